What follows belongs to an exercise in optimizing a design on an open flow for small area, a short achievable clock period and few clock cycles per item; a production flow would make more cautious choices.
In this exercise RTL edits were held to simulation tests only and were not proved equivalent to the original.
Runs are listed by start time; runs that overlapped did not see each other's results, and the first one shown may already differ from the original design.
Not every run is shown, and edits may drop behaviour that the tests do not exercise.
No activity file was given, so power comes from the tool's default toggle rates.

### constraint.sdc
create_clock -name core_clock -period 22.0 [get_ports {clk}]
set_input_delay 4.4000 -clock core_clock [delete_from_list [all_inputs] [get_ports {clk}]]
set_output_delay 4.4000 -clock core_clock [all_outputs]
set_load 0.01 [all_outputs]
### run.sh
#!/bin/bash
# synth_recipe.tcl (not shown) runs the flow's synth.tcl, then flattens the netlist and writes it again
# the make line also repeats each setting of config.mk as NAME=value (left out here)
make -C /OpenROAD-flow-scripts/flow DESIGN_CONFIG=/design/flow/config.mk WORK_HOME=/design/flow/orfs CLKGATE_MAP_FILE= SYNTH_SCRIPT=/design/flow/synth_recipe.tcl finish
### design.v
module fft(clk, rst, data_in, wr_en, data_out, next_data_rd, busy, start);
/*verilator lint_off WIDTH*/
/*verilator lint_off BLKSEQ*/
parameter INT_WIDTH = 8;
parameter FRAC_WIDTH = 12;
parameter FFT_WIDTH = 6;
parameter BIT_WIDTH = (INT_WIDTH+FRAC_WIDTH);
parameter FFT_SIZE = (2**FFT_WIDTH);
parameter MEM_SIZE = FFT_SIZE-1;
input wire clk;
input wire rst;  
input wire [BIT_WIDTH-1:0] data_in;
input wire wr_en;
output reg [BIT_WIDTH-1:0] data_out;
input wire next_data_rd;
input wire start;
output reg busy;
reg [FFT_WIDTH-1:0] cur_wr_addr;
reg [FFT_WIDTH-1:0] cur_wr_addr_calc;
reg [FFT_WIDTH:0] cur_rd_addr;  
reg [FFT_WIDTH:0] cur_rd_addr_calc;
reg running;
reg [7:0] fft_cur_stage;
reg [FFT_WIDTH-1:0] mem_addr_calc_first;
reg [FFT_WIDTH-1:0] mem_addr_calc_second;
reg [FFT_WIDTH-1:0] w_addr_calc;
reg [BIT_WIDTH*2:0] mult_calc;
reg [BIT_WIDTH*2:0] bit_ext_mem_re;
reg [BIT_WIDTH*2:0] bit_ext_mem_imag;
reg [BIT_WIDTH*2:0] bit_ext_cos;
reg [BIT_WIDTH*2:0] bit_ext_sin;
reg [BIT_WIDTH-1:0] mem_real [0:MEM_SIZE];
reg [BIT_WIDTH-1:0] mem_real_sec [0:MEM_SIZE];
reg [BIT_WIDTH-1:0] mem_imag [0:MEM_SIZE];
reg [BIT_WIDTH-1:0] mem_imag_sec [0:MEM_SIZE];
reg [FFT_WIDTH-1:0] mem_idx_counter;
wire [BIT_WIDTH-1:0] W_weights_cos [0:MEM_SIZE];
wire [BIT_WIDTH-1:0] W_weights_sin [0:MEM_SIZE];
assign W_weights_cos[0] = 20'h01000; assign W_weights_sin[0] = 20'h00000;
assign W_weights_cos[1] = 20'h00fec; assign W_weights_sin[1] = 20'h00191;
assign W_weights_cos[2] = 20'h00fb1; assign W_weights_sin[2] = 20'h0031f;
assign W_weights_cos[3] = 20'h00f50; assign W_weights_sin[3] = 20'h004a5;
assign W_weights_cos[4] = 20'h00ec8; assign W_weights_sin[4] = 20'h0061f;
assign W_weights_cos[5] = 20'h00e1c; assign W_weights_sin[5] = 20'h0078b;
assign W_weights_cos[6] = 20'h00d4e; assign W_weights_sin[6] = 20'h008e4;
assign W_weights_cos[7] = 20'h00c5e; assign W_weights_sin[7] = 20'h00a26;
assign W_weights_cos[8] = 20'h00b50; assign W_weights_sin[8] = 20'h00b50;
assign W_weights_cos[9] = 20'h00a26; assign W_weights_sin[9] = 20'h00c5e;
assign W_weights_cos[10] = 20'h008e4; assign W_weights_sin[10] = 20'h00d4e;
assign W_weights_cos[11] = 20'h0078b; assign W_weights_sin[11] = 20'h00e1c;
assign W_weights_cos[12] = 20'h0061f; assign W_weights_sin[12] = 20'h00ec8;
assign W_weights_cos[13] = 20'h004a5; assign W_weights_sin[13] = 20'h00f50;
assign W_weights_cos[14] = 20'h0031f; assign W_weights_sin[14] = 20'h00fb1;
assign W_weights_cos[15] = 20'h00191; assign W_weights_sin[15] = 20'h00fec;
assign W_weights_cos[16] = 20'h00000; assign W_weights_sin[16] = 20'h01000;
assign W_weights_cos[17] = 20'hffe6f; assign W_weights_sin[17] = 20'h00fec;
assign W_weights_cos[18] = 20'hffce1; assign W_weights_sin[18] = 20'h00fb1;
assign W_weights_cos[19] = 20'hffb5b; assign W_weights_sin[19] = 20'h00f50;
assign W_weights_cos[20] = 20'hff9e1; assign W_weights_sin[20] = 20'h00ec8;
assign W_weights_cos[21] = 20'hff875; assign W_weights_sin[21] = 20'h00e1c;
assign W_weights_cos[22] = 20'hff71c; assign W_weights_sin[22] = 20'h00d4e;
assign W_weights_cos[23] = 20'hff5da; assign W_weights_sin[23] = 20'h00c5e;
assign W_weights_cos[24] = 20'hff4b0; assign W_weights_sin[24] = 20'h00b50;
assign W_weights_cos[25] = 20'hff3a2; assign W_weights_sin[25] = 20'h00a26;
assign W_weights_cos[26] = 20'hff2b2; assign W_weights_sin[26] = 20'h008e4;
assign W_weights_cos[27] = 20'hff1e4; assign W_weights_sin[27] = 20'h0078b;
assign W_weights_cos[28] = 20'hff138; assign W_weights_sin[28] = 20'h0061f;
assign W_weights_cos[29] = 20'hff0b0; assign W_weights_sin[29] = 20'h004a5;
assign W_weights_cos[30] = 20'hff04f; assign W_weights_sin[30] = 20'h0031f;
assign W_weights_cos[31] = 20'hff014; assign W_weights_sin[31] = 20'h00191;
assign W_weights_cos[32] = 20'hff000; assign W_weights_sin[32] = 20'h00000;
assign W_weights_cos[33] = 20'hff014; assign W_weights_sin[33] = 20'hffe6f;
assign W_weights_cos[34] = 20'hff04f; assign W_weights_sin[34] = 20'hffce1;
assign W_weights_cos[35] = 20'hff0b0; assign W_weights_sin[35] = 20'hffb5b;
assign W_weights_cos[36] = 20'hff138; assign W_weights_sin[36] = 20'hff9e1;
assign W_weights_cos[37] = 20'hff1e4; assign W_weights_sin[37] = 20'hff875;
assign W_weights_cos[38] = 20'hff2b2; assign W_weights_sin[38] = 20'hff71c;
assign W_weights_cos[39] = 20'hff3a2; assign W_weights_sin[39] = 20'hff5da;
assign W_weights_cos[40] = 20'hff4b0; assign W_weights_sin[40] = 20'hff4b0;
assign W_weights_cos[41] = 20'hff5da; assign W_weights_sin[41] = 20'hff3a2;
assign W_weights_cos[42] = 20'hff71c; assign W_weights_sin[42] = 20'hff2b2;
assign W_weights_cos[43] = 20'hff875; assign W_weights_sin[43] = 20'hff1e4;
assign W_weights_cos[44] = 20'hff9e1; assign W_weights_sin[44] = 20'hff138;
assign W_weights_cos[45] = 20'hffb5b; assign W_weights_sin[45] = 20'hff0b0;
assign W_weights_cos[46] = 20'hffce1; assign W_weights_sin[46] = 20'hff04f;
assign W_weights_cos[47] = 20'hffe6f; assign W_weights_sin[47] = 20'hff014;
assign W_weights_cos[48] = 20'h00000; assign W_weights_sin[48] = 20'hff000;
assign W_weights_cos[49] = 20'h00191; assign W_weights_sin[49] = 20'hff014;
assign W_weights_cos[50] = 20'h0031f; assign W_weights_sin[50] = 20'hff04f;
assign W_weights_cos[51] = 20'h004a5; assign W_weights_sin[51] = 20'hff0b0;
assign W_weights_cos[52] = 20'h0061f; assign W_weights_sin[52] = 20'hff138;
assign W_weights_cos[53] = 20'h0078b; assign W_weights_sin[53] = 20'hff1e4;
assign W_weights_cos[54] = 20'h008e4; assign W_weights_sin[54] = 20'hff2b2;
assign W_weights_cos[55] = 20'h00a26; assign W_weights_sin[55] = 20'hff3a2;
assign W_weights_cos[56] = 20'h00b50; assign W_weights_sin[56] = 20'hff4b0;
assign W_weights_cos[57] = 20'h00c5e; assign W_weights_sin[57] = 20'hff5da;
assign W_weights_cos[58] = 20'h00d4e; assign W_weights_sin[58] = 20'hff71c;
assign W_weights_cos[59] = 20'h00e1c; assign W_weights_sin[59] = 20'hff875;
assign W_weights_cos[60] = 20'h00ec8; assign W_weights_sin[60] = 20'hff9e1;
assign W_weights_cos[61] = 20'h00f50; assign W_weights_sin[61] = 20'hffb5b;
assign W_weights_cos[62] = 20'h00fb1; assign W_weights_sin[62] = 20'hffce1;
assign W_weights_cos[63] = 20'h00fec; assign W_weights_sin[63] = 20'hffe6f;
always @(posedge clk)
begin
    busy <= 0;
    if(FFT_WIDTH[0] == 0) begin
        data_out <= cur_rd_addr[FFT_WIDTH]? mem_imag[cur_rd_addr[FFT_WIDTH-1:0]] : mem_real[cur_rd_addr[FFT_WIDTH-1:0]];
    end else begin
        data_out <= cur_rd_addr[FFT_WIDTH]? mem_imag_sec[cur_rd_addr[FFT_WIDTH-1:0]] : mem_real_sec[cur_rd_addr[FFT_WIDTH-1:0]];
    end
    if(wr_en == 1) begin
        for(int i = 0; i < FFT_WIDTH; i++) begin
            cur_wr_addr_calc[FFT_WIDTH-1-i] = cur_wr_addr[i];
        end
        mem_real[cur_wr_addr_calc] <= data_in;
        mem_imag[cur_wr_addr_calc] <= 0;
        cur_wr_addr <= cur_wr_addr+1;
    end
    if(next_data_rd == 1) begin
        cur_rd_addr_calc = cur_rd_addr+1;
        if(FFT_WIDTH[0] == 0) begin
            data_out <= cur_rd_addr_calc[FFT_WIDTH]? mem_imag[cur_rd_addr_calc[FFT_WIDTH-1:0]] : mem_real[cur_rd_addr_calc[FFT_WIDTH-1:0]];
        end else begin
            data_out <= cur_rd_addr_calc[FFT_WIDTH]? mem_imag_sec[cur_rd_addr_calc[FFT_WIDTH-1:0]] : mem_real_sec[cur_rd_addr_calc[FFT_WIDTH-1:0]];
        end
        cur_rd_addr <= cur_rd_addr+1;
    end
    if(start == 1) begin
        running <= 1;
        fft_cur_stage <= 0;
        busy <= 1;
        mem_idx_counter <= 0;
    end
    if(running == 1) begin
        busy <= 1;
        mem_addr_calc_first = mem_idx_counter;
        mem_addr_calc_first[fft_cur_stage] = 0;
        mem_addr_calc_second = mem_idx_counter;
        mem_addr_calc_second[fft_cur_stage] = 1;
        w_addr_calc = 0;
        for(int i = 0; i < FFT_WIDTH; i++) begin
            if(i <= fft_cur_stage) begin
                w_addr_calc[FFT_WIDTH-1-fft_cur_stage+i] = mem_idx_counter[i];
            end
        end
        if(fft_cur_stage[0] == 0) begin
            bit_ext_mem_re = { {BIT_WIDTH{mem_real[ mem_addr_calc_second ][BIT_WIDTH-1]}}, mem_real[ mem_addr_calc_second ]};
            bit_ext_mem_imag = { {BIT_WIDTH{mem_imag[ mem_addr_calc_second ][BIT_WIDTH-1]}}, mem_imag[ mem_addr_calc_second ]};
            bit_ext_cos = { {BIT_WIDTH{W_weights_cos[w_addr_calc][BIT_WIDTH-1]}}, W_weights_cos[w_addr_calc]};
            bit_ext_sin = { {BIT_WIDTH{W_weights_sin[w_addr_calc][BIT_WIDTH-1]}}, W_weights_sin[w_addr_calc]};
            mult_calc = (bit_ext_cos*bit_ext_mem_re)>>FRAC_WIDTH;
            mult_calc = mult_calc+((bit_ext_sin*bit_ext_mem_imag)>>FRAC_WIDTH);
            mem_real_sec[mem_idx_counter] <= mem_real[mem_addr_calc_first]+mult_calc;
            mult_calc = (bit_ext_cos*bit_ext_mem_imag)>>FRAC_WIDTH;
            mult_calc = mult_calc-((bit_ext_sin*bit_ext_mem_re)>>FRAC_WIDTH);
            mem_imag_sec[mem_idx_counter] <= mem_imag[mem_addr_calc_first]+mult_calc;
        end else begin
            bit_ext_mem_re = { {BIT_WIDTH{mem_real_sec[ mem_addr_calc_second ][BIT_WIDTH-1]}}, mem_real_sec[ mem_addr_calc_second ]};
            bit_ext_mem_imag = { {BIT_WIDTH{mem_imag_sec[ mem_addr_calc_second ][BIT_WIDTH-1]}}, mem_imag_sec[ mem_addr_calc_second ]};
            bit_ext_cos = { {BIT_WIDTH{W_weights_cos[w_addr_calc][BIT_WIDTH-1]}}, W_weights_cos[w_addr_calc]};
            bit_ext_sin = { {BIT_WIDTH{W_weights_sin[w_addr_calc][BIT_WIDTH-1]}}, W_weights_sin[w_addr_calc]};
            mult_calc = (bit_ext_cos*bit_ext_mem_re)>>FRAC_WIDTH;
            mult_calc = mult_calc+((bit_ext_sin*bit_ext_mem_imag)>>FRAC_WIDTH);
            mem_real[mem_idx_counter] <= mem_real_sec[mem_addr_calc_first]+mult_calc;
            mult_calc = (bit_ext_cos*bit_ext_mem_imag)>>FRAC_WIDTH;
            mult_calc = mult_calc-((bit_ext_sin*bit_ext_mem_re)>>FRAC_WIDTH);
            mem_imag[mem_idx_counter] <= mem_imag_sec[mem_addr_calc_first]+mult_calc;
        end
        mem_idx_counter <= mem_idx_counter+1;
        if(mem_idx_counter == MEM_SIZE) begin
            mem_idx_counter <= 0;
            fft_cur_stage <= fft_cur_stage+1;
            if(fft_cur_stage+1 == FFT_WIDTH) begin
                fft_cur_stage <= 0;
                running <= 0;
            end
        end
    end
    if(rst == 1) begin
        cur_wr_addr <= 0;
        cur_rd_addr <= 0;
        running <= 0;
        fft_cur_stage <= 0;
        busy <= 0;
    end
end
endmodule
### config.mk
export PLATFORM = sky130hd
export DESIGN_NAME = fft
export DESIGN_NICKNAME = fft
export VERILOG_FILES = /design/flow/design.v
export SDC_FILE = /design/flow/constraint.sdc
export NUM_CORES = 8
export LEC_CHECK = 0
export CAP_MARGIN = 20
export CORE_AREA = 10 10 990 990
export DIE_AREA = 0 0 1000 1000
export PLACE_DENSITY = 0.35
export SLEW_MARGIN = 20
==> impl_results.html, run 1 <==
<table>
<tr><th>Metric</th><th>Value</th></tr>
<tr><th colspan="2">Status</th></tr>
<tr><td>Outcome</td><td>timing/DRC/antenna clean</td></tr>
<tr><th colspan="2">Worst setup path</th></tr>
<tr><td>Data required time of the critical path</td><td>22.83 ns</td></tr>
<tr><td>Critical-path maximum fanout</td><td>64</td></tr>
<tr><td>Crit path DAT</td><td>21.94 ns</td></tr>
<tr><td>Delay of the slowest critical-path stage</td><td>0.89 ns</td></tr>
<tr><td>Critical path launch point type</td><td>flop</td></tr>
<tr><td>Class of the most critical setup path</td><td>flop to flop</td></tr>
<tr><td>Setup crit end kind</td><td>flop</td></tr>
<tr><td>Slowest library cell on the worst path</td><td>sky130_fd_sc_hd__o31ai_4</td></tr>
<tr><td>Most Frequent Cell on Critical Path</td><td>sky130_fd_sc_hd__nor2_1</td></tr>
<tr><th colspan="2">GRT</th></tr>
<tr><td>Total congestion overflow after global routing</td><td>0</td></tr>
<tr><td>Pin count of the biggest net entering global routing</td><td>107</td></tr>
<tr><td>Number of global-route vias before repair</td><td>306000</td></tr>
<tr><td>Antenna violations before repair</td><td>192</td></tr>
<tr><td>Total routing resource utilization after global routing</td><td>39.4%</td></tr>
<tr><td>Wire length of the first global-routing pass</td><td>2690000 µm</td></tr>
<tr><th colspan="2">Layout</th></tr>
<tr><td>Register area</td><td>0.155 mm²</td></tr>
<tr><td>Commonest cells after routing, fill and taps aside</td><td>5126 x sky130_fd_sc_hd__edfxtp_1, 4222 x sky130_fd_sc_hd__mux4_2, 3521 x sky130_fd_sc_hd__nand2_1</td></tr>
<tr><td>Final core area utilization</td><td>47.4%</td></tr>
<tr><td>Fraction of final layout cells with drive strength greater than 1</td><td>23.8%</td></tr>
<tr><td>Relative area change from synthesis to final layout</td><td>10.3%</td></tr>
<tr><td>Number of filler instances in the final layout</td><td>between 80000 and 90000</td></tr>
<tr><td>Most frequent standard cell in the layout excluding fill and tap cells</td><td>sky130_fd_sc_hd__edfxtp_1</td></tr>
<tr><td>Nets@finish</td><td>35600</td></tr>
<tr><td>Combined area of the multi-input logic cells</td><td>approximately 0.24 mm²</td></tr>
<tr><th colspan="2">Timing</th></tr>
<tr><td>Final period util</td><td>96.0%</td></tr>
<tr><td>F_max</td><td>0.0474 GHz</td></tr>
<tr><td>Setup violations, final</td><td>0</td></tr>
<tr><td>Pins over their slew limit</td><td>0</td></tr>
<tr><td>Shortest clock period the worst path allows after layout</td><td>21.11 ns</td></tr>
<tr><td>Worst max-slew margin expressed relative to the limit</td><td>11.9%</td></tr>
<tr><td>Hold Fails Final Rpt</td><td>0</td></tr>
<tr><td>Setup repair after global routing missed its margin</td><td>false</td></tr>
<tr><td>Transition time at the pin with the least slew margin</td><td>1.31 ns</td></tr>
<tr><td>Clock skew</td><td>0.124 ns</td></tr>
<tr><th colspan="2">Clocking</th></tr>
<tr><td>CTS tree</td><td>yes</td></tr>
<tr><td>Clock latency on the worst-skew pair</td><td>1.15 ns</td></tr>
<tr><td>Number of clock sinks</td><td>5175</td></tr>
<tr><td>Number of CTS-inserted buffers</td><td>632</td></tr>
<tr><td>Count of H-tree levels built during CTS</td><td>6</td></tr>
<tr><td>CTS clock-pin slew for the worst setup and hold paths</td><td>~0.060 ns</td></tr>
<tr><td>Hold-fix buffer count after cts</td><td>0</td></tr>
<tr><td>Buffer levels on the longest clock path</td><td>5</td></tr>
<tr><td>Clk Tree Root Cell</td><td>sky130_fd_sc_hd__clkbuf_16</td></tr>
<tr><th colspan="2">Floorplan</th></tr>
<tr><td>Core area</td><td>0.957 mm²</td></tr>
<tr><td>Count of pins on the block boundary</td><td>46</td></tr>
<tr><td>Initial Utilization</td><td>42.9%</td></tr>
<tr><td># rows</td><td>359</td></tr>
<tr><td>Die W</td><td>about 1000 µm</td></tr>
<tr><td>Floorplan die height</td><td>1000 µm</td></tr>
<tr><td>Die Area</td><td>1.00 mm²</td></tr>
<tr><th colspan="2">Synthesis</th></tr>
<tr><td>Synthesized netlist net count</td><td>36400</td></tr>
<tr><td>Count of synthesis-stage warnings from yosys</td><td>1</td></tr>
<tr><td>Post-synthesis compound-gate area fraction</td><td>5.63%</td></tr>
<tr><td>Multiplexer fraction of the synthesized cell area</td><td>24.0%</td></tr>
<tr><td>Share of synthesized area occupied by flip-flops and latches</td><td>a little under two fifths</td></tr>
<tr><td>Avg Synthesized Cell Area</td><td>~13 µm²</td></tr>
<tr><td>Primary FF master, synth</td><td>sky130_fd_sc_hd__edfxtp_1</td></tr>
<tr><td>Post-synthesis instance total</td><td>approximately 33000</td></tr>
<tr><td>Share of flip-flops with an asynchronous set or reset</td><td>0%</td></tr>
<tr><td>Netlist Area Pre-Place</td><td>0.411 mm²</td></tr>
<tr><td>Synth Register Bits</td><td>around 5200</td></tr>
<tr><td>Post-synthesis adder-cell area fraction</td><td>approximately 16%</td></tr>
<tr><td>Post-Synth Simple-Gate Area</td><td>9.39%</td></tr>
<tr><td>Number of enable-type register cells in the synthesized netlist</td><td>~5000</td></tr>
<tr><td>Main combinational cell family by area after synthesis</td><td>multiplexers</td></tr>
<tr><td>XOR/XNOR share of the synthesized area</td><td>1.28%</td></tr>
<tr><td>Unique cell type count in the Yosys netlist</td><td>120</td></tr>
<tr><th colspan="2">Routing</th></tr>
<tr><td>Total via count after detailed routing</td><td>311000</td></tr>
<tr><td>Number of iterations in the first detailed-routing pass</td><td>8</td></tr>
<tr><td>Post-DRT Antenna Nets</td><td>0</td></tr>
<tr><td>Iteration-0 DRC count of the detailed router</td><td>47000</td></tr>
<tr><td>Average detailed-routed wire length per instance</td><td>roughly 44 µm</td></tr>
<tr><td>Routed Wire Length</td><td>2000000 µm</td></tr>
<tr><td>Average vias per placed instance</td><td>6.89</td></tr>
<tr><td>Post-route DRC violation count</td><td>0</td></tr>
<tr><th colspan="2">Placement</th></tr>
<tr><td># port buffers</td><td>45</td></tr>
<tr><td>DP HPWL</td><td>1310000 µm</td></tr>
<tr><td>GPL Wtd Cong</td><td>around 0.93</td></tr>
<tr><th colspan="2">Job</th></tr>
<tr><td>Number of violations of the max-capacitance limit</td><td>0</td></tr>
<tr><th colspan="2">Min path</th></tr>
<tr><td>Hold crit path type</td><td>flop to flop</td></tr>
</table>
## worst paths after layout
path                                    endpoint  slack [ns]             start  cells after the start
worst max-delay path            mem_imag[40][19]        0.89  fft_cur_stage[1]                     75
worst min-delay path                        flop        0.58    cur_rd_addr[1]                      2
worst max register to register  mem_imag[40][19]        0.89  fft_cur_stage[1]                     75
worst min register to register              flop        0.58    cur_rd_addr[1]                      2
## state kept, by name, summed over array words and instances, names as in the netlist, named ones only
register and flops:
mem_imag 1280, running 1, mem_real_sec 1280, mem_idx_counter 6
data_out 20, fft_cur_stage 8, cur_wr_addr 6, mem_imag_sec 1280
cur_rd_addr 7, busy 1, mem_real 1280
## cells in the mapped netlist, drive strengths merged (47+ instances only)
| cell | count | area, µm² |
|---|---|---|
| nor4 | 53 | 387 |
| and2 | 367 | 2300 |
| or4 | 47 | 360 |
| a21oi | 474 | 2400 |
| o21ai | 1464 | 7330 |
| xnor2 | 438 | 3880 |
| or2 | 313 | 1960 |
| nor2 | 3015 | 11300 |
| nand2b | 273 | 1710 |
| fa | 2702 | 54100 |
| nor3 | 154 | 797 |
| a311oi | 361 | 3160 |
| and3 | 193 | 1210 |
| clkbuf | 2206 | 8280 |
| or3 | 58 | 363 |
| nand4 | 63 | 394 |
| inv | 3047 | 11400 |
| dfxtp | 49 | 981 |
| xor2 | 130 | 1140 |
| nor2b | 109 | 682 |
| nand2 | 3594 | 13500 |
| mux2 | 211 | 2380 |
| ha | 1084 | 13600 |
| mux2i | 114 | 1140 |
| mux4 | 4222 | 95100 |
| buf | 703 | 3040 |
| a31oi | 284 | 1800 |
| o21a | 55 | 413 |
| nand3 | 565 | 2830 |
| edfxtp | 5126 | 154000 |
| a211oi | 470 | 3540 |
| a21o | 121 | 908 |
## worst max-delay path: cells and delay by family (launching register included)
kind | cells | cell delay (ns)
AO/OA/AOI/OAI | 28 | 7.94
adder cells (fa/ha/maj) | 13 | 5.01
buffers and inverters | 9 | 1.80
AND/OR/NAND/NOR | 20 | 4.32
flip-flops | 1 | 0.44
XOR/XNOR | 5 | 1.10
## through the flow
step	TNS, ns	cells	hold WS, ns	worst slack (ns)	cell area [µm²]
6_report	0	45100	0.579	0.890	453000
2_1_floorplan	0	32600	0.491	1.60	411000
4_1_cts	0	44800	0.575	0.000139	452000
5_1_grt	0	45000	0.616	0.00803	453000
3_5_place_dp	-33.80	43800	0.567	-0.387	432000
3_3_place_gp	-27.34	43700	0.556	-0.445	432000
## layout make-up
cell class                      count  share of cell area, %
Antenna cell                      238                  0.131
Clock buffer                      778                   3.69
Clock inverter                    308                  0.629
Inverter                         3054                   2.53
Multi-Input combinational cell  21400                   52.5
Sequential cell                  5175                   34.2
Tap cell                        12600                   3.49
Timing Repair Buffer             1471                   2.84
## what timing repair did
item	in CTS	in global routing
pin swaps	0	13
setup endpoints to repair	236	1159
resized for setup	7	83
setup buffers	0	17
gates cloned	0	5
## per-layer routing
metal | GRT usage [%] | share of wire (%) | vias up
met5 | 0.265 | 0.042 | -
met4 | 21.0 | 6.5 | 71
met3 | 15.8 | 14 | 4671
met2 | 57.0 | 43 | 22700
met1 | 50.8 | 37 | 165000
li1 | - | - | 118000
## cells by family (layout without fill, tap and decap cells)
logic type               count (synthesis)  in the layout
AND/OR/NAND/NOR                       8894           8896
buffers and inverters                 5963           5611
flip-flops                            5175           5175
multiplexers                          4547           4547
adder cells (fa/ha/maj)               3787           3787
AO/OA/AOI/OAI                         3638           3640
XOR/XNOR                               578            578
other                                    0            238
Testbench counts, summed over its fixed seeds: cycles 36,992, frames 64.
Power of run 1 is not shown: default switching activity piles up to over one toggle a cycle in this logic, so the estimate is an artifact.
==> run 2, diff against run 1 <==
==> design.v (replaced) <==
module fft(clk, rst, data_in, wr_en, data_out, next_data_rd, busy, start);
input wire clk;
input wire rst;
input wire [19:0] data_in;
input wire wr_en;
output reg [19:0] data_out;
input wire next_data_rd;
input wire start;
output reg busy;
localparam ST_WR = 2'd0, ST_BUSY = 2'd1, ST_RD = 2'd2;
reg [1:0] state;
reg [5:0] wcnt;
reg wfull;
reg [6:0] bc;
reg [6:0] ir;
reg [6:0] rdc;
reg [19:0] xq;
reg weq;
function [2:0] rev3;
    input [2:0] v;
    rev3 = {v[0], v[1], v[2]};
endfunction
function [27:0] tw;
    input [5:0] w;
    case (w)
      6'd0: tw = {14'h1000, 14'h0000};
      6'd1: tw = {14'h0fec, 14'h0191};
      6'd2: tw = {14'h0fb1, 14'h031f};
      6'd3: tw = {14'h0f50, 14'h04a5};
      6'd4: tw = {14'h0ec8, 14'h061f};
      6'd5: tw = {14'h0e1c, 14'h078b};
      6'd6: tw = {14'h0d4e, 14'h08e4};
      6'd7: tw = {14'h0c5e, 14'h0a26};
      6'd8: tw = {14'h0b50, 14'h0b50};
      6'd9: tw = {14'h0a26, 14'h0c5e};
      6'd10: tw = {14'h08e4, 14'h0d4e};
      6'd11: tw = {14'h078b, 14'h0e1c};
      6'd12: tw = {14'h061f, 14'h0ec8};
      6'd13: tw = {14'h04a5, 14'h0f50};
      6'd14: tw = {14'h031f, 14'h0fb1};
      6'd15: tw = {14'h0191, 14'h0fec};
      6'd16: tw = {14'h0000, 14'h1000};
      6'd17: tw = {14'h3e6f, 14'h0fec};
      6'd18: tw = {14'h3ce1, 14'h0fb1};
      6'd19: tw = {14'h3b5b, 14'h0f50};
      6'd20: tw = {14'h39e1, 14'h0ec8};
      6'd21: tw = {14'h3875, 14'h0e1c};
      6'd22: tw = {14'h371c, 14'h0d4e};
      6'd23: tw = {14'h35da, 14'h0c5e};
      6'd24: tw = {14'h34b0, 14'h0b50};
      6'd25: tw = {14'h33a2, 14'h0a26};
      6'd26: tw = {14'h32b2, 14'h08e4};
      6'd27: tw = {14'h31e4, 14'h078b};
      6'd28: tw = {14'h3138, 14'h061f};
      6'd29: tw = {14'h30b0, 14'h04a5};
      6'd30: tw = {14'h304f, 14'h031f};
      6'd31: tw = {14'h3014, 14'h0191};
      6'd32: tw = {14'h3000, 14'h0000};
      6'd33: tw = {14'h3014, 14'h3e6f};
      6'd34: tw = {14'h304f, 14'h3ce1};
      6'd35: tw = {14'h30b0, 14'h3b5b};
      6'd36: tw = {14'h3138, 14'h39e1};
      6'd37: tw = {14'h31e4, 14'h3875};
      6'd38: tw = {14'h32b2, 14'h371c};
      6'd39: tw = {14'h33a2, 14'h35da};
      6'd40: tw = {14'h34b0, 14'h34b0};
      6'd41: tw = {14'h35da, 14'h33a2};
      6'd42: tw = {14'h371c, 14'h32b2};
      6'd43: tw = {14'h3875, 14'h31e4};
      6'd44: tw = {14'h39e1, 14'h3138};
      6'd45: tw = {14'h3b5b, 14'h30b0};
      6'd46: tw = {14'h3ce1, 14'h304f};
      6'd47: tw = {14'h3e6f, 14'h3014};
      6'd48: tw = {14'h0000, 14'h3000};
      6'd49: tw = {14'h0191, 14'h3014};
      6'd50: tw = {14'h031f, 14'h304f};
      6'd51: tw = {14'h04a5, 14'h30b0};
      6'd52: tw = {14'h061f, 14'h3138};
      6'd53: tw = {14'h078b, 14'h31e4};
      6'd54: tw = {14'h08e4, 14'h32b2};
      6'd55: tw = {14'h0a26, 14'h33a2};
      6'd56: tw = {14'h0b50, 14'h34b0};
      6'd57: tw = {14'h0c5e, 14'h35da};
      6'd58: tw = {14'h0d4e, 14'h371c};
      6'd59: tw = {14'h0e1c, 14'h3875};
      6'd60: tw = {14'h0ec8, 14'h39e1};
      6'd61: tw = {14'h0f50, 14'h3b5b};
      6'd62: tw = {14'h0fb1, 14'h3ce1};
      6'd63: tw = {14'h0fec, 14'h3e6f};
    endcase
endfunction
wire [39:0] Q [0:63];
wire [39:0] Dn [0:63];
wire [39:0] tin [0:7];
wire [7:0] en;
genvar gb, gp;
generate
    for (gb = 0; gb < 8; gb = gb + 1) begin : lane
        for (gp = 0; gp < 8; gp = gp + 1) begin : pos
            reg [39:0] r;
            assign Q[gb*8+gp] = r;
            always @(posedge clk)
                if (en[gb]) r <= Dn[gb*8+gp];
        end
    end
endgenerate
function [19:0] RE;
    input [39:0] v;
    RE = v[39:20];
endfunction
function [19:0] IM;
    input [39:0] v;
    IM = v[19:0];
endfunction
wire wr_go = (state == ST_WR) & weq & ~wfull;
wire [2:0] wb = wcnt[5:3];
wire [19:0] hH = (wb[1:0] == 2'd0) ? RE(Q[0]) : (wb[1:0] == 2'd1) ? RE(Q[8]) :
                 (wb[1:0] == 2'd2) ? RE(Q[16]) : RE(Q[24]);
wire [19:0] wp = hH + xq;
wire [19:0] wq = hH - xq;
wire [19:0] hG = wb[0] ? RE(Q[8]) : RE(Q[0]);
wire [19:0] hE = wb[0] ? RE(Q[40]) : RE(Q[32]);
wire [19:0] wGp = hG + wp;
wire [19:0] wGm = hG - wp;
wire [19:0] wnq = -wq;
wire [7:0] wsel;
wire [39:0] wval [0:7];
assign wsel[0] = (wb == 3'd0) | (wb == 3'd4) | (wb == 3'd6);
assign wsel[1] = (wb == 3'd1) | (wb == 3'd5) | (wb == 3'd7);
assign wsel[2] = (wb == 3'd2) | (wb == 3'd6);
assign wsel[3] = (wb == 3'd3) | (wb == 3'd7);
assign wsel[4] = (wb == 3'd4) | (wb == 3'd6);
assign wsel[5] = (wb == 3'd5) | (wb == 3'd7);
assign wsel[6] = (wb == 3'd6);
assign wsel[7] = (wb == 3'd7);
assign wval[0] = {(wb[2] ? (wb[1] ? wGp : wp) : xq), 20'd0};
assign wval[1] = {(wb[2] ? (wb[1] ? wGp : wp) : xq), 20'd0};
assign wval[2] = {(wb[2] ? wGm : xq), 20'd0};
assign wval[3] = {(wb[2] ? wGm : xq), 20'd0};
assign wval[4] = wb[1] ? {hE, wnq} : {wq, 20'd0};
assign wval[5] = wb[1] ? {hE, wnq} : {wq, 20'd0};
assign wval[6] = {hE, wq};
assign wval[7] = {hE, wq};
function [22:0] sched;
    input [6:0] c;
    reg inX, pX, pY;
    reg [1:0] sX, sY;
    reg [4:0] tX, tY;
    reg [6:0] cm4, cm6;
    reg [2:0] rX, rY;
    reg [5:0] wX, wY;
    begin
        inX = (c < 7'd96);
        sX = c[6:5];
        tX = c[4:0];
        pX = inX & ((sX == 2'd0) ? ~tX[3] : (sX == 2'd1) ? ~tX[2] : ~tX[1]);
        cm4 = c - 7'd4;
        cm6 = c - 7'd6;
        if (c >= 7'd4 && c < 7'd36) begin
            sY = 2'd0; tY = cm4[4:0]; pY = ~tY[3];
        end else if (c >= 7'd36 && c < 7'd64) begin
            sY = 2'd1; tY = cm4[4:0]; pY = ~tY[2];
        end else if (c >= 7'd70 && c < 7'd102) begin
            sY = 2'd2; tY = cm6[4:0]; pY = ~tY[1];
        end else begin
            sY = 2'd3; tY = 5'd0; pY = 1'b0;
        end
        rX = rev3({1'b0, tX[4:3]});
        rY = rev3({1'b1, tY[4:3]});
        wX = (sX == 2'd1) ? {1'b0, rX, 2'b00} : {2'b00, rX, 1'b0} + {1'b0, tX[2], 4'b0000};
        wY = (sY == 2'd0) ? {rY, 3'b000} : (sY == 2'd1) ? {1'b0, rY, 2'b00} :
             {2'b00, rY, 1'b0} + {1'b0, tY[2], 4'b0000};
        sched = {pX, pY, sX, sY, tX, wX, wY};
    end
endfunction
wire [22:0] sc0 = sched(bc);
wire [22:0] sc1 = sched(bc + 7'd1);
wire busy_st = (state == ST_BUSY);
wire pX0 = busy_st & sc0[22];
wire pY0 = busy_st & sc0[21];
wire [1:0] sX0 = sc0[20:19];
wire [1:0] sY0 = sc0[18:17];
wire [4:0] tX0 = sc0[16:12];
wire pX1 = sc1[22];
wire pY1 = sc1[21];
wire [1:0] sX1 = sc1[20:19];
wire [1:0] sY1 = sc1[18:17];
wire [5:0] wX1 = sc1[11:6];
wire [5:0] wY1 = sc1[5:0];
wire lkY = pY1;
wire lkX = pX1 & (sX1 != 2'd0);
wire Xflat = busy_st & (bc < 7'd96);
wire Yflat = busy_st & (bc < 7'd102);
wire Yrot = busy_st & (((bc >= 7'd4) && (bc < 7'd64)) || ((bc >= 7'd66) && (bc < 7'd102)));
wire prefill = busy_st & ((bc == 7'd101) | (bc == 7'd102));
wire iss = prefill | ((state == ST_RD) & next_data_rd);
wire [2:0] ib = rev3(ir[2:0]);
wire [39:0] iss_f = Q[{ib, 3'd0}];
wire [39:0] iss_g = Q[{ib, 3'd1}];
reg [39:0] gop;
reg [5:0] wop;
always @(*) begin
    gop = iss_g;
    wop = ir[5:0];
    if (busy_st & ~prefill) begin
        if (lkY) begin
            wop = wY1;
            case (sY1)
            2'd0: gop = (bc == 7'd3) ? Q[40] : Q[41];
            2'd1: gop = Q[37];
            default: gop = Q[35];
            endcase
        end else begin
            wop = wX1;
            gop = (sX1 == 2'd1) ? Q[5] : Q[3];
        end
    end
end
wire [27:0] twv = tw(wop);
wire signed [13:0] tC = twv[27:14];
wire signed [13:0] tS = twv[13:0];
wire signed [19:0] gre = gop[39:20];
wire signed [19:0] gim = gop[19:0];
wire signed [33:0] P1 = gre * tC;
wire signed [33:0] P2 = gim * tS;
wire signed [33:0] P3 = gim * tC;
wire signed [33:0] P4 = gre * tS;
reg [19:0] fl1, fl2, fl3, fl4;
reg z1, z2, z3, z4;
reg [19:0] FR;
reg PART;
wire mb_en = (busy_st & ~prefill) | iss;
always @(posedge clk) begin
    if (mb_en) begin
        fl1 <= P1[31:12]; z1 <= (P1[11:0] == 12'd0);
        fl2 <= P2[31:12]; z2 <= (P2[11:0] == 12'd0);
        fl3 <= P3[31:12]; z3 <= (P3[11:0] == 12'd0);
        fl4 <= P4[31:12]; z4 <= (P4[11:0] == 12'd0);
        FR <= ir[6] ? IM(iss_f) : RE(iss_f);
        PART <= ir[6];
    end
end
wire bX0 = pX0 & (sX0 != 2'd0);
wire [19:0] fre = bX0 ? RE(Q[0]) : pY0 ? RE(Q[32]) : FR;
wire [19:0] fim = bX0 ? IM(Q[0]) : pY0 ? IM(Q[32]) : FR;
wire [19:0] bf_re = fre + fl1 + fl2;
wire [19:0] bf_im = fim + fl3 + ~fl4 + 20'd1;
wire [19:0] bg_re = fre + ~fl1 + ~fl2 + {19'd0, z1} + {19'd0, z2};
wire [19:0] bg_im = fim + ~fl3 + fl4 + {19'd0, z3} + {19'd0, ~z4};
wire [39:0] bf = {bf_re, bf_im};
wire [39:0] bg = {bg_re, bg_im};
wire [19:0] tf = RE(Q[0]);
wire [19:0] tg = RE(Q[8]);
wire tw0 = ~tX0[4];
wire [19:0] tsum = tf + tg;
wire [19:0] tdif = tf - tg;
wire [19:0] tneg = -tg;
wire [39:0] trf = tw0 ? {tsum, 20'd0} : {tf, tneg};
wire [39:0] trg = tw0 ? {tdif, 20'd0} : {tf, tg};
wire xtriv = pX0 & (sX0 == 2'd0);
wire [39:0] Xout = pX0 ? (xtriv ? trf : bf) : Q[0];
wire [39:0] Yout = pY0 ? bf : Q[32];
wire [2:0] istep = (ir[4:3] == 2'd1) ? 3'd6 : (ir[4:3] == 2'd3) ? 3'd2 : 3'd4;
genvar gl;
generate
    for (gl = 0; gl < 8; gl = gl + 1) begin : lctl
        reg [2:0] rot;
        wire flat = (gl < 4) ? Xflat : Yflat;
        wire frot = (gl < 4) ? Xflat : Yrot;
        assign en[gl] = wr_go | frot | ((state != ST_WR) & (rot != 3'd0));
        wire [39:0] own = Q[gl*8];
        wire [39:0] nxt = (gl == 3) ? Xout : (gl == 7) ? Yout : Q[gl*8+8];
        assign tin[gl] = (state == ST_WR) ? (wsel[gl] ? wval[gl] : own) :
                         flat ? ((gl == 0 && xtriv) ? trg : (gl == 4 && pY0 && sY0 == 2'd0) ? bg : nxt) :
                         own;
        always @(posedge clk) begin
            if (state == ST_WR)
                rot <= 3'd0;
            else if (iss && ib == gl)
                rot <= istep;
            else if (rot != 3'd0)
                rot <= rot - 3'd1;
        end
        for (gp = 0; gp < 8; gp = gp + 1) begin : dn
            if (gp == 7) begin : t
                assign Dn[gl*8+gp] = tin[gl];
            end else if (gl == 0 && gp == 3) begin : w3x
                assign Dn[gl*8+gp] = (pX0 && sX0 == 2'd1) ? bg : Q[gl*8+gp+1];
            end else if (gl == 0 && gp == 1) begin : w1x
                assign Dn[gl*8+gp] = (pX0 && sX0 == 2'd2) ? bg : Q[gl*8+gp+1];
            end else if (gl == 4 && gp == 3) begin : w3y
                assign Dn[gl*8+gp] = (pY0 && sY0 == 2'd1) ? bg : Q[gl*8+gp+1];
            end else if (gl == 4 && gp == 1) begin : w1y
                assign Dn[gl*8+gp] = (pY0 && sY0 == 2'd2) ? bg : Q[gl*8+gp+1];
            end else begin : sh
                assign Dn[gl*8+gp] = Q[gl*8+gp+1];
            end
        end
    end
endgenerate
always @(posedge clk) begin
    xq <= data_in;
    weq <= wr_en & ~rst;
    if ((state == ST_BUSY && bc == 7'd102) || (state == ST_RD && next_data_rd))
        data_out <= PART ? bf_im : bf_re;
    if (iss)
        ir <= ir + 7'd1;
    if (rst) begin
        state <= ST_WR;
        wcnt <= 6'd0;
        wfull <= 1'b0;
        busy <= 1'b0;
        bc <= 7'd0;
    end else begin
        case (state)
        ST_WR: begin
            if (wr_go) begin
                wcnt <= wcnt + 6'd1;
                if (wcnt == 6'd63)
                    wfull <= 1'b1;
            end
            if (start) begin
                state <= ST_BUSY;
                busy <= 1'b1;
                bc <= 7'd0;
                ir <= 7'd0;
            end
        end
        ST_BUSY: begin
            bc <= bc + 7'd1;
            if (bc == 7'd102) begin
                state <= ST_RD;
                busy <= 1'b0;
                rdc <= 7'd0;
            end
        end
        default: begin
            if (next_data_rd) begin
                rdc <= rdc + 7'd1;
                if (rdc == 7'd127) begin
                    state <= ST_WR;
                    wcnt <= 6'd0;
                    wfull <= 1'b0;
                end
            end
        end
        endcase
    end
end
endmodule
==> run 2 against run 1 <==
  * Non-clock buffer count is 973 lower
  * Register-to-register slack improved by 8.1 ns
  * Maximum frequency grew 63%
  * Via count down 66%
  * Sequential share of layout area grew 11 points
  * Worst setup slack better by 8.1 ns
  * Clock-buffer cell count down 410
  * Clock skew decreased by 0.020 ns
  * Final cell count fell by 43%
  * Area after synthesis is 62% lower
  * Critical endpoint is now fl1[19]
==> impl_results.html, run 2 <==
<table>
<tr><th>Metric</th><th>Value</th></tr>
<tr><th colspan="2">Status</th></tr>
<tr><td>Outcome</td><td>timing/DRC/antenna clean</td></tr>
<tr><th colspan="2">Synthesis</th></tr>
<tr><td>Post-synthesis instance total</td><td>12600</td></tr>
<tr><td>Count of synthesis-stage warnings from yosys</td><td>1</td></tr>
<tr><td>Share of flip-flops with an asynchronous set or reset</td><td>0%</td></tr>
<tr><td>Synthesized netlist net count</td><td>~14000</td></tr>
<tr><td>Synth area leaders</td><td>sky130_fd_sc_hd__edfxtp_1 52%, sky130_fd_sc_hd__fa_1 15%, sky130_fd_sc_hd__ha_1 4.3%</td></tr>
<tr><td>Unique cell type count in the Yosys netlist</td><td>100</td></tr>
<tr><td>Share of synthesized area occupied by flip-flops and latches</td><td>53.2%</td></tr>
<tr><td>Avg Synthesized Cell Area</td><td>12.3 µm²</td></tr>
<tr><td>Leading area contributor after synthesis</td><td>sky130_fd_sc_hd__edfxtp_1</td></tr>
<tr><td>Primary FF master, synth</td><td>sky130_fd_sc_hd__edfxtp_1</td></tr>
<tr><td>Netlist Area Pre-Place</td><td>0.155 mm²</td></tr>
<tr><td>Most frequently used cell type in the post-synthesis netlist</td><td>sky130_fd_sc_hd__edfxtp_1</td></tr>
<tr><td>Share of the synthesized area in the top cell type</td><td>52.3%</td></tr>
<tr><td>Synth Register Bits</td><td>2761</td></tr>
<tr><td>Top post-synthesis cells by count</td><td>2692 x sky130_fd_sc_hd__edfxtp_1, 1481 x sky130_fd_sc_hd__inv_1, 1339 x sky130_fd_sc_hd__nand2_1</td></tr>
<tr><td>Number of enable-type register cells in the synthesized netlist</td><td>2692</td></tr>
<tr><th colspan="2">Clocking</th></tr>
<tr><td>Setup bufs post-CTS</td><td>0</td></tr>
<tr><td>Count of H-tree levels built during CTS</td><td>5</td></tr>
<tr><td>Number of clock sinks</td><td>2761</td></tr>
<tr><td>Post-cts sizing count</td><td>0</td></tr>
<tr><td>CTS tree</td><td>yes</td></tr>
<tr><td>Buffer levels on the longest clock path</td><td>4</td></tr>
<tr><td>Number of CTS-inserted buffers</td><td>311</td></tr>
<tr><td>CTS clock-pin slew for the worst setup and hold paths</td><td>roughly 0.06 ns</td></tr>
<tr><td>Hold-fix buffer count after cts</td><td>0</td></tr>
<tr><td>Clk Tree Root Cell</td><td>sky130_fd_sc_hd__clkbuf_16</td></tr>
<tr><td>Clock latency on the worst-skew pair</td><td>1.02 ns</td></tr>
<tr><th colspan="2">Timing</th></tr>
<tr><td>Final period util</td><td>about three fifths</td></tr>
<tr><td>Shortest clock period the worst path allows after layout</td><td>12.98 ns</td></tr>
<tr><td>Clock skew</td><td>0.104 ns</td></tr>
<tr><td>Worst max-slew margin expressed relative to the limit</td><td>~17%</td></tr>
<tr><td>F_max</td><td>a little under 0.08 GHz</td></tr>
<tr><td>Transition time at the pin with the least slew margin</td><td>1.24 ns</td></tr>
<tr><td>Setup repair after global routing missed its margin</td><td>false</td></tr>
<tr><td>Pins over their slew limit</td><td>0</td></tr>
<tr><td>Hold Fails Final Rpt</td><td>0</td></tr>
<tr><td>Setup violations, final</td><td>0</td></tr>
<tr><th colspan="2">Floorplan</th></tr>
<tr><td>Core area</td><td>0.957 mm²</td></tr>
<tr><td>Initial Utilization</td><td>16.2%</td></tr>
<tr><td>Die W</td><td>1000 µm</td></tr>
<tr><td># rows</td><td>359</td></tr>
<tr><td>Floorplan die height</td><td>~1000 µm</td></tr>
<tr><td>Count of pins on the block boundary</td><td>46</td></tr>
<tr><td>Die Area</td><td>1.00 mm²</td></tr>
<tr><th colspan="2">Worst setup path</th></tr>
<tr><td>Critical path launch point type</td><td>flop</td></tr>
<tr><td>Slowest library cell on the worst path</td><td>sky130_fd_sc_hd__nor4_1</td></tr>
<tr><td>Cell depth of the worst flop-to-flop path</td><td>43</td></tr>
<tr><td>Terminus of the critical flop-to-flop path</td><td>fl1[19]</td></tr>
<tr><td>R2R Path Start</td><td>bc[6]</td></tr>
<tr><td>Class of the most critical setup path</td><td>flop to flop</td></tr>
<tr><td>Minimum setup slack among reg-to-reg paths</td><td>~9.0 ns</td></tr>
<tr><td>Data required time of the critical path</td><td>22.72 ns</td></tr>
<tr><td>Critical-path maximum fanout</td><td>30</td></tr>
<tr><td>Setup crit end kind</td><td>flop</td></tr>
<tr><td>Crit path DAT</td><td>13.71 ns</td></tr>
<tr><td>Delay of the slowest critical-path stage</td><td>between 0.9 and 1 ns</td></tr>
<tr><td>Most Frequent Cell on Critical Path</td><td>sky130_fd_sc_hd__inv_1</td></tr>
<tr><th colspan="2">Routing</th></tr>
<tr><td>Routed Wire Length</td><td>678000 µm</td></tr>
<tr><td>Average detailed-routed wire length per instance</td><td>26.4 µm</td></tr>
<tr><td>Average vias per placed instance</td><td>4.07</td></tr>
<tr><td>Iteration-0 DRC count of the detailed router</td><td>11500</td></tr>
<tr><td>Post-DRT Antenna Nets</td><td>0</td></tr>
<tr><td>Post-route DRC violation count</td><td>0</td></tr>
<tr><td>Total via count after detailed routing</td><td>between 100k and 150k</td></tr>
<tr><td>Number of iterations in the first detailed-routing pass</td><td>6</td></tr>
<tr><th colspan="2">GRT</th></tr>
<tr><td>Met1 track demand over resource</td><td>between 15 and 20%</td></tr>
<tr><td>Total routing resource utilization after global routing</td><td>13.1%</td></tr>
<tr><td>Most crowded layer after global routing</td><td>met2</td></tr>
<tr><td>Antenna violations before repair</td><td>66</td></tr>
<tr><td>Number of global-route vias before repair</td><td>103000</td></tr>
<tr><td>Global-route track usage on met3</td><td>1.89%</td></tr>
<tr><td>Met2 routing resource usage after global routing</td><td>roughly a fifth</td></tr>
<tr><td>Total congestion overflow after global routing</td><td>0</td></tr>
<tr><td>Wire length of the first global-routing pass</td><td>916000 µm</td></tr>
<tr><td>Pin count of the biggest net entering global routing</td><td>141</td></tr>
<tr><th colspan="2">Placement</th></tr>
<tr><td>Cell Area, Placed</td><td>around 0.17 mm²</td></tr>
<tr><td>GPL Wtd Cong</td><td>just under 0.9</td></tr>
<tr><td># port buffers</td><td>45</td></tr>
<tr><td>DP HPWL</td><td>489000 µm</td></tr>
<tr><th colspan="2">Min path</th></tr>
<tr><td>Cells on Worst Hold Path</td><td>0</td></tr>
<tr><td>Hold wc startpoint</td><td>lane[5].pos[4].r[8]</td></tr>
<tr><td>Endpoint with the worst hold slack</td><td>lane[5].pos[3].r[8]</td></tr>
<tr><td>Hold crit path type</td><td>flop to flop</td></tr>
<tr><th colspan="2">Layout</th></tr>
<tr><td>Leading registers by flop count</td><td>lane.pos.r x2560, lctl.rot x24</td></tr>
<tr><td>Fraction of final layout cells with drive strength greater than 1</td><td>10.1%</td></tr>
<tr><td>Commonest cells after routing, fill and taps aside</td><td>2692 x sky130_fd_sc_hd__edfxtp_1, 1479 x sky130_fd_sc_hd__inv_1, 1327 x sky130_fd_sc_hd__nand2_1</td></tr>
<tr><td>Nets@finish</td><td>~14000</td></tr>
<tr><td>Most frequent standard cell in the layout excluding fill and tap cells</td><td>sky130_fd_sc_hd__edfxtp_1</td></tr>
<tr><td>Relative area change from synthesis to final layout</td><td>18.6%</td></tr>
<tr><td>Max FFs per register</td><td>2560</td></tr>
<tr><td>Final design area excluding fillers</td><td>roughly 0.18 mm²</td></tr>
<tr><td>Top reg by flops</td><td>lane.pos.r</td></tr>
<tr><th colspan="2">Job</th></tr>
<tr><td>Number of violations of the max-capacitance limit</td><td>0</td></tr>
</table>
run 2: cell types whose count changed after synthesis, moves of 276 or more:
cell | before | now
sky130_fd_sc_hd__nor2_1 | 3013 | 1088
sky130_fd_sc_hd__a211oi_1 | 468 | 66
sky130_fd_sc_hd__fa_1 | 2702 | 1125
sky130_fd_sc_hd__clkbuf_1 | 2204 | 481
sky130_fd_sc_hd__inv_1 | 3045 | 1481
sky130_fd_sc_hd__ha_1 | 1084 | 532
sky130_fd_sc_hd__or2_2 | 312 | 36
sky130_fd_sc_hd__nand2_1 | 3594 | 1339
sky130_fd_sc_hd__mux4_2 | 4222 | 36
sky130_fd_sc_hd__buf_1 | 467 | 69
sky130_fd_sc_hd__edfxtp_1 | 5126 | 2692
sky130_fd_sc_hd__a311oi_1 | 361 | 11
sky130_fd_sc_hd__nand3_1 | 565 | 112
sky130_fd_sc_hd__o21ai_0 | 1451 | 476
run 2: worst max path at each step:
stage	from	to	slack, ns
4_1_cts	bc[6]	fl1[18]	9.22
5_1_grt	bc[6]	fl1[19]	8.38
6_report	bc[6]	fl1[19]	9.02
3_5_place_dp	bc[6]	fl1[18]	9.24
2_1_floorplan	state[0]	lane[0].pos[0].r[0]	-3.32
3_3_place_gp	bc[6]	fl1[18]	9.26
run 2: layout make-up:
| class | count | area [µm²] |
|---|---|---|
| clock buffers | 368 | 8110 |
| inverters | 1486 | 5580 |
| flip-flops and latches | 2761 | 82200 |
| clock inverters | 190 | 2030 |
| multi-input cells | 7688 | 65500 |
| fillers | 104000 | 773000 |
| well taps | 12600 | 15800 |
| repair buffers | 498 | 4000 |
| diodes | 30 | 75.1 |
run 2: layer usage:
| metal | wire, µm | share of wire (%) |
|---|---|---|
| met4 | 37100 | 5.5 |
| met3 | 41100 | 6.1 |
| met1 | 292000 | 43 |
| met2 | 308000 | 45 |
| met5 | 68 | 0.010 |
run 2: cells by family after synthesis:
group | share of synthesized area (%)
and+or+nand+nor | 8.60
AOI/OAI and AO/OA | 9.30
buffers and inverters | 5.19
adders and majority gates | 18.9
muxes | 2.88
DFF | 53.2
xor gates and xnor gates | 1.99
run 2: metrics by stage:
step	setup WS [ns]	hold WS (ns)	util (%)	setup TNS [ns]	cells
3_3_place_gp	9.26	0.400	18.1	0	25100
6_report	9.02	0.329	19.2	0	25700
2_1_floorplan	-3.32	0.400	-	-7868.14	12600
4_1_cts	9.22	0.335	19.2	0	25600
3_5_place_dp	9.24	0.405	18.1	0	25100
5_1_grt	8.38	0.319	19.2	0	25600
run 2: critical path: cells and delay by family (launching register included):
kind,cells,cell delay [ns]
AO/OA/AOI/OAI,10,3.19
adder cells (fa/ha/maj),8,3.85
XOR/XNOR,1,0.08
flip-flops,1,0.30
AND/OR/NAND/NOR,10,2.27
buffers and inverters,14,2.93
Testbench counts for the RTL of run 2, summed over its fixed seeds: cycles 18,944, frames 64.
Power of run 2 is left out for the same reason.
==> run 3, diff against run 2 <==
==> design.v (replaced) <==
module fft(clk, rst, data_in, wr_en, data_out, next_data_rd, busy, start);
input wire clk;
input wire rst;
input wire [19:0] data_in;
input wire wr_en;
output reg [19:0] data_out;
input wire next_data_rd;
input wire start;
output reg busy;
localparam ST_WR = 2'd0, ST_BUSY = 2'd1, ST_RD = 2'd2;
localparam BC_DONE = 7'd105;
reg [1:0] state;
reg [5:0] wcnt;
reg wfull;
reg [6:0] bc;
reg [6:0] ir;
reg [6:0] rdc;
reg [19:0] xq;
reg weq;
function [2:0] rev3;
    input [2:0] v;
    rev3 = {v[0], v[1], v[2]};
endfunction
function [41:0] twb;
    input [5:0] w;
    case (w)
      6'd0: twb = {21'h040000, 21'h000000};
      6'd1: twb = {21'h040168, 21'h002c41};
      6'd2: twb = {21'h040b41, 21'h00d085};
      6'd3: twb = {21'h045240, 21'h009b89};
      6'd4: twb = {21'h045a70, 21'h016085};
      6'd5: twb = {21'h0460a8, 21'h010c6d};
      6'd6: twb = {21'h069246, 21'h071188};
      6'd7: twb = {21'h068286, 21'h06e396};
      6'd8: twb = {21'h06d240, 21'h06d240};
      6'd9: twb = {21'h06e396, 21'h068286};
      6'd10: twb = {21'h071188, 21'h069246};
      6'd11: twb = {21'h010c6d, 21'h0460a8};
      6'd12: twb = {21'h016085, 21'h045a70};
      6'd13: twb = {21'h009b89, 21'h045240};
      6'd14: twb = {21'h00d085, 21'h040b41};
      6'd15: twb = {21'h002c41, 21'h040168};
      6'd16: twb = {21'h000000, 21'h040000};
      6'd17: twb = {21'h006545, 21'h040168};
      6'd18: twb = {21'h029181, 21'h040b41};
      6'd19: twb = {21'h02d2ad, 21'h045240};
      6'd20: twb = {21'h032181, 21'h045a70};
      6'd21: twb = {21'h030549, 21'h0460a8};
      6'd22: twb = {21'h1550a8, 21'h069246};
      6'd23: twb = {21'h14aaae, 21'h068286};
      6'd24: twb = {21'h149b40, 21'h06d240};
      6'd25: twb = {21'h148b8e, 21'h06e396};
      6'd26: twb = {21'h14db4e, 21'h071188};
      6'd27: twb = {21'h142188, 21'h010c6d};
      6'd28: twb = {21'h141230, 21'h016085};
      6'd29: twb = {21'h141b40, 21'h009b89};
      6'd30: twb = {21'h140245, 21'h00d085};
      6'd31: twb = {21'h140048, 21'h002c41};
      6'd32: twb = {21'h140000, 21'h000000};
      6'd33: twb = {21'h140048, 21'h006545};
      6'd34: twb = {21'h140245, 21'h029181};
      6'd35: twb = {21'h141b40, 21'h02d2ad};
      6'd36: twb = {21'h141230, 21'h032181};
      6'd37: twb = {21'h142188, 21'h030549};
      6'd38: twb = {21'h14db4e, 21'h1550a8};
      6'd39: twb = {21'h148b8e, 21'h14aaae};
      6'd40: twb = {21'h149b40, 21'h149b40};
      6'd41: twb = {21'h14aaae, 21'h148b8e};
      6'd42: twb = {21'h1550a8, 21'h14db4e};
      6'd43: twb = {21'h030549, 21'h142188};
      6'd44: twb = {21'h032181, 21'h141230};
      6'd45: twb = {21'h02d2ad, 21'h141b40};
      6'd46: twb = {21'h029181, 21'h140245};
      6'd47: twb = {21'h006545, 21'h140048};
      6'd48: twb = {21'h000000, 21'h140000};
      6'd49: twb = {21'h002c41, 21'h140048};
      6'd50: twb = {21'h00d085, 21'h140245};
      6'd51: twb = {21'h009b89, 21'h141b40};
      6'd52: twb = {21'h016085, 21'h141230};
      6'd53: twb = {21'h010c6d, 21'h142188};
      6'd54: twb = {21'h071188, 21'h14db4e};
      6'd55: twb = {21'h06e396, 21'h148b8e};
      6'd56: twb = {21'h06d240, 21'h149b40};
      6'd57: twb = {21'h068286, 21'h14aaae};
      6'd58: twb = {21'h069246, 21'h1550a8};
      6'd59: twb = {21'h0460a8, 21'h030549};
      6'd60: twb = {21'h045a70, 21'h032181};
      6'd61: twb = {21'h045240, 21'h02d2ad};
      6'd62: twb = {21'h040b41, 21'h029181};
      6'd63: twb = {21'h040168, 21'h006545};
    endcase
endfunction
function [19:0] RE;
    input [39:0] v;
    RE = v[39:20];
endfunction
function [19:0] IM;
    input [39:0] v;
    IM = v[19:0];
endfunction
function [17:0] proc;
    input [6:0] e;
    reg pX, pY;
    reg [1:0] sX, sY;
    reg [4:0] tX, tY;
    reg [6:0] em4, em6;
    reg [2:0] rX, rY;
    reg [5:0] wX, wY;
    begin
        sX = e[6:5];
        tX = e[4:0];
        pX = (e < 7'd96) & ((sX == 2'd0) ? ~tX[3] : (sX == 2'd1) ? ~tX[2] : ~tX[1]);
        em4 = e - 7'd4;
        em6 = e - 7'd6;
        if (e >= 7'd4 && e < 7'd36) begin
            sY = 2'd0; tY = em4[4:0]; pY = ~tY[3];
        end else if (e >= 7'd36 && e < 7'd64) begin
            sY = 2'd1; tY = em4[4:0]; pY = ~tY[2];
        end else if (e >= 7'd70 && e < 7'd102) begin
            sY = 2'd2; tY = em6[4:0]; pY = ~tY[1];
        end else begin
            sY = 2'd3; tY = 5'd0; pY = 1'b0;
        end
        rX = rev3({1'b0, tX[4:3]});
        rY = rev3({1'b1, tY[4:3]});
        wX = (sX == 2'd1) ? {1'b0, rX, 2'b00} : {2'b00, rX, 1'b0} + {1'b0, tX[2], 4'b0000};
        wY = (sY == 2'd0) ? {rY, 3'b000} : (sY == 2'd1) ? {1'b0, rY, 2'b00} :
             {2'b00, rY, 1'b0} + {1'b0, tY[2], 4'b0000};
        proc = {pX, sX, wX, pY, sY, wY};
    end
endfunction
localparam CW_XROT = 0, CW_YROT = 1, CW_YFLAT = 2, CW_PXT = 3, CW_TW0 = 4, CW_PXB = 5,
           CW_WBX3 = 6, CW_WBX1 = 7, CW_PY = 8, CW_WBY7 = 9, CW_WBY3 = 10, CW_WBY1 = 11,
           CW_TX6 = 12, CW_TX4 = 13, CW_TY0 = 14, CW_TY1 = 15, CW_TY2 = 16, CW_TY6 = 17,
           CW_TY4 = 18, CW_W = 19, CW_PRE = 25, CW_DONE = 26, CW_PB1 = 27, CW_PB2 = 28,
           CW_FX = 29, CW_FY0 = 30, CW_FY1 = 31, CW_N = 32;
function [CW_N-1:0] dec;
    input [6:0] c;
    reg [17:0] p0, p1, p2;
    reg pX0, pY0, pX1, pY1, pX2, pY2;
    reg [1:0] sX0, sY0, sX1, sX2, sY2;
    reg [CW_N-1:0] d;
    begin
        p0 = proc(c);
        p1 = proc(c + 7'd1);
        p2 = proc(c + 7'd2);
        pX1 = p1[17]; sX1 = p1[16:15]; pY1 = p1[8];
        pX0 = p0[17]; sX0 = p0[16:15]; pY0 = p0[8]; sY0 = p0[7:6];
        pX2 = p2[17]; sX2 = p2[16:15]; pY2 = p2[8]; sY2 = p2[7:6];
        d = {CW_N{1'b0}};
        d[CW_XROT] = (c < 7'd96);
        d[CW_YROT] = ((c >= 7'd4) && (c < 7'd64)) || ((c >= 7'd66) && (c < 7'd102));
        d[CW_YFLAT] = (c < 7'd102);
        d[CW_PXT] = pX0 & (sX0 == 2'd0);
        d[CW_TW0] = ~c[4];
        d[CW_PXB] = pX0 & (sX0 != 2'd0);
        d[CW_WBX3] = pX0 & (sX0 == 2'd1);
        d[CW_WBX1] = pX0 & (sX0 == 2'd2);
        d[CW_PY] = pY0;
        d[CW_WBY7] = pY0 & (sY0 == 2'd0);
        d[CW_WBY3] = pY0 & (sY0 == 2'd1);
        d[CW_WBY1] = pY0 & (sY0 == 2'd2);
        if (pY2) begin
            d[CW_TY0] = (sY2 == 2'd0) & (c == 7'd2);
            d[CW_TY1] = (sY2 == 2'd0) & (c == 7'd3);
            d[CW_TY2] = (sY2 == 2'd0) & (c != 7'd2) & (c != 7'd3);
            d[CW_TY6] = (sY2 == 2'd1);
            d[CW_TY4] = (sY2 == 2'd2);
            d[CW_W+5:CW_W] = p2[5:0];
        end else if (pX2 & (sX2 != 2'd0)) begin
            d[CW_TX6] = (sX2 == 2'd1);
            d[CW_TX4] = (sX2 == 2'd2);
            d[CW_W+5:CW_W] = p2[14:9];
        end
        d[CW_FX] = pX1 & (sX1 != 2'd0);
        d[CW_FY0] = pY1 & (c == 7'd3);
        d[CW_FY1] = pY1 & (c != 7'd3);
        d[CW_PRE] = (c >= 7'd101) && (c <= BC_DONE);
        d[CW_DONE] = (c == BC_DONE);
        d[CW_PB1] = (c == BC_DONE - 7'd1);
        d[CW_PB2] = (c == BC_DONE - 7'd2);
        dec = d;
    end
endfunction
wire busy_st = (state == ST_BUSY);
reg [CW_N-1:0] cw;
always @(posedge clk)
    cw <= (state == ST_WR) ? dec(7'd0) : (busy_st & ~cw[CW_DONE]) ? dec(bc + 7'd1) : {CW_N{1'b0}};
wire [CW_N-1:0] cwb = cw;
wire [39:0] Q [0:63];
wire [39:0] Dn [0:63];
wire [39:0] tin [0:7];
wire [7:0] en;
genvar gb, gp;
generate
    for (gb = 0; gb < 8; gb = gb + 1) begin : lane
        for (gp = 0; gp < 8; gp = gp + 1) begin : pos
            reg [39:0] r;
            assign Q[gb*8+gp] = r;
            always @(posedge clk)
                if (en[gb]) r <= Dn[gb*8+gp];
        end
    end
endgenerate
wire wr_go = (state == ST_WR) & weq & ~wfull;
wire [2:0] wb = wcnt[5:3];
wire [19:0] hH = (wb[1:0] == 2'd0) ? RE(Q[0]) : (wb[1:0] == 2'd1) ? RE(Q[8]) :
                 (wb[1:0] == 2'd2) ? RE(Q[16]) : RE(Q[24]);
wire [19:0] wp = hH + xq;
wire [19:0] wq = hH - xq;
wire [19:0] hG = wb[0] ? RE(Q[8]) : RE(Q[0]);
wire [19:0] hE = wb[0] ? RE(Q[40]) : RE(Q[32]);
wire [19:0] wGp = hG + wp;
wire [19:0] wGm = hG - wp;
wire [19:0] wnq = -wq;
wire [7:0] wsel;
wire [39:0] wval [0:7];
assign wsel[0] = (wb == 3'd0) | (wb == 3'd4) | (wb == 3'd6);
assign wsel[1] = (wb == 3'd1) | (wb == 3'd5) | (wb == 3'd7);
assign wsel[2] = (wb == 3'd2) | (wb == 3'd6);
assign wsel[3] = (wb == 3'd3) | (wb == 3'd7);
assign wsel[4] = (wb == 3'd4) | (wb == 3'd6);
assign wsel[5] = (wb == 3'd5) | (wb == 3'd7);
assign wsel[6] = (wb == 3'd6);
assign wsel[7] = (wb == 3'd7);
assign wval[0] = {(wb[2] ? (wb[1] ? wGp : wp) : xq), 20'd0};
assign wval[1] = {(wb[2] ? (wb[1] ? wGp : wp) : xq), 20'd0};
assign wval[2] = {(wb[2] ? wGm : xq), 20'd0};
assign wval[3] = {(wb[2] ? wGm : xq), 20'd0};
assign wval[4] = wb[1] ? {hE, wnq} : {wq, 20'd0};
assign wval[5] = wb[1] ? {hE, wnq} : {wq, 20'd0};
assign wval[6] = {hE, wq};
assign wval[7] = {hE, wq};
reg rdq;
wire rd_st = (state == ST_RD);
wire rd_go = rd_st & next_data_rd;
wire iss = cwb[CW_PRE] | (rd_st & rdq);
wire imode = rd_st | cwb[CW_PRE];
wire adv = busy_st | (rd_st & rdq);
wire [2:0] ib = rev3(ir[2:0]);
wire [39:0] iss_f = Q[{ib, 3'd0}];
wire [39:0] iss_g = Q[{ib, 3'd1}];
wire [39:0] tap = ({40{cwb[CW_TX6]}} & Q[6]) | ({40{cwb[CW_TX4]}} & Q[4]) |
                  ({40{cwb[CW_TY0]}} & Q[40]) | ({40{cwb[CW_TY1]}} & Q[41]) |
                  ({40{cwb[CW_TY2]}} & Q[42]) | ({40{cwb[CW_TY6]}} & Q[38]) |
                  ({40{cwb[CW_TY4]}} & Q[36]);
wire [41:0] twv = twb(imode ? ir[5:0] : cw[CW_W+5:CW_W]);
reg [39:0] ga;
reg [20:0] tca, tsa;
reg [19:0] fa;
reg pa;
always @(posedge clk) begin
    if (adv) begin
        ga <= imode ? iss_g : tap;
        tca <= twv[41:21];
        tsa <= twv[20:0];
        fa <= ir[6] ? IM(iss_f) : RE(iss_f);
        pa <= ir[6];
    end
end
wire [19:0] S1, C1, S2, C2, S3, C3, S4, C4;
wire c1, c2, c3, c4, y1, y2, y3, y4;
bmul m1 (.x(ga[39:20]), .bd(tca), .sh(S1), .ch(C1), .c12(c1), .z(y1));
bmul m2 (.x(ga[19:0]),  .bd(tsa), .sh(S2), .ch(C2), .c12(c2), .z(y2));
bmul m3 (.x(ga[19:0]),  .bd(tca), .sh(S3), .ch(C3), .c12(c3), .z(y3));
bmul m4 (.x(ga[39:20]), .bd(tsa), .sh(S4), .ch(C4), .c12(c4), .z(y4));
function [39:0] csa20;
    input [19:0] a, b, c;
    input cin;
    reg [19:0] x, y;
    begin
        x = a ^ b ^ c;
        y = (a & b) | (a & c) | (b & c);
        csa20 = {x, y[18:0], cin};
    end
endfunction
wire [39:0] ra1 = csa20(S1, C1, S2, c1);
wire [39:0] ra2 = csa20(ra1[39:20], ra1[19:0], C2, c2);
wire [39:0] ri1 = csa20(S3, C3, ~S4, c3);
wire [39:0] ri2 = csa20(ri1[39:20], ri1[19:0], ~C4, ~c4);
reg [19:0] rA, rB, rD, rE;
reg z1, z2, z3, z4;
reg [39:0] F;
reg pb;
always @(posedge clk) begin
    if (adv) begin
        rA <= ra2[39:20]; rB <= ra2[19:0];
        rD <= ri2[39:20]; rE <= ri2[19:0];
        z1 <= y1; z2 <= y2; z3 <= y3; z4 <= y4;
        F <= cwb[CW_FX] ? Q[1] : cwb[CW_FY0] ? Q[32] : cwb[CW_FY1] ? Q[33] : {fa, fa};
        pb <= pa;
    end
end
wire [19:0] fre = F[39:20];
wire [19:0] fim = F[19:0];
wire [19:0] bf_re = fre + rA + rB;
wire [19:0] bf_im = fim + rD + rE + 20'd1;
wire [19:0] bg_re = fre + ~rA + ~rB + {19'd0, z1} + {19'd0, z2};
wire [19:0] bg_im = fim + ~rD + ~rE + {19'd0, z3} + {19'd0, ~z4};
wire [39:0] bf = {bf_re, bf_im};
wire [39:0] bg = {bg_re, bg_im};
wire [19:0] tf = RE(Q[0]);
wire [19:0] tg = RE(Q[8]);
wire [19:0] tsum = tf + tg;
wire [19:0] tdif = tf - tg;
wire [19:0] tneg = -tg;
wire [39:0] trf = cw[CW_TW0] ? {tsum, 20'd0} : {tf, tneg};
wire [39:0] trg = cw[CW_TW0] ? {tdif, 20'd0} : {tf, tg};
wire [19:0] ow = pb ? bf_im : bf_re;
reg [19:0] ob1, ob2;
wire [39:0] Xout = cwb[CW_PXT] ? trf : cwb[CW_PXB] ? bf : Q[0];
wire [39:0] Yout = cwb[CW_PY] ? bf : Q[32];
wire [2:0] istep = (ir[4:3] == 2'd1) ? 3'd6 : (ir[4:3] == 2'd3) ? 3'd2 : 3'd4;
genvar gl;
generate
    for (gl = 0; gl < 8; gl = gl + 1) begin : lctl
        reg [2:0] rot;
        wire flat = busy_st & ((gl < 4) ? cw[CW_XROT] : cw[CW_YFLAT]);
        wire frot = busy_st & ((gl < 4) ? cw[CW_XROT] : cw[CW_YROT]);
        assign en[gl] = wr_go | frot | ((state != ST_WR) & (rot != 3'd0));
        wire [39:0] own = Q[gl*8];
        wire [39:0] nxt = (gl == 3) ? Xout : (gl == 7) ? Yout :
                          (gl == 0 && 1) ? (cwb[CW_PXT] ? trg : Q[8]) :
                          (gl == 4 && 1) ? (cwb[CW_WBY7] ? bg : Q[40]) : Q[gl*8+8];
        assign tin[gl] = (state == ST_WR) ? (wsel[gl] ? wval[gl] : own) :
                         flat ? nxt : own;
        always @(posedge clk) begin
            if (state == ST_WR)
                rot <= 3'd0;
            else if (iss && ib == gl)
                rot <= istep;
            else if (rot != 3'd0)
                rot <= rot - 3'd1;
        end
        for (gp = 0; gp < 8; gp = gp + 1) begin : dn
            if (gp == 7) begin : t
                assign Dn[gl*8+gp] = tin[gl];
            end else if (gl == 0 && gp == 3) begin : w3x
                assign Dn[gl*8+gp] = cwb[CW_WBX3] ? bg : Q[gl*8+gp+1];
            end else if (gl == 0 && gp == 1) begin : w1x
                assign Dn[gl*8+gp] = cwb[CW_WBX1] ? bg : Q[gl*8+gp+1];
            end else if (gl == 4 && gp == 3) begin : w3y
                assign Dn[gl*8+gp] = cwb[CW_WBY3] ? bg : Q[gl*8+gp+1];
            end else if (gl == 4 && gp == 1) begin : w1y
                assign Dn[gl*8+gp] = cwb[CW_WBY1] ? bg : Q[gl*8+gp+1];
            end else begin : sh
                assign Dn[gl*8+gp] = Q[gl*8+gp+1];
            end
        end
    end
endgenerate
always @(posedge clk) begin
    xq <= data_in;
    weq <= wr_en & ~rst;
    rdq <= rd_go;
    if (cwb[CW_PB2] | rd_go)
        data_out <= cwb[CW_PB2] ? ow : ob1;
    if (cwb[CW_PB1] | rd_go)
        ob1 <= (cwb[CW_PB1] | rdq) ? ow : ob2;
    if (cwb[CW_DONE] | (rd_st & rdq))
        ob2 <= ow;
    if (iss)
        ir <= ir + 7'd1;
    if (rst) begin
        state <= ST_WR;
        wcnt <= 6'd0;
        wfull <= 1'b0;
        busy <= 1'b0;
        bc <= 7'd0;
    end else begin
        case (state)
        ST_WR: begin
            if (wr_go) begin
                wcnt <= wcnt + 6'd1;
                if (wcnt == 6'd63)
                    wfull <= 1'b1;
            end
            if (start) begin
                state <= ST_BUSY;
                busy <= 1'b1;
                bc <= 7'd0;
                ir <= 7'd0;
            end
        end
        ST_BUSY: begin
            bc <= bc + 7'd1;
            if (cw[CW_DONE]) begin
                state <= ST_RD;
                busy <= 1'b0;
                rdc <= 7'd0;
            end
        end
        default: begin
            if (next_data_rd) begin
                rdc <= rdc + 7'd1;
                if (rdc == 7'd127) begin
                    state <= ST_WR;
                    wcnt <= 6'd0;
                    wfull <= 1'b0;
                end
            end
        end
        endcase
    end
end
endmodule
module bmul(x, bd, sh, ch, c12, z);
input wire [19:0] x;
input wire [20:0] bd;
output wire [19:0] sh;
output wire [19:0] ch;
output wire c12;
output wire z;
wire [20:0] xe = {x[19], x};
wire [20:0] xt = {x, 1'b0};
wire [31:0] row [0:6];
wire [6:0] ng;
genvar i;
generate
    for (i = 0; i < 7; i = i + 1) begin : pp
        wire one = bd[3*i];
        wire two = bd[3*i+1];
        assign ng[i] = bd[3*i+2];
        wire [20:0] r = (({21{one}} & xe) | ({21{two}} & xt)) ^ {21{ng[i]}};
        wire [31:0] u = {11'd0, ~r[20], r[19:0]};
        assign row[i] = u << (2*i);
    end
endgenerate
wire [31:0] nv = 32'haab00000 | {19'd0, ng[6], 1'b0, ng[5], 1'b0, ng[4], 1'b0, ng[3], 1'b0,
                                  ng[2], 1'b0, ng[1], 1'b0, ng[0]};
function [63:0] csa;
    input [31:0] a, b, c;
    reg [31:0] s, k;
    begin
        s = a ^ b ^ c;
        k = (a & b) | (a & c) | (b & c);
        csa = {s, k[30:0], 1'b0};
    end
endfunction
wire [63:0] l1a = csa(row[0], row[1], row[2]);
wire [63:0] l1b = csa(row[3], row[4], row[5]);
wire [63:0] l2a = csa(l1a[63:32], l1a[31:0], l1b[63:32]);
wire [63:0] l2b = csa(l1b[31:0], row[6], nv);
wire [63:0] l3 = csa(l2a[63:32], l2a[31:0], l2b[63:32]);
wire [63:0] l4 = csa(l3[63:32], l3[31:0], l2b[31:0]);
wire [31:0] S = l4[63:32];
wire [31:0] C = l4[31:0];
wire [12:0] lo = {1'b0, S[11:0]} + {1'b0, C[11:0]};
assign sh = S[31:12];
assign ch = C[31:12];
assign c12 = lo[12];
assign z = (lo[11:0] == 12'd0);
endmodule
==> config.mk (replaced) <==
export PLATFORM = sky130hd
export DESIGN_NAME = fft
export DESIGN_NICKNAME = fft
export VERILOG_FILES = /design/flow/design.v
export SDC_FILE = /design/flow/constraint.sdc
export NUM_CORES = 8
export LEC_CHECK = 0
export CAP_MARGIN = 70
export CORE_AREA = 5 5 555 555
export DIE_AREA = 0 0 560 560
export PLACE_DENSITY = 0.65
export SETUP_SLACK_MARGIN = 5
export SLEW_MARGIN = 70
==> run 3 against run 2 <==
  * Wire length down 21%
  * Global-route usage increased by 20 points
  * Register-to-register slack improved by 6.9 ns
  * Sequential share of layout area increased by 6.8 points
  * Still clean on timing, DRC and antenna
  * Clock skew grew 0.0020 ns
  * Flip-flop and latch count grew 193
  * Clock-buffer cell count grew 1
  * Final cell count fell by 40%
  * Utilization grew 37 points
  * Maximum frequency is 100% higher
  * Via count fell by 3.3%
  * Area after synthesis fell by 5.1%
==> impl_results.html, run 3 <==
<table>
<tr><th>Metric</th><th>Value</th></tr>
<tr><th colspan="2">Routing</th></tr>
<tr><td>Average detailed-routed wire length per instance</td><td>between 30 and 40 µm</td></tr>
<tr><td>Routed Wire Length</td><td>538000 µm</td></tr>
<tr><td>Average vias per placed instance</td><td>~6.6</td></tr>
<tr><td>Post-route DRC violation count</td><td>0</td></tr>
<tr><td>Iteration-0 DRC count of the detailed router</td><td>15900</td></tr>
<tr><td>Number of iterations in the first detailed-routing pass</td><td>9</td></tr>
<tr><td>Total via count after detailed routing</td><td>101000</td></tr>
<tr><td>Post-DRT Antenna Nets</td><td>0</td></tr>
<tr><th colspan="2">Floorplan</th></tr>
<tr><td>Count of pins on the block boundary</td><td>46</td></tr>
<tr><td>Die W</td><td>approximately 560 µm</td></tr>
<tr><td>Initial Utilization</td><td>48.6%</td></tr>
<tr><td># rows</td><td>202</td></tr>
<tr><td>Die Area</td><td>0.314 mm²</td></tr>
<tr><td>Core area</td><td>0.302 mm²</td></tr>
<tr><td>Floorplan die height</td><td>560 µm</td></tr>
<tr><th colspan="2">Layout</th></tr>
<tr><td>Relative area change from synthesis to final layout</td><td>15.9%</td></tr>
<tr><td>Fraction of final layout cells with drive strength greater than 1</td><td>15.7%</td></tr>
<tr><td>Max FFs per register</td><td>around 2600</td></tr>
<tr><td>Commonest cells after routing, fill and taps aside</td><td>2853 x sky130_fd_sc_hd__edfxtp_1, 788 x sky130_fd_sc_hd__inv_1, 600 x sky130_fd_sc_hd__nand2_1</td></tr>
<tr><td>Most frequent standard cell in the layout excluding fill and tap cells</td><td>sky130_fd_sc_hd__edfxtp_1</td></tr>
<tr><td>Final core area utilization</td><td>56.3%</td></tr>
<tr><td>Leading registers by flop count</td><td>lane.pos.r x2560, F x40, ga x40</td></tr>
<tr><td>Nets@finish</td><td>12200</td></tr>
<tr><td>Number of filler instances in the final layout</td><td>approximately 24000</td></tr>
<tr><td>Top reg by flops</td><td>lane.pos.r</td></tr>
<tr><th colspan="2">Synthesis</th></tr>
<tr><td>Synth area leaders</td><td>sky130_fd_sc_hd__edfxtp_1 58%, sky130_fd_sc_hd__fa_1 7.2%, sky130_fd_sc_hd__ha_1 4.0%</td></tr>
<tr><td>Avg Synthesized Cell Area</td><td>13.4 µm²</td></tr>
<tr><td>Primary FF master, synth</td><td>sky130_fd_sc_hd__edfxtp_1</td></tr>
<tr><td>Synth Register Bits</td><td>2954</td></tr>
<tr><td>Leading area contributor after synthesis</td><td>sky130_fd_sc_hd__edfxtp_1</td></tr>
<tr><td>Top post-synthesis cells by count</td><td>2853 x sky130_fd_sc_hd__edfxtp_1, 789 x sky130_fd_sc_hd__inv_1, 619 x sky130_fd_sc_hd__nand2_1</td></tr>
<tr><td>Number of enable-type register cells in the synthesized netlist</td><td>2853</td></tr>
<tr><td>Synthesized netlist net count</td><td>between 10000 and 15000</td></tr>
<tr><td>Count of synthesis-stage warnings from yosys</td><td>2</td></tr>
<tr><td>Post-synthesis instance total</td><td>about 11000</td></tr>
<tr><td>Most frequently used cell type in the post-synthesis netlist</td><td>sky130_fd_sc_hd__edfxtp_1</td></tr>
<tr><td>Share of the synthesized area in the top cell type</td><td>approximately three fifths</td></tr>
<tr><td>Unique cell type count in the Yosys netlist</td><td>100</td></tr>
<tr><td>Share of flip-flops with an asynchronous set or reset</td><td>0%</td></tr>
<tr><td>Share of synthesized area occupied by flip-flops and latches</td><td>between 50% and 60%</td></tr>
<tr><td>Netlist Area Pre-Place</td><td>roughly 0.15 mm²</td></tr>
<tr><th colspan="2">Min path</th></tr>
<tr><td>Hold crit path type</td><td>flop to flop</td></tr>
<tr><td>Endpoint with the worst hold slack</td><td>lane[5].pos[2].r[25]</td></tr>
<tr><td>Hold wc startpoint</td><td>lane[5].pos[3].r[25]</td></tr>
<tr><td>Cells on Worst Hold Path</td><td>0</td></tr>
<tr><th colspan="2">Clocking</th></tr>
<tr><td>Buffer levels on the longest clock path</td><td>4</td></tr>
<tr><td>Clk Tree Root Cell</td><td>sky130_fd_sc_hd__clkbuf_16</td></tr>
<tr><td>CTS clock-pin slew for the worst setup and hold paths</td><td>around 0.060 ns</td></tr>
<tr><td>Count of H-tree levels built during CTS</td><td>5</td></tr>
<tr><td>Number of CTS-inserted buffers</td><td>a little over 300</td></tr>
<tr><td>Hold-fix buffer count after cts</td><td>0</td></tr>
<tr><td>Setup bufs post-CTS</td><td>0</td></tr>
<tr><td>Post-cts sizing count</td><td>0</td></tr>
<tr><td>Number of clock sinks</td><td>2954</td></tr>
<tr><td>CTS tree</td><td>yes</td></tr>
<tr><td>Clock latency on the worst-skew pair</td><td>0.98 ns</td></tr>
<tr><th colspan="2">Timing</th></tr>
<tr><td>F_max</td><td>0.155 GHz</td></tr>
<tr><td>Worst max-slew margin expressed relative to the limit</td><td>approximately two thirds</td></tr>
<tr><td>Shortest clock period the worst path allows after layout</td><td>about 6.5 ns</td></tr>
<tr><td>Hold Fails Final Rpt</td><td>0</td></tr>
<tr><td>Transition time at the pin with the least slew margin</td><td>0.525 ns</td></tr>
<tr><td>Clock skew</td><td>0.106 ns</td></tr>
<tr><td>Pins over their slew limit</td><td>0</td></tr>
<tr><td>Smallest hold slack</td><td>0.374 ns</td></tr>
<tr><td>Setup repair after global routing missed its margin</td><td>false</td></tr>
<tr><td>Final period util</td><td>29.3%</td></tr>
<tr><td>Setup violations, final</td><td>0</td></tr>
<tr><th colspan="2">Worst setup path</th></tr>
<tr><td>Slowest library cell on the worst path</td><td>sky130_fd_sc_hd__clkdlybuf4s50_1</td></tr>
<tr><td>Count of buffer and inverter cells on the critical path</td><td>1</td></tr>
<tr><td>Data required time of the critical path</td><td>about 18 ns</td></tr>
<tr><td>R2R Path Start</td><td>wcnt[3]</td></tr>
<tr><td>Delay of the slowest critical-path stage</td><td>0.59 ns</td></tr>
<tr><td>Minimum setup slack among reg-to-reg paths</td><td>15.93 ns</td></tr>
<tr><td>Critical path launch point type</td><td>flop</td></tr>
<tr><td>Critical-path maximum fanout</td><td>1</td></tr>
<tr><td>Cell depth of the worst flop-to-flop path</td><td>19</td></tr>
<tr><td>Crit path DAT</td><td>between 2 and 2.5 ns</td></tr>
<tr><td>Terminus of the critical flop-to-flop path</td><td>lane[0].pos[7].r[39]</td></tr>
<tr><td>Family of cells with the greatest summed delay on the critical path</td><td>buffers and inverters</td></tr>
<tr><td>Setup crit end kind</td><td>output pin</td></tr>
<tr><td>Chain of cells forming the critical path</td><td>clkdlybuf4s50_1</td></tr>
<tr><td>Class of the most critical setup path</td><td>flop to output pin</td></tr>
<tr><th colspan="2">GRT</th></tr>
<tr><td>Pin count of the biggest net entering global routing</td><td>52</td></tr>
<tr><td>Wire length of the first global-routing pass</td><td>about 750000 µm</td></tr>
<tr><td>Number of global-route vias before repair</td><td>97800</td></tr>
<tr><td>Total congestion overflow after global routing</td><td>0</td></tr>
<tr><td>Total routing resource utilization after global routing</td><td>33.6%</td></tr>
<tr><td>Antenna violations before repair</td><td>49</td></tr>
<tr><th colspan="2">Pwr</th></tr>
<tr><td>Maximum vdd drop</td><td>~210 µV</td></tr>
<tr><td>Power after layout</td><td>roughly 25000 µW</td></tr>
<tr><td>Static power due to leakage</td><td>0.0607 µW</td></tr>
<tr><td>Ratio of total power to cell area</td><td>146 mW/mm²</td></tr>
<tr><th colspan="2">Job</th></tr>
<tr><td>Number of violations of the max-capacitance limit</td><td>0</td></tr>
<tr><th colspan="2">Placement</th></tr>
<tr><td># port buffers</td><td>45</td></tr>
<tr><td>DP HPWL</td><td>378000 µm</td></tr>
<tr><td>GPL Wtd Cong</td><td>1.00</td></tr>
<tr><th colspan="2">Status</th></tr>
<tr><td>Outcome</td><td>timing/DRC/antenna clean</td></tr>
</table>
==> run 3: cell types whose count changed after synthesis, sizes merged, moves of 133 or more <==
cell    previous run  this run
fa              1125       527
nor2            1088       553
xnor2            264       600
clkbuf           482       615
a22oi            177       572
nand2           1339       619
xor2              82       251
inv             1484       795
edfxtp          2692      2853
==> run 3: cell type report <==
type                       instances  area [µm²]  share of cell area, %
timing repair buffer             634        7630                   4.48
sequential                      2954       87800                   51.6
tap                             3978        4980                   2.93
clock inverter                   183        2010                   1.18
antenna                           24        60.1                 0.0353
inverter                         797        3010                   1.77
multi-input combinational       6474       56600                   33.3
clock buffer                     369        8020                   4.72
==> run 3: cells by family (layout without fill, tap and decap cells) <==
| kind of cell | Yosys count | count (layout) | share of synthesized area [%] |
|---|---|---|---|
| other | 1 | 25 | 0.00255 |
| xor gates and xnor gates | 851 | 851 | 5.08 |
| buffers and inverters | 1517 | 1983 | 3.92 |
| and+or+nand+nor | 1720 | 1720 | 5.21 |
| muxes | 424 | 424 | 3.43 |
| DFF | 2954 | 2954 | 59.7 |
| adders and majority gates | 1001 | 1001 | 11.2 |
| AOI/OAI and AO/OA | 2477 | 2477 | 11.4 |
==> run 3: worst max path at each step <==
stage            startpoint                   end  slack (ns)  depth (start not counted)
3_5_place_dp   next_data_rd               wcnt[3]       15.73                          6
5_1_grt        data_out[18]          data_out[18]       15.54                          1
6_report       data_out[18]          data_out[18]       15.54                          1
4_1_cts        data_out[18]          data_out[18]       15.54                          1
2_1_floorplan      state[1]   lane[0].pos[0].r[0]       -2.84                          5
3_3_place_gp        wcnt[3]  lane[0].pos[7].r[39]       15.10                         19
==> run 3: metrics by stage <==
step           cells  cell area [µm²]  worst slack, ns  TNS [ns]
2_1_floorplan  10900           147000            -2.84  -7026.25
3_3_place_gp   14600           153000            15.10         0
3_5_place_dp   14800           159000            15.73         0
4_1_cts        15400           169000            15.54         0
5_1_grt        15400           170000            15.54         0
6_report       15400           170000            15.54         0
==> run 3: per-layer routing <==
layer / track usage (%) / wire length [µm] / part of all wire (%) / up-vias
met4: 20.0 / 42500 / 7.9 / 40
met5: 0 / 281 / 0.052 / -
met1: 43.3 / 192000 / 36 / 50500
met3: 12.0 / 75100 / 14 / 1899
met2: 48.9 / 228000 / 42 / 7787
li1: - / - / - / 40700
==> run 3: power by group <==
part,switching [µW],internal (µW)
Sequential,449,7490
Clock,2330,2940
Combinational,7620,4100
Testbench counts for the RTL of run 3, summed over its fixed seeds: cycles 19,136, frames 64.
==> run 4, diff against run 3 <==
--- a/design.v
+++ b/design.v
@@ -9,5 +9,5 @@
 output reg busy;
 localparam ST_WR = 2'd0, ST_BUSY = 2'd1, ST_RD = 2'd2;
-localparam BC_DONE = 7'd105;
+localparam BC_DONE = 7'd103;
 reg [1:0] state;
 reg [5:0] wcnt;
@@ -104,21 +104,24 @@
     reg [1:0] sX, sY;
     reg [4:0] tX, tY;
-    reg [6:0] em4, em6;
+    reg [6:0] em2, em4;
     reg [2:0] rX, rY;
     reg [5:0] wX, wY;
     begin
-        sX = e[6:5];
-        tX = e[4:0];
-        pX = (e < 7'd96) & ((sX == 2'd0) ? ~tX[3] : (sX == 2'd1) ? ~tX[2] : ~tX[1]);
+        em2 = e - 7'd2;
         em4 = e - 7'd4;
-        em6 = e - 7'd6;
-        if (e >= 7'd4 && e < 7'd36) begin
-            sY = 2'd0; tY = em4[4:0]; pY = ~tY[3];
-        end else if (e >= 7'd36 && e < 7'd64) begin
-            sY = 2'd1; tY = em4[4:0]; pY = ~tY[2];
-        end else if (e >= 7'd70 && e < 7'd102) begin
-            sY = 2'd2; tY = em6[4:0]; pY = ~tY[1];
+        if (e < 7'd32) begin
+            sX = 2'd0; tX = e[4:0]; pX = ~tX[3];
+        end else if (e < 7'd60) begin
+            sX = 2'd1; tX = e[4:0]; pX = ~tX[2];
+        end else if (e >= 7'd66 && e < 7'd98) begin
+            sX = 2'd2; tX = em2[4:0]; pX = ~tX[1];
         end else begin
-            sY = 2'd3; tY = 5'd0; pY = 1'b0;
+            sX = 2'd3; tX = 5'd0; pX = 1'b0;
+        end
+        tY = em4[4:0];
+        if (e >= 7'd4 && e < 7'd100) begin
+            sY = em4[6:5]; pY = (sY == 2'd0) ? ~tY[3] : (sY == 2'd1) ? ~tY[2] : ~tY[1];
+        end else begin
+            sY = 2'd3; pY = 1'b0;
         end
         rX = rev3({1'b0, tX[4:3]});
@@ -134,5 +137,5 @@
            CW_TX6 = 12, CW_TX4 = 13, CW_TY0 = 14, CW_TY1 = 15, CW_TY2 = 16, CW_TY6 = 17,
            CW_TY4 = 18, CW_W = 19, CW_PRE = 25, CW_DONE = 26, CW_PB1 = 27, CW_PB2 = 28,
-           CW_FX = 29, CW_FY0 = 30, CW_FY1 = 31, CW_N = 32;
+           CW_FX = 29, CW_FY0 = 30, CW_FY1 = 31, CW_XFLAT = 32, CW_N = 33;
 function [CW_N-1:0] dec;
     input [6:0] c;
@@ -149,7 +152,8 @@
         pX2 = p2[17]; sX2 = p2[16:15]; pY2 = p2[8]; sY2 = p2[7:6];
         d = {CW_N{1'b0}};
-        d[CW_XROT] = (c < 7'd96);
-        d[CW_YROT] = ((c >= 7'd4) && (c < 7'd64)) || ((c >= 7'd66) && (c < 7'd102));
-        d[CW_YFLAT] = (c < 7'd102);
+        d[CW_XROT] = (c < 7'd60) || ((c >= 7'd62) && (c < 7'd98));
+        d[CW_XFLAT] = (c < 7'd98);
+        d[CW_YROT] = (c >= 7'd4) && (c < 7'd100);
+        d[CW_YFLAT] = (c < 7'd100);
         d[CW_PXT] = pX0 & (sX0 == 2'd0);
         d[CW_TW0] = ~c[4];
@@ -176,5 +180,5 @@
         d[CW_FY0] = pY1 & (c == 7'd3);
         d[CW_FY1] = pY1 & (c != 7'd3);
-        d[CW_PRE] = (c >= 7'd101) && (c <= BC_DONE);
+        d[CW_PRE] = (c >= BC_DONE - 7'd4) && (c <= BC_DONE);
         d[CW_DONE] = (c == BC_DONE);
         d[CW_PB1] = (c == BC_DONE - 7'd1);
@@ -309,4 +313,5 @@
 wire [19:0] ow = pb ? bf_im : bf_re;
 reg [19:0] ob1, ob2;
+reg [19:0] dq;        
 wire [39:0] Xout = cwb[CW_PXT] ? trf : cwb[CW_PXB] ? bf : Q[0];
 wire [39:0] Yout = cwb[CW_PY] ? bf : Q[32];
@@ -316,5 +321,5 @@
     for (gl = 0; gl < 8; gl = gl + 1) begin : lctl
         reg [2:0] rot;
-        wire flat = busy_st & ((gl < 4) ? cw[CW_XROT] : cw[CW_YFLAT]);
+        wire flat = busy_st & ((gl < 4) ? cw[CW_XFLAT] : cw[CW_YFLAT]);
         wire frot = busy_st & ((gl < 4) ? cw[CW_XROT] : cw[CW_YROT]);
         assign en[gl] = wr_go | frot | ((state != ST_WR) & (rot != 3'd0));
@@ -355,5 +360,7 @@
     rdq <= rd_go;
     if (cwb[CW_PB2] | rd_go)
-        data_out <= cwb[CW_PB2] ? ow : ob1;
+        dq <= cwb[CW_PB2] ? ow : ob1;
+    data_out <= cwb[CW_PB2] ? ow : rd_go ? ob1 : dq;
+    busy <= ~rst & (((state == ST_WR) & start) | (busy_st & ~cw[CW_DONE]));
     if (cwb[CW_PB1] | rd_go)
         ob1 <= (cwb[CW_PB1] | rdq) ? ow : ob2;
@@ -366,5 +373,4 @@
         wcnt <= 6'd0;
         wfull <= 1'b0;
-        busy <= 1'b0;
         bc <= 7'd0;
     end else begin
@@ -378,5 +384,4 @@
             if (start) begin
                 state <= ST_BUSY;
-                busy <= 1'b1;
                 bc <= 7'd0;
                 ir <= 7'd0;
@@ -387,5 +392,4 @@
             if (cw[CW_DONE]) begin
                 state <= ST_RD;
-                busy <= 1'b0;
                 rdc <= 7'd0;
             end
==> run 4 against run 3 <==
  * Hold slack better by 0.017 ns
  * Area after synthesis up 0.72%
  * Global-route usage down 1.3 points
  * Register-to-register slack worse by 0.14 ns
  * Utilization up 0.32 points
  * Cell area up 0.58%
  * Non-clock buffer count up 14
  * Critical path depth unchanged
  * Combinational power up 4%
  * Wire length down 3.8%
  * Highest routed layer unchanged
  * Synthesized cell count up 0.92%
==> impl_results.html, run 4 <==
<table>
<tr><th>Metric</th><th>Value</th></tr>
<tr><th colspan="2">Timing</th></tr>
<tr><td>F_max</td><td>0.158 GHz</td></tr>
<tr><td>Clock skew</td><td>0.0710 ns</td></tr>
<tr><td>Hold Fails Final Rpt</td><td>0</td></tr>
<tr><td>Setup violations, final</td><td>0</td></tr>
<tr><td>Setup repair after global routing missed its margin</td><td>false</td></tr>
<tr><td>Sum of negative setup slack</td><td>0 ns</td></tr>
<tr><td>Transition time at the pin with the least slew margin</td><td>0.524 ns</td></tr>
<tr><td>Worst max-slew margin expressed relative to the limit</td><td>65.1%</td></tr>
<tr><td>Shortest clock period the worst path allows after layout</td><td>6.33 ns</td></tr>
<tr><td>Pins over their slew limit</td><td>0</td></tr>
<tr><td>Final period util</td><td>between 20% and 30%</td></tr>
<tr><th colspan="2">Routing</th></tr>
<tr><td>Routed Wire Length</td><td>518000 µm</td></tr>
<tr><td>Number of iterations in the first detailed-routing pass</td><td>10</td></tr>
<tr><td>Total via count after detailed routing</td><td>100000</td></tr>
<tr><td>Post-DRT Antenna Nets</td><td>0</td></tr>
<tr><td>Average detailed-routed wire length per instance</td><td>33.3 µm</td></tr>
<tr><td>Average vias per placed instance</td><td>6.45</td></tr>
<tr><td>Iteration-0 DRC count of the detailed router</td><td>15100</td></tr>
<tr><td>Post-route DRC violation count</td><td>0</td></tr>
<tr><th colspan="2">Synthesis</th></tr>
<tr><td>Netlist Area Pre-Place</td><td>0.148 mm²</td></tr>
<tr><td>Share of flip-flops with an asynchronous set or reset</td><td>0%</td></tr>
<tr><td>Unique cell type count in the Yosys netlist</td><td>90</td></tr>
<tr><td>Most frequently used cell type in the post-synthesis netlist</td><td>sky130_fd_sc_hd__edfxtp_1</td></tr>
<tr><td>Primary FF master, synth</td><td>sky130_fd_sc_hd__edfxtp_1</td></tr>
<tr><td>Leading area contributor after synthesis</td><td>sky130_fd_sc_hd__edfxtp_1</td></tr>
<tr><td>Count of synthesis-stage warnings from yosys</td><td>2</td></tr>
<tr><td>Share of the synthesized area in the top cell type</td><td>slightly below 60%</td></tr>
<tr><td>Number of enable-type register cells in the synthesized netlist</td><td>2853</td></tr>
<tr><td>Avg Synthesized Cell Area</td><td>around 13 µm²</td></tr>
<tr><td>Synth area leaders</td><td>sky130_fd_sc_hd__edfxtp_1 58%, sky130_fd_sc_hd__fa_1 7.1%, sky130_fd_sc_hd__ha_1 4.0%</td></tr>
<tr><td>Post-synthesis instance total</td><td>11000</td></tr>
<tr><td>Synthesized netlist net count</td><td>12100</td></tr>
<tr><td>Synth Register Bits</td><td>slightly below 3000</td></tr>
<tr><td>Top post-synthesis cells by count</td><td>2853 x sky130_fd_sc_hd__edfxtp_1, 792 x sky130_fd_sc_hd__inv_1, 629 x sky130_fd_sc_hd__clkbuf_1</td></tr>
<tr><td>Share of synthesized area occupied by flip-flops and latches</td><td>59.6%</td></tr>
<tr><th colspan="2">Clocking</th></tr>
<tr><td>Post-cts sizing count</td><td>0</td></tr>
<tr><td>Number of CTS-inserted buffers</td><td>308</td></tr>
<tr><td>Buffer levels on the longest clock path</td><td>4</td></tr>
<tr><td>CTS clock-pin slew for the worst setup and hold paths</td><td>around 0.060 ns</td></tr>
<tr><td>Number of clock sinks</td><td>between 2000 and 3000</td></tr>
<tr><td>CTS tree</td><td>yes</td></tr>
<tr><td>Setup bufs post-CTS</td><td>0</td></tr>
<tr><td>Clk Tree Root Cell</td><td>sky130_fd_sc_hd__clkbuf_16</td></tr>
<tr><td>Count of H-tree levels built during CTS</td><td>5</td></tr>
<tr><td>Clock latency on the worst-skew pair</td><td>0.96 ns</td></tr>
<tr><td>Hold-fix buffer count after cts</td><td>0</td></tr>
<tr><th colspan="2">Worst setup path</th></tr>
<tr><td>Critical-path maximum fanout</td><td>1</td></tr>
<tr><td>Class of the most critical setup path</td><td>flop to output pin</td></tr>
<tr><td>Minimum setup slack among reg-to-reg paths</td><td>15.79 ns</td></tr>
<tr><td>Slowest library cell on the worst path</td><td>sky130_fd_sc_hd__clkdlybuf4s50_1</td></tr>
<tr><td>Setup crit end kind</td><td>output pin</td></tr>
<tr><td>Count of buffer and inverter cells on the critical path</td><td>1</td></tr>
<tr><td>Family of cells with the greatest summed delay on the critical path</td><td>buffers and inverters</td></tr>
<tr><td>Crit path DAT</td><td>1.93 ns</td></tr>
<tr><td>Chain of cells forming the critical path</td><td>clkdlybuf4s50_1</td></tr>
<tr><td>R2R Path Start</td><td>wcnt[3]</td></tr>
<tr><td>Terminus of the critical flop-to-flop path</td><td>lane[0].pos[7].r[39]</td></tr>
<tr><td>Delay of the slowest critical-path stage</td><td>approximately 0.58 ns</td></tr>
<tr><td>Critical path launch point type</td><td>flop</td></tr>
<tr><td>Cell depth of the worst flop-to-flop path</td><td>22</td></tr>
<tr><td>Data required time of the critical path</td><td>~18 ns</td></tr>
<tr><th colspan="2">Pwr</th></tr>
<tr><td>Maximum vdd drop</td><td>167 µV</td></tr>
<tr><td>P_sw</td><td>10700 µW</td></tr>
<tr><td>Ratio of total power to cell area</td><td>between 100 and 150 mW/mm²</td></tr>
<tr><td>Proportion of power drawn by combinational gates</td><td>47.9%</td></tr>
<tr><td>Portion of total power attributed to sequential cells</td><td>31.0%</td></tr>
<tr><td>Net Sw Frac</td><td>42.2%</td></tr>
<tr><td>Internal power consumption</td><td>14700 µW</td></tr>
<tr><td>Static power due to leakage</td><td>between 0.06 and 0.07 µW</td></tr>
<tr><td>Clock group share of total power</td><td>21.1%</td></tr>
<tr><th colspan="2">Min path</th></tr>
<tr><td>Endpoint with the worst hold slack</td><td>lane[4].pos[4].r[6]</td></tr>
<tr><td>Hold crit path type</td><td>flop to flop</td></tr>
<tr><td>Hold wc startpoint</td><td>lane[4].pos[5].r[6]</td></tr>
<tr><td>Cells on Worst Hold Path</td><td>0</td></tr>
<tr><th colspan="2">GRT</th></tr>
<tr><td>Total congestion overflow after global routing</td><td>0</td></tr>
<tr><td>Antenna violations before repair</td><td>40</td></tr>
<tr><td>Total routing resource utilization after global routing</td><td>32.2%</td></tr>
<tr><td>Number of global-route vias before repair</td><td>97700</td></tr>
<tr><td>Wire length of the first global-routing pass</td><td>730000 µm</td></tr>
<tr><td>Pin count of the biggest net entering global routing</td><td>around 80</td></tr>
<tr><th colspan="2">Layout</th></tr>
<tr><td>Register area</td><td>0.0882 mm²</td></tr>
<tr><td>Top reg by flops</td><td>lane.pos.r</td></tr>
<tr><td>Number of filler instances in the final layout</td><td>23800</td></tr>
<tr><td>Fraction of final layout cells with drive strength greater than 1</td><td>15.6%</td></tr>
<tr><td>Commonest cells after routing, fill and taps aside</td><td>2853 x sky130_fd_sc_hd__edfxtp_1, 788 x sky130_fd_sc_hd__inv_1, 573 x sky130_fd_sc_hd__a21oi_1</td></tr>
<tr><td>Max FFs per register</td><td>2560</td></tr>
<tr><td>Leading registers by flop count</td><td>lane.pos.r x2560, F x40, ga x40</td></tr>
<tr><td>Combined area of the multi-input logic cells</td><td>0.0569 mm²</td></tr>
<tr><td>Relative area change from synthesis to final layout</td><td>15.7%</td></tr>
<tr><td>Final core area utilization</td><td>56.6%</td></tr>
<tr><td>Nets@finish</td><td>~12000</td></tr>
<tr><td>Most frequent standard cell in the layout excluding fill and tap cells</td><td>sky130_fd_sc_hd__edfxtp_1</td></tr>
<tr><th colspan="2">Floorplan</th></tr>
<tr><td># rows</td><td>202</td></tr>
<tr><td>Floorplan die height</td><td>560 µm</td></tr>
<tr><td>Die Area</td><td>~0.31 mm²</td></tr>
<tr><td>Die W</td><td>560 µm</td></tr>
<tr><td>Count of pins on the block boundary</td><td>46</td></tr>
<tr><td>Initial Utilization</td><td>about half</td></tr>
<tr><td>Core area</td><td>0.302 mm²</td></tr>
<tr><th colspan="2">Job</th></tr>
<tr><td>Number of violations of the max-capacitance limit</td><td>0</td></tr>
<tr><th colspan="2">Status</th></tr>
<tr><td>Outcome</td><td>timing/DRC/antenna clean</td></tr>
<tr><th colspan="2">Placement</th></tr>
<tr><td>GPL Wtd Cong</td><td>between 0.9 and 1</td></tr>
<tr><td># port buffers</td><td>45</td></tr>
<tr><td>DP HPWL</td><td>365000 µm</td></tr>
</table>
## run 4: layout make-up
class                   instances  share of cell area (%)
repair buffers                648                    4.50
multi-input cells            6543                    33.3
well taps                    3978                    2.91
inverters                     798                    1.76
diodes                         21                  0.0307
flip-flops and latches       2975                    51.6
clock inverters               170                    1.22
clock buffers                 388                    4.74
## run 4: per-stage QoR
stage | instances | power [µW] | hold slack [ns] | setup slack [ns] | instance area, µm²
after detailed placement | 14900 | 19600 | 0.405 | 15.68 | 160000
after CTS | 15400 | 25100 | 0.392 | 15.61 | 170000
after global routing | 15500 | 26400 | 0.397 | 15.50 | 171000
after floorplan | 11000 | 13900 | 0.400 | -2.72 | 148000
after global placement | 14600 | 18600 | 0.400 | 14.42 | 153000
final | 15500 | 25400 | 0.391 | 15.67 | 171000
## run 4: per-layer routing
layer	GRT usage [%]	wire, µm	up-vias
met3	10.5	66800	1450
li1	-	-	41100
met2	48.1	226000	6999
met4	16.7	32800	20
met1	42.3	192000	50500
met5	0	256	-
## run 4: how the worst max path moves through the flow
stage                      start                    to  slack, ns  cells past startpoint
floorplan               state[1]   lane[4].pos[0].r[0]      -2.72                      4
global placement    next_data_rd                dq[17]      14.42                      3
detailed placement  next_data_rd               wcnt[5]      15.68                      8
CTS                 data_out[18]          data_out[18]      15.61                      1
global route             wcnt[3]  lane[1].pos[7].r[39]      15.50                     22
finish              data_out[18]          data_out[18]      15.67                      1
## run 4: cells by family (layout without fill, tap and decap cells)
family / after synthesis / after routing / share of synthesized area, %
other: 1 / 22 / 0.00254
AOI/OAI and AO/OA: 2501 / 2501 / 11.3
DFF: 2975 / 2975 / 59.6
muxes: 465 / 465 / 3.79
buffers and inverters: 1528 / 2004 / 3.88
adders and majority gates: 997 / 997 / 11.1
xor gates and xnor gates: 853 / 853 / 5.08
and+or+nand+nor: 1726 / 1726 / 5.22
## run 4: power groups by stage
stage,clock network (µW),logic [µW],registers [µW]
final,5350,12200,7880
after global routing,5640,12800,7930
after CTS,5400,11800,7880
after detailed placement,0,11600,7980
after global placement,0,10700,7990
after floorplan,0,5520,8360
Testbench counts for the RTL of run 4, summed over its fixed seeds: cycles 19,008, frames 64.
==> run 5, diff against run 4 <==
==> flow/run.sh (new file) <==
#!/bin/bash
# Layout flow: the standard ORFS flow (standard.sh, all steps, with the
# settings of config.mk), except that the timing repairs (after floorplan,
# clock tree synthesis and global routing) aim for 16 ns of setup slack at
# the 22 ns clock instead of 0, so that they also speed up paths that already
# meet it.  The clock, constraints, synthesis and everything else are the
# standard flow's.  The whole output of the flow goes to flow.log; ORFS keeps
# the log of each of its steps under orfs/logs.
set -euo pipefail
export SETUP_SLACK_MARGIN=16
bash standard.sh > flow.log 2>&1
==> standard.sh (new file) <==
#!/bin/bash
# synth_recipe.tcl (not shown) runs the flow's synth.tcl, then flattens the netlist and writes it again
# the make line also repeats each setting of config.mk as NAME=value (left out here)
make -C /OpenROAD-flow-scripts/flow DESIGN_CONFIG=/design/flow/config.mk WORK_HOME=/design/flow/orfs CLKGATE_MAP_FILE= SYNTH_SCRIPT=/design/flow/synth_recipe.tcl "${@:-finish}"
--- a/config.mk
+++ b/config.mk
@@ -10,4 +10,3 @@
 export DIE_AREA = 0 0 560 560
 export PLACE_DENSITY = 0.65
-export SETUP_SLACK_MARGIN = 5
 export SLEW_MARGIN = 70
removed: run.sh
==> run 5 against run 4 <==
  * Still clean
  * Maximum frequency increased by 6.6%
  * Global-route usage decreased by 0.28 points
  * Register-to-register slack improved by 0.43 ns
  * Wire length decreased by 0.91%
  * Utilization decreased by 0.079 points
  * First-iteration DRC count increased by 0.49%
  * Via count about the same
  * Power decreased by 1.0%
  * Flip-flop and latch count unchanged
  * Die area unchanged
  * Largest power group unchanged
==> impl_results.html, run 5 <==
<table>
<tr><th>Metric</th><th>Value</th></tr>
<tr><th colspan="2">Placement</th></tr>
<tr><td>DP HPWL</td><td>roughly 360000 µm</td></tr>
<tr><td># port buffers</td><td>45</td></tr>
<tr><td>Cell Area, Placed</td><td>0.160 mm²</td></tr>
<tr><td>GPL Wtd Cong</td><td>0.966</td></tr>
<tr><th colspan="2">Synthesis</th></tr>
<tr><td>Share of synthesized area occupied by flip-flops and latches</td><td>59.6%</td></tr>
<tr><td>Primary FF master, synth</td><td>sky130_fd_sc_hd__edfxtp_1</td></tr>
<tr><td>Post-synthesis instance total</td><td>11000</td></tr>
<tr><td>Synth Register Bits</td><td>slightly below 3000</td></tr>
<tr><td>Avg Synthesized Cell Area</td><td>13.4 µm²</td></tr>
<tr><td>Count of synthesis-stage warnings from yosys</td><td>2</td></tr>
<tr><td>Number of enable-type register cells in the synthesized netlist</td><td>2853</td></tr>
<tr><td>Share of flip-flops with an asynchronous set or reset</td><td>0%</td></tr>
<tr><td>Most frequently used cell type in the post-synthesis netlist</td><td>sky130_fd_sc_hd__edfxtp_1</td></tr>
<tr><td>Synthesized netlist net count</td><td>12100</td></tr>
<tr><td>Unique cell type count in the Yosys netlist</td><td>90</td></tr>
<tr><td>Top post-synthesis cells by count</td><td>2853 x sky130_fd_sc_hd__edfxtp_1, 792 x sky130_fd_sc_hd__inv_1, 629 x sky130_fd_sc_hd__clkbuf_1</td></tr>
<tr><td>Synth area leaders</td><td>sky130_fd_sc_hd__edfxtp_1 58%, sky130_fd_sc_hd__fa_1 7.1%, sky130_fd_sc_hd__ha_1 4.0%</td></tr>
<tr><td>Netlist Area Pre-Place</td><td>0.148 mm²</td></tr>
<tr><td>Share of the synthesized area in the top cell type</td><td>57.9%</td></tr>
<tr><td>Leading area contributor after synthesis</td><td>sky130_fd_sc_hd__edfxtp_1</td></tr>
<tr><th colspan="2">Routing</th></tr>
<tr><td>Iteration-0 DRC count of the detailed router</td><td>15100</td></tr>
<tr><td>Total via count after detailed routing</td><td>roughly 100k</td></tr>
<tr><td>Average detailed-routed wire length per instance</td><td>33.0 µm</td></tr>
<tr><td>Average vias per placed instance</td><td>6.45</td></tr>
<tr><td>Post-DRT Antenna Nets</td><td>0</td></tr>
<tr><td>Post-route DRC violation count</td><td>0</td></tr>
<tr><td>Routed Wire Length</td><td>approximately 510000 µm</td></tr>
<tr><td>Number of iterations in the first detailed-routing pass</td><td>9</td></tr>
<tr><th colspan="2">GRT</th></tr>
<tr><td>Number of global-route vias before repair</td><td>97900</td></tr>
<tr><td>Antenna violations before repair</td><td>36</td></tr>
<tr><td>Total routing resource utilization after global routing</td><td>31.9%</td></tr>
<tr><td>Wire length of the first global-routing pass</td><td>between 700000 and 800000 µm</td></tr>
<tr><td>Total congestion overflow after global routing</td><td>0</td></tr>
<tr><td>Pin count of the biggest net entering global routing</td><td>58</td></tr>
<tr><th colspan="2">Clocking</th></tr>
<tr><td>Clock latency on the worst-skew pair</td><td>0.90 ns</td></tr>
<tr><td>CTS clock-pin slew for the worst setup and hold paths</td><td>~0.060 ns</td></tr>
<tr><td>Clk Tree Root Cell</td><td>sky130_fd_sc_hd__clkbuf_16</td></tr>
<tr><td>CTS tree</td><td>yes</td></tr>
<tr><td>Buffer levels on the longest clock path</td><td>4</td></tr>
<tr><td>Number of clock sinks</td><td>2975</td></tr>
<tr><td>Count of H-tree levels built during CTS</td><td>5</td></tr>
<tr><td>Number of CTS-inserted buffers</td><td>313</td></tr>
<tr><th colspan="2">Floorplan</th></tr>
<tr><td>Die Area</td><td>between 0.3 and 0.4 mm²</td></tr>
<tr><td>Initial Utilization</td><td>49.0%</td></tr>
<tr><td>Core area</td><td>slightly above 0.3 mm²</td></tr>
<tr><td>Die W</td><td>560 µm</td></tr>
<tr><td>Count of pins on the block boundary</td><td>46</td></tr>
<tr><td># rows</td><td>202</td></tr>
<tr><td>Floorplan die height</td><td>560 µm</td></tr>
<tr><th colspan="2">Layout</th></tr>
<tr><td>Top reg by flops</td><td>lane.pos.r</td></tr>
<tr><td>Final design area excluding fillers</td><td>0.171 mm²</td></tr>
<tr><td>Register area</td><td>between 0.08 and 0.09 mm²</td></tr>
<tr><td>Nets@finish</td><td>12300</td></tr>
<tr><td>Leading registers by flop count</td><td>lane.pos.r x2560, F x40, ga x40</td></tr>
<tr><td>Combined area of the multi-input logic cells</td><td>~0.057 mm²</td></tr>
<tr><td>Most frequent standard cell in the layout excluding fill and tap cells</td><td>sky130_fd_sc_hd__edfxtp_1</td></tr>
<tr><td>Relative area change from synthesis to final layout</td><td>15.5%</td></tr>
<tr><td>Fraction of final layout cells with drive strength greater than 1</td><td>between 10% and 20%</td></tr>
<tr><td>Commonest cells after routing, fill and taps aside</td><td>2853 x sky130_fd_sc_hd__edfxtp_1, 787 x sky130_fd_sc_hd__inv_1, 565 x sky130_fd_sc_hd__a21oi_1</td></tr>
<tr><td>Max FFs per register</td><td>2560</td></tr>
<tr><td>Number of filler instances in the final layout</td><td>between 20000 and 25000</td></tr>
<tr><td>Final core area utilization</td><td>a little under three fifths</td></tr>
<tr><th colspan="2">Timing</th></tr>
<tr><td>F_max</td><td>0.168 GHz</td></tr>
<tr><td>Final period util</td><td>27.0%</td></tr>
<tr><td>Worst max-slew margin expressed relative to the limit</td><td>65.2%</td></tr>
<tr><td>Sum of negative setup slack</td><td>0 ns</td></tr>
<tr><td>Setup violations, final</td><td>0</td></tr>
<tr><td>Shortest clock period the worst path allows after layout</td><td>about 6 ns</td></tr>
<tr><td>Transition time at the pin with the least slew margin</td><td>between 0.5 and 0.6 ns</td></tr>
<tr><td>Clock skew</td><td>approximately 0.06 ns</td></tr>
<tr><td>Hold Fails Final Rpt</td><td>0</td></tr>
<tr><td>Pins over their slew limit</td><td>0</td></tr>
<tr><td>Setup repair after global routing missed its margin</td><td>false</td></tr>
<tr><th colspan="2">Worst setup path</th></tr>
<tr><td>Data required time of the critical path</td><td>17.60 ns</td></tr>
<tr><td>Slowest library cell on the worst path</td><td>sky130_fd_sc_hd__dfxtp_2</td></tr>
<tr><td>Chain of cells forming the critical path</td><td>dlygate4sd2_1</td></tr>
<tr><td>Delay of the slowest critical-path stage</td><td>0.37 ns</td></tr>
<tr><td>Setup crit end kind</td><td>output pin</td></tr>
<tr><td>Critical path launch point type</td><td>flop</td></tr>
<tr><td>Count of buffer and inverter cells on the critical path</td><td>1</td></tr>
<tr><td>Crit path DAT</td><td>approximately 1.5 ns</td></tr>
<tr><td>Critical-path maximum fanout</td><td>1</td></tr>
<tr><td>Family of cells with the greatest summed delay on the critical path</td><td>flip-flops</td></tr>
<tr><td>R2R Path Start</td><td>lane[1].pos[0].r[20]</td></tr>
<tr><td>Class of the most critical setup path</td><td>flop to output pin</td></tr>
<tr><td>Crit path launch</td><td>data_out[17]</td></tr>
<tr><th colspan="2">Status</th></tr>
<tr><td>Outcome</td><td>timing/DRC/antenna clean</td></tr>
<tr><th colspan="2">Pwr</th></tr>
<tr><td>Ratio of total power to cell area</td><td>147 mW/mm²</td></tr>
<tr><td>Static power due to leakage</td><td>0.0609 µW</td></tr>
<tr><td>Power after layout</td><td>25100 µW</td></tr>
<tr><td>Maximum vdd drop</td><td>around 210 µV</td></tr>
<tr><th colspan="2">Job</th></tr>
<tr><td>Number of violations of the max-capacitance limit</td><td>0</td></tr>
<tr><th colspan="2">Min path</th></tr>
<tr><td>Hold wc startpoint</td><td>lane[0].pos[5].r[27]</td></tr>
<tr><td>Hold crit path type</td><td>flop to flop</td></tr>
</table>
==> run 5: cell counts after synthesis <==
Identical to the previous run, type by type.
==> run 5: per-stage QoR <==
step / std cells / setup slack (ns) / hold WS (ns)
6_report: 15500 / 16.06 / 0.390
5_1_grt: 15500 / 16.01 / 0.399
4_1_cts: 15400 / 15.98 / 0.393
3_5_place_dp: 14900 / 15.74 / 0.405
3_3_place_gp: 14600 / 14.50 / 0.400
2_1_floorplan: 11000 / 15.47 / 0.400
==> run 5: kinds of logic after synthesis <==
group / count (synthesis) / share of synthesized area [%]
other cells: 1 / 0.00254
simple gates: 1726 / 5.22
fa+ha+maj: 997 / 11.1
xor+xnor: 853 / 5.08
compound gates: 2501 / 11.3
buf+inv: 1528 / 3.88
mux: 465 / 3.79
flops: 2975 / 59.6
==> run 5: worst paths after layout <==
path	slack, ns	end	depth (start not counted)
setup / recovery	16.06	data_out[17]	1
hold / removal	0.39	lane[0].pos[4].r[27]	0
setup reg to reg	16.22	lane[3].pos[7].r[39]	23
hold reg to reg	0.39	lane[0].pos[4].r[27]	0
==> run 5: report_power, final <==
group	switching, µW	leakage (µW)	internal (µW)
sequential	429	0.0279	7460
combinational	7720	0.0281	4220
clock	2290	0.00488	3010
==> run 5: layout make-up <==
type | instances | area share [%]
flip-flops and latches | 2975 | 51.6
multi-input cells | 6543 | 33.4
clock buffers | 366 | 4.78
repair buffers | 646 | 4.39
well taps | 3978 | 2.91
inverters | 798 | 1.76
clock inverters | 193 | 1.10
diodes | 28 | 0.0410
==> run 5: per-layer routing <==
metal,part of all wire (%),vias up,track usage (%)
met3,13,1421,9.44
met2,44,6944,48.3
met4,6.1,28,15.4
met1,37,50600,42.4
met5,0.047,-,0.168
li1,-,41100,-
==> run 5: timing repair <==
item                                    in CTS  in global routing
endpoints found under the setup margin      31                 18
pin swaps                                    0                  5
buffers inserted                             0                  9
gates resized for setup                     35                 15
hold buffers                                 0                  0
cloned                                       0                  1
==> run 6, diff against run 5 <==
--- a/design.v
+++ b/design.v
@@ -9,5 +9,5 @@
 output reg busy;
 localparam ST_WR = 2'd0, ST_BUSY = 2'd1, ST_RD = 2'd2;
-localparam BC_DONE = 7'd103;
+localparam BC_DONE = 7'd102;
 reg [1:0] state;
 reg [5:0] wcnt;
@@ -180,8 +180,8 @@
         d[CW_FY0] = pY1 & (c == 7'd3);
         d[CW_FY1] = pY1 & (c != 7'd3);
-        d[CW_PRE] = (c >= BC_DONE - 7'd4) && (c <= BC_DONE);
+        d[CW_PRE] = (c >= BC_DONE - 7'd3) && (c <= BC_DONE);
         d[CW_DONE] = (c == BC_DONE);
-        d[CW_PB1] = (c == BC_DONE - 7'd1);
-        d[CW_PB2] = (c == BC_DONE - 7'd2);
+        d[CW_PB1] = (c == BC_DONE);
+        d[CW_PB2] = (c == BC_DONE - 7'd1);
         dec = d;
     end
@@ -358,5 +358,5 @@
     xq <= data_in;
     weq <= wr_en & ~rst;
-    rdq <= rd_go;
+    rdq <= rd_go | cwb[CW_DONE];
     if (cwb[CW_PB2] | rd_go)
         dq <= cwb[CW_PB2] ? ow : ob1;
@@ -365,5 +365,5 @@
     if (cwb[CW_PB1] | rd_go)
         ob1 <= (cwb[CW_PB1] | rdq) ? ow : ob2;
-    if (cwb[CW_DONE] | (rd_st & rdq))
+    if (rd_st & rdq)
         ob2 <= ow;
     if (iss)
@@ -418,36 +418,254 @@
 wire [20:0] xe = {x[19], x};
 wire [20:0] xt = {x, 1'b0};
-wire [31:0] row [0:6];
-wire [6:0] ng;
-genvar i;
-generate
-    for (i = 0; i < 7; i = i + 1) begin : pp
-        wire one = bd[3*i];
-        wire two = bd[3*i+1];
-        assign ng[i] = bd[3*i+2];
-        wire [20:0] r = (({21{one}} & xe) | ({21{two}} & xt)) ^ {21{ng[i]}};
-        wire [31:0] u = {11'd0, ~r[20], r[19:0]};
-        assign row[i] = u << (2*i);
-    end
-endgenerate
-wire [31:0] nv = 32'haab00000 | {19'd0, ng[6], 1'b0, ng[5], 1'b0, ng[4], 1'b0, ng[3], 1'b0,
-                                  ng[2], 1'b0, ng[1], 1'b0, ng[0]};
-function [63:0] csa;
-    input [31:0] a, b, c;
-    reg [31:0] s, k;
-    begin
-        s = a ^ b ^ c;
-        k = (a & b) | (a & c) | (b & c);
-        csa = {s, k[30:0], 1'b0};
-    end
-endfunction
-wire [63:0] l1a = csa(row[0], row[1], row[2]);
-wire [63:0] l1b = csa(row[3], row[4], row[5]);
-wire [63:0] l2a = csa(l1a[63:32], l1a[31:0], l1b[63:32]);
-wire [63:0] l2b = csa(l1b[31:0], row[6], nv);
-wire [63:0] l3 = csa(l2a[63:32], l2a[31:0], l2b[63:32]);
-wire [63:0] l4 = csa(l3[63:32], l3[31:0], l2b[31:0]);
-wire [31:0] S = l4[63:32];
-wire [31:0] C = l4[31:0];
+wire [6:0] ng = {bd[20], bd[17], bd[14], bd[11], bd[8], bd[5], bd[2]};
+wire [20:0] pp0 = (({21{bd[0]}} & xe) | ({21{bd[1]}} & xt)) ^ {21{ng[0]}};
+wire [20:0] pp1 = (({21{bd[3]}} & xe) | ({21{bd[4]}} & xt)) ^ {21{ng[1]}};
+wire [20:0] pp2 = (({21{bd[6]}} & xe) | ({21{bd[7]}} & xt)) ^ {21{ng[2]}};
+wire [20:0] pp3 = (({21{bd[9]}} & xe) | ({21{bd[10]}} & xt)) ^ {21{ng[3]}};
+wire [20:0] pp4 = (({21{bd[12]}} & xe) | ({21{bd[13]}} & xt)) ^ {21{ng[4]}};
+wire [20:0] pp5 = (({21{bd[15]}} & xe) | ({21{bd[16]}} & xt)) ^ {21{ng[5]}};
+wire [20:0] pp6 = (({21{bd[18]}} & xe) | ({21{bd[19]}} & xt)) ^ {21{ng[6]}};
+wire s1 = pp0[10] ^ pp1[8];
+wire k2 = pp0[10] & pp1[8];
+wire s3 = pp0[11] ^ pp1[9];
+wire k4 = pp0[11] & pp1[9];
+wire s5 = pp0[12] ^ pp1[10] ^ pp2[8];
+wire k6 = (pp0[12] & pp1[10]) | (pp0[12] & pp2[8]) | (pp1[10] & pp2[8]);
+wire s7 = pp3[6] ^ pp4[4];
+wire k8 = pp3[6] & pp4[4];
+wire s9 = pp0[13] ^ pp1[11] ^ pp2[9];
+wire k10 = (pp0[13] & pp1[11]) | (pp0[13] & pp2[9]) | (pp1[11] & pp2[9]);
+wire s11 = pp3[7] ^ pp4[5];
+wire k12 = pp3[7] & pp4[5];
+wire s13 = pp0[14] ^ pp1[12] ^ pp2[10];
+wire k14 = (pp0[14] & pp1[12]) | (pp0[14] & pp2[10]) | (pp1[12] & pp2[10]);
+wire s15 = pp3[8] ^ pp4[6];
+wire k16 = pp3[8] & pp4[6];
+wire s17 = pp0[15] ^ pp1[13] ^ pp2[11];
+wire k18 = (pp0[15] & pp1[13]) | (pp0[15] & pp2[11]) | (pp1[13] & pp2[11]);
+wire s19 = pp3[9] ^ pp4[7];
+wire k20 = pp3[9] & pp4[7];
+wire s21 = pp0[16] ^ pp1[14] ^ pp2[12];
+wire k22 = (pp0[16] & pp1[14]) | (pp0[16] & pp2[12]) | (pp1[14] & pp2[12]);
+wire s23 = pp3[10] ^ pp4[8];
+wire k24 = pp3[10] & pp4[8];
+wire s25 = pp0[17] ^ pp1[15] ^ pp2[13];
+wire k26 = (pp0[17] & pp1[15]) | (pp0[17] & pp2[13]) | (pp1[15] & pp2[13]);
+wire s27 = pp3[11] ^ pp4[9];
+wire k28 = pp3[11] & pp4[9];
+wire s29 = pp0[18] ^ pp1[16] ^ pp2[14];
+wire k30 = (pp0[18] & pp1[16]) | (pp0[18] & pp2[14]) | (pp1[16] & pp2[14]);
+wire s31 = pp3[12] ^ pp4[10];
+wire k32 = pp3[12] & pp4[10];
+wire s33 = pp0[19] ^ pp1[17] ^ pp2[15];
+wire k34 = (pp0[19] & pp1[17]) | (pp0[19] & pp2[15]) | (pp1[17] & pp2[15]);
+wire s35 = pp3[13] ^ pp4[11];
+wire k36 = pp3[13] & pp4[11];
+wire s37 = ~pp0[20] ^ pp1[18] ^ pp2[16];
+wire k38 = (~pp0[20] & pp1[18]) | (~pp0[20] & pp2[16]) | (pp1[18] & pp2[16]);
+wire s39 = pp3[14] ^ pp4[12] ^ pp5[10];
+wire k40 = (pp3[14] & pp4[12]) | (pp3[14] & pp5[10]) | (pp4[12] & pp5[10]);
+wire s41 = pp1[19] ^ pp2[17] ^ pp3[15];
+wire k42 = (pp1[19] & pp2[17]) | (pp1[19] & pp3[15]) | (pp2[17] & pp3[15]);
+wire s43 = pp4[13] ^ pp5[11];
+wire k44 = pp4[13] & pp5[11];
+wire s45 = ~pp1[20] ^ pp2[18] ^ pp3[16];
+wire k46 = (~pp1[20] & pp2[18]) | (~pp1[20] & pp3[16]) | (pp2[18] & pp3[16]);
+wire s47 = pp2[19] ^ pp3[17];
+wire k48 = pp2[19] & pp3[17];
+wire s49 = pp0[6] ^ pp1[4];
+wire k50 = pp0[6] & pp1[4];
+wire s51 = pp0[7] ^ pp1[5];
+wire k52 = pp0[7] & pp1[5];
+wire s53 = pp0[8] ^ pp1[6] ^ pp2[4];
+wire k54 = (pp0[8] & pp1[6]) | (pp0[8] & pp2[4]) | (pp1[6] & pp2[4]);
+wire s55 = pp3[2] ^ pp4[0];
+wire k56 = pp3[2] & pp4[0];
+wire s57 = pp0[9] ^ pp1[7] ^ pp2[5];
+wire k58 = (pp0[9] & pp1[7]) | (pp0[9] & pp2[5]) | (pp1[7] & pp2[5]);
+wire s59 = pp3[3] ^ pp4[1];
+wire k60 = pp3[3] & pp4[1];
+wire s61 = s1 ^ pp2[6] ^ pp3[4];
+wire k62 = (s1 & pp2[6]) | (s1 & pp3[4]) | (pp2[6] & pp3[4]);
+wire s63 = pp4[2] ^ pp5[0] ^ ng[5];
+wire k64 = (pp4[2] & pp5[0]) | (pp4[2] & ng[5]) | (pp5[0] & ng[5]);
+wire s65 = k2 ^ s3 ^ pp2[7];
+wire k66 = (k2 & s3) | (k2 & pp2[7]) | (s3 & pp2[7]);
+wire s67 = pp3[5] ^ pp4[3] ^ pp5[1];
+wire k68 = (pp3[5] & pp4[3]) | (pp3[5] & pp5[1]) | (pp4[3] & pp5[1]);
+wire s69 = k4 ^ s5 ^ s7;
+wire k70 = (k4 & s5) | (k4 & s7) | (s5 & s7);
+wire s71 = pp5[2] ^ pp6[0] ^ ng[6];
+wire k72 = (pp5[2] & pp6[0]) | (pp5[2] & ng[6]) | (pp6[0] & ng[6]);
+wire s73 = k6 ^ k8 ^ s9;
+wire k74 = (k6 & k8) | (k6 & s9) | (k8 & s9);
+wire s75 = s11 ^ pp5[3] ^ pp6[1];
+wire k76 = (s11 & pp5[3]) | (s11 & pp6[1]) | (pp5[3] & pp6[1]);
+wire s77 = k10 ^ k12 ^ s13;
+wire k78 = (k10 & k12) | (k10 & s13) | (k12 & s13);
+wire s79 = s15 ^ pp5[4] ^ pp6[2];
+wire k80 = (s15 & pp5[4]) | (s15 & pp6[2]) | (pp5[4] & pp6[2]);
+wire s81 = k14 ^ k16 ^ s17;
+wire k82 = (k14 & k16) | (k14 & s17) | (k16 & s17);
+wire s83 = s19 ^ pp5[5] ^ pp6[3];
+wire k84 = (s19 & pp5[5]) | (s19 & pp6[3]) | (pp5[5] & pp6[3]);
+wire s85 = k18 ^ k20 ^ s21;
+wire k86 = (k18 & k20) | (k18 & s21) | (k20 & s21);
+wire s87 = s23 ^ pp5[6] ^ pp6[4];
+wire k88 = (s23 & pp5[6]) | (s23 & pp6[4]) | (pp5[6] & pp6[4]);
+wire s89 = k22 ^ k24 ^ s25;
+wire k90 = (k22 & k24) | (k22 & s25) | (k24 & s25);
+wire s91 = s27 ^ pp5[7] ^ pp6[5];
+wire k92 = (s27 & pp5[7]) | (s27 & pp6[5]) | (pp5[7] & pp6[5]);
+wire s93 = k26 ^ k28 ^ s29;
+wire k94 = (k26 & k28) | (k26 & s29) | (k28 & s29);
+wire s95 = s31 ^ pp5[8] ^ pp6[6];
+wire k96 = (s31 & pp5[8]) | (s31 & pp6[6]) | (pp5[8] & pp6[6]);
+wire s97 = k30 ^ k32 ^ s33;
+wire k98 = (k30 & k32) | (k30 & s33) | (k32 & s33);
+wire s99 = s35 ^ pp5[9] ^ pp6[7];
+wire k100 = (s35 & pp5[9]) | (s35 & pp6[7]) | (pp5[9] & pp6[7]);
+wire s101 = k34 ^ k36 ^ s37;
+wire k102 = (k34 & k36) | (k34 & s37) | (k36 & s37);
+wire s103 = s39 ^ pp6[8] ^ 1'b1;
+wire k104 = (s39 & pp6[8]) | (s39 & 1'b1) | (pp6[8] & 1'b1);
+wire s105 = k38 ^ k40 ^ s41;
+wire k106 = (k38 & k40) | (k38 & s41) | (k40 & s41);
+wire s107 = s43 ^ pp6[9] ^ 1'b1;
+wire k108 = (s43 & pp6[9]) | (s43 & 1'b1) | (pp6[9] & 1'b1);
+wire s109 = k42 ^ k44 ^ s45;
+wire k110 = (k42 & k44) | (k42 & s45) | (k44 & s45);
+wire s111 = pp4[14] ^ pp5[12] ^ pp6[10];
+wire k112 = (pp4[14] & pp5[12]) | (pp4[14] & pp6[10]) | (pp5[12] & pp6[10]);
+wire s113 = k46 ^ s47 ^ pp4[15];
+wire k114 = (k46 & s47) | (k46 & pp4[15]) | (s47 & pp4[15]);
+wire s115 = pp5[13] ^ pp6[11] ^ 1'b1;
+wire k116 = (pp5[13] & pp6[11]) | (pp5[13] & 1'b1) | (pp6[11] & 1'b1);
+wire s117 = k48 ^ ~pp2[20] ^ pp3[18];
+wire k118 = (k48 & ~pp2[20]) | (k48 & pp3[18]) | (~pp2[20] & pp3[18]);
+wire s119 = pp4[16] ^ pp5[14] ^ pp6[12];
+wire k120 = (pp4[16] & pp5[14]) | (pp4[16] & pp6[12]) | (pp5[14] & pp6[12]);
+wire s121 = pp3[19] ^ pp4[17] ^ pp5[15];
+wire k122 = (pp3[19] & pp4[17]) | (pp3[19] & pp5[15]) | (pp4[17] & pp5[15]);
+wire s123 = pp6[13] ^ 1'b1;
+wire k124 = pp6[13] & 1'b1;
+wire s125 = ~pp3[20] ^ pp4[18] ^ pp5[16];
+wire k126 = (~pp3[20] & pp4[18]) | (~pp3[20] & pp5[16]) | (pp4[18] & pp5[16]);
+wire s127 = pp4[19] ^ pp5[17];
+wire k128 = pp4[19] & pp5[17];
+wire s129 = pp0[4] ^ pp1[2];
+wire k130 = pp0[4] & pp1[2];
+wire s131 = pp0[5] ^ pp1[3];
+wire k132 = pp0[5] & pp1[3];
+wire s133 = s49 ^ pp2[2] ^ pp3[0];
+wire k134 = (s49 & pp2[2]) | (s49 & pp3[0]) | (pp2[2] & pp3[0]);
+wire s135 = k50 ^ s51 ^ pp2[3];
+wire k136 = (k50 & s51) | (k50 & pp2[3]) | (s51 & pp2[3]);
+wire s137 = k52 ^ s53 ^ s55;
+wire k138 = (k52 & s53) | (k52 & s55) | (s53 & s55);
+wire s139 = k54 ^ k56 ^ s57;
+wire k140 = (k54 & k56) | (k54 & s57) | (k56 & s57);
+wire s141 = k58 ^ k60 ^ s61;
+wire k142 = (k58 & k60) | (k58 & s61) | (k60 & s61);
+wire s143 = k62 ^ k64 ^ s65;
+wire k144 = (k62 & k64) | (k62 & s65) | (k64 & s65);
+wire s145 = k66 ^ k68 ^ s69;
+wire k146 = (k66 & k68) | (k66 & s69) | (k68 & s69);
+wire s147 = k70 ^ k72 ^ s73;
+wire k148 = (k70 & k72) | (k70 & s73) | (k72 & s73);
+wire s149 = k74 ^ k76 ^ s77;
+wire k150 = (k74 & k76) | (k74 & s77) | (k76 & s77);
+wire s151 = k78 ^ k80 ^ s81;
+wire k152 = (k78 & k80) | (k78 & s81) | (k80 & s81);
+wire s153 = k82 ^ k84 ^ s85;
+wire k154 = (k82 & k84) | (k82 & s85) | (k84 & s85);
+wire s155 = k86 ^ k88 ^ s89;
+wire k156 = (k86 & k88) | (k86 & s89) | (k88 & s89);
+wire s157 = k90 ^ k92 ^ s93;
+wire k158 = (k90 & k92) | (k90 & s93) | (k92 & s93);
+wire s159 = k94 ^ k96 ^ s97;
+wire k160 = (k94 & k96) | (k94 & s97) | (k96 & s97);
+wire s161 = k98 ^ k100 ^ s101;
+wire k162 = (k98 & k100) | (k98 & s101) | (k100 & s101);
+wire s163 = k102 ^ k104 ^ s105;
+wire k164 = (k102 & k104) | (k102 & s105) | (k104 & s105);
+wire s165 = k106 ^ k108 ^ s109;
+wire k166 = (k106 & k108) | (k106 & s109) | (k108 & s109);
+wire s167 = k110 ^ k112 ^ s113;
+wire k168 = (k110 & k112) | (k110 & s113) | (k112 & s113);
+wire s169 = k114 ^ k116 ^ s117;
+wire k170 = (k114 & k116) | (k114 & s117) | (k116 & s117);
+wire s171 = k118 ^ k120 ^ s121;
+wire k172 = (k118 & k120) | (k118 & s121) | (k120 & s121);
+wire s173 = k122 ^ k124 ^ s125;
+wire k174 = (k122 & k124) | (k122 & s125) | (k124 & s125);
+wire s175 = k126 ^ s127 ^ pp6[15];
+wire k176 = (k126 & s127) | (k126 & pp6[15]) | (s127 & pp6[15]);
+wire s177 = k128 ^ ~pp4[20] ^ pp5[18];
+wire k178 = (k128 & ~pp4[20]) | (k128 & pp5[18]) | (~pp4[20] & pp5[18]);
+wire s179 = pp5[19] ^ pp6[17];
+wire k180 = pp5[19] & pp6[17];
+wire s181 = pp0[2] ^ pp1[0];
+wire k182 = pp0[2] & pp1[0];
+wire s183 = pp0[3] ^ pp1[1];
+wire k184 = pp0[3] & pp1[1];
+wire s185 = s129 ^ pp2[0] ^ ng[2];
+wire k186 = (s129 & pp2[0]) | (s129 & ng[2]) | (pp2[0] & ng[2]);
+wire s187 = k130 ^ s131 ^ pp2[1];
+wire k188 = (k130 & s131) | (k130 & pp2[1]) | (s131 & pp2[1]);
+wire s189 = k132 ^ s133 ^ ng[3];
+wire k190 = (k132 & s133) | (k132 & ng[3]) | (s133 & ng[3]);
+wire s191 = k134 ^ s135 ^ pp3[1];
+wire k192 = (k134 & s135) | (k134 & pp3[1]) | (s135 & pp3[1]);
+wire s193 = k136 ^ s137 ^ ng[4];
+wire k194 = (k136 & s137) | (k136 & ng[4]) | (s137 & ng[4]);
+wire s195 = k138 ^ s139 ^ s59;
+wire k196 = (k138 & s139) | (k138 & s59) | (s139 & s59);
+wire s197 = k140 ^ s141 ^ s63;
+wire k198 = (k140 & s141) | (k140 & s63) | (s141 & s63);
+wire s199 = k142 ^ s143 ^ s67;
+wire k200 = (k142 & s143) | (k142 & s67) | (s143 & s67);
+wire s201 = k144 ^ s145 ^ s71;
+wire k202 = (k144 & s145) | (k144 & s71) | (s145 & s71);
+wire s203 = k146 ^ s147 ^ s75;
+wire k204 = (k146 & s147) | (k146 & s75) | (s147 & s75);
+wire s205 = k148 ^ s149 ^ s79;
+wire k206 = (k148 & s149) | (k148 & s79) | (s149 & s79);
+wire s207 = k150 ^ s151 ^ s83;
+wire k208 = (k150 & s151) | (k150 & s83) | (s151 & s83);
+wire s209 = k152 ^ s153 ^ s87;
+wire k210 = (k152 & s153) | (k152 & s87) | (s153 & s87);
+wire s211 = k154 ^ s155 ^ s91;
+wire k212 = (k154 & s155) | (k154 & s91) | (s155 & s91);
+wire s213 = k156 ^ s157 ^ s95;
+wire k214 = (k156 & s157) | (k156 & s95) | (s157 & s95);
+wire s215 = k158 ^ s159 ^ s99;
+wire k216 = (k158 & s159) | (k158 & s99) | (s159 & s99);
+wire s217 = k160 ^ s161 ^ s103;
+wire k218 = (k160 & s161) | (k160 & s103) | (s161 & s103);
+wire s219 = k162 ^ s163 ^ s107;
+wire k220 = (k162 & s163) | (k162 & s107) | (s163 & s107);
+wire s221 = k164 ^ s165 ^ s111;
+wire k222 = (k164 & s165) | (k164 & s111) | (s165 & s111);
+wire s223 = k166 ^ s167 ^ s115;
+wire k224 = (k166 & s167) | (k166 & s115) | (s167 & s115);
+wire s225 = k168 ^ s169 ^ s119;
+wire k226 = (k168 & s169) | (k168 & s119) | (s169 & s119);
+wire s227 = k170 ^ s171 ^ s123;
+wire k228 = (k170 & s171) | (k170 & s123) | (s171 & s123);
+wire s229 = k172 ^ s173 ^ pp6[14];
+wire k230 = (k172 & s173) | (k172 & pp6[14]) | (s173 & pp6[14]);
+wire s231 = k174 ^ s175 ^ 1'b1;
+wire k232 = (k174 & s175) | (k174 & 1'b1) | (s175 & 1'b1);
+wire s233 = k176 ^ s177 ^ pp6[16];
+wire k234 = (k176 & s177) | (k176 & pp6[16]) | (s177 & pp6[16]);
+wire s235 = k178 ^ s179 ^ 1'b1;
+wire k236 = (k178 & s179) | (k178 & 1'b1) | (s179 & 1'b1);
+wire s237 = k180 ^ ~pp5[20] ^ pp6[18];
+wire k238 = (k180 & ~pp5[20]) | (k180 & pp6[18]) | (~pp5[20] & pp6[18]);
+wire s239 = pp6[19] ^ 1'b1;
+wire k240 = pp6[19] & 1'b1;
+wire [31:0] S = {k238, k236, k234, k232, k230, k228, k226, k224, k222, k220, k218, k216, k214, k212, k210, k208, k206, k204, k202, k200, k198, k196, k194, k192, k190, k188, k186, k184, k182, s181, pp0[1], pp0[0]};
+wire [31:0] C = {s239, s237, s235, s233, s231, s229, s227, s225, s223, s221, s219, s217, s215, s213, s211, s209, s207, s205, s203, s201, s199, s197, s195, s193, s191, s189, s187, s185, s183, ng[1], 1'b0, ng[0]};
 wire [12:0] lo = {1'b0, S[11:0]} + {1'b0, C[11:0]};
 assign sh = S[31:12];
--- a/config.mk
+++ b/config.mk
@@ -6,7 +6,7 @@
 export NUM_CORES = 8
 export LEC_CHECK = 0
-export CAP_MARGIN = 70
+export CAP_MARGIN = 20
 export CORE_AREA = 5 5 555 555
 export DIE_AREA = 0 0 560 560
 export PLACE_DENSITY = 0.65
-export SLEW_MARGIN = 70
+export SLEW_MARGIN = 20
==> run 6 against run 5 <==
  * Sequential share of layout area up 2.4 points
  * Cell area down 4.4%
  * Combinational power down 15%
  * Maximum frequency down 0.23%
  * Wire length down 0.35%
  * Still clean on timing, DRC and antenna
  * Hold slack better by 0.0012 ns
  * Via count down 1.8%
  * Critical path type is now input port to flop
  * Final cell count down 1.8%
==> impl_results.html, run 6 <==
<table>
<tr><th>Metric</th><th>Value</th></tr>
<tr><th colspan="2">Status</th></tr>
<tr><td>Outcome</td><td>timing/DRC/antenna clean</td></tr>
<tr><th colspan="2">Routing</th></tr>
<tr><td>Post-DRT Antenna Nets</td><td>0</td></tr>
<tr><td>Met2 wire len</td><td>222000 µm</td></tr>
<tr><td>Average vias per placed instance</td><td>~6.4</td></tr>
<tr><td>Highest metal layer used by the detailed router</td><td>met5</td></tr>
<tr><td>Total via count after detailed routing</td><td>slightly below 100k</td></tr>
<tr><td>Number of iterations in the first detailed-routing pass</td><td>10</td></tr>
<tr><td>Routed met1 length</td><td>around 200000 µm</td></tr>
<tr><td>Average detailed-routed wire length per instance</td><td>33.5 µm</td></tr>
<tr><td>Iteration-0 DRC count of the detailed router</td><td>roughly 14000</td></tr>
<tr><td>Post-route DRC violation count</td><td>0</td></tr>
<tr><td>Met3 routed wirelength</td><td>67300 µm</td></tr>
<tr><td>Routed Wire Length</td><td>511000 µm</td></tr>
<tr><th colspan="2">Synthesis</th></tr>
<tr><td>Netlist Area Pre-Place</td><td>0.147 mm²</td></tr>
<tr><td>Multiplexer fraction of the synthesized cell area</td><td>under 10%</td></tr>
<tr><td>Share of synthesized area occupied by flip-flops and latches</td><td>59.9%</td></tr>
<tr><td>Leading area contributor after synthesis</td><td>sky130_fd_sc_hd__edfxtp_1</td></tr>
<tr><td>Avg Synthesized Cell Area</td><td>approximately 13 µm²</td></tr>
<tr><td>Synthesized netlist net count</td><td>around 12000</td></tr>
<tr><td>Top post-synthesis cells by count</td><td>2853 x sky130_fd_sc_hd__edfxtp_1, 744 x sky130_fd_sc_hd__inv_1, 633 x sky130_fd_sc_hd__nor2_1</td></tr>
<tr><td>Most frequently used cell type in the post-synthesis netlist</td><td>sky130_fd_sc_hd__edfxtp_1</td></tr>
<tr><td>Share of flip-flops with an asynchronous set or reset</td><td>0%</td></tr>
<tr><td>Post-synthesis compound-gate area fraction</td><td>between 10% and 20%</td></tr>
<tr><td>Unique cell type count in the Yosys netlist</td><td>106</td></tr>
<tr><td>XOR/XNOR share of the synthesized area</td><td>under 10%</td></tr>
<tr><td>Number of enable-type register cells in the synthesized netlist</td><td>2853</td></tr>
<tr><td>Synth area leaders</td><td>sky130_fd_sc_hd__edfxtp_1 58%, sky130_fd_sc_hd__fa_1 7.0%, sky130_fd_sc_hd__ha_1 3.4%</td></tr>
<tr><td>Count of synthesis-stage warnings from yosys</td><td>1</td></tr>
<tr><td>Post-synthesis adder-cell area fraction</td><td>10.4%</td></tr>
<tr><td>Share of the synthesized area in the top cell type</td><td>58.2%</td></tr>
<tr><td>Post-synthesis instance total</td><td>11000</td></tr>
<tr><td>Synth Register Bits</td><td>2974</td></tr>
<tr><td>Primary FF master, synth</td><td>sky130_fd_sc_hd__edfxtp_1</td></tr>
<tr><td>Main combinational cell family by area after synthesis</td><td>compound AO/OA/AOI/OAI gates</td></tr>
<tr><td>Post-Synth Simple-Gate Area</td><td>5.41%</td></tr>
<tr><th colspan="2">Worst setup path</th></tr>
<tr><td>Chain of cells forming the critical path</td><td>clkdlybuf4s50_1 -&gt; buf_4 -&gt; nand4_1 -&gt; nand2_1 -&gt; and4_1 -&gt; xnor2_1 -&gt; nor2_2</td></tr>
<tr><td>Critical path launch point type</td><td>input port</td></tr>
<tr><td>Class of the most critical setup path</td><td>input port to flop</td></tr>
<tr><td>Slowest library cell on the worst path</td><td>sky130_fd_sc_hd__nor2_2</td></tr>
<tr><td>Setup crit end kind</td><td>flop</td></tr>
<tr><td>Crit path DAT</td><td>6.71 ns</td></tr>
<tr><td>Critical-path maximum fanout</td><td>5</td></tr>
<tr><td>Delay of the slowest critical-path stage</td><td>0.53 ns</td></tr>
<tr><td>Data required time of the critical path</td><td>22.75 ns</td></tr>
<tr><th colspan="2">Clocking</th></tr>
<tr><td>CTS tree</td><td>yes</td></tr>
<tr><td>CTS clock-pin slew for the worst setup and hold paths</td><td>0.06 ns</td></tr>
<tr><td>Count of H-tree levels built during CTS</td><td>5</td></tr>
<tr><td>Hold-fix buffer count after cts</td><td>0</td></tr>
<tr><td>Clk Tree Root Cell</td><td>sky130_fd_sc_hd__clkbuf_16</td></tr>
<tr><td>Clock latency on the worst-skew pair</td><td>0.94 ns</td></tr>
<tr><td>Number of clock sinks</td><td>between 2000 and 3000</td></tr>
<tr><td>Number of CTS-inserted buffers</td><td>313</td></tr>
<tr><td>Buffer levels on the longest clock path</td><td>4</td></tr>
<tr><th colspan="2">Placement</th></tr>
<tr><td>DP HPWL</td><td>349000 µm</td></tr>
<tr><td>GPL Wtd Cong</td><td>0.984</td></tr>
<tr><td># port buffers</td><td>45</td></tr>
<tr><td>Pre-CTS setup slack</td><td>14.91 ns</td></tr>
<tr><th colspan="2">Timing</th></tr>
<tr><td>Final period util</td><td>27.1%</td></tr>
<tr><td>Setup violations, final</td><td>0</td></tr>
<tr><td>Clock skew</td><td>0.0481 ns</td></tr>
<tr><td>Worst max-slew margin expressed relative to the limit</td><td>13.2%</td></tr>
<tr><td>Hold Fails Final Rpt</td><td>0</td></tr>
<tr><td>Transition time at the pin with the least slew margin</td><td>1.30 ns</td></tr>
<tr><td>Sum of negative setup slack</td><td>0 ns</td></tr>
<tr><td>Shortest clock period the worst path allows after layout</td><td>around 6 ns</td></tr>
<tr><td>Setup WS post-layout</td><td>about 16 ns</td></tr>
<tr><td>F_max</td><td>between 0.15 and 0.2 GHz</td></tr>
<tr><td>Setup repair after global routing missed its margin</td><td>false</td></tr>
<tr><td>Pins over their slew limit</td><td>0</td></tr>
<tr><th colspan="2">Floorplan</th></tr>
<tr><td>Floorplan die height</td><td>560 µm</td></tr>
<tr><td>Core area</td><td>0.302 mm²</td></tr>
<tr><td>Initial Utilization</td><td>around 50%</td></tr>
<tr><td>Count of pins on the block boundary</td><td>46</td></tr>
<tr><td>Die W</td><td>roughly 560 µm</td></tr>
<tr><td># rows</td><td>202</td></tr>
<tr><td>Die Area</td><td>0.314 mm²</td></tr>
<tr><th colspan="2">Layout</th></tr>
<tr><td>Register area</td><td>0.0882 mm²</td></tr>
<tr><td>Most frequent standard cell in the layout excluding fill and tap cells</td><td>sky130_fd_sc_hd__edfxtp_1</td></tr>
<tr><td>Leading registers by flop count</td><td>lane.pos.r x2560, F x40, ga x40</td></tr>
<tr><td>Max FFs per register</td><td>2560</td></tr>
<tr><td>Combined area of the multi-input logic cells</td><td>about 0.054 mm²</td></tr>
<tr><td>Fraction of final layout cells with drive strength greater than 1</td><td>10.8%</td></tr>
<tr><td>Nets@finish</td><td>~12000</td></tr>
<tr><td>Number of filler instances in the final layout</td><td>24700</td></tr>
<tr><td>Top reg by flops</td><td>lane.pos.r</td></tr>
<tr><td>Commonest cells after routing, fill and taps aside</td><td>2853 x sky130_fd_sc_hd__edfxtp_1, 743 x sky130_fd_sc_hd__inv_1, 610 x sky130_fd_sc_hd__nor2_1</td></tr>
<tr><td>Relative area change from synthesis to final layout</td><td>10.9%</td></tr>
<tr><th colspan="2">Pwr</th></tr>
<tr><td>Proportion of power drawn by combinational gates</td><td>43.0%</td></tr>
<tr><td>P_sw</td><td>roughly 10000 µW</td></tr>
<tr><td>Internal power consumption</td><td>about 14000 µW</td></tr>
<tr><td>Maximum vdd drop</td><td>173 µV</td></tr>
<tr><td>Static power due to leakage</td><td>0.0578 µW</td></tr>
<tr><td>Ratio of total power to cell area</td><td>143 mW/mm²</td></tr>
<tr><td>Net Sw Frac</td><td>approximately two fifths</td></tr>
<tr><td>Clock group share of total power</td><td>a little under a quarter</td></tr>
<tr><td>Portion of total power attributed to sequential cells</td><td>34.1%</td></tr>
<tr><th colspan="2">Min path</th></tr>
<tr><td>Hold crit path type</td><td>flop to flop</td></tr>
<tr><th colspan="2">GRT</th></tr>
<tr><td>Wire length of the first global-routing pass</td><td>720000 µm</td></tr>
<tr><td>Pin count of the biggest net entering global routing</td><td>170</td></tr>
<tr><td>Total routing resource utilization after global routing</td><td>31.8%</td></tr>
<tr><td>Total congestion overflow after global routing</td><td>0</td></tr>
<tr><td>Antenna violations before repair</td><td>49</td></tr>
<tr><td>Number of global-route vias before repair</td><td>94800</td></tr>
<tr><th colspan="2">Job</th></tr>
<tr><td>Number of violations of the max-capacitance limit</td><td>0</td></tr>
</table>
run 6: changes by cell type in the layout (fill, tap and decap cells not counted), moves of 44 or more:
cell and delta:
sky130_fd_sc_hd__mux2i_1 +53, sky130_fd_sc_hd__buf_2 -65, sky130_fd_sc_hd__inv_1 -44, sky130_fd_sc_hd__buf_8 -72, sky130_fd_sc_hd__nor2_1 +84, sky130_fd_sc_hd__ha_1 -57
sky130_fd_sc_hd__xnor2_1 -71, sky130_fd_sc_hd__xor2_1 +109, sky130_fd_sc_hd__buf_12 -89, sky130_fd_sc_hd__buf_4 +103, sky130_fd_sc_hd__buf_6 -69, sky130_fd_sc_hd__o21ai_0 +128
run 6: power by group through the flow:
stage	combinational [µW]	clock (µW)	sequential (µW)
after floorplan	5200	0	7900
after global placement	9610	0	8030
after detailed placement	9600	0	8050
after CTS	9800	5410	7950
after global routing	10800	5650	8020
final	10100	5360	7970
run 6: logic make-up (layout without fill, tap and decap cells):
logic type | count (synthesis) | after routing
flops | 2974 | 2974
mux | 486 | 486
simple gates | 1793 | 1793
xor+xnor | 836 | 836
compound gates | 2559 | 2559
fa+ha+maj | 912 | 912
buf+inv | 1483 | 1680
other cells | 1 | 28
run 6: area by class of cell:
class | count | area share (%)
antenna | 27 | 0.0414
clock inverter | 187 | 1.19
inverter | 750 | 1.73
multi-input combinational | 6587 | 33.1
clock buffer | 382 | 5.08
timing repair buffer | 361 | 1.82
sequential | 2974 | 54.0
tap | 3978 | 3.05
run 6: critical path: cells and delay by family:
kind / cells / cell delay (ns)
buffers and inverters: 2 / 0.71
xor gates and xnor gates: 1 / 0.10
and+or+nand+nor: 4 / 1.48
run 6: final timing paths:
check,start,endpoint,slack [ns],cells past startpoint
hold / removal,lane[4].pos[5].r[29],lane[4].pos[4].r[29],0.39,0
setup reg to reg,wcnt[4],lane[2].pos[7].r[39],16.16,19
setup / recovery,next_data_rd,wcnt[3],16.04,7
hold reg to reg,lane[4].pos[5].r[29],lane[4].pos[4].r[29],0.39,0
run 6: timing repair:
action,in CTS,in global routing
endpoints found under the hold margin,0,0
resized for setup,48,17
buffers inserted,0,22
pin swaps,1,7
setup endpoints to repair,57,34
run 6: through the flow:
step	instances	power (µW)	utilization [%]	cell area, µm²	hold slack, ns
after floorplan	11000	13100	-	147000	0.400
after global placement	14600	17600	50.5	152000	0.400
after detailed placement	14600	17700	50.5	153000	0.405
after CTS	15200	23200	53.9	163000	0.398
after global routing	15200	24500	54.0	163000	0.399
final	15200	23400	54.0	163000	0.391
run 6: layer usage:
metal / global-route usage, % / vias up
met3: 10.9 / 1259
met1: 43.4 / 49800
met5: 0 / -
met2: 47.0 / 6611
li1: - / 40500
met4: 12.7 / 34
Testbench counts for the RTL of run 6, summed over its fixed seeds: cycles 18,944, frames 64.
==> run 7, diff against run 6 <==
--- a/config.mk
+++ b/config.mk
@@ -7,6 +7,8 @@
 export LEC_CHECK = 0
 export CAP_MARGIN = 20
-export CORE_AREA = 5 5 555 555
-export DIE_AREA = 0 0 560 560
-export PLACE_DENSITY = 0.65
+export CORE_AREA = 5 5 515 515
+export CTS_CLUSTER_DIAMETER = 90
+export CTS_CLUSTER_SIZE = 24
+export DIE_AREA = 0 0 520 520
+export PLACE_DENSITY = 0.72
 export SLEW_MARGIN = 20
==> run 7 against run 6 <==
  * Still clean on timing, DRC and antenna
  * Non-clock buffer count down 25
  * Utilization up 6.4 points
  * Power down 10%
  * Worst setup slack better by 0.021 ns
  * Via count down 0.84%
  * Die area down 14%
  * Register-to-register slack worse by 0.08 ns
  * Global-route usage up 3.6 points
  * Final cell count down 6.2%
  * Critical path type is now flop to output pin
  * Largest cell class unchanged
==> impl_results.html, run 7 <==
<table>
<tr><th>Metric</th><th>Value</th></tr>
<tr><th colspan="2">Synthesis</th></tr>
<tr><td>Avg Synthesized Cell Area</td><td>between 10 and 15 µm²</td></tr>
<tr><td>Count of synthesis-stage warnings from yosys</td><td>1</td></tr>
<tr><td>Primary FF master, synth</td><td>sky130_fd_sc_hd__edfxtp_1</td></tr>
<tr><td>Synth area leaders</td><td>sky130_fd_sc_hd__edfxtp_1 58%, sky130_fd_sc_hd__fa_1 7.0%, sky130_fd_sc_hd__ha_1 3.4%</td></tr>
<tr><td>Synthesized netlist net count</td><td>12000</td></tr>
<tr><td>Synth Register Bits</td><td>2974</td></tr>
<tr><td>Netlist Area Pre-Place</td><td>0.147 mm²</td></tr>
<tr><td>Share of the synthesized area in the top cell type</td><td>58.2%</td></tr>
<tr><td>Share of flip-flops with an asynchronous set or reset</td><td>0%</td></tr>
<tr><td>Number of enable-type register cells in the synthesized netlist</td><td>~2900</td></tr>
<tr><td>Post-synthesis instance total</td><td>11000</td></tr>
<tr><td>Top post-synthesis cells by count</td><td>2853 x sky130_fd_sc_hd__edfxtp_1, 744 x sky130_fd_sc_hd__inv_1, 633 x sky130_fd_sc_hd__nor2_1</td></tr>
<tr><td>Leading area contributor after synthesis</td><td>sky130_fd_sc_hd__edfxtp_1</td></tr>
<tr><td>Unique cell type count in the Yosys netlist</td><td>roughly 110</td></tr>
<tr><td>Most frequently used cell type in the post-synthesis netlist</td><td>sky130_fd_sc_hd__edfxtp_1</td></tr>
<tr><td>Share of synthesized area occupied by flip-flops and latches</td><td>59.9%</td></tr>
<tr><th colspan="2">Routing</th></tr>
<tr><td>Total via count after detailed routing</td><td>97500</td></tr>
<tr><td>Post-route DRC violation count</td><td>0</td></tr>
<tr><td>Average detailed-routed wire length per instance</td><td>34.1 µm</td></tr>
<tr><td>Average vias per placed instance</td><td>6.82</td></tr>
<tr><td>Post-DRT Antenna Nets</td><td>0</td></tr>
<tr><td>Routed Wire Length</td><td>roughly 490000 µm</td></tr>
<tr><td>Iteration-0 DRC count of the detailed router</td><td>roughly 15000</td></tr>
<tr><td>Number of iterations in the first detailed-routing pass</td><td>10</td></tr>
<tr><th colspan="2">Pwr</th></tr>
<tr><td>Static power due to leakage</td><td>approximately 0.055 µW</td></tr>
<tr><td>Maximum vdd drop</td><td>160 µV</td></tr>
<tr><td>Ratio of total power to cell area</td><td>134 mW/mm²</td></tr>
<tr><td>Power after layout</td><td>21000 µW</td></tr>
<tr><th colspan="2">Worst setup path</th></tr>
<tr><td>Data required time of the critical path</td><td>17.60 ns</td></tr>
<tr><td>Family of cells with the greatest summed delay on the critical path</td><td>flip-flops</td></tr>
<tr><td>Cell depth of the worst flop-to-flop path</td><td>23</td></tr>
<tr><td>Crit path DAT</td><td>about 1.5 ns</td></tr>
<tr><td>Critical path launch point type</td><td>flop</td></tr>
<tr><td>Chain of cells forming the critical path</td><td>dlygate4sd2_1</td></tr>
<tr><td>Minimum setup slack among reg-to-reg paths</td><td>16.08 ns</td></tr>
<tr><td>Delay of the slowest critical-path stage</td><td>roughly 0.37 ns</td></tr>
<tr><td>Setup crit end kind</td><td>output pin</td></tr>
<tr><td>Critical-path maximum fanout</td><td>1</td></tr>
<tr><td>Terminus of the critical flop-to-flop path</td><td>lane[2].pos[7].r[39]</td></tr>
<tr><td>Count of buffer and inverter cells on the critical path</td><td>1</td></tr>
<tr><td>Class of the most critical setup path</td><td>flop to output pin</td></tr>
<tr><td>R2R Path Start</td><td>wcnt[3]</td></tr>
<tr><td>Slowest library cell on the worst path</td><td>sky130_fd_sc_hd__dfxtp_1</td></tr>
<tr><th colspan="2">Layout</th></tr>
<tr><td>Top reg by flops</td><td>lane.pos.r</td></tr>
<tr><td>Final design area excluding fillers</td><td>0.157 mm²</td></tr>
<tr><td>Most frequent standard cell in the layout excluding fill and tap cells</td><td>sky130_fd_sc_hd__edfxtp_1</td></tr>
<tr><td>Fraction of final layout cells with drive strength greater than 1</td><td>8.56%</td></tr>
<tr><td>Nets@finish</td><td>~12000</td></tr>
<tr><td>Commonest cells after routing, fill and taps aside</td><td>2853 x sky130_fd_sc_hd__edfxtp_1, 743 x sky130_fd_sc_hd__inv_1, 605 x sky130_fd_sc_hd__nor2_1</td></tr>
<tr><td>Post-layout instance count excluding filler cells</td><td>between 10000 and 15000</td></tr>
<tr><td>Leading registers by flop count</td><td>lane.pos.r x2560, F x40, ga x40</td></tr>
<tr><td>Number of filler instances in the final layout</td><td>19700</td></tr>
<tr><td>Relative area change from synthesis to final layout</td><td>6.55%</td></tr>
<tr><td>Max FFs per register</td><td>2560</td></tr>
<tr><th colspan="2">Placement</th></tr>
<tr><td>Total instance count after detailed placement</td><td>14000</td></tr>
<tr><td># port buffers</td><td>45</td></tr>
<tr><td>Cell Area, Placed</td><td>0.152 mm²</td></tr>
<tr><td>DP HPWL</td><td>335000 µm</td></tr>
<tr><td>GPL Wtd Cong</td><td>around 1.0</td></tr>
<tr><th colspan="2">Floorplan</th></tr>
<tr><td># rows</td><td>187</td></tr>
<tr><td>Die Area</td><td>0.270 mm²</td></tr>
<tr><td>Floorplan die height</td><td>520 µm</td></tr>
<tr><td>Die W</td><td>between 500 and 600 µm</td></tr>
<tr><td>Core area</td><td>0.259 mm²</td></tr>
<tr><td>Count of pins on the block boundary</td><td>46</td></tr>
<tr><td>Initial Utilization</td><td>56.8%</td></tr>
<tr><th colspan="2">GRT</th></tr>
<tr><td>Antenna violations before repair</td><td>39</td></tr>
<tr><td>Total congestion overflow after global routing</td><td>0</td></tr>
<tr><td>Total routing resource utilization after global routing</td><td>35.4%</td></tr>
<tr><td>Number of global-route vias before repair</td><td>93700</td></tr>
<tr><td>Pin count of the biggest net entering global routing</td><td>170</td></tr>
<tr><td>Wire length of the first global-routing pass</td><td>690000 µm</td></tr>
<tr><th colspan="2">Timing</th></tr>
<tr><td>Worst max-slew margin expressed relative to the limit</td><td>about a tenth</td></tr>
<tr><td>Transition time at the pin with the least slew margin</td><td>~1.3 ns</td></tr>
<tr><td>Hold Fails Final Rpt</td><td>0</td></tr>
<tr><td>Sum of negative setup slack</td><td>0 ns</td></tr>
<tr><td>Smallest hold slack</td><td>0.406 ns</td></tr>
<tr><td>Clock skew</td><td>0.0404 ns</td></tr>
<tr><td>Shortest clock period the worst path allows after layout</td><td>5.93 ns</td></tr>
<tr><td>Setup repair after global routing missed its margin</td><td>true</td></tr>
<tr><td>F_max</td><td>0.168 GHz</td></tr>
<tr><td>Final period util</td><td>27.0%</td></tr>
<tr><td>Pins over their slew limit</td><td>0</td></tr>
<tr><td>Setup violations, final</td><td>0</td></tr>
<tr><th colspan="2">Clocking</th></tr>
<tr><td>Clk Tree Root Cell</td><td>sky130_fd_sc_hd__clkbuf_16</td></tr>
<tr><td>Buffer levels on the longest clock path</td><td>3</td></tr>
<tr><td>Hold-fix buffer count after cts</td><td>0</td></tr>
<tr><td>Number of CTS-inserted buffers</td><td>around 160</td></tr>
<tr><td>CTS clock-pin slew for the worst setup and hold paths</td><td>about 0.090 ns</td></tr>
<tr><td>Number of clock sinks</td><td>2974</td></tr>
<tr><td>CTS tree</td><td>yes</td></tr>
<tr><td>Clock latency on the worst-skew pair</td><td>0.88 ns</td></tr>
<tr><td>Count of H-tree levels built during CTS</td><td>4</td></tr>
<tr><th colspan="2">Status</th></tr>
<tr><td>Outcome</td><td>timing/DRC/antenna clean</td></tr>
<tr><th colspan="2">Min path</th></tr>
<tr><td>Cells on Worst Hold Path</td><td>0</td></tr>
<tr><td>Hold wc startpoint</td><td>lane[7].pos[3].r[22]</td></tr>
<tr><td>Endpoint with the worst hold slack</td><td>lane[7].pos[2].r[22]</td></tr>
<tr><td>Hold crit path type</td><td>flop to flop</td></tr>
<tr><th colspan="2">Job</th></tr>
<tr><td>Number of violations of the max-capacitance limit</td><td>0</td></tr>
</table>
run 7: power breakdown:
group,switching [µW],internal [µW],total (µW)
logic,6640,3110,9760
clock network,1900,1390,3290
registers,488,7470,7960
run 7: layout make-up:
type                       count  area [µm²]  area share (%)
multi-input combinational   6587       53900            34.4
sequential                  2974       88200            56.2
clock inverter                44         756           0.482
clock buffer                 194        4040            2.57
inverter                     750        2820            1.80
timing repair buffer         336        2780            1.77
antenna                       11        27.5          0.0176
tap                         3402        4260            2.72
run 7: logic make-up (layout without fill, tap and decap cells):
group | Yosys count | in the layout | synth area share (%)
xor+xnor | 836 | 836 | 5.03
fa+ha+maj | 912 | 912 | 10.4
simple gates | 1793 | 1793 | 5.41
flops | 2974 | 2974 | 59.9
compound gates | 2559 | 2559 | 11.6
buf+inv | 1483 | 1324 | 3.81
mux | 486 | 486 | 3.91
other cells | 1 | 12 | 0.00255
run 7: worst max path at each step:
| stage | start | cells past startpoint | endpoint |
|---|---|---|---|
| floorplan | state[0] | 5 | lane[0].pos[0].r[0] |
| global placement | next_data_rd | 4 | dq[14] |
| detailed placement | next_data_rd | 4 | dq[15] |
| CTS | data_out[4] | 1 | data_out[4] |
| global route | wcnt[3] | 23 | lane[3].pos[7].r[39] |
| finish | data_out[14] | 1 | data_out[14] |
run 7: per-layer routing:
metal  GRT usage, %  up-vias  routed length, µm
met1           48.5    48900             181000
met4           13.8       32              24800
li1               -    39900                  -
met3           12.7     1260              70400
met2           52.2     7354             211000
met5              0        -                277
run 7: what timing repair did:
action,CTS,global route
cloned,0,0
endpoints found under the setup margin,64,30
buffers inserted,4,12
pin swaps,2,3
hold endpoints to repair,0,0
resized for setup,36,15
run 7: metrics by stage:
step | setup slack [ns] | util [%]
3_5_place_dp | 14.94 | 58.5
4_1_cts | 16.00 | 60.4
5_1_grt | 15.93 | 60.5
6_report | 16.07 | 60.5
2_1_floorplan | 15.53 | -
3_3_place_gp | 15.00 | 58.5
==> run 8, diff against run 7 <==
--- a/design.v
+++ b/design.v
@@ -209,31 +209,17 @@
 wire wr_go = (state == ST_WR) & weq & ~wfull;
 wire [2:0] wb = wcnt[5:3];
-wire [19:0] hH = (wb[1:0] == 2'd0) ? RE(Q[0]) : (wb[1:0] == 2'd1) ? RE(Q[8]) :
-                 (wb[1:0] == 2'd2) ? RE(Q[16]) : RE(Q[24]);
-wire [19:0] wp = hH + xq;
-wire [19:0] wq = hH - xq;
-wire [19:0] hG = wb[0] ? RE(Q[8]) : RE(Q[0]);
-wire [19:0] hE = wb[0] ? RE(Q[40]) : RE(Q[32]);
+wire w67 = wb[2] & wb[1];
+wire [19:0] hX = RE(Q[0]);           
+wire [19:0] hG = RE(Q[16]);          
+wire [19:0] hE = RE(Q[48]);          
+wire [19:0] wp = hX + xq;
+wire [19:0] wq = hX - xq;
 wire [19:0] wGp = hG + wp;
 wire [19:0] wGm = hG - wp;
 wire [19:0] wnq = -wq;
-wire [7:0] wsel;
-wire [39:0] wval [0:7];
-assign wsel[0] = (wb == 3'd0) | (wb == 3'd4) | (wb == 3'd6);
-assign wsel[1] = (wb == 3'd1) | (wb == 3'd5) | (wb == 3'd7);
-assign wsel[2] = (wb == 3'd2) | (wb == 3'd6);
-assign wsel[3] = (wb == 3'd3) | (wb == 3'd7);
-assign wsel[4] = (wb == 3'd4) | (wb == 3'd6);
-assign wsel[5] = (wb == 3'd5) | (wb == 3'd7);
-assign wsel[6] = (wb == 3'd6);
-assign wsel[7] = (wb == 3'd7);
-assign wval[0] = {(wb[2] ? (wb[1] ? wGp : wp) : xq), 20'd0};
-assign wval[1] = {(wb[2] ? (wb[1] ? wGp : wp) : xq), 20'd0};
-assign wval[2] = {(wb[2] ? wGm : xq), 20'd0};
-assign wval[3] = {(wb[2] ? wGm : xq), 20'd0};
-assign wval[4] = wb[1] ? {hE, wnq} : {wq, 20'd0};
-assign wval[5] = wb[1] ? {hE, wnq} : {wq, 20'd0};
-assign wval[6] = {hE, wq};
-assign wval[7] = {hE, wq};
+wire [39:0] Xin = {(wb[2] ? (wb[1] ? wGm : wp) : xq), 20'd0};
+wire [39:0] Yin = wb[1] ? {hE, wq} : {wq, 20'd0};
+wire [39:0] X15 = {wGp, 20'd0};
+wire [39:0] Y15 = {hE, wnq};
 reg rdq;
 wire rd_st = (state == ST_RD);
@@ -321,15 +307,19 @@
     for (gl = 0; gl < 8; gl = gl + 1) begin : lctl
         reg [2:0] rot;
-        wire flat = busy_st & ((gl < 4) ? cw[CW_XFLAT] : cw[CW_YFLAT]);
+        wire wrst = (state == ST_WR);
+        wire flat = wrst | (busy_st & ((gl < 4) ? cw[CW_XFLAT] : cw[CW_YFLAT]));
         wire frot = busy_st & ((gl < 4) ? cw[CW_XROT] : cw[CW_YROT]);
-        assign en[gl] = wr_go | frot | ((state != ST_WR) & (rot != 3'd0));
+        wire wsh = (gl < 4) ? wr_go : (wr_go & wcnt[5]);
+        assign en[gl] = wsh | frot | (~wrst & (rot != 3'd0));
         wire [39:0] own = Q[gl*8];
-        wire [39:0] nxt = (gl == 3) ? Xout : (gl == 7) ? Yout :
-                          (gl == 0 && 1) ? (cwb[CW_PXT] ? trg : Q[8]) :
-                          (gl == 4 && 1) ? (cwb[CW_WBY7] ? bg : Q[40]) : Q[gl*8+8];
-        assign tin[gl] = (state == ST_WR) ? (wsel[gl] ? wval[gl] : own) :
-                         flat ? nxt : own;
+        wire [39:0] nxt = (gl == 3) ? (wrst ? Xin : Xout) :
+                          (gl == 7) ? (wrst ? Yin : Yout) :
+                          (gl == 1) ? ((wrst & w67) ? X15 : Q[16]) :
+                          (gl == 5) ? ((wrst & w67) ? Y15 : Q[48]) :
+                          (gl == 0) ? ((busy_st & cwb[CW_PXT]) ? trg : Q[8]) :
+                          (gl == 4) ? ((busy_st & cwb[CW_WBY7]) ? bg : Q[40]) : Q[gl*8+8];
+        assign tin[gl] = flat ? nxt : own;
         always @(posedge clk) begin
-            if (state == ST_WR)
+            if (wrst)
                 rot <= 3'd0;
             else if (iss && ib == gl)
==> run 8 against run 7 <==
  * Critical endpoint is now busy
  * Utilization shrank 0.89 points
  * Now fails the layout checks on max-capacitance violations, max-slew violations
  * Cell area shrank 1.5%
  * Global-route usage shrank 2.4 points
  * Clock-buffer cell count shrank 7
  * Non-clock buffer count shrank 39
  * Synthesized cell count shrank 1.9%
  * Via count shrank 3.2%
  * Register-to-register slack gained 0.02 ns
==> impl_results.html, run 8 <==
<table>
<tr><th>Metric</th><th>Value</th></tr>
<tr><th colspan="2">Clocking</th></tr>
<tr><td>Clock latency on the worst-skew pair</td><td>0.92 ns</td></tr>
<tr><td>Count of H-tree levels built during CTS</td><td>4</td></tr>
<tr><td>Post-cts sizing count</td><td>21</td></tr>
<tr><td>Setup bufs post-CTS</td><td>0</td></tr>
<tr><td>Buffer levels on the longest clock path</td><td>3</td></tr>
<tr><td>CTS clock-pin slew for the worst setup and hold paths</td><td>0.10 ns</td></tr>
<tr><td>CTS tree</td><td>yes</td></tr>
<tr><td>Hold-fix buffer count after cts</td><td>0</td></tr>
<tr><td>Clk Tree Root Cell</td><td>sky130_fd_sc_hd__clkbuf_16</td></tr>
<tr><td>Number of CTS-inserted buffers</td><td>155</td></tr>
<tr><td>Number of clock sinks</td><td>2974</td></tr>
<tr><th colspan="2">Status</th></tr>
<tr><td>Outcome</td><td>finished with violations</td></tr>
<tr><td>Layout checks that failed</td><td>max-capacitance violations, max-slew violations</td></tr>
<tr><th colspan="2">Synthesis</th></tr>
<tr><td>Primary FF master, synth</td><td>sky130_fd_sc_hd__edfxtp_1</td></tr>
<tr><td>Most frequently used cell type in the post-synthesis netlist</td><td>sky130_fd_sc_hd__edfxtp_1</td></tr>
<tr><td>Post-synthesis instance total</td><td>10800</td></tr>
<tr><td>Leading area contributor after synthesis</td><td>sky130_fd_sc_hd__edfxtp_1</td></tr>
<tr><td>Share of flip-flops with an asynchronous set or reset</td><td>0%</td></tr>
<tr><td>Netlist Area Pre-Place</td><td>0.145 mm²</td></tr>
<tr><td>Count of synthesis-stage warnings from yosys</td><td>1</td></tr>
<tr><td>Synth Register Bits</td><td>between 2000 and 3000</td></tr>
<tr><td>Synth area leaders</td><td>sky130_fd_sc_hd__edfxtp_1 59%, sky130_fd_sc_hd__fa_1 7.1%, sky130_fd_sc_hd__ha_1 3.4%</td></tr>
<tr><td>Synthesized netlist net count</td><td>11800</td></tr>
<tr><td>Avg Synthesized Cell Area</td><td>13.4 µm²</td></tr>
<tr><td>Share of the synthesized area in the top cell type</td><td>59.1%</td></tr>
<tr><td>Number of enable-type register cells in the synthesized netlist</td><td>2853</td></tr>
<tr><td>Top post-synthesis cells by count</td><td>2853 x sky130_fd_sc_hd__edfxtp_1, 811 x sky130_fd_sc_hd__nand2_1, 799 x sky130_fd_sc_hd__inv_1</td></tr>
<tr><td>Share of synthesized area occupied by flip-flops and latches</td><td>about three fifths</td></tr>
<tr><td>Unique cell type count in the Yosys netlist</td><td>86</td></tr>
<tr><th colspan="2">Floorplan</th></tr>
<tr><td>Floorplan die height</td><td>between 500 and 600 µm</td></tr>
<tr><td>Count of pins on the block boundary</td><td>46</td></tr>
<tr><td># rows</td><td>187</td></tr>
<tr><td>Die Area</td><td>between 0.2 and 0.3 mm²</td></tr>
<tr><td>Die W</td><td>~520 µm</td></tr>
<tr><td>Initial Utilization</td><td>56.0%</td></tr>
<tr><td>Core area</td><td>0.259 mm²</td></tr>
<tr><th colspan="2">Layout</th></tr>
<tr><td>Fraction of final layout cells with drive strength greater than 1</td><td>7.81%</td></tr>
<tr><td>Nets@finish</td><td>11500</td></tr>
<tr><td>Leading registers by flop count</td><td>lane.pos.r x2560, F x40, ga x40</td></tr>
<tr><td>Commonest cells after routing, fill and taps aside</td><td>2853 x sky130_fd_sc_hd__edfxtp_1, 807 x sky130_fd_sc_hd__nand2_1, 798 x sky130_fd_sc_hd__inv_1</td></tr>
<tr><td>Relative area change from synthesis to final layout</td><td>6.50%</td></tr>
<tr><td>Most frequent standard cell in the layout excluding fill and tap cells</td><td>sky130_fd_sc_hd__edfxtp_1</td></tr>
<tr><td>Top reg by flops</td><td>lane.pos.r</td></tr>
<tr><td>Final core area utilization</td><td>59.6%</td></tr>
<tr><td>Max FFs per register</td><td>roughly 2600</td></tr>
<tr><th colspan="2">Timing</th></tr>
<tr><td>Sum of negative setup slack</td><td>0 ns</td></tr>
<tr><td>Smallest hold slack</td><td>between 0.3 and 0.4 ns</td></tr>
<tr><td>Shortest clock period the worst path allows after layout</td><td>between 5 and 6 ns</td></tr>
<tr><td>F_max</td><td>between 0.15 and 0.2 GHz</td></tr>
<tr><td>Hold Fails Final Rpt</td><td>0</td></tr>
<tr><td>Pins over their slew limit</td><td>3</td></tr>
<tr><td>Worst max-slew margin expressed relative to the limit</td><td>-6.47%</td></tr>
<tr><td>Final period util</td><td>between 20% and 30%</td></tr>
<tr><td>Setup repair after global routing missed its margin</td><td>false</td></tr>
<tr><td>Transition time at the pin with the least slew margin</td><td>roughly 1.6 ns</td></tr>
<tr><td>Setup violations, final</td><td>0</td></tr>
<tr><td>Clock skew</td><td>0.0454 ns</td></tr>
<tr><th colspan="2">Routing</th></tr>
<tr><td>Routed Wire Length</td><td>452000 µm</td></tr>
<tr><td>Met2 wire len</td><td>193000 µm</td></tr>
<tr><td>Post-DRT Antenna Nets</td><td>0</td></tr>
<tr><td>Highest metal layer used by the detailed router</td><td>met5</td></tr>
<tr><td>Total via count after detailed routing</td><td>about 94000</td></tr>
<tr><td>Average vias per placed instance</td><td>6.70</td></tr>
<tr><td>Post-route DRC violation count</td><td>0</td></tr>
<tr><td>Number of iterations in the first detailed-routing pass</td><td>7</td></tr>
<tr><td>Iteration-0 DRC count of the detailed router</td><td>about 15000</td></tr>
<tr><td>Average detailed-routed wire length per instance</td><td>32.1 µm</td></tr>
<tr><td>Routed met1 length</td><td>164000 µm</td></tr>
<tr><td>Met3 routed wirelength</td><td>67200 µm</td></tr>
<tr><th colspan="2">Worst setup path</th></tr>
<tr><td>Family of cells with the greatest summed delay on the critical path</td><td>flip-flops</td></tr>
<tr><td>Class of the most critical setup path</td><td>flop to output pin</td></tr>
<tr><td>Critical path launch point type</td><td>flop</td></tr>
<tr><td>Slowest library cell on the worst path</td><td>sky130_fd_sc_hd__dfxtp_1</td></tr>
<tr><td>Data required time of the critical path</td><td>17.60 ns</td></tr>
<tr><td>Crit path DAT</td><td>1.52 ns</td></tr>
<tr><td>R2R Path Start</td><td>ga[29]</td></tr>
<tr><td>Critical-path maximum fanout</td><td>1</td></tr>
<tr><td>Delay of the slowest critical-path stage</td><td>about 0.36 ns</td></tr>
<tr><td>Chain of cells forming the critical path</td><td>dlygate4sd2_1</td></tr>
<tr><td>Crit path launch</td><td>busy</td></tr>
<tr><td>Setup crit end kind</td><td>output pin</td></tr>
<tr><td>Count of buffer and inverter cells on the critical path</td><td>1</td></tr>
<tr><th colspan="2">Placement</th></tr>
<tr><td># port buffers</td><td>45</td></tr>
<tr><td>GPL Wtd Cong</td><td>about 0.98</td></tr>
<tr><td>DP HPWL</td><td>roughly 300000 µm</td></tr>
<tr><th colspan="2">GRT</th></tr>
<tr><td>Pin count of the biggest net entering global routing</td><td>170</td></tr>
<tr><td>Wire length of the first global-routing pass</td><td>around 650000 µm</td></tr>
<tr><td>Total congestion overflow after global routing</td><td>0</td></tr>
<tr><td>Total routing resource utilization after global routing</td><td>about a third</td></tr>
<tr><td>Antenna violations before repair</td><td>39</td></tr>
<tr><td>Number of global-route vias before repair</td><td>91200</td></tr>
<tr><th colspan="2">Job</th></tr>
<tr><td>Number of violations of the max-capacitance limit</td><td>1</td></tr>
<tr><th colspan="2">Min path</th></tr>
<tr><td>Hold wc startpoint</td><td>lane[6].pos[2].r[39]</td></tr>
<tr><td>Hold crit path type</td><td>flop to flop</td></tr>
</table>
run 8: cell type report:
type	count	area, µm²
Sequential cell	2974	88100
Multi-Input combinational cell	6361	51800
Clock buffer	187	4030
Inverter	807	3030
Tap cell	3402	4260
Clock inverter	45	768
Antenna cell	19	47.5
Fill cell	19700	105000
Timing Repair Buffer	297	2440
run 8: path summary, 6_finish.rpt:
path                     endpoint  slack [ns]  cells past startpoint
max                          busy       16.08                      1
max reg2reg                    z4       16.10                     16
min reg2reg  lane[6].pos[1].r[39]        0.38                      0
min          lane[6].pos[1].r[39]        0.38                      0
run 8: layer usage:
layer	up-vias	track usage [%]
li1	38800	-
met1	46900	44.6
met2	7068	47.6
met3	1491	12.0
met4	36	16.0
met5	-	0
run 8: through the flow:
| stage | std cells | setup slack, ns | instance area, µm² |
|---|---|---|---|
| 3_3_place_gp | 13800 | 15.61 | 150000 |
| 2_1_floorplan | 10800 | 15.67 | 145000 |
| 5_1_grt | 14100 | 15.99 | 154000 |
| 3_5_place_dp | 13800 | 15.57 | 150000 |
| 4_1_cts | 14100 | 16.05 | 154000 |
| 6_report | 14100 | 16.08 | 154000 |
run 8: kinds of logic after synthesis:
family / Yosys count / share of synthesized area, %
adder cells (fa/ha/maj): 913 / 10.5
AO/OA/AOI/OAI: 2323 / 10.8
AND/OR/NAND/NOR: 1870 / 5.64
multiplexers: 403 / 3.29
flip-flops: 2974 / 60.7
XOR/XNOR: 851 / 5.15
other: 1 / 0.00259
buffers and inverters: 1502 / 3.89
Testbench counts for the RTL of run 8, summed over its fixed seeds: cycles 18,944, frames 64.
Power of run 8 is not shown: the default activity estimate is doubtful for this run.
==> run 9, diff against run 8 <==
--- a/design.v
+++ b/design.v
@@ -9,5 +9,5 @@
 output reg busy;
 localparam ST_WR = 2'd0, ST_BUSY = 2'd1, ST_RD = 2'd2;
-localparam BC_DONE = 7'd102;
+localparam BC_DONE = 7'd89;
 reg [1:0] state;
 reg [5:0] wcnt;
@@ -99,48 +99,56 @@
     IM = v[19:0];
 endfunction
-function [17:0] proc;
+function [19:0] proc;
     input [6:0] e;
-    reg pX, pY;
+    reg pX, pY, hX, hY;
     reg [1:0] sX, sY;
     reg [4:0] tX, tY;
-    reg [6:0] em2, em4;
+    reg [6:0] eX2, eX3, eX4, eY2, eY3, eY4;
+    reg [1:0] lX, lY;
     reg [2:0] rX, rY;
     reg [5:0] wX, wY;
     begin
-        em2 = e - 7'd2;
-        em4 = e - 7'd4;
-        if (e < 7'd32) begin
-            sX = 2'd0; tX = e[4:0]; pX = ~tX[3];
-        end else if (e < 7'd60) begin
-            sX = 2'd1; tX = e[4:0]; pX = ~tX[2];
-        end else if (e >= 7'd66 && e < 7'd98) begin
-            sX = 2'd2; tX = em2[4:0]; pX = ~tX[1];
+        eX2 = e - 7'd6; eX3 = e - 7'd22; eX4 = e - 7'd54;
+        eY2 = e - 7'd2; eY3 = e - 7'd18; eY4 = e - 7'd52;
+        hX = 1'b0; hY = 1'b0;
+        if (e >= 7'd6 && e < 7'd22) begin
+            sX = 2'd0; tX = eX2[4:0]; pX = 1'b1; hX = tX[3];
+        end else if (e >= 7'd22 && e < 7'd54) begin
+            sX = 2'd1; tX = eX3[4:0]; pX = ~tX[2];
+        end else if (e >= 7'd54 && e < 7'd86) begin
+            sX = 2'd2; tX = eX4[4:0]; pX = ~tX[1];
         end else begin
             sX = 2'd3; tX = 5'd0; pX = 1'b0;
         end
-        tY = em4[4:0];
-        if (e >= 7'd4 && e < 7'd100) begin
-            sY = em4[6:5]; pY = (sY == 2'd0) ? ~tY[3] : (sY == 2'd1) ? ~tY[2] : ~tY[1];
+        if (e >= 7'd2 && e < 7'd18) begin
+            sY = 2'd0; tY = eY2[4:0]; pY = 1'b1; hY = tY[3];
+        end else if (e >= 7'd18 && e < 7'd46) begin
+            sY = 2'd1; tY = eY3[4:0]; pY = ~tY[2];
+        end else if (e >= 7'd52 && e < 7'd84) begin
+            sY = 2'd2; tY = eY4[4:0]; pY = ~tY[1];
         end else begin
-            sY = 2'd3; pY = 1'b0;
+            sY = 2'd3; tY = 5'd0; pY = 1'b0;
         end
-        rX = rev3({1'b0, tX[4:3]});
-        rY = rev3({1'b1, tY[4:3]});
+        lX = tX[4:3] + 2'd2;
+        lY = tY[4:3] + 2'd2;
+        rX = rev3({1'b0, lX});
+        rY = rev3({1'b1, lY});
         wX = (sX == 2'd1) ? {1'b0, rX, 2'b00} : {2'b00, rX, 1'b0} + {1'b0, tX[2], 4'b0000};
-        wY = (sY == 2'd0) ? {rY, 3'b000} : (sY == 2'd1) ? {1'b0, rY, 2'b00} :
+        wY = (sY == 2'd0) ? (hY ? 6'd24 : 6'd8) : (sY == 2'd1) ? {1'b0, rY, 2'b00} :
              {2'b00, rY, 1'b0} + {1'b0, tY[2], 4'b0000};
-        proc = {pX, sX, wX, pY, sY, wY};
+        proc = {pX, sX, hX, wX, pY, sY, hY, wY};
     end
 endfunction
-localparam CW_XROT = 0, CW_YROT = 1, CW_YFLAT = 2, CW_PXT = 3, CW_TW0 = 4, CW_PXB = 5,
+localparam CW_XROT = 0, CW_YROT = 1, CW_YFLAT = 2, CW_PXT = 3, CW_XH = 4, CW_PXB = 5,
            CW_WBX3 = 6, CW_WBX1 = 7, CW_PY = 8, CW_WBY7 = 9, CW_WBY3 = 10, CW_WBY1 = 11,
            CW_TX6 = 12, CW_TX4 = 13, CW_TY0 = 14, CW_TY1 = 15, CW_TY2 = 16, CW_TY6 = 17,
            CW_TY4 = 18, CW_W = 19, CW_PRE = 25, CW_DONE = 26, CW_PB1 = 27, CW_PB2 = 28,
-           CW_FX = 29, CW_FY0 = 30, CW_FY1 = 31, CW_XFLAT = 32, CW_N = 33;
+           CW_FX = 29, CW_FY0 = 30, CW_FY1 = 31, CW_XFLAT = 32, CW_TY18 = 33, CW_FY9 = 34,
+           CW_PY2H = 35, CW_N = 36;
 function [CW_N-1:0] dec;
     input [6:0] c;
-    reg [17:0] p0, p1, p2;
-    reg pX0, pY0, pX1, pY1, pX2, pY2;
-    reg [1:0] sX0, sY0, sX1, sX2, sY2;
+    reg [19:0] p0, p1, p2;
+    reg pX0, pY0, pX1, pY1, pX2, pY2, hX0, hY0, hY1, hY2;
+    reg [1:0] sX0, sY0, sX1, sY1, sX2, sY2;
     reg [CW_N-1:0] d;
     begin
@@ -148,25 +156,27 @@
         p1 = proc(c + 7'd1);
         p2 = proc(c + 7'd2);
-        pX1 = p1[17]; sX1 = p1[16:15]; pY1 = p1[8];
-        pX0 = p0[17]; sX0 = p0[16:15]; pY0 = p0[8]; sY0 = p0[7:6];
-        pX2 = p2[17]; sX2 = p2[16:15]; pY2 = p2[8]; sY2 = p2[7:6];
+        pX0 = p0[19]; sX0 = p0[18:17]; hX0 = p0[16]; pY0 = p0[9]; sY0 = p0[8:7]; hY0 = p0[6];
+        pX1 = p1[19]; sX1 = p1[18:17]; pY1 = p1[9]; sY1 = p1[8:7]; hY1 = p1[6];
+        pX2 = p2[19]; sX2 = p2[18:17]; pY2 = p2[9]; sY2 = p2[8:7]; hY2 = p2[6];
         d = {CW_N{1'b0}};
-        d[CW_XROT] = (c < 7'd60) || ((c >= 7'd62) && (c < 7'd98));
-        d[CW_XFLAT] = (c < 7'd98);
-        d[CW_YROT] = (c >= 7'd4) && (c < 7'd100);
-        d[CW_YFLAT] = (c < 7'd100);
+        d[CW_XROT] = (c >= 7'd6) && (c < 7'd86);
+        d[CW_XFLAT] = (c < 7'd86);
+        d[CW_YROT] = ((c >= 7'd2) && (c < 7'd46)) || ((c >= 7'd48) && (c < 7'd84));
+        d[CW_YFLAT] = (c < 7'd84);
         d[CW_PXT] = pX0 & (sX0 == 2'd0);
-        d[CW_TW0] = ~c[4];
+        d[CW_XH] = hX0;
         d[CW_PXB] = pX0 & (sX0 != 2'd0);
         d[CW_WBX3] = pX0 & (sX0 == 2'd1);
         d[CW_WBX1] = pX0 & (sX0 == 2'd2);
         d[CW_PY] = pY0;
-        d[CW_WBY7] = pY0 & (sY0 == 2'd0);
+        d[CW_WBY7] = pY0 & (sY0 == 2'd0) & ~hY0;
+        d[CW_PY2H] = pY0 & (sY0 == 2'd0) & hY0;
         d[CW_WBY3] = pY0 & (sY0 == 2'd1);
         d[CW_WBY1] = pY0 & (sY0 == 2'd2);
         if (pY2) begin
-            d[CW_TY0] = (sY2 == 2'd0) & (c == 7'd2);
-            d[CW_TY1] = (sY2 == 2'd0) & (c == 7'd3);
-            d[CW_TY2] = (sY2 == 2'd0) & (c != 7'd2) & (c != 7'd3);
+            d[CW_TY0] = (sY2 == 2'd0) & (c == 7'd0);
+            d[CW_TY1] = (sY2 == 2'd0) & (c == 7'd1);
+            d[CW_TY2] = (sY2 == 2'd0) & ~hY2 & (c != 7'd0) & (c != 7'd1);
+            d[CW_TY18] = (sY2 == 2'd0) & hY2;
             d[CW_TY6] = (sY2 == 2'd1);
             d[CW_TY4] = (sY2 == 2'd2);
@@ -175,9 +185,10 @@
             d[CW_TX6] = (sX2 == 2'd1);
             d[CW_TX4] = (sX2 == 2'd2);
-            d[CW_W+5:CW_W] = p2[14:9];
+            d[CW_W+5:CW_W] = p2[15:10];
         end
         d[CW_FX] = pX1 & (sX1 != 2'd0);
-        d[CW_FY0] = pY1 & (c == 7'd3);
-        d[CW_FY1] = pY1 & (c != 7'd3);
+        d[CW_FY0] = pY1 & (c == 7'd1);
+        d[CW_FY1] = pY1 & (c != 7'd1) & ~((sY1 == 2'd0) & hY1);
+        d[CW_FY9] = pY1 & (sY1 == 2'd0) & hY1;
         d[CW_PRE] = (c >= BC_DONE - 7'd3) && (c <= BC_DONE);
         d[CW_DONE] = (c == BC_DONE);
@@ -191,5 +202,5 @@
 always @(posedge clk)
     cw <= (state == ST_WR) ? dec(7'd0) : (busy_st & ~cw[CW_DONE]) ? dec(bc + 7'd1) : {CW_N{1'b0}};
-wire [CW_N-1:0] cwb = cw;
+wire [CW_N-1:0] cwb = cw & {CW_N{busy_st}};
 wire [39:0] Q [0:63];
 wire [39:0] Dn [0:63];
@@ -228,10 +239,12 @@
 wire imode = rd_st | cwb[CW_PRE];
 wire adv = busy_st | (rd_st & rdq);
-wire [2:0] ib = rev3(ir[2:0]);
+wire [2:0] il = rev3(ir[2:0]);                  
+wire [2:0] ib = {il[2], il[1:0] + 2'd2};        
 wire [39:0] iss_f = Q[{ib, 3'd0}];
 wire [39:0] iss_g = Q[{ib, 3'd1}];
 wire [39:0] tap = ({40{cwb[CW_TX6]}} & Q[6]) | ({40{cwb[CW_TX4]}} & Q[4]) |
                   ({40{cwb[CW_TY0]}} & Q[40]) | ({40{cwb[CW_TY1]}} & Q[41]) |
-                  ({40{cwb[CW_TY2]}} & Q[42]) | ({40{cwb[CW_TY6]}} & Q[38]) |
+                  ({40{cwb[CW_TY2]}} & Q[42]) | ({40{cwb[CW_TY18]}} & Q[50]) |
+                  ({40{cwb[CW_TY6]}} & Q[38]) |
                   ({40{cwb[CW_TY4]}} & Q[36]);
 wire [41:0] twv = twb(imode ? ir[5:0] : cw[CW_W+5:CW_W]);
@@ -278,5 +291,6 @@
         rD <= ri2[39:20]; rE <= ri2[19:0];
         z1 <= y1; z2 <= y2; z3 <= y3; z4 <= y4;
-        F <= cwb[CW_FX] ? Q[1] : cwb[CW_FY0] ? Q[32] : cwb[CW_FY1] ? Q[33] : {fa, fa};
+        F <= cwb[CW_FX] ? Q[1] : cwb[CW_FY0] ? Q[32] : cwb[CW_FY1] ? Q[33] :
+             cwb[CW_FY9] ? Q[41] : {fa, fa};
         pb <= pa;
     end
@@ -290,16 +304,18 @@
 wire [39:0] bf = {bf_re, bf_im};
 wire [39:0] bg = {bg_re, bg_im};
-wire [19:0] tf = RE(Q[0]);
-wire [19:0] tg = RE(Q[8]);
+wire [19:0] tf = cw[CW_XH] ? RE(Q[8]) : RE(Q[0]);
+wire [19:0] tg = cw[CW_XH] ? RE(Q[16]) : RE(Q[8]);
 wire [19:0] tsum = tf + tg;
 wire [19:0] tdif = tf - tg;
 wire [19:0] tneg = -tg;
-wire [39:0] trf = cw[CW_TW0] ? {tsum, 20'd0} : {tf, tneg};
-wire [39:0] trg = cw[CW_TW0] ? {tdif, 20'd0} : {tf, tg};
+wire [39:0] trf = cw[CW_XH] ? {tf, tneg} : {tsum, 20'd0};
+wire [39:0] trg = cw[CW_XH] ? {tf, tg} : {tdif, 20'd0};
 wire [19:0] ow = pb ? bf_im : bf_re;
 reg [19:0] ob1, ob2;
 reg [19:0] dq;        
-wire [39:0] Xout = cwb[CW_PXT] ? trf : cwb[CW_PXB] ? bf : Q[0];
-wire [39:0] Yout = cwb[CW_PY] ? bf : Q[32];
+wire xt0 = cwb[CW_PXT] & ~cw[CW_XH];
+wire xt1 = cwb[CW_PXT] & cw[CW_XH];
+wire [39:0] Xout = xt0 ? trf : cwb[CW_PXB] ? bf : Q[0];
+wire [39:0] Yout = (cwb[CW_PY] & ~cwb[CW_PY2H]) ? bf : Q[32];
 wire [2:0] istep = (ir[4:3] == 2'd1) ? 3'd6 : (ir[4:3] == 2'd3) ? 3'd2 : 3'd4;
 genvar gl;
@@ -315,8 +331,8 @@
         wire [39:0] nxt = (gl == 3) ? (wrst ? Xin : Xout) :
                           (gl == 7) ? (wrst ? Yin : Yout) :
-                          (gl == 1) ? ((wrst & w67) ? X15 : Q[16]) :
-                          (gl == 5) ? ((wrst & w67) ? Y15 : Q[48]) :
-                          (gl == 0) ? ((busy_st & cwb[CW_PXT]) ? trg : Q[8]) :
-                          (gl == 4) ? ((busy_st & cwb[CW_WBY7]) ? bg : Q[40]) : Q[gl*8+8];
+                          (gl == 1) ? ((wrst & w67) ? X15 : xt1 ? trg : Q[16]) :
+                          (gl == 5) ? ((wrst & w67) ? Y15 : cwb[CW_PY2H] ? bg : Q[48]) :
+                          (gl == 0) ? (xt0 ? trg : xt1 ? trf : Q[8]) :
+                          (gl == 4) ? (cwb[CW_WBY7] ? bg : cwb[CW_PY2H] ? bf : Q[40]) : Q[gl*8+8];
         assign tin[gl] = flat ? nxt : own;
         always @(posedge clk) begin
==> run 9 against run 8 <==
  * The run now finishes clean
  * Register-to-register slack barely moved
  * Via count up 4.7%
  * Synthesized cell count up 5.1%
  * Flip-flop and latch count increased by 2
  * Global-route usage grew 2.5 points
  * Hold slack improved by 0.0037 ns
  * Cell area up 1.1%
  * Utilization increased by 0.67 points
  * Area after synthesis grew 0.97%
  * Clock skew grew 0.020 ns
  * Die area stayed put
  * Critical endpoint is now dq[10]
==> impl_results.html, run 9 <==
<table>
<tr><th>Metric</th><th>Value</th></tr>
<tr><th colspan="2">Timing</th></tr>
<tr><td>Setup violations, final</td><td>0</td></tr>
<tr><td>Clock skew</td><td>0.0652 ns</td></tr>
<tr><td>Hold Fails Final Rpt</td><td>0</td></tr>
<tr><td>Setup WS post-layout</td><td>between 15 and 20 ns</td></tr>
<tr><td>Setup repair after global routing missed its margin</td><td>true</td></tr>
<tr><td>Sum of negative setup slack</td><td>0 ns</td></tr>
<tr><td>F_max</td><td>0.164 GHz</td></tr>
<tr><td>Shortest clock period the worst path allows after layout</td><td>between 6 and 7 ns</td></tr>
<tr><td>Transition time at the pin with the least slew margin</td><td>roughly 1.2 ns</td></tr>
<tr><td>Pins over their slew limit</td><td>0</td></tr>
<tr><td>Final period util</td><td>27.7%</td></tr>
<tr><td>Worst max-slew margin expressed relative to the limit</td><td>between 10% and 20%</td></tr>
<tr><th colspan="2">Clocking</th></tr>
<tr><td>Number of CTS-inserted buffers</td><td>161</td></tr>
<tr><td>CTS clock-pin slew for the worst setup and hold paths</td><td>0.10 ns</td></tr>
<tr><td>Hold-fix buffer count after cts</td><td>0</td></tr>
<tr><td>Buffer levels on the longest clock path</td><td>3</td></tr>
<tr><td>CTS tree</td><td>yes</td></tr>
<tr><td>Setup bufs post-CTS</td><td>0</td></tr>
<tr><td>Clock latency on the worst-skew pair</td><td>0.91 ns</td></tr>
<tr><td>Count of H-tree levels built during CTS</td><td>4</td></tr>
<tr><td>Clk Tree Root Cell</td><td>sky130_fd_sc_hd__clkbuf_16</td></tr>
<tr><td>Number of clock sinks</td><td>2976</td></tr>
<tr><th colspan="2">Layout</th></tr>
<tr><td>Fraction of final layout cells with drive strength greater than 1</td><td>6.49%</td></tr>
<tr><td>Relative area change from synthesis to final layout</td><td>6.65%</td></tr>
<tr><td>Final core area utilization</td><td>60.3%</td></tr>
<tr><td>Commonest cells after routing, fill and taps aside</td><td>2853 x sky130_fd_sc_hd__edfxtp_1, 1050 x sky130_fd_sc_hd__nand2_1, 789 x sky130_fd_sc_hd__inv_1</td></tr>
<tr><td>Nets@finish</td><td>12100</td></tr>
<tr><td>Top reg by flops</td><td>lane.pos.r</td></tr>
<tr><td>Max FFs per register</td><td>2560</td></tr>
<tr><td>Most frequent standard cell in the layout excluding fill and tap cells</td><td>sky130_fd_sc_hd__edfxtp_1</td></tr>
<tr><td>Leading registers by flop count</td><td>lane.pos.r x2560, F x40, ga x40</td></tr>
<tr><th colspan="2">Placement</th></tr>
<tr><td>GPL Wtd Cong</td><td>1.00</td></tr>
<tr><td>DP HPWL</td><td>roughly 320000 µm</td></tr>
<tr><td># port buffers</td><td>45</td></tr>
<tr><td>Pre-CTS setup slack</td><td>14.76 ns</td></tr>
<tr><th colspan="2">Worst setup path</th></tr>
<tr><td>Critical path launch point type</td><td>input port</td></tr>
<tr><td>Setup crit end kind</td><td>flop</td></tr>
<tr><td>Class of the most critical setup path</td><td>input port to flop</td></tr>
<tr><td>Critical-path maximum fanout</td><td>20</td></tr>
<tr><td>Crit path DAT</td><td>6.60 ns</td></tr>
<tr><td>Data required time of the critical path</td><td>22.51 ns</td></tr>
<tr><td>Minimum setup slack among reg-to-reg paths</td><td>16.10 ns</td></tr>
<tr><th colspan="2">Synthesis</th></tr>
<tr><td>Number of enable-type register cells in the synthesized netlist</td><td>about 2900</td></tr>
<tr><td>Share of flip-flops with an asynchronous set or reset</td><td>0%</td></tr>
<tr><td>Avg Synthesized Cell Area</td><td>12.9 µm²</td></tr>
<tr><td>Synth Register Bits</td><td>2976</td></tr>
<tr><td>Most frequently used cell type in the post-synthesis netlist</td><td>sky130_fd_sc_hd__edfxtp_1</td></tr>
<tr><td>Synth area leaders</td><td>sky130_fd_sc_hd__edfxtp_1 58%, sky130_fd_sc_hd__fa_1 7.0%, sky130_fd_sc_hd__ha_1 3.5%</td></tr>
<tr><td>Share of synthesized area occupied by flip-flops and latches</td><td>60.2%</td></tr>
<tr><td>Share of the synthesized area in the top cell type</td><td>58.5%</td></tr>
<tr><td>Primary FF master, synth</td><td>sky130_fd_sc_hd__edfxtp_1</td></tr>
<tr><td>Netlist Area Pre-Place</td><td>0.146 mm²</td></tr>
<tr><td>Leading area contributor after synthesis</td><td>sky130_fd_sc_hd__edfxtp_1</td></tr>
<tr><td>Unique cell type count in the Yosys netlist</td><td>103</td></tr>
<tr><td>Top post-synthesis cells by count</td><td>2853 x sky130_fd_sc_hd__edfxtp_1, 1065 x sky130_fd_sc_hd__nand2_1, 791 x sky130_fd_sc_hd__inv_1</td></tr>
<tr><td>Count of synthesis-stage warnings from yosys</td><td>1</td></tr>
<tr><td>Post-synthesis instance total</td><td>11400</td></tr>
<tr><td>Synthesized netlist net count</td><td>approximately 12000</td></tr>
<tr><th colspan="2">Floorplan</th></tr>
<tr><td>Die W</td><td>between 500 and 600 µm</td></tr>
<tr><td>Count of pins on the block boundary</td><td>46</td></tr>
<tr><td>Floorplan die height</td><td>520 µm</td></tr>
<tr><td># rows</td><td>187</td></tr>
<tr><td>Core area</td><td>0.259 mm²</td></tr>
<tr><td>Die Area</td><td>0.270 mm²</td></tr>
<tr><td>Initial Utilization</td><td>56.5%</td></tr>
<tr><th colspan="2">Routing</th></tr>
<tr><td>Number of iterations in the first detailed-routing pass</td><td>9</td></tr>
<tr><td>Post-route DRC violation count</td><td>0</td></tr>
<tr><td>Post-DRT Antenna Nets</td><td>0</td></tr>
<tr><td>Average detailed-routed wire length per instance</td><td>33.3 µm</td></tr>
<tr><td>Routed Wire Length</td><td>488000 µm</td></tr>
<tr><td>Total via count after detailed routing</td><td>98700</td></tr>
<tr><td>Iteration-0 DRC count of the detailed router</td><td>16000</td></tr>
<tr><td>Average vias per placed instance</td><td>6.74</td></tr>
<tr><th colspan="2">GRT</th></tr>
<tr><td>Number of global-route vias before repair</td><td>93600</td></tr>
<tr><td>Antenna violations before repair</td><td>31</td></tr>
<tr><td>Pin count of the biggest net entering global routing</td><td>147</td></tr>
<tr><td>Total routing resource utilization after global routing</td><td>approximately 36%</td></tr>
<tr><td>Wire length of the first global-routing pass</td><td>692000 µm</td></tr>
<tr><td>Total congestion overflow after global routing</td><td>0</td></tr>
<tr><th colspan="2">Min path</th></tr>
<tr><td>Hold crit path type</td><td>flop to flop</td></tr>
<tr><th colspan="2">Status</th></tr>
<tr><td>Outcome</td><td>timing/DRC/antenna clean</td></tr>
<tr><th colspan="2">Job</th></tr>
<tr><td>Number of violations of the max-capacitance limit</td><td>0</td></tr>
</table>
-- run 9: final timing paths --
check / from / to / cells past startpoint
max: next_data_rd / dq[10] / 3
min: lane[6].pos[6].r[7] / lane[6].pos[5].r[7] / 0
max reg2reg: cw[4] / lane[3].pos[7].r[36] / 16
min reg2reg: lane[6].pos[6].r[7] / lane[6].pos[5].r[7] / 0
-- run 9: critical path: stages --
cell and delay [ns]:
sky130_fd_sc_hd__clkdlybuf4s50_1 0.87, sky130_fd_sc_hd__nand2_1 0.64, sky130_fd_sc_hd__nand2_2 0.69
-- run 9: kinds of logic (layout without fill, tap and decap cells) --
| group | Yosys count | after routing | synth area share [%] |
|---|---|---|---|
| and+or+nand+nor | 2186 | 2186 | 6.36 |
| AOI/OAI and AO/OA | 2697 | 2697 | 12.3 |
| other | 0 | 24 | 0 |
| adders and majority gates | 920 | 920 | 10.5 |
| buffers and inverters | 1552 | 1393 | 4.00 |
| muxes | 198 | 198 | 1.46 |
| xor gates and xnor gates | 864 | 864 | 5.24 |
| DFF | 2976 | 2976 | 60.2 |
-- run 9: area by class of cell --
class                           instances  area [µm²]
Fill cell                           20000      103000
Sequential cell                      2976       88200
Multi-Input combinational cell       6865       52900
Clock buffer                          219        4300
Tap cell                             3402        4260
Inverter                              798        3000
Timing Repair Buffer                  330        2740
Clock inverter                         46         801
Antenna cell                           24        60.1
-- run 9: what timing repair did --
action	in CTS	in global routing
endpoints found under the hold margin	0	0
endpoints found under the setup margin	62	41
resized for setup	25	1
-- run 9: layer usage --
layer	share of wire, %	global-route usage, %	vias to the layer above
li1	-	-	40600
met1	36	48.3	48800
met2	43	51.4	7745
met3	13	9.94	1628
met4	7.7	20.9	18
met5	0.052	0	-
-- run 9: through the flow --
| step | instance area [µm²] | instances | hold WS, ns |
|---|---|---|---|
| 2_1_floorplan | 147000 | 11400 | 0.400 |
| 3_3_place_gp | 151000 | 14400 | 0.400 |
| 3_5_place_dp | 151000 | 14400 | 0.405 |
| 4_1_cts | 156000 | 14600 | 0.378 |
| 5_1_grt | 156000 | 14600 | 0.393 |
| 6_report | 156000 | 14700 | 0.381 |
Testbench counts for the RTL of run 9, summed over its fixed seeds: cycles 18,112, frames 64.
Power of run 9 is not shown: the default activity estimate is doubtful for this run.
==> run 10, diff against run 9 <==
==> flow/run.sh (replaced) <==
#!/bin/bash
# Layout flow: the standard ORFS flow (standard.sh, all steps, with the
# settings of config.mk), with two changes:
#  - the timing repairs (after floorplan, clock tree synthesis and global
#    routing) aim for 16 ns of setup slack at the 22 ns clock instead of 0,
#    so that they also speed up paths that already meet it;
#  - the buffers that the flow puts on every input and output port are
#    sky130_fd_sc_hd__buf_2 cells (instead of the flow's first pick, a delay
#    cell), which the repairs may then resize.
# The clock, constraints, synthesis and everything else are the standard
# flow's.  The whole output of the flow goes to flow.log; ORFS keeps the log
# of each of its steps under orfs/logs.
set -euo pipefail
export SETUP_SLACK_MARGIN=16
export BUFFER_PORTS_ARGS="-buffer_cell sky130_fd_sc_hd__buf_2"
bash standard.sh > flow.log 2>&1
--- a/config.mk
+++ b/config.mk
@@ -8,6 +8,6 @@
 export CAP_MARGIN = 20
 export CORE_AREA = 5 5 515 515
-export CTS_CLUSTER_DIAMETER = 90
-export CTS_CLUSTER_SIZE = 24
+export CTS_CLUSTER_DIAMETER = 80
+export CTS_CLUSTER_SIZE = 20
 export DIE_AREA = 0 0 520 520
 export PLACE_DENSITY = 0.72
==> run 10 against run 9 <==
  * Still clean
  * Area after synthesis unchanged
  * Non-clock buffer count down 16
  * Clock skew up 0.045 ns
  * Worst setup slack better by 0.18 ns
  * Wire length down 0.92%
  * Final cell count about the same
  * Synthesized cell count unchanged
  * Hold slack worse by 0.017 ns
  * Critical path type is now flop to output pin
  * Largest cell class unchanged
==> impl_results.html, run 10 <==
<table>
<tr><th>Metric</th><th>Value</th></tr>
<tr><th colspan="2">Status</th></tr>
<tr><td>Outcome</td><td>timing/DRC/antenna clean</td></tr>
<tr><th colspan="2">Synthesis</th></tr>
<tr><td>Leading area contributor after synthesis</td><td>sky130_fd_sc_hd__edfxtp_1</td></tr>
<tr><td>Share of the synthesized area in the top cell type</td><td>between 50 and 60%</td></tr>
<tr><td>Synthesized netlist net count</td><td>12300</td></tr>
<tr><td>Avg Synthesized Cell Area</td><td>12.9 µm²</td></tr>
<tr><td>XOR/XNOR share of the synthesized area</td><td>5.24%</td></tr>
<tr><td>Count of synthesis-stage warnings from yosys</td><td>1</td></tr>
<tr><td>Share of flip-flops with an asynchronous set or reset</td><td>0%</td></tr>
<tr><td>Netlist Area Pre-Place</td><td>0.146 mm²</td></tr>
<tr><td>Post-synthesis instance total</td><td>around 11000</td></tr>
<tr><td>Primary FF master, synth</td><td>sky130_fd_sc_hd__edfxtp_1</td></tr>
<tr><td>Synth Register Bits</td><td>2976</td></tr>
<tr><td>Unique cell type count in the Yosys netlist</td><td>a little over 100</td></tr>
<tr><td>Top post-synthesis cells by count</td><td>2853 x sky130_fd_sc_hd__edfxtp_1, 1065 x sky130_fd_sc_hd__nand2_1, 791 x sky130_fd_sc_hd__inv_1</td></tr>
<tr><td>Main combinational cell family by area after synthesis</td><td>compound AO/OA/AOI/OAI gates</td></tr>
<tr><td>Synth area leaders</td><td>sky130_fd_sc_hd__edfxtp_1 58%, sky130_fd_sc_hd__fa_1 7.0%, sky130_fd_sc_hd__ha_1 3.5%</td></tr>
<tr><td>Post-synthesis adder-cell area fraction</td><td>between 10% and 20%</td></tr>
<tr><td>Post-synthesis compound-gate area fraction</td><td>12.3%</td></tr>
<tr><td>Share of synthesized area occupied by flip-flops and latches</td><td>60.2%</td></tr>
<tr><td>Most frequently used cell type in the post-synthesis netlist</td><td>sky130_fd_sc_hd__edfxtp_1</td></tr>
<tr><td>Multiplexer fraction of the synthesized cell area</td><td>1.46%</td></tr>
<tr><td>Number of enable-type register cells in the synthesized netlist</td><td>2853</td></tr>
<tr><td>Post-Synth Simple-Gate Area</td><td>6.36%</td></tr>
<tr><th colspan="2">Min path</th></tr>
<tr><td>Cells on Worst Hold Path</td><td>0</td></tr>
<tr><td>Hold crit path type</td><td>flop to flop</td></tr>
<tr><td>Endpoint with the worst hold slack</td><td>lane[5].pos[3].r[20]</td></tr>
<tr><td>Hold wc startpoint</td><td>lane[5].pos[4].r[20]</td></tr>
<tr><th colspan="2">Floorplan</th></tr>
<tr><td># rows</td><td>187</td></tr>
<tr><td>Die Area</td><td>0.270 mm²</td></tr>
<tr><td>Count of pins on the block boundary</td><td>46</td></tr>
<tr><td>Die W</td><td>520 µm</td></tr>
<tr><td>Core area</td><td>0.259 mm²</td></tr>
<tr><td>Initial Utilization</td><td>56.5%</td></tr>
<tr><td>Floorplan die height</td><td>520 µm</td></tr>
<tr><th colspan="2">Layout</th></tr>
<tr><td>Most frequent standard cell in the layout excluding fill and tap cells</td><td>sky130_fd_sc_hd__edfxtp_1</td></tr>
<tr><td>Max FFs per register</td><td>~2600</td></tr>
<tr><td>Commonest cells after routing, fill and taps aside</td><td>2853 x sky130_fd_sc_hd__edfxtp_1, 1052 x sky130_fd_sc_hd__nand2_1, 790 x sky130_fd_sc_hd__inv_1</td></tr>
<tr><td>Nets@finish</td><td>12100</td></tr>
<tr><td>Number of filler instances in the final layout</td><td>a little under 20000</td></tr>
<tr><td>Relative area change from synthesis to final layout</td><td>6.70%</td></tr>
<tr><td>Final core area utilization</td><td>between 60 and 70%</td></tr>
<tr><td>Leading registers by flop count</td><td>lane.pos.r x2560, F x40, ga x40</td></tr>
<tr><td>Top reg by flops</td><td>lane.pos.r</td></tr>
<tr><td>Fraction of final layout cells with drive strength greater than 1</td><td>7.00%</td></tr>
<tr><th colspan="2">Timing</th></tr>
<tr><td>Setup WS post-layout</td><td>16.08 ns</td></tr>
<tr><td>Clock skew</td><td>roughly 0.11 ns</td></tr>
<tr><td>Transition time at the pin with the least slew margin</td><td>1.32 ns</td></tr>
<tr><td>Setup violations, final</td><td>0</td></tr>
<tr><td>Shortest clock period the worst path allows after layout</td><td>5.92 ns</td></tr>
<tr><td>Final period util</td><td>26.9%</td></tr>
<tr><td>F_max</td><td>0.169 GHz</td></tr>
<tr><td>Hold Fails Final Rpt</td><td>0</td></tr>
<tr><td>Pins over their slew limit</td><td>0</td></tr>
<tr><td>Setup repair after global routing missed its margin</td><td>false</td></tr>
<tr><td>Worst max-slew margin expressed relative to the limit</td><td>11.4%</td></tr>
<tr><td>Sum of negative setup slack</td><td>0 ns</td></tr>
<tr><th colspan="2">Routing</th></tr>
<tr><td>Iteration-0 DRC count of the detailed router</td><td>16100</td></tr>
<tr><td>Number of iterations in the first detailed-routing pass</td><td>9</td></tr>
<tr><td>Highest metal layer used by the detailed router</td><td>met5</td></tr>
<tr><td>Routed met1 length</td><td>~170000 µm</td></tr>
<tr><td>Post-route DRC violation count</td><td>0</td></tr>
<tr><td>Post-DRT Antenna Nets</td><td>0</td></tr>
<tr><td>Average detailed-routed wire length per instance</td><td>33.0 µm</td></tr>
<tr><td>Average vias per placed instance</td><td>6.76</td></tr>
<tr><td>Met2 wire len</td><td>~200000 µm</td></tr>
<tr><td>Routed Wire Length</td><td>483000 µm</td></tr>
<tr><td>Met3 routed wirelength</td><td>70300 µm</td></tr>
<tr><td>Total via count after detailed routing</td><td>99100</td></tr>
<tr><th colspan="2">Worst setup path</th></tr>
<tr><td>Cell depth of the worst flop-to-flop path</td><td>17</td></tr>
<tr><td>Data required time of the critical path</td><td>17.60 ns</td></tr>
<tr><td>Critical path launch point type</td><td>flop</td></tr>
<tr><td>Family of cells with the greatest summed delay on the critical path</td><td>flip-flops</td></tr>
<tr><td>Count of buffer and inverter cells on the critical path</td><td>1</td></tr>
<tr><td>Delay of the slowest critical-path stage</td><td>0.48 ns</td></tr>
<tr><td>Chain of cells forming the critical path</td><td>buf_2</td></tr>
<tr><td>Setup crit end kind</td><td>output pin</td></tr>
<tr><td>Crit path DAT</td><td>approximately 1.5 ns</td></tr>
<tr><td>Class of the most critical setup path</td><td>flop to output pin</td></tr>
<tr><td>R2R Path Start</td><td>tca[11]</td></tr>
<tr><td>Minimum setup slack among reg-to-reg paths</td><td>16.26 ns</td></tr>
<tr><td>Slowest library cell on the worst path</td><td>sky130_fd_sc_hd__dfxtp_2</td></tr>
<tr><td>Terminus of the critical flop-to-flop path</td><td>z3</td></tr>
<tr><td>Critical-path maximum fanout</td><td>1</td></tr>
<tr><th colspan="2">GRT</th></tr>
<tr><td>Pin count of the biggest net entering global routing</td><td>152</td></tr>
<tr><td>Total routing resource utilization after global routing</td><td>a little over a third</td></tr>
<tr><td>Number of global-route vias before repair</td><td>~95000</td></tr>
<tr><td>Wire length of the first global-routing pass</td><td>689000 µm</td></tr>
<tr><td>Antenna violations before repair</td><td>33</td></tr>
<tr><td>Total congestion overflow after global routing</td><td>0</td></tr>
<tr><th colspan="2">Clocking</th></tr>
<tr><td>Buffer levels on the longest clock path</td><td>3</td></tr>
<tr><td>CTS tree</td><td>yes</td></tr>
<tr><td>Setup bufs post-CTS</td><td>0</td></tr>
<tr><td>Clock latency on the worst-skew pair</td><td>between 0.9 and 1 ns</td></tr>
<tr><td>Clk Tree Root Cell</td><td>sky130_fd_sc_hd__clkbuf_16</td></tr>
<tr><td>CTS clock-pin slew for the worst setup and hold paths</td><td>0.09 ns</td></tr>
<tr><td>Number of CTS-inserted buffers</td><td>183</td></tr>
<tr><td>Count of H-tree levels built during CTS</td><td>4</td></tr>
<tr><td>Number of clock sinks</td><td>2976</td></tr>
<tr><th colspan="2">Placement</th></tr>
<tr><td># port buffers</td><td>45</td></tr>
<tr><td>Pre-CTS setup slack</td><td>around 15 ns</td></tr>
<tr><td>GPL Wtd Cong</td><td>1.02</td></tr>
<tr><td>DP HPWL</td><td>321000 µm</td></tr>
<tr><th colspan="2">Job</th></tr>
<tr><td>Number of violations of the max-capacitance limit</td><td>0</td></tr>
</table>
==> run 10: cell types whose count changed in the layout (fill, tap and decap cells not counted), moves of 7 or more <==
cell                              before  now
sky130_fd_sc_hd__buf_4               272  259
sky130_fd_sc_hd__clkbuf_16           163  183
sky130_fd_sc_hd__clkinv_8             10    3
sky130_fd_sc_hd__buf_2                 0   45
sky130_fd_sc_hd__diode_2              24   12
sky130_fd_sc_hd__dlygate4sd2_1        20    0
sky130_fd_sc_hd__clkdlybuf4s50_1      24    0
sky130_fd_sc_hd__inv_6                 5   13
==> run 10: how the worst max path moves through the flow <==
| stage | from | to | slack (ns) | cells after the start |
|---|---|---|---|---|
| 3_3_place_gp | next_data_rd | dq[19] | 15.45 | 3 |
| 5_1_grt | busy | busy | 16.02 | 1 |
| 6_report | busy | busy | 16.08 | 1 |
| 2_1_floorplan | state[0] | lane[0].pos[0].r[0] | 15.56 | 5 |
| 3_5_place_dp | next_data_rd | dq[3] | 15.44 | 3 |
| 4_1_cts | busy | busy | 16.00 | 1 |
==> run 10: cells by family after synthesis <==
logic type	count (synthesis)
flops	2976
compound gates	2697
simple gates	2186
buf+inv	1552
fa+ha+maj	920
xor+xnor	864
mux	198
==> run 10: stage by stage <==
step / hold slack [ns] / cells / instance area (µm²)
6_report: 0.364 / 14700 / 156000
5_1_grt: 0.393 / 14600 / 156000
4_1_cts: 0.373 / 14600 / 156000
3_5_place_dp: 0.405 / 14400 / 151000
3_3_place_gp: 0.400 / 14400 / 151000
2_1_floorplan: 0.400 / 11400 / 147000
==> run 10: cell type report <==
| class | instances | area (µm²) | share of cell area (%) |
|---|---|---|---|
| tap | 3402 | 4260 | 2.72 |
| antenna | 12 | 30.0 | 0.0192 |
| multi-input combinational | 6865 | 53000 | 33.9 |
| clock buffer | 237 | 4810 | 3.08 |
| clock inverter | 46 | 723 | 0.463 |
| sequential | 2976 | 88200 | 56.4 |
| timing repair buffer | 314 | 2360 | 1.51 |
| inverter | 798 | 3000 | 1.92 |
==> run 10: what timing repair did <==
item | 4_1_cts | 5_1_grt
endpoints found under the setup margin | 2 | 1
pin swaps | 0 | 0
hold buffers | 0 | 0
resized for setup | 2 | 1
==> run 10: metal layers <==
layer	up-vias	track usage, %
li1	40600	-
met1	48700	48.3
met2	7987	49.2
met3	1772	11.1
met4	30	21.6
met5	-	0
Power of run 10 is not shown: the default activity estimate is doubtful for this run.
==> run 11, diff against run 10 <==
--- a/design.v
+++ b/design.v
@@ -9,5 +9,5 @@
 output reg busy;
 localparam ST_WR = 2'd0, ST_BUSY = 2'd1, ST_RD = 2'd2;
-localparam BC_DONE = 7'd89;
+localparam BC_DONE = 7'd88;
 reg [1:0] state;
 reg [5:0] wcnt;
@@ -191,5 +191,5 @@
         d[CW_FY1] = pY1 & (c != 7'd1) & ~((sY1 == 2'd0) & hY1);
         d[CW_FY9] = pY1 & (sY1 == 2'd0) & hY1;
-        d[CW_PRE] = (c >= BC_DONE - 7'd3) && (c <= BC_DONE);
+        d[CW_PRE] = (c >= BC_DONE - 7'd2) && (c <= BC_DONE);
         d[CW_DONE] = (c == BC_DONE);
         d[CW_PB1] = (c == BC_DONE);
@@ -233,10 +233,9 @@
 wire [39:0] X15 = {wGp, 20'd0};
 wire [39:0] Y15 = {hE, wnq};
-reg rdq;
 wire rd_st = (state == ST_RD);
 wire rd_go = rd_st & next_data_rd;
-wire iss = cwb[CW_PRE] | (rd_st & rdq);
+wire iss = cwb[CW_PRE] | rd_go;
 wire imode = rd_st | cwb[CW_PRE];
-wire adv = busy_st | (rd_st & rdq);
+wire adv = busy_st | rd_go;
 wire [2:0] il = rev3(ir[2:0]);                  
 wire [2:0] ib = {il[2], il[1:0] + 2'd2};        
@@ -312,5 +311,4 @@
 wire [39:0] trg = cw[CW_XH] ? {tf, tg} : {tdif, 20'd0};
 wire [19:0] ow = pb ? bf_im : bf_re;
-reg [19:0] ob1, ob2;
 reg [19:0] dq;        
 wire xt0 = cwb[CW_PXT] & ~cw[CW_XH];
@@ -364,13 +362,8 @@
     xq <= data_in;
     weq <= wr_en & ~rst;
-    rdq <= rd_go | cwb[CW_DONE];
-    if (cwb[CW_PB2] | rd_go)
-        dq <= cwb[CW_PB2] ? ow : ob1;
-    data_out <= cwb[CW_PB2] ? ow : rd_go ? ob1 : dq;
+    if (cwb[CW_DONE] | rd_go)
+        dq <= ow;
+    data_out <= (cwb[CW_DONE] | rd_go) ? ow : dq;
     busy <= ~rst & (((state == ST_WR) & start) | (busy_st & ~cw[CW_DONE]));
-    if (cwb[CW_PB1] | rd_go)
-        ob1 <= (cwb[CW_PB1] | rdq) ? ow : ob2;
-    if (rd_st & rdq)
-        ob2 <= ow;
     if (iss)
         ir <= ir + 7'd1;
--- a/flow/run.sh
+++ b/flow/run.sh
@@ -3,5 +3,5 @@
 # settings of config.mk), with two changes:
 #  - the timing repairs (after floorplan, clock tree synthesis and global
-#    routing) aim for 16 ns of setup slack at the 22 ns clock instead of 0,
+#    routing) aim for 16.2 ns of setup slack at the 22 ns clock instead of 0,
 #    so that they also speed up paths that already meet it;
 #  - the buffers that the flow puts on every input and output port are
@@ -12,5 +12,5 @@
 # of each of its steps under orfs/logs.
 set -euo pipefail
-export SETUP_SLACK_MARGIN=16
+export SETUP_SLACK_MARGIN=16.2
 export BUFFER_PORTS_ARGS="-buffer_cell sky130_fd_sc_hd__buf_2"
 bash standard.sh > flow.log 2>&1
==> run 11 against run 10 <==
  * Global-route usage down 2.4 points
  * Final cell count down 1.6%
  * Clock skew down 0.073 ns
  * Die area unchanged
  * Utilization down 1.1 points
  * Maximum frequency up 2.2%
  * Register-to-register slack better by 0.04 ns
  * Critical path depth unchanged
  * Cell area down 1.9%
  * Largest cell class unchanged
==> impl_results.html, run 11 <==
<table>
<tr><th>Metric</th><th>Value</th></tr>
<tr><th colspan="2">Placement</th></tr>
<tr><td>Pre-CTS setup slack</td><td>14.33 ns</td></tr>
<tr><td># port buffers</td><td>between 40 and 50</td></tr>
<tr><td>DP HPWL</td><td>between 200000 and 300000 µm</td></tr>
<tr><td>GPL Wtd Cong</td><td>around 0.97</td></tr>
<tr><th colspan="2">Status</th></tr>
<tr><td>Outcome</td><td>timing/DRC/antenna clean</td></tr>
<tr><th colspan="2">Synthesis</th></tr>
<tr><td>Most frequently used cell type in the post-synthesis netlist</td><td>sky130_fd_sc_hd__edfxtp_1</td></tr>
<tr><td>Synth Register Bits</td><td>2914</td></tr>
<tr><td>Count of synthesis-stage warnings from yosys</td><td>1</td></tr>
<tr><td>Avg Synthesized Cell Area</td><td>12.9 µm²</td></tr>
<tr><td>Leading area contributor after synthesis</td><td>sky130_fd_sc_hd__edfxtp_1</td></tr>
<tr><td>Share of synthesized area occupied by flip-flops and latches</td><td>60.2%</td></tr>
<tr><td>Primary FF master, synth</td><td>sky130_fd_sc_hd__edfxtp_1</td></tr>
<tr><td>Synth area leaders</td><td>sky130_fd_sc_hd__edfxtp_1 59%, sky130_fd_sc_hd__fa_1 7.2%, sky130_fd_sc_hd__a22oi_1 3.7%</td></tr>
<tr><td>Top post-synthesis cells by count</td><td>2813 x sky130_fd_sc_hd__edfxtp_1, 1028 x sky130_fd_sc_hd__nand2_1, 782 x sky130_fd_sc_hd__inv_1</td></tr>
<tr><td>Share of the synthesized area in the top cell type</td><td>between 50 and 60%</td></tr>
<tr><td>Post-synthesis instance total</td><td>about 11000</td></tr>
<tr><td>Share of flip-flops with an asynchronous set or reset</td><td>0%</td></tr>
<tr><td>Number of enable-type register cells in the synthesized netlist</td><td>2813</td></tr>
<tr><td>Unique cell type count in the Yosys netlist</td><td>a little under 100</td></tr>
<tr><td>Synthesized netlist net count</td><td>12100</td></tr>
<tr><td>Netlist Area Pre-Place</td><td>0.144 mm²</td></tr>
<tr><th colspan="2">Worst setup path</th></tr>
<tr><td>Critical-path maximum fanout</td><td>1</td></tr>
<tr><td>Class of the most critical setup path</td><td>flop to output pin</td></tr>
<tr><td>Count of buffer and inverter cells on the critical path</td><td>1</td></tr>
<tr><td>Critical path launch point type</td><td>flop</td></tr>
<tr><td>Family of cells with the greatest summed delay on the critical path</td><td>flip-flops</td></tr>
<tr><td>Chain of cells forming the critical path</td><td>buf_2</td></tr>
<tr><td>Data required time of the critical path</td><td>~18 ns</td></tr>
<tr><td>Setup crit end kind</td><td>output pin</td></tr>
<tr><td>Slowest library cell on the worst path</td><td>sky130_fd_sc_hd__edfxtp_1</td></tr>
<tr><td>Delay of the slowest critical-path stage</td><td>0.38 ns</td></tr>
<tr><td>Crit path DAT</td><td>1.40 ns</td></tr>
<tr><th colspan="2">Timing</th></tr>
<tr><td>Pins over their slew limit</td><td>0</td></tr>
<tr><td>Hold Fails Final Rpt</td><td>0</td></tr>
<tr><td>F_max</td><td>0.173 GHz</td></tr>
<tr><td>Clock skew</td><td>0.0377 ns</td></tr>
<tr><td>Sum of negative setup slack</td><td>0 ns</td></tr>
<tr><td>Setup violations, final</td><td>0</td></tr>
<tr><td>Setup repair after global routing missed its margin</td><td>true</td></tr>
<tr><td>Smallest hold slack</td><td>0.407 ns</td></tr>
<tr><td>Final period util</td><td>26.3%</td></tr>
<tr><td>Setup WS post-layout</td><td>between 15 and 20 ns</td></tr>
<tr><td>Shortest clock period the worst path allows after layout</td><td>5.80 ns</td></tr>
<tr><td>Worst max-slew margin expressed relative to the limit</td><td>approximately 3.0%</td></tr>
<tr><td>Transition time at the pin with the least slew margin</td><td>1.45 ns</td></tr>
<tr><th colspan="2">Floorplan</th></tr>
<tr><td># rows</td><td>around 190</td></tr>
<tr><td>Floorplan die height</td><td>520 µm</td></tr>
<tr><td>Die Area</td><td>approximately 0.27 mm²</td></tr>
<tr><td>Initial Utilization</td><td>55.4%</td></tr>
<tr><td>Core area</td><td>around 0.26 mm²</td></tr>
<tr><td>Count of pins on the block boundary</td><td>46</td></tr>
<tr><td>Die W</td><td>520 µm</td></tr>
<tr><th colspan="2">GRT</th></tr>
<tr><td>Wire length of the first global-routing pass</td><td>approximately 650000 µm</td></tr>
<tr><td>Total congestion overflow after global routing</td><td>0</td></tr>
<tr><td>Antenna violations before repair</td><td>29</td></tr>
<tr><td>Number of global-route vias before repair</td><td>93100</td></tr>
<tr><td>Pin count of the biggest net entering global routing</td><td>148</td></tr>
<tr><td>Total routing resource utilization after global routing</td><td>about a third</td></tr>
<tr><th colspan="2">Min path</th></tr>
<tr><td>Hold crit path type</td><td>flop to flop</td></tr>
<tr><th colspan="2">Clocking</th></tr>
<tr><td>CTS clock-pin slew for the worst setup and hold paths</td><td>0.09 ns</td></tr>
<tr><td>Number of CTS-inserted buffers</td><td>177</td></tr>
<tr><td>CTS tree</td><td>yes</td></tr>
<tr><td>Number of clock sinks</td><td>just under 3000</td></tr>
<tr><td>Count of H-tree levels built during CTS</td><td>4</td></tr>
<tr><td>Buffer levels on the longest clock path</td><td>3</td></tr>
<tr><td>Clock latency on the worst-skew pair</td><td>0.88 ns</td></tr>
<tr><td>Clk Tree Root Cell</td><td>sky130_fd_sc_hd__clkbuf_16</td></tr>
<tr><th colspan="2">Layout</th></tr>
<tr><td>Top reg by flops</td><td>lane.pos.r</td></tr>
<tr><td>Leading registers by flop count</td><td>lane.pos.r x2560, F x40, ga x40</td></tr>
<tr><td>Final core area utilization</td><td>59.2%</td></tr>
<tr><td>Most frequent standard cell in the layout excluding fill and tap cells</td><td>sky130_fd_sc_hd__edfxtp_1</td></tr>
<tr><td>Fraction of final layout cells with drive strength greater than 1</td><td>under 10%</td></tr>
<tr><td>Max FFs per register</td><td>2560</td></tr>
<tr><td>Relative area change from synthesis to final layout</td><td>6.71%</td></tr>
<tr><td>Nets@finish</td><td>11900</td></tr>
<tr><td>Commonest cells after routing, fill and taps aside</td><td>2813 x sky130_fd_sc_hd__edfxtp_1, 1012 x sky130_fd_sc_hd__nand2_1, 782 x sky130_fd_sc_hd__inv_1</td></tr>
<tr><td>Number of filler instances in the final layout</td><td>roughly 20000</td></tr>
<tr><th colspan="2">Routing</th></tr>
<tr><td>Number of iterations in the first detailed-routing pass</td><td>9</td></tr>
<tr><td>Routed Wire Length</td><td>454000 µm</td></tr>
<tr><td>Post-DRT Antenna Nets</td><td>0</td></tr>
<tr><td>Average detailed-routed wire length per instance</td><td>approximately 31 µm</td></tr>
<tr><td>Iteration-0 DRC count of the detailed router</td><td>15900</td></tr>
<tr><td>Average vias per placed instance</td><td>a little under 7</td></tr>
<tr><td>Total via count after detailed routing</td><td>slightly below 100k</td></tr>
<tr><td>Post-route DRC violation count</td><td>0</td></tr>
<tr><th colspan="2">Job</th></tr>
<tr><td>Number of violations of the max-capacitance limit</td><td>0</td></tr>
</table>
[run 11: changes by cell type in the layout (fill, tap and decap cells not counted), moves of 14 or more]
| cell | delta |
|---|---|
| sky130_fd_sc_hd__dfxtp_1 | -20 |
| sky130_fd_sc_hd__nor2_1 | -47 |
| sky130_fd_sc_hd__nor3_1 | -31 |
| sky130_fd_sc_hd__nand4_1 | +38 |
| sky130_fd_sc_hd__nand2_1 | -40 |
| sky130_fd_sc_hd__a31oi_1 | -23 |
| sky130_fd_sc_hd__diode_2 | +14 |
| sky130_fd_sc_hd__a22oi_1 | +102 |
| sky130_fd_sc_hd__o21a_1 | +14 |
| sky130_fd_sc_hd__mux2_2 | -17 |
| sky130_fd_sc_hd__a22o_1 | -55 |
| sky130_fd_sc_hd__a221oi_1 | -36 |
| sky130_fd_sc_hd__nand3_1 | -50 |
| sky130_fd_sc_hd__edfxtp_1 | -40 |
[run 11: per-layer routing]
layer	part of all wire (%)	wire, µm	global-route usage, %
met5	0.13	586	0.544
met4	5.9	26600	14.8
met3	15	69300	11.9
met2	43	196000	48.5
met1	36	162000	43.9
[run 11: timing repair]
action                                 in CTS  in global routing
setup buffers                               2                  0
hold buffers                                0                  0
setup endpoints to repair                 230                 83
endpoints found under the hold margin       0                  0
gates resized for setup                     5                  7
pin swaps                                   1                  0
[run 11: cells by family after synthesis]
group,after synthesis,synth area share (%)
adder cells (fa/ha/maj),918,10.7
buffers and inverters,1530,4.02
XOR/XNOR,859,5.31
multiplexers,185,1.39
AND/OR/NAND/NOR,2060,6.14
AO/OA/AOI/OAI,2683,12.3
flip-flops,2914,60.2
[run 11: path summary, 6_finish.rpt]
path | startpoint | slack (ns) | to | cells after the start
max | dq[11] | 16.20 | data_out[11] | 1
min | lane[7].pos[6].r[1] | 0.41 | lane[7].pos[5].r[1] | 0
max reg2reg | F[22] | 16.30 | lane[3].pos[7].r[38] | 13
min reg2reg | lane[7].pos[6].r[1] | 0.41 | lane[7].pos[5].r[1] | 0
[run 11: layout make-up]
class | instances | area, µm² | share of cell area [%]
Sequential cell | 2914 | 86500 | 56.4
Multi-Input combinational cell | 6705 | 51900 | 33.9
Clock buffer | 220 | 4680 | 3.05
Tap cell | 3402 | 4260 | 2.78
Inverter | 787 | 2960 | 1.93
Timing Repair Buffer | 323 | 2460 | 1.60
Clock inverter | 40 | 513 | 0.334
Antenna cell | 26 | 65.1 | 0.0424
[run 11: stage by stage]
step	instances	instance area (µm²)
2_1_floorplan	11100	144000
3_3_place_gp	14100	148000
3_5_place_dp	14100	148000
4_1_cts	14400	153000
5_1_grt	14400	153000
6_report	14400	153000
Testbench counts for the RTL of run 11, summed over its fixed seeds: cycles 18,048, frames 64.
Power of run 11 is not shown: the default activity estimate is doubtful for this run.
==> run 12, diff against run 11 <==
--- a/design.v
+++ b/design.v
@@ -99,4 +99,5 @@
     IM = v[19:0];
 endfunction
+wire wr_go = (state == ST_WR) & weq & ~wfull;
 function [19:0] proc;
     input [6:0] e;
@@ -143,7 +144,6 @@
            CW_WBX3 = 6, CW_WBX1 = 7, CW_PY = 8, CW_WBY7 = 9, CW_WBY3 = 10, CW_WBY1 = 11,
            CW_TX6 = 12, CW_TX4 = 13, CW_TY0 = 14, CW_TY1 = 15, CW_TY2 = 16, CW_TY6 = 17,
-           CW_TY4 = 18, CW_W = 19, CW_PRE = 25, CW_DONE = 26, CW_PB1 = 27, CW_PB2 = 28,
-           CW_FX = 29, CW_FY0 = 30, CW_FY1 = 31, CW_XFLAT = 32, CW_TY18 = 33, CW_FY9 = 34,
-           CW_PY2H = 35, CW_N = 36;
+           CW_TY4 = 18, CW_W = 19, CW_PRE = 25, CW_DONE = 26, CW_FX = 27, CW_FY0 = 28,
+           CW_FY1 = 29, CW_XFLAT = 30, CW_TY18 = 31, CW_FY9 = 32, CW_PY2H = 33, CW_N = 34;
 function [CW_N-1:0] dec;
     input [6:0] c;
@@ -193,14 +193,16 @@
         d[CW_PRE] = (c >= BC_DONE - 7'd2) && (c <= BC_DONE);
         d[CW_DONE] = (c == BC_DONE);
-        d[CW_PB1] = (c == BC_DONE);
-        d[CW_PB2] = (c == BC_DONE - 7'd1);
         dec = d;
     end
 endfunction
+localparam [CW_N-1:0] CW_SPEC = (1 << CW_TY2) | (8 << CW_W) | (1 << CW_FY1);
 wire busy_st = (state == ST_BUSY);
+reg wgp;                             
+wire fast = wr_go & wgp & (wcnt == 6'd63);
 reg [CW_N-1:0] cw;
 always @(posedge clk)
-    cw <= (state == ST_WR) ? dec(7'd0) : (busy_st & ~cw[CW_DONE]) ? dec(bc + 7'd1) : {CW_N{1'b0}};
-wire [CW_N-1:0] cwb = cw & {CW_N{busy_st}};
+    cw <= (state == ST_WR) ? (start ? (fast ? dec(7'd2) : dec(7'd0)) : CW_SPEC) :
+          (busy_st & ~cw[CW_DONE]) ? dec(bc + 7'd1) : {CW_N{1'b0}};
+wire [CW_N-1:0] cwb = cw;
 wire [39:0] Q [0:63];
 wire [39:0] Dn [0:63];
@@ -218,5 +220,4 @@
     end
 endgenerate
-wire wr_go = (state == ST_WR) & weq & ~wfull;
 wire [2:0] wb = wcnt[5:3];
 wire w67 = wb[2] & wb[1];
@@ -237,5 +238,5 @@
 wire iss = cwb[CW_PRE] | rd_go;
 wire imode = rd_st | cwb[CW_PRE];
-wire adv = busy_st | rd_go;
+wire adv = busy_st | rd_go | (state == ST_WR);
 wire [2:0] il = rev3(ir[2:0]);                  
 wire [2:0] ib = {il[2], il[1:0] + 2'd2};        
@@ -310,5 +311,5 @@
 wire [39:0] trf = cw[CW_XH] ? {tf, tneg} : {tsum, 20'd0};
 wire [39:0] trg = cw[CW_XH] ? {tf, tg} : {tdif, 20'd0};
-wire [19:0] ow = pb ? bf_im : bf_re;
+wire [19:0] ow = pb ? bf_im : bf_re;    
 reg [19:0] dq;        
 wire xt0 = cwb[CW_PXT] & ~cw[CW_XH];
@@ -362,4 +363,5 @@
     xq <= data_in;
     weq <= wr_en & ~rst;
+    wgp <= wr_go;
     if (cwb[CW_DONE] | rd_go)
         dq <= ow;
@@ -383,5 +385,5 @@
             if (start) begin
                 state <= ST_BUSY;
-                bc <= 7'd0;
+                bc <= fast ? 7'd2 : 7'd0;
                 ir <= 7'd0;
             end
==> run 12 against run 11 <==
  * Critical endpoint is now data_out[13]
  * Critical path depth unchanged
  * Area after synthesis up 0.76%
  * Via count is 0.26% higher
  * Worst setup slack worse by 0.0018 ns
==> impl_results.html, run 12 <==
<table>
<tr><th>Metric</th><th>Value</th></tr>
<tr><th colspan="2">Clocking</th></tr>
<tr><td>Clk Tree Root Cell</td><td>sky130_fd_sc_hd__clkbuf_16</td></tr>
<tr><td>Count of H-tree levels built during CTS</td><td>4</td></tr>
<tr><td>Buffer levels on the longest clock path</td><td>3</td></tr>
<tr><td>CTS clock-pin slew for the worst setup and hold paths</td><td>0.08 ns</td></tr>
<tr><td>Number of CTS-inserted buffers</td><td>179</td></tr>
<tr><td>CTS tree</td><td>yes</td></tr>
<tr><td>Clock latency on the worst-skew pair</td><td>around 0.90 ns</td></tr>
<tr><td>Number of clock sinks</td><td>2915</td></tr>
<tr><td>Setup bufs post-CTS</td><td>0</td></tr>
<tr><th colspan="2">Timing</th></tr>
<tr><td>Hold Fails Final Rpt</td><td>0</td></tr>
<tr><td>F_max</td><td>0.172 GHz</td></tr>
<tr><td>Worst max-slew margin expressed relative to the limit</td><td>roughly 14%</td></tr>
<tr><td>Transition time at the pin with the least slew margin</td><td>~1.3 ns</td></tr>
<tr><td>Shortest clock period the worst path allows after layout</td><td>just under 6 ns</td></tr>
<tr><td>Final period util</td><td>between 20% and 30%</td></tr>
<tr><td>Sum of negative setup slack</td><td>0 ns</td></tr>
<tr><td>Pins over their slew limit</td><td>0</td></tr>
<tr><td>Clock skew</td><td>0.0426 ns</td></tr>
<tr><td>Setup repair after global routing missed its margin</td><td>true</td></tr>
<tr><td>Setup violations, final</td><td>0</td></tr>
<tr><th colspan="2">Placement</th></tr>
<tr><td>GPL Wtd Cong</td><td>0.975</td></tr>
<tr><td>Cell Area, Placed</td><td>0.149 mm²</td></tr>
<tr><td># port buffers</td><td>45</td></tr>
<tr><td>DP HPWL</td><td>311000 µm</td></tr>
<tr><th colspan="2">Synthesis</th></tr>
<tr><td>Avg Synthesized Cell Area</td><td>13.1 µm²</td></tr>
<tr><td>Primary FF master, synth</td><td>sky130_fd_sc_hd__edfxtp_1</td></tr>
<tr><td>Synth Register Bits</td><td>roughly 3000</td></tr>
<tr><td>Share of flip-flops with an asynchronous set or reset</td><td>0%</td></tr>
<tr><td>Share of synthesized area occupied by flip-flops and latches</td><td>59.7%</td></tr>
<tr><td>Most frequently used cell type in the post-synthesis netlist</td><td>sky130_fd_sc_hd__edfxtp_1</td></tr>
<tr><td>Number of enable-type register cells in the synthesized netlist</td><td>2813</td></tr>
<tr><td>Share of the synthesized area in the top cell type</td><td>58.3%</td></tr>
<tr><td>Leading area contributor after synthesis</td><td>sky130_fd_sc_hd__edfxtp_1</td></tr>
<tr><td>Top post-synthesis cells by count</td><td>2813 x sky130_fd_sc_hd__edfxtp_1, 885 x sky130_fd_sc_hd__nand2_1, 776 x sky130_fd_sc_hd__inv_1</td></tr>
<tr><td>Unique cell type count in the Yosys netlist</td><td>93</td></tr>
<tr><td>Synth area leaders</td><td>sky130_fd_sc_hd__edfxtp_1 58%, sky130_fd_sc_hd__fa_1 7.1%, sky130_fd_sc_hd__ha_1 3.5%</td></tr>
<tr><td>Netlist Area Pre-Place</td><td>approximately 0.14 mm²</td></tr>
<tr><td>Synthesized netlist net count</td><td>approximately 12000</td></tr>
<tr><td>Post-synthesis instance total</td><td>11100</td></tr>
<tr><td>Count of synthesis-stage warnings from yosys</td><td>1</td></tr>
<tr><th colspan="2">GRT</th></tr>
<tr><td>Pin count of the biggest net entering global routing</td><td>between 150 and 200</td></tr>
<tr><td>Antenna violations before repair</td><td>39</td></tr>
<tr><td>Wire length of the first global-routing pass</td><td>roughly 670000 µm</td></tr>
<tr><td>Total congestion overflow after global routing</td><td>0</td></tr>
<tr><td>Total routing resource utilization after global routing</td><td>34.0%</td></tr>
<tr><td>Number of global-route vias before repair</td><td>93700</td></tr>
<tr><th colspan="2">Layout</th></tr>
<tr><td>Top reg by flops</td><td>lane.pos.r</td></tr>
<tr><td>Final design area excluding fillers</td><td>approximately 0.15 mm²</td></tr>
<tr><td>Fraction of final layout cells with drive strength greater than 1</td><td>8.40%</td></tr>
<tr><td>Max FFs per register</td><td>2560</td></tr>
<tr><td>Relative area change from synthesis to final layout</td><td>6.84%</td></tr>
<tr><td>Combined area of the multi-input logic cells</td><td>0.0530 mm²</td></tr>
<tr><td>Number of filler instances in the final layout</td><td>around 20000</td></tr>
<tr><td>Most frequent standard cell in the layout excluding fill and tap cells</td><td>sky130_fd_sc_hd__edfxtp_1</td></tr>
<tr><td>Register area</td><td>0.0866 mm²</td></tr>
<tr><td>Nets@finish</td><td>about 12000</td></tr>
<tr><td>Leading registers by flop count</td><td>lane.pos.r x2560, F x40, ga x40</td></tr>
<tr><td>Commonest cells after routing, fill and taps aside</td><td>2813 x sky130_fd_sc_hd__edfxtp_1, 881 x sky130_fd_sc_hd__nand2_1, 775 x sky130_fd_sc_hd__inv_1</td></tr>
<tr><th colspan="2">Worst setup path</th></tr>
<tr><td>Critical-path maximum fanout</td><td>1</td></tr>
<tr><td>Data required time of the critical path</td><td>17.60 ns</td></tr>
<tr><td>R2R Path Start</td><td>lane[0].pos[0].r[20]</td></tr>
<tr><td>Terminus of the critical flop-to-flop path</td><td>lane[3].pos[7].r[38]</td></tr>
<tr><td>Cell depth of the worst flop-to-flop path</td><td>16</td></tr>
<tr><td>Critical path depth</td><td>1</td></tr>
<tr><td>Crit path DAT</td><td>1.40 ns</td></tr>
<tr><td>Crit path launch</td><td>dq[13]</td></tr>
<tr><td>Critical path launch point type</td><td>flop</td></tr>
<tr><td>Minimum setup slack among reg-to-reg paths</td><td>16.32 ns</td></tr>
<tr><td>Slowest library cell on the worst path</td><td>sky130_fd_sc_hd__edfxtp_1</td></tr>
<tr><td>Family of cells with the greatest summed delay on the critical path</td><td>flip-flops</td></tr>
<tr><td>Chain of cells forming the critical path</td><td>buf_2</td></tr>
<tr><td>Count of buffer and inverter cells on the critical path</td><td>1</td></tr>
<tr><td>Delay of the slowest critical-path stage</td><td>0.37 ns</td></tr>
<tr><td>Class of the most critical setup path</td><td>flop to output pin</td></tr>
<tr><td>End point of the critical path</td><td>data_out[13]</td></tr>
<tr><td>Setup crit end kind</td><td>output pin</td></tr>
<tr><th colspan="2">Job</th></tr>
<tr><td>Number of violations of the max-capacitance limit</td><td>0</td></tr>
<tr><th colspan="2">Floorplan</th></tr>
<tr><td>Die Area</td><td>between 0.2 and 0.3 mm²</td></tr>
<tr><td>Initial Utilization</td><td>55.9%</td></tr>
<tr><td>Floorplan die height</td><td>520 µm</td></tr>
<tr><td>Die W</td><td>520 µm</td></tr>
<tr><td># rows</td><td>187</td></tr>
<tr><td>Count of pins on the block boundary</td><td>46</td></tr>
<tr><td>Core area</td><td>0.259 mm²</td></tr>
<tr><th colspan="2">Routing</th></tr>
<tr><td>Post-DRT Antenna Nets</td><td>0</td></tr>
<tr><td>Iteration-0 DRC count of the detailed router</td><td>15600</td></tr>
<tr><td>Number of iterations in the first detailed-routing pass</td><td>7</td></tr>
<tr><td>Post-route DRC violation count</td><td>0</td></tr>
<tr><td>Total via count after detailed routing</td><td>approximately 97000</td></tr>
<tr><td>Average vias per placed instance</td><td>6.77</td></tr>
<tr><td>Average detailed-routed wire length per instance</td><td>32.6 µm</td></tr>
<tr><td>Routed Wire Length</td><td>469000 µm</td></tr>
<tr><th colspan="2">Status</th></tr>
<tr><td>Outcome</td><td>timing/DRC/antenna clean</td></tr>
<tr><th colspan="2">Pwr</th></tr>
<tr><td>Ratio of total power to cell area</td><td>~140 mW/mm²</td></tr>
<tr><td>Static power due to leakage</td><td>0.0549 µW</td></tr>
<tr><td>Maximum vdd drop</td><td>roughly 200 µV</td></tr>
<tr><th colspan="2">Min path</th></tr>
<tr><td>Hold crit path type</td><td>flop to flop</td></tr>
</table>
## run 12: cell families (layout without fill, tap and decap cells)
kind of cell             count (synthesis)  in the layout  share of synthesized area, %
buffers and inverters                 1502           1372                          3.91
XOR/XNOR                               846            846                          5.16
AND/OR/NAND/NOR                       1938           1938                          5.77
flip-flops                            2915           2915                          59.7
adder cells (fa/ha/maj)                919            919                          10.6
other                                    0             19                             0
multiplexers                           455            455                          3.44
AO/OA/AOI/OAI                         2507           2507                          11.4
## run 12: cell type report
class	instances	share of cell area, %
clock inverter	41	0.403
sequential	2915	56.0
inverter	780	1.89
multi-input combinational	6665	34.3
antenna	19	0.0307
tap	3402	2.75
timing repair buffer	329	1.61
clock buffer	222	3.07
## run 12: routing by layer
layer / vias up / GRT usage (%) / wire length, µm / share of wire [%]
met1: 48200 / 45.4 / 168000 / 36
met5: - / 0.246 / 211 / 0.045
met3: 1689 / 13.0 / 72900 / 16
met4: 32 / 15.8 / 28500 / 6.1
li1: 39600 / - / - / -
met2: 7711 / 49.5 / 199000 / 43
## run 12: how the worst min path moves through the flow
stage | startpoint | end | slack (ns) | cells past startpoint
floorplan | lane[0].pos[3].r[0] | lane[0].pos[2].r[0] | 0.40 | 0
finish | lane[6].pos[4].r[37] | lane[6].pos[3].r[37] | 0.40 | 0
CTS | lane[2].pos[3].r[29] | lane[2].pos[2].r[29] | 0.40 | 0
global placement | lane[0].pos[5].r[31] | lane[0].pos[4].r[31] | 0.40 | 0
global route | lane[5].pos[7].r[15] | lane[5].pos[6].r[15] | 0.41 | 0
detailed placement | lane[0].pos[3].r[18] | lane[0].pos[2].r[18] | 0.40 | 0
## run 12: report_power, final
group          leakage [µW]  switching [µW]  internal (µW)  total, µW
clock network       0.00260            1890           1590       3480
logic                0.0252            7350           3490      10800
registers            0.0271             357           7150       7510
total                0.0549            9600          12200      21800
## run 12: per-stage QoR
step           total power (µW)  hold slack [ns]  worst slack (ns)  util (%)  std cells
6_report                  21800            0.404             16.20      59.7      14400
2_1_floorplan             13400            0.400             13.47         -      11100
4_1_cts                   21500            0.402             16.13      59.6      14400
3_3_place_gp              17800            0.400             15.31      57.5      14100
3_5_place_dp              18000            0.405             15.27      57.5      14100
5_1_grt                   22900            0.412             16.13      59.7      14400
## run 12: repair_timing
action	CTS	global route
hold buffers	0	0
endpoints found under the hold margin	0	0
setup endpoints to repair	21	233
resized for setup	2	10
pin swaps	0	0
cloned	0	0
Testbench counts for the RTL of run 12, summed over its fixed seeds: cycles 17,920, frames 64.
==> run 13, diff against run 12 <==
==> design.v: back to that of run 9 <==
==> run.sh (new file) <==
#!/bin/bash
# synth_recipe.tcl (not shown) runs the flow's synth.tcl, then flattens the netlist and writes it again
# the make line also repeats each setting of config.mk as NAME=value (left out here)
make -C /OpenROAD-flow-scripts/flow DESIGN_CONFIG=/design/flow/config.mk WORK_HOME=/design/flow/orfs CLKGATE_MAP_FILE= SYNTH_SCRIPT=/design/flow/synth_recipe.tcl finish
--- a/config.mk
+++ b/config.mk
@@ -6,5 +6,5 @@
 export NUM_CORES = 8
 export LEC_CHECK = 0
-export CAP_MARGIN = 20
+export CAP_MARGIN = 70
 export CORE_AREA = 5 5 515 515
 export CTS_CLUSTER_DIAMETER = 80
@@ -12,3 +12,4 @@
 export DIE_AREA = 0 0 520 520
 export PLACE_DENSITY = 0.72
-export SLEW_MARGIN = 20
+export SETUP_SLACK_MARGIN = 5
+export SLEW_MARGIN = 70
removed: flow/run.sh
removed: standard.sh
==> run 13 against run 12 <==
  * Still clean on timing, DRC and antenna
  * Flip-flop and latch count up 61
  * Hold slack got worse by 0.053 ns
  * Cell area grew 5.7%
  * Die area did not move
  * Synthesized cell count up 2.8%
  * Critical path depth stayed put
  * Global-route usage up 1.8 points
  * Clock skew increased by 0.047 ns
  * Non-clock buffer count is 241 higher
  * Largest cell class unchanged
==> impl_results.html, run 13 <==
<table>
<tr><th>Metric</th><th>Value</th></tr>
<tr><th colspan="2">Worst setup path</th></tr>
<tr><td>End point of the critical path</td><td>data_out[7]</td></tr>
<tr><td>Delay of the slowest critical-path stage</td><td>0.56 ns</td></tr>
<tr><td>Cell depth of the worst flop-to-flop path</td><td>21</td></tr>
<tr><td>R2R Path Start</td><td>lane[0].pos[0].r[20]</td></tr>
<tr><td>Critical-path maximum fanout</td><td>1</td></tr>
<tr><td>Crit path launch</td><td>data_out[7]</td></tr>
<tr><td>Critical path depth</td><td>1</td></tr>
<tr><td>Critical path launch point type</td><td>flop</td></tr>
<tr><td>Setup crit end kind</td><td>output pin</td></tr>
<tr><td>Count of buffer and inverter cells on the critical path</td><td>1</td></tr>
<tr><td>Family of cells with the greatest summed delay on the critical path</td><td>buffers and inverters</td></tr>
<tr><td>Slowest library cell on the worst path</td><td>sky130_fd_sc_hd__clkdlybuf4s50_1</td></tr>
<tr><td>Chain of cells forming the critical path</td><td>clkdlybuf4s50_1</td></tr>
<tr><td>Class of the most critical setup path</td><td>flop to output pin</td></tr>
<tr><td>Crit path DAT</td><td>1.85 ns</td></tr>
<tr><td>Data required time of the critical path</td><td>17.60 ns</td></tr>
<tr><td>Terminus of the critical flop-to-flop path</td><td>lane[3].pos[7].r[36]</td></tr>
<tr><td>Minimum setup slack among reg-to-reg paths</td><td>16.55 ns</td></tr>
<tr><th colspan="2">Floorplan</th></tr>
<tr><td>Floorplan die height</td><td>about 520 µm</td></tr>
<tr><td>Initial Utilization</td><td>56.5%</td></tr>
<tr><td>Die W</td><td>approximately 520 µm</td></tr>
<tr><td>Core area</td><td>0.259 mm²</td></tr>
<tr><td>Die Area</td><td>0.270 mm²</td></tr>
<tr><td># rows</td><td>around 190</td></tr>
<tr><td>Count of pins on the block boundary</td><td>46</td></tr>
<tr><th colspan="2">Clocking</th></tr>
<tr><td>CTS clock-pin slew for the worst setup and hold paths</td><td>roughly 0.090 ns</td></tr>
<tr><td>CTS tree</td><td>yes</td></tr>
<tr><td>Count of H-tree levels built during CTS</td><td>4</td></tr>
<tr><td>Post-cts sizing count</td><td>0</td></tr>
<tr><td>Setup bufs post-CTS</td><td>0</td></tr>
<tr><td>Hold-fix buffer count after cts</td><td>0</td></tr>
<tr><td>Number of CTS-inserted buffers</td><td>184</td></tr>
<tr><td>Buffer levels on the longest clock path</td><td>3</td></tr>
<tr><td>Clk Tree Root Cell</td><td>sky130_fd_sc_hd__clkbuf_16</td></tr>
<tr><td>Clock latency on the worst-skew pair</td><td>0.92 ns</td></tr>
<tr><td>Number of clock sinks</td><td>roughly 3000</td></tr>
<tr><th colspan="2">Layout</th></tr>
<tr><td>Max FFs per register</td><td>2560</td></tr>
<tr><td>Relative area change from synthesis to final layout</td><td>11.6%</td></tr>
<tr><td>Combined area of the multi-input logic cells</td><td>about 0.055 mm²</td></tr>
<tr><td>Number of filler instances in the final layout</td><td>19100</td></tr>
<tr><td>Most frequent standard cell in the layout excluding fill and tap cells</td><td>sky130_fd_sc_hd__edfxtp_1</td></tr>
<tr><td>Top reg by flops</td><td>lane.pos.r</td></tr>
<tr><td>Register area</td><td>0.0882 mm²</td></tr>
<tr><td>Fraction of final layout cells with drive strength greater than 1</td><td>10.8%</td></tr>
<tr><td>Leading registers by flop count</td><td>lane.pos.r x2560, F x40, ga x40</td></tr>
<tr><td>Nets@finish</td><td>~12000</td></tr>
<tr><td>Commonest cells after routing, fill and taps aside</td><td>2853 x sky130_fd_sc_hd__edfxtp_1, 1042 x sky130_fd_sc_hd__nand2_1, 788 x sky130_fd_sc_hd__inv_1</td></tr>
<tr><td>Post-layout instance count excluding filler cells</td><td>14900</td></tr>
<tr><th colspan="2">Timing</th></tr>
<tr><td>Clock skew</td><td>between 0.08 and 0.09 ns</td></tr>
<tr><td>Worst max-slew margin expressed relative to the limit</td><td>65.1%</td></tr>
<tr><td>Transition time at the pin with the least slew margin</td><td>0.522 ns</td></tr>
<tr><td>F_max</td><td>0.160 GHz</td></tr>
<tr><td>Setup violations, final</td><td>0</td></tr>
<tr><td>Sum of negative setup slack</td><td>0 ns</td></tr>
<tr><td>Smallest hold slack</td><td>approximately 0.35 ns</td></tr>
<tr><td>Setup repair after global routing missed its margin</td><td>false</td></tr>
<tr><td>Hold Fails Final Rpt</td><td>0</td></tr>
<tr><td>Shortest clock period the worst path allows after layout</td><td>6.25 ns</td></tr>
<tr><td>Final period util</td><td>28.4%</td></tr>
<tr><td>Setup WS post-layout</td><td>around 16 ns</td></tr>
<tr><td>Pins over their slew limit</td><td>0</td></tr>
<tr><th colspan="2">GRT</th></tr>
<tr><td>Number of global-route vias before repair</td><td>96600</td></tr>
<tr><td>Pin count of the biggest net entering global routing</td><td>60</td></tr>
<tr><td>Total congestion overflow after global routing</td><td>0</td></tr>
<tr><td>Antenna violations before repair</td><td>44</td></tr>
<tr><td>Wire length of the first global-routing pass</td><td>roughly 700000 µm</td></tr>
<tr><td>Total routing resource utilization after global routing</td><td>between 30% and 40%</td></tr>
<tr><th colspan="2">Min path</th></tr>
<tr><td>Hold crit path type</td><td>flop to flop</td></tr>
<tr><th colspan="2">Routing</th></tr>
<tr><td>Total via count after detailed routing</td><td>101000</td></tr>
<tr><td>Number of iterations in the first detailed-routing pass</td><td>7</td></tr>
<tr><td>Routed Wire Length</td><td>494000 µm</td></tr>
<tr><td>Post-route DRC violation count</td><td>0</td></tr>
<tr><td>Iteration-0 DRC count of the detailed router</td><td>roughly 16000</td></tr>
<tr><td>Average vias per placed instance</td><td>approximately 6.7</td></tr>
<tr><td>Average detailed-routed wire length per instance</td><td>33.1 µm</td></tr>
<tr><td>Post-DRT Antenna Nets</td><td>0</td></tr>
<tr><th colspan="2">Placement</th></tr>
<tr><td># port buffers</td><td>45</td></tr>
<tr><td>GPL Wtd Cong</td><td>~1.0</td></tr>
<tr><td>Pre-CTS setup slack</td><td>15.69 ns</td></tr>
<tr><td>Total instance count after detailed placement</td><td>14600</td></tr>
<tr><td>DP HPWL</td><td>341000 µm</td></tr>
<tr><th colspan="2">Synthesis</th></tr>
<tr><td>Most frequently used cell type in the post-synthesis netlist</td><td>sky130_fd_sc_hd__edfxtp_1</td></tr>
<tr><td>Synthesized netlist net count</td><td>12300</td></tr>
<tr><td>Synth area leaders</td><td>sky130_fd_sc_hd__edfxtp_1 58%, sky130_fd_sc_hd__fa_1 7.0%, sky130_fd_sc_hd__ha_1 3.5%</td></tr>
<tr><td>Post-synthesis instance total</td><td>11400</td></tr>
<tr><td>Top post-synthesis cells by count</td><td>2853 x sky130_fd_sc_hd__edfxtp_1, 1065 x sky130_fd_sc_hd__nand2_1, 791 x sky130_fd_sc_hd__inv_1</td></tr>
<tr><td>Netlist Area Pre-Place</td><td>0.146 mm²</td></tr>
<tr><td>Primary FF master, synth</td><td>sky130_fd_sc_hd__edfxtp_1</td></tr>
<tr><td>Share of flip-flops with an asynchronous set or reset</td><td>0%</td></tr>
<tr><td>Count of synthesis-stage warnings from yosys</td><td>1</td></tr>
<tr><td>Synth Register Bits</td><td>between 2000 and 3000</td></tr>
<tr><td>Number of enable-type register cells in the synthesized netlist</td><td>2853</td></tr>
<tr><td>Unique cell type count in the Yosys netlist</td><td>103</td></tr>
<tr><td>Leading area contributor after synthesis</td><td>sky130_fd_sc_hd__edfxtp_1</td></tr>
<tr><td>Share of synthesized area occupied by flip-flops and latches</td><td>60.2%</td></tr>
<tr><td>Share of the synthesized area in the top cell type</td><td>58.5%</td></tr>
<tr><td>Avg Synthesized Cell Area</td><td>12.9 µm²</td></tr>
<tr><th colspan="2">Job</th></tr>
<tr><td>Number of violations of the max-capacitance limit</td><td>0</td></tr>
<tr><th colspan="2">Status</th></tr>
<tr><td>Outcome</td><td>timing/DRC/antenna clean</td></tr>
</table>
[run 13: cell count changes in the layout (fill, tap and decap cells not counted), sizes merged, moves of 39 or more]
cell	change
a21oi	-117
o21ai	+125
a22o	+81
nor2	+48
mux2	-152
a31oi	+62
nand2	+179
buf	+167
edfxtp	+40
a211oi	+39
mux2i	-98
clkdlybuf4s50	+50
[run 13: how the worst min path moves through the flow]
stage	start	endpoint	slack (ns)	cells after the start
3_5_place_dp	lane[0].pos[3].r[15]	lane[0].pos[2].r[15]	0.40	0
3_3_place_gp	lane[3].pos[3].r[12]	lane[3].pos[2].r[12]	0.40	0
5_1_grt	lane[5].pos[3].r[20]	lane[5].pos[2].r[20]	0.37	0
4_1_cts	lane[5].pos[3].r[20]	lane[5].pos[2].r[20]	0.35	0
6_report	lane[5].pos[3].r[20]	lane[5].pos[2].r[20]	0.35	0
2_1_floorplan	lane[0].pos[3].r[0]	lane[0].pos[2].r[0]	0.40	0
[run 13: cells by family after synthesis]
| family | after synthesis | share of synthesized area, % |
|---|---|---|
| buf+inv | 1552 | 4.00 |
| mux | 198 | 1.46 |
| simple gates | 2186 | 6.36 |
| xor+xnor | 864 | 5.24 |
| fa+ha+maj | 920 | 10.5 |
| compound gates | 2697 | 12.3 |
| flops | 2976 | 60.2 |
[run 13: layout make-up]
class	instances	area share [%]
inverters	798	1.84
well taps	3402	2.60
multi-input cells	6865	33.8
flip-flops and latches	2976	53.9
clock buffers	239	2.97
clock inverters	49	0.484
diodes	26	0.0398
repair buffers	570	4.31
[run 13: routing by layer]
metal  track usage (%)  share of wire, %  vias up
met5             0.263             0.021        -
met4              20.6               7.7       16
met3              10.8                14     1827
met2              51.8                42     8097
met1              48.5                36    49600
li1                  -                 -    41100
[run 13: stage by stage]
step                      area, µm²  utilization, %
after floorplan              146000               -
after global placement       151000            58.2
after detailed placement     157000            60.5
after CTS                    163000            62.7
after global routing         163000            63.0
final                        164000            63.1
Testbench counts for the RTL of run 13, summed over its fixed seeds: cycles 18,112, frames 64.
Power of run 13 is not shown: the default activity estimate is doubtful for this run.

## afterwards: timing with drivers on the ports
In the flow no input, the clock included, has a driving cell. The finished layouts below were timed again as built, in two steps.
Step 1, drivers: a clkbuf_16 drives clk and a buf_2 each remaining input, both assumed.
Step 2, shift: input delay + t, output delay - t, t = (earliest + latest rising clock arrival at the registers) / 2. This alone moves slack from input paths to output paths.
Slacks: ideal / step 1 / step 2; pairs: ideal / step 1.
run | shift t [ns] | slack for setup (ns) | latest minus earliest clock arrival (ns) | cell pins on the clock port's net
run 1 | 1.240 | 0.890 / 0.890 / 0.890 | 0.124 / 0.124 | 1
run 2 | 1.093 | 9.015 / 9.015 / 9.015 | 0.104 / 0.105 | 1
run 3 | 1.024 | 15.544 / 15.444 / 15.706 | 0.120 / 0.120 | 1
run 4 | 1.026 | 15.669 / 15.565 / 15.624 | 0.074 / 0.074 | 1
run 5 | 0.971 | 16.058 / 15.958 / 15.667 | 0.060 / 0.060 | 1
run 6 | 1.014 | 16.044 / 15.976 / 15.102 | 0.052 / 0.051 | 1
run 7 | 0.959 | 16.065 / 15.969 / 15.371 | 0.043 / 0.043 | 1
run 8 | 0.986 | 16.079 / 15.992 / 15.530 | 0.052 / 0.052 | 1
run 9 | 0.969 | 15.902 / 15.851 / 15.006 | 0.069 / 0.070 | 1
run 10 | 0.986 | 16.078 / 15.977 / 15.428 | 0.112 / 0.112 | 1
run 11 | 0.955 | 16.204 / 16.110 / 15.363 | 0.050 / 0.050 | 1
run 12 | 0.973 | 16.202 / 16.105 / 15.401 | 0.046 / 0.046 | 1
run 13 | 0.976 | 15.752 / 15.653 / 15.821 | 0.091 / 0.092 | 1
For run 6, which loses most, drivers alone change the setup slack by -0.068 ns; drivers and shift together by -0.942 ns.
